From an optimization exercise on the open Yosys and OpenROAD flow, aimed at small area, a short achievable clock period and few clock cycles per item; shortcuts taken in it are not production practice. Function was checked by simulation only, so behaviour that the tests miss may differ from the original. Runs are listed by start time; runs that overlapped did not see each other's results, and the first one shown may already differ from the original design. Some runs may be left out. An edit can pass the tests and still lose a function that they never use. Power figures rest on the tool's default switching activity, not on a simulated workload.

**flow/design.v**
```verilog
module WD(
    clk,
    rst_n,
    in_valid,
    keyboard,
    answer,
    weight,
    match_target,
    out_valid,
    result,
    out_value
);
input clk, rst_n, in_valid;
input [4:0] keyboard, answer;
input [3:0] weight;
input [2:0] match_target;
output reg out_valid;
output reg [4:0]  result;
output reg [10:0] out_value;
parameter IDLE    = 2'd0;
parameter INPUT   = 2'd1;
parameter CAL     = 2'd2;
parameter OUT     = 2'd3;
integer i, j, k, l, m, n, r;
reg [1:0] current_state, next_state;
reg [4:0] key [0:7];
reg [4:0] ans [0:4];
reg [3:0] wei [0:4];
reg [2:0] mat_a, mat_b;
reg [4:0] nans [0:2];
reg [2:0] cnt0;
reg [2:0] cnt1;
reg [2:0] cnt2;
reg [2:0] cnt3;
reg [2:0] cnt4;
reg [2:0] cnt_a, cnt_b;
reg [5:0] cnt_56;
reg [6:0] cnt_120;
reg [2:0] cnt_out;
reg [4:0] temp;
reg [4:0] resultsss [0:4];
reg finish;
reg [3:0] cnt;
reg [6:0] cnt_cal;
reg [10:0] out_val;
reg [10:0] outs;
always @(posedge clk or negedge rst_n) begin
    if(!rst_n)
		current_state <= IDLE;
    else
		current_state <= next_state;
end
always @(*) begin
    if (!rst_n) next_state = IDLE;
    else begin
        case (current_state)
			IDLE: begin
				if (in_valid)	next_state = INPUT;
				else 			next_state = current_state;
			end
            INPUT: begin
                if (cnt == 7)   next_state = CAL;
                else            next_state = current_state;
            end
			CAL: begin
				if (cnt_120 == 120 && cnt_56 == 1)		next_state = OUT;
				else 			next_state = current_state;
			end
			OUT: begin
				if (cnt_out == 5)	next_state = IDLE;
				else 			next_state = current_state;
			end
            default: 			next_state = current_state;
        endcase
    end
end
function [14:0] comb_rom;
	input [5:0] a;
	begin
		case (a)
			6'd0: comb_rom = {3'd4, 3'd3, 3'd2, 3'd1, 3'd0};
			6'd1: comb_rom = {3'd5, 3'd3, 3'd2, 3'd1, 3'd0};
			6'd2: comb_rom = {3'd6, 3'd3, 3'd2, 3'd1, 3'd0};
			6'd3: comb_rom = {3'd7, 3'd3, 3'd2, 3'd1, 3'd0};
			6'd4: comb_rom = {3'd5, 3'd4, 3'd2, 3'd1, 3'd0};
			6'd5: comb_rom = {3'd6, 3'd4, 3'd2, 3'd1, 3'd0};
			6'd6: comb_rom = {3'd7, 3'd4, 3'd2, 3'd1, 3'd0};
			6'd7: comb_rom = {3'd6, 3'd5, 3'd2, 3'd1, 3'd0};
			6'd8: comb_rom = {3'd7, 3'd5, 3'd2, 3'd1, 3'd0};
			6'd9: comb_rom = {3'd7, 3'd6, 3'd2, 3'd1, 3'd0};
			6'd10: comb_rom = {3'd5, 3'd4, 3'd3, 3'd1, 3'd0};
			6'd11: comb_rom = {3'd6, 3'd4, 3'd3, 3'd1, 3'd0};
			6'd12: comb_rom = {3'd7, 3'd4, 3'd3, 3'd1, 3'd0};
			6'd13: comb_rom = {3'd6, 3'd5, 3'd3, 3'd1, 3'd0};
			6'd14: comb_rom = {3'd7, 3'd5, 3'd3, 3'd1, 3'd0};
			6'd15: comb_rom = {3'd7, 3'd6, 3'd3, 3'd1, 3'd0};
			6'd16: comb_rom = {3'd6, 3'd5, 3'd4, 3'd1, 3'd0};
			6'd17: comb_rom = {3'd7, 3'd5, 3'd4, 3'd1, 3'd0};
			6'd18: comb_rom = {3'd7, 3'd6, 3'd4, 3'd1, 3'd0};
			6'd19: comb_rom = {3'd7, 3'd6, 3'd5, 3'd1, 3'd0};
			6'd20: comb_rom = {3'd5, 3'd4, 3'd3, 3'd2, 3'd0};
			6'd21: comb_rom = {3'd6, 3'd4, 3'd3, 3'd2, 3'd0};
			6'd22: comb_rom = {3'd7, 3'd4, 3'd3, 3'd2, 3'd0};
			6'd23: comb_rom = {3'd6, 3'd5, 3'd3, 3'd2, 3'd0};
			6'd24: comb_rom = {3'd7, 3'd5, 3'd3, 3'd2, 3'd0};
			6'd25: comb_rom = {3'd7, 3'd6, 3'd3, 3'd2, 3'd0};
			6'd26: comb_rom = {3'd6, 3'd5, 3'd4, 3'd2, 3'd0};
			6'd27: comb_rom = {3'd7, 3'd5, 3'd4, 3'd2, 3'd0};
			6'd28: comb_rom = {3'd7, 3'd6, 3'd4, 3'd2, 3'd0};
			6'd29: comb_rom = {3'd7, 3'd6, 3'd5, 3'd2, 3'd0};
			6'd30: comb_rom = {3'd6, 3'd5, 3'd4, 3'd3, 3'd0};
			6'd31: comb_rom = {3'd7, 3'd5, 3'd4, 3'd3, 3'd0};
			6'd32: comb_rom = {3'd7, 3'd6, 3'd4, 3'd3, 3'd0};
			6'd33: comb_rom = {3'd7, 3'd6, 3'd5, 3'd3, 3'd0};
			6'd34: comb_rom = {3'd7, 3'd6, 3'd5, 3'd4, 3'd0};
			6'd35: comb_rom = {3'd5, 3'd4, 3'd3, 3'd2, 3'd1};
			6'd36: comb_rom = {3'd6, 3'd4, 3'd3, 3'd2, 3'd1};
			6'd37: comb_rom = {3'd7, 3'd4, 3'd3, 3'd2, 3'd1};
			6'd38: comb_rom = {3'd6, 3'd5, 3'd3, 3'd2, 3'd1};
			6'd39: comb_rom = {3'd7, 3'd5, 3'd3, 3'd2, 3'd1};
			6'd40: comb_rom = {3'd7, 3'd6, 3'd3, 3'd2, 3'd1};
			6'd41: comb_rom = {3'd6, 3'd5, 3'd4, 3'd2, 3'd1};
			6'd42: comb_rom = {3'd7, 3'd5, 3'd4, 3'd2, 3'd1};
			6'd43: comb_rom = {3'd7, 3'd6, 3'd4, 3'd2, 3'd1};
			6'd44: comb_rom = {3'd7, 3'd6, 3'd5, 3'd2, 3'd1};
			6'd45: comb_rom = {3'd6, 3'd5, 3'd4, 3'd3, 3'd1};
			6'd46: comb_rom = {3'd7, 3'd5, 3'd4, 3'd3, 3'd1};
			6'd47: comb_rom = {3'd7, 3'd6, 3'd4, 3'd3, 3'd1};
			6'd48: comb_rom = {3'd7, 3'd6, 3'd5, 3'd3, 3'd1};
			6'd49: comb_rom = {3'd7, 3'd6, 3'd5, 3'd4, 3'd1};
			6'd50: comb_rom = {3'd6, 3'd5, 3'd4, 3'd3, 3'd2};
			6'd51: comb_rom = {3'd7, 3'd5, 3'd4, 3'd3, 3'd2};
			6'd52: comb_rom = {3'd7, 3'd6, 3'd4, 3'd3, 3'd2};
			6'd53: comb_rom = {3'd7, 3'd6, 3'd5, 3'd3, 3'd2};
			6'd54: comb_rom = {3'd7, 3'd6, 3'd5, 3'd4, 3'd2};
			6'd55: comb_rom = {3'd7, 3'd6, 3'd5, 3'd4, 3'd3};
			default: comb_rom = {3'd4, 3'd3, 3'd2, 3'd1, 3'd0};
		endcase
	end
endfunction
function [14:0] perm_rom;
	input [6:0] a;
	begin
		case (a)
			7'd0: perm_rom = {3'd4, 3'd3, 3'd2, 3'd1, 3'd0};
			7'd1: perm_rom = {3'd3, 3'd4, 3'd2, 3'd1, 3'd0};
			7'd2: perm_rom = {3'd4, 3'd2, 3'd3, 3'd1, 3'd0};
			7'd3: perm_rom = {3'd2, 3'd4, 3'd3, 3'd1, 3'd0};
			7'd4: perm_rom = {3'd2, 3'd3, 3'd4, 3'd1, 3'd0};
			7'd5: perm_rom = {3'd3, 3'd2, 3'd4, 3'd1, 3'd0};
			7'd6: perm_rom = {3'd4, 3'd3, 3'd1, 3'd2, 3'd0};
			7'd7: perm_rom = {3'd3, 3'd4, 3'd1, 3'd2, 3'd0};
			7'd8: perm_rom = {3'd4, 3'd1, 3'd3, 3'd2, 3'd0};
			7'd9: perm_rom = {3'd1, 3'd4, 3'd3, 3'd2, 3'd0};
			7'd10: perm_rom = {3'd1, 3'd3, 3'd4, 3'd2, 3'd0};
			7'd11: perm_rom = {3'd3, 3'd1, 3'd4, 3'd2, 3'd0};
			7'd12: perm_rom = {3'd4, 3'd2, 3'd1, 3'd3, 3'd0};
			7'd13: perm_rom = {3'd2, 3'd4, 3'd1, 3'd3, 3'd0};
			7'd14: perm_rom = {3'd4, 3'd1, 3'd2, 3'd3, 3'd0};
			7'd15: perm_rom = {3'd1, 3'd4, 3'd2, 3'd3, 3'd0};
			7'd16: perm_rom = {3'd2, 3'd1, 3'd4, 3'd3, 3'd0};
			7'd17: perm_rom = {3'd1, 3'd2, 3'd4, 3'd3, 3'd0};
			7'd18: perm_rom = {3'd1, 3'd3, 3'd2, 3'd4, 3'd0};
			7'd19: perm_rom = {3'd3, 3'd1, 3'd2, 3'd4, 3'd0};
			7'd20: perm_rom = {3'd2, 3'd1, 3'd3, 3'd4, 3'd0};
			7'd21: perm_rom = {3'd1, 3'd2, 3'd3, 3'd4, 3'd0};
			7'd22: perm_rom = {3'd2, 3'd3, 3'd1, 3'd4, 3'd0};
			7'd23: perm_rom = {3'd3, 3'd2, 3'd1, 3'd4, 3'd0};
			7'd24: perm_rom = {3'd4, 3'd3, 3'd2, 3'd0, 3'd1};
			7'd25: perm_rom = {3'd3, 3'd4, 3'd2, 3'd0, 3'd1};
			7'd26: perm_rom = {3'd4, 3'd2, 3'd3, 3'd0, 3'd1};
			7'd27: perm_rom = {3'd2, 3'd4, 3'd3, 3'd0, 3'd1};
			7'd28: perm_rom = {3'd3, 3'd2, 3'd4, 3'd0, 3'd1};
			7'd29: perm_rom = {3'd2, 3'd3, 3'd4, 3'd0, 3'd1};
			7'd30: perm_rom = {3'd4, 3'd3, 3'd0, 3'd2, 3'd1};
			7'd31: perm_rom = {3'd3, 3'd4, 3'd0, 3'd2, 3'd1};
			7'd32: perm_rom = {3'd4, 3'd0, 3'd3, 3'd2, 3'd1};
			7'd33: perm_rom = {3'd0, 3'd4, 3'd3, 3'd2, 3'd1};
			7'd34: perm_rom = {3'd0, 3'd3, 3'd4, 3'd2, 3'd1};
			7'd35: perm_rom = {3'd3, 3'd0, 3'd4, 3'd2, 3'd1};
			7'd36: perm_rom = {3'd4, 3'd2, 3'd0, 3'd3, 3'd1};
			7'd37: perm_rom = {3'd2, 3'd4, 3'd0, 3'd3, 3'd1};
			7'd38: perm_rom = {3'd4, 3'd0, 3'd2, 3'd3, 3'd1};
			7'd39: perm_rom = {3'd0, 3'd4, 3'd2, 3'd3, 3'd1};
			7'd40: perm_rom = {3'd2, 3'd0, 3'd4, 3'd3, 3'd1};
			7'd41: perm_rom = {3'd0, 3'd2, 3'd4, 3'd3, 3'd1};
			7'd42: perm_rom = {3'd3, 3'd2, 3'd0, 3'd4, 3'd1};
			7'd43: perm_rom = {3'd2, 3'd3, 3'd0, 3'd4, 3'd1};
			7'd44: perm_rom = {3'd2, 3'd0, 3'd3, 3'd4, 3'd1};
			7'd45: perm_rom = {3'd0, 3'd2, 3'd3, 3'd4, 3'd1};
			7'd46: perm_rom = {3'd0, 3'd3, 3'd2, 3'd4, 3'd1};
			7'd47: perm_rom = {3'd3, 3'd0, 3'd2, 3'd4, 3'd1};
			7'd48: perm_rom = {3'd4, 3'd3, 3'd1, 3'd0, 3'd2};
			7'd49: perm_rom = {3'd3, 3'd4, 3'd1, 3'd0, 3'd2};
			7'd50: perm_rom = {3'd4, 3'd1, 3'd3, 3'd0, 3'd2};
			7'd51: perm_rom = {3'd1, 3'd4, 3'd3, 3'd0, 3'd2};
			7'd52: perm_rom = {3'd1, 3'd3, 3'd4, 3'd0, 3'd2};
			7'd53: perm_rom = {3'd3, 3'd1, 3'd4, 3'd0, 3'd2};
			7'd54: perm_rom = {3'd4, 3'd3, 3'd0, 3'd1, 3'd2};
			7'd55: perm_rom = {3'd3, 3'd4, 3'd0, 3'd1, 3'd2};
			7'd56: perm_rom = {3'd4, 3'd0, 3'd3, 3'd1, 3'd2};
			7'd57: perm_rom = {3'd0, 3'd4, 3'd3, 3'd1, 3'd2};
			7'd58: perm_rom = {3'd3, 3'd0, 3'd4, 3'd1, 3'd2};
			7'd59: perm_rom = {3'd0, 3'd3, 3'd4, 3'd1, 3'd2};
			7'd60: perm_rom = {3'd1, 3'd4, 3'd0, 3'd3, 3'd2};
			7'd61: perm_rom = {3'd4, 3'd1, 3'd0, 3'd3, 3'd2};
			7'd62: perm_rom = {3'd1, 3'd0, 3'd4, 3'd3, 3'd2};
			7'd63: perm_rom = {3'd0, 3'd1, 3'd4, 3'd3, 3'd2};
			7'd64: perm_rom = {3'd4, 3'd0, 3'd1, 3'd3, 3'd2};
			7'd65: perm_rom = {3'd0, 3'd4, 3'd1, 3'd3, 3'd2};
			7'd66: perm_rom = {3'd1, 3'd0, 3'd3, 3'd4, 3'd2};
			7'd67: perm_rom = {3'd0, 3'd1, 3'd3, 3'd4, 3'd2};
			7'd68: perm_rom = {3'd3, 3'd0, 3'd1, 3'd4, 3'd2};
			7'd69: perm_rom = {3'd0, 3'd3, 3'd1, 3'd4, 3'd2};
			7'd70: perm_rom = {3'd1, 3'd3, 3'd0, 3'd4, 3'd2};
			7'd71: perm_rom = {3'd3, 3'd1, 3'd0, 3'd4, 3'd2};
			7'd72: perm_rom = {3'd0, 3'd4, 3'd2, 3'd1, 3'd3};
			7'd73: perm_rom = {3'd4, 3'd0, 3'd2, 3'd1, 3'd3};
			7'd74: perm_rom = {3'd2, 3'd4, 3'd0, 3'd1, 3'd3};
			7'd75: perm_rom = {3'd4, 3'd2, 3'd0, 3'd1, 3'd3};
			7'd76: perm_rom = {3'd2, 3'd0, 3'd4, 3'd1, 3'd3};
			7'd77: perm_rom = {3'd0, 3'd2, 3'd4, 3'd1, 3'd3};
			7'd78: perm_rom = {3'd1, 3'd4, 3'd0, 3'd2, 3'd3};
			7'd79: perm_rom = {3'd4, 3'd1, 3'd0, 3'd2, 3'd3};
			7'd80: perm_rom = {3'd4, 3'd0, 3'd1, 3'd2, 3'd3};
			7'd81: perm_rom = {3'd0, 3'd4, 3'd1, 3'd2, 3'd3};
			7'd82: perm_rom = {3'd1, 3'd0, 3'd4, 3'd2, 3'd3};
			7'd83: perm_rom = {3'd0, 3'd1, 3'd4, 3'd2, 3'd3};
			7'd84: perm_rom = {3'd1, 3'd0, 3'd2, 3'd4, 3'd3};
			7'd85: perm_rom = {3'd0, 3'd1, 3'd2, 3'd4, 3'd3};
			7'd86: perm_rom = {3'd2, 3'd1, 3'd0, 3'd4, 3'd3};
			7'd87: perm_rom = {3'd1, 3'd2, 3'd0, 3'd4, 3'd3};
			7'd88: perm_rom = {3'd2, 3'd0, 3'd1, 3'd4, 3'd3};
			7'd89: perm_rom = {3'd0, 3'd2, 3'd1, 3'd4, 3'd3};
			7'd90: perm_rom = {3'd1, 3'd4, 3'd2, 3'd0, 3'd3};
			7'd91: perm_rom = {3'd4, 3'd1, 3'd2, 3'd0, 3'd3};
			7'd92: perm_rom = {3'd2, 3'd4, 3'd1, 3'd0, 3'd3};
			7'd93: perm_rom = {3'd4, 3'd2, 3'd1, 3'd0, 3'd3};
			7'd94: perm_rom = {3'd2, 3'd1, 3'd4, 3'd0, 3'd3};
			7'd95: perm_rom = {3'd1, 3'd2, 3'd4, 3'd0, 3'd3};
			7'd96: perm_rom = {3'd0, 3'd3, 3'd2, 3'd1, 3'd4};
			7'd97: perm_rom = {3'd3, 3'd0, 3'd2, 3'd1, 3'd4};
			7'd98: perm_rom = {3'd2, 3'd0, 3'd3, 3'd1, 3'd4};
			7'd99: perm_rom = {3'd0, 3'd2, 3'd3, 3'd1, 3'd4};
			7'd100: perm_rom = {3'd2, 3'd3, 3'd0, 3'd1, 3'd4};
			7'd101: perm_rom = {3'd3, 3'd2, 3'd0, 3'd1, 3'd4};
			7'd102: perm_rom = {3'd3, 3'd0, 3'd1, 3'd2, 3'd4};
			7'd103: perm_rom = {3'd0, 3'd3, 3'd1, 3'd2, 3'd4};
			7'd104: perm_rom = {3'd1, 3'd0, 3'd3, 3'd2, 3'd4};
			7'd105: perm_rom = {3'd0, 3'd1, 3'd3, 3'd2, 3'd4};
			7'd106: perm_rom = {3'd1, 3'd3, 3'd0, 3'd2, 3'd4};
			7'd107: perm_rom = {3'd3, 3'd1, 3'd0, 3'd2, 3'd4};
			7'd108: perm_rom = {3'd1, 3'd0, 3'd2, 3'd3, 3'd4};
			7'd109: perm_rom = {3'd0, 3'd1, 3'd2, 3'd3, 3'd4};
			7'd110: perm_rom = {3'd2, 3'd0, 3'd1, 3'd3, 3'd4};
			7'd111: perm_rom = {3'd0, 3'd2, 3'd1, 3'd3, 3'd4};
			7'd112: perm_rom = {3'd2, 3'd1, 3'd0, 3'd3, 3'd4};
			7'd113: perm_rom = {3'd1, 3'd2, 3'd0, 3'd3, 3'd4};
			7'd114: perm_rom = {3'd1, 3'd3, 3'd2, 3'd0, 3'd4};
			7'd115: perm_rom = {3'd3, 3'd1, 3'd2, 3'd0, 3'd4};
			7'd116: perm_rom = {3'd1, 3'd2, 3'd3, 3'd0, 3'd4};
			7'd117: perm_rom = {3'd2, 3'd1, 3'd3, 3'd0, 3'd4};
			7'd118: perm_rom = {3'd2, 3'd3, 3'd1, 3'd0, 3'd4};
			7'd119: perm_rom = {3'd3, 3'd2, 3'd1, 3'd0, 3'd4};
			default: perm_rom = {3'd4, 3'd3, 3'd2, 3'd1, 3'd0};
		endcase
	end
endfunction
function [2:0] row_sel;
	input [14:0] row;
	input [2:0] k;
	begin
		case (k)
			3'd0: row_sel = row[2:0];
			3'd1: row_sel = row[5:3];
			3'd2: row_sel = row[8:6];
			3'd3: row_sel = row[11:9];
			3'd4: row_sel = row[14:12];
			default: row_sel = row[2:0];
		endcase
	end
endfunction
wire [14:0] comb_row = comb_rom(cnt_56);
wire [14:0] perm_row = perm_rom(cnt_120);
wire [14:0] comb_first = comb_rom(6'd0);
always @(*) begin
	if(key[cnt0] == ans[0]) begin					 
		if(key[cnt1] == ans[1]) begin				 
			if(key[cnt2] == ans[2]) begin			 
				if(key[cnt3] == ans[3]) begin		 
					if(key[cnt4] == ans[4]) begin	 
						cnt_a = 5;
						cnt_b = 0;
					end
					else begin								 
						cnt_a = 4;
						cnt_b = 0;
					end
				end
				else if(key[cnt3] == ans[4] || key[cnt3] == ans[0] || key[cnt3] == ans[1] || key[cnt3] == ans[2]) begin
					if(key[cnt4] == ans[4]) begin	 
						cnt_a = 4;
						cnt_b = 1;
					end
					else if(key[cnt4] == ans[0] || key[cnt4] == ans[1] || key[cnt4] == ans[2] || key[cnt4] == ans[3]) begin
						cnt_a = 3;
						cnt_b = 2;
					end
					else begin
						cnt_a = 3;
						cnt_b = 1;
					end
				end
				else begin
					if(key[cnt4] == ans[4]) begin	 
						cnt_a = 4;
						cnt_b = 0;
					end
					else if(key[cnt4] == ans[0] || key[cnt4] == ans[1] || key[cnt4] == ans[2] || key[cnt4] == ans[3]) begin
						cnt_a = 3;
						cnt_b = 1;
					end
					else begin
						cnt_a = 3;
						cnt_b = 0;
					end
				end
			end
			else if(key[cnt2] == ans[3] || key[cnt2] == ans[4] || key[cnt2] == ans[0] || key[cnt2] == ans[1]) begin
				if(key[cnt3] == ans[3]) begin		 
					if(key[cnt4] == ans[4]) begin
						cnt_a = 4;
						cnt_b = 1;
					end
					else if(key[cnt4] == ans[0] || key[cnt4] == ans[1] || key[cnt4] == ans[2] || key[cnt4] == ans[3]) begin
						cnt_a = 3;
						cnt_b = 2;
					end
					else begin
						cnt_a = 3;
						cnt_b = 1;
					end
				end
				else if(key[cnt3] == ans[4] || key[cnt3] == ans[0] || key[cnt3] == ans[1] || key[cnt3] == ans[2]) begin
					if(key[cnt4] == ans[4]) begin
						cnt_a = 3;
						cnt_b = 2;
					end
					else if(key[cnt4] == ans[0] || key[cnt4] == ans[1] || key[cnt4] == ans[2] || key[cnt4] == ans[3]) begin
						cnt_a = 2;
						cnt_b = 3;
					end
					else begin
						cnt_a = 2;
						cnt_b = 2;
					end
				end
				else begin									 
					if(key[cnt4] == ans[4]) begin
						cnt_a = 3;
						cnt_b = 1;
					end
					else if(key[cnt4] == ans[0] || key[cnt4] == ans[1] || key[cnt4] == ans[2] || key[cnt4] == ans[3]) begin
						cnt_a = 2;
						cnt_b = 2;
					end
					else begin
						cnt_a = 2;
						cnt_b = 1;
					end
				end
			end
			else begin										 
				if(key[cnt3] == ans[3]) begin		 
					if(key[cnt4] == ans[4]) begin
						cnt_a = 4;
						cnt_b = 0;
					end
					else if(key[cnt4] == ans[0] || key[cnt4] == ans[1] || key[cnt4] == ans[2] || key[cnt4] == ans[3]) begin
						cnt_a = 3;
						cnt_b = 1;
					end
					else begin
						cnt_a = 3;
						cnt_b = 0;
					end
				end
				else if(key[cnt3] == ans[4] || key[cnt3] == ans[0] || key[cnt3] == ans[1] || key[cnt3] == ans[2]) begin
					if(key[cnt4] == ans[4]) begin
						cnt_a = 3;
						cnt_b = 1;
					end
					else if(key[cnt4] == ans[0] || key[cnt4] == ans[1] || key[cnt4] == ans[2] || key[cnt4] == ans[3]) begin
						cnt_a = 2;
						cnt_b = 2;
					end
					else begin
						cnt_a = 2;
						cnt_b = 1;
					end
				end
				else begin									 
					if(key[cnt4] == ans[4]) begin
						cnt_a = 3;
						cnt_b = 0;
					end
					else if(key[cnt4] == ans[0] || key[cnt4] == ans[1] || key[cnt4] == ans[2] || key[cnt4] == ans[3]) begin
						cnt_a = 2;
						cnt_b = 1;
					end
					else begin
						cnt_a = 2;
						cnt_b = 0;
					end
				end
			end
		end
		else if(key[cnt1] == ans[2] || key[cnt1] == ans[3] || key[cnt1] == ans[4] || key[cnt1] == ans[0]) begin
			if(key[cnt2] == ans[2]) begin			 
				if(key[cnt3] == ans[3]) begin		 
					if(key[cnt4] == ans[4]) begin	 
						cnt_a = 4;
						cnt_b = 1;
					end
					else if(key[cnt4] == ans[0] || key[cnt4] == ans[1] || key[cnt4] == ans[2] || key[cnt4] == ans[3]) begin
						cnt_a = 3;
						cnt_b = 2;
					end
					else begin								 
						cnt_a = 3;
						cnt_b = 1;
					end
				end
				else if(key[cnt3] == ans[4] || key[cnt3] == ans[0] || key[cnt3] == ans[1] || key[cnt3] == ans[2]) begin
					if(key[cnt4] == ans[4]) begin	 
						cnt_a = 3;
						cnt_b = 2;
					end
					else if(key[cnt4] == ans[0] || key[cnt4] == ans[1] || key[cnt4] == ans[2] || key[cnt4] == ans[3]) begin
						cnt_a = 2;
						cnt_b = 3;
					end
					else begin
						cnt_a = 2;
						cnt_b = 2;
					end
				end
				else begin									 
					if(key[cnt4] == ans[4]) begin	 
						cnt_a = 3;
						cnt_b = 1;
					end
					else if(key[cnt4] == ans[0] || key[cnt4] == ans[1] || key[cnt4] == ans[2] || key[cnt4] == ans[3]) begin
						cnt_a = 2;
						cnt_b = 2;
					end
					else begin
						cnt_a = 2;
						cnt_b = 1;
					end
				end
			end
			else if(key[cnt2] == ans[3] || key[cnt2] == ans[4] || key[cnt2] == ans[0] || key[cnt2] == ans[1]) begin
				if(key[cnt3] == ans[3]) begin		 
					if(key[cnt4] == ans[4]) begin
						cnt_a = 3;
						cnt_b = 2;
					end
					else if(key[cnt4] == ans[0] || key[cnt4] == ans[1] || key[cnt4] == ans[2] || key[cnt4] == ans[3]) begin
						cnt_a = 2;
						cnt_b = 3;
					end
					else begin
						cnt_a = 2;
						cnt_b = 2;
					end
				end
				else if(key[cnt3] == ans[4] || key[cnt3] == ans[0] || key[cnt3] == ans[1] || key[cnt3] == ans[2]) begin
					if(key[cnt4] == ans[4]) begin
						cnt_a = 2;
						cnt_b = 3;
					end
					else if(key[cnt4] == ans[0] || key[cnt4] == ans[1] || key[cnt4] == ans[2] || key[cnt4] == ans[3]) begin
						cnt_a = 1;
						cnt_b = 4;
					end
					else begin
						cnt_a = 1;
						cnt_b = 3;
					end
				end
				else begin									 
					if(key[cnt4] == ans[4]) begin
						cnt_a = 2;
						cnt_b = 2;
					end
					else if(key[cnt4] == ans[0] || key[cnt4] == ans[1] || key[cnt4] == ans[2] || key[cnt4] == ans[3]) begin
						cnt_a = 1;
						cnt_b = 3;
					end
					else begin
						cnt_a = 1;
						cnt_b = 2;
					end
				end
			end
			else begin										 
				if(key[cnt3] == ans[3]) begin		 
					if(key[cnt4] == ans[4]) begin
						cnt_a = 3;
						cnt_b = 1;
					end
					else if(key[cnt4] == ans[0] || key[cnt4] == ans[1] || key[cnt4] == ans[2] || key[cnt4] == ans[3]) begin
						cnt_a = 2;
						cnt_b = 2;
					end
					else begin
						cnt_a = 2;
						cnt_b = 1;
					end
				end
				else if(key[cnt3] == ans[4] || key[cnt3] == ans[0] || key[cnt3] == ans[1] || key[cnt3] == ans[2]) begin
					if(key[cnt4] == ans[4]) begin
						cnt_a = 2;
						cnt_b = 2;
					end
					else if(key[cnt4] == ans[0] || key[cnt4] == ans[1] || key[cnt4] == ans[2] || key[cnt4] == ans[3]) begin
						cnt_a = 1;
						cnt_b = 3;
					end
					else begin
						cnt_a = 1;
						cnt_b = 2;
					end
				end
				else begin									 
					if(key[cnt4] == ans[4]) begin
						cnt_a = 2;
						cnt_b = 1;
					end
					else if(key[cnt4] == ans[0] || key[cnt4] == ans[1] || key[cnt4] == ans[2] || key[cnt4] == ans[3]) begin
						cnt_a = 1;
						cnt_b = 2;
					end
					else begin
						cnt_a = 1;
						cnt_b = 1;
					end
				end
			end
		end
		else begin											 
			if(key[cnt2] == ans[2]) begin			 
				if(key[cnt3] == ans[3]) begin		 
					if(key[cnt4] == ans[4]) begin	 
						cnt_a = 4;
						cnt_b = 0;
					end
					else if(key[cnt4] == ans[0] || key[cnt4] == ans[1] || key[cnt4] == ans[2] || key[cnt4] == ans[3]) begin
						cnt_a = 3;
						cnt_b = 1;
					end
					else begin								 
						cnt_a = 3;
						cnt_b = 0;
					end
				end
				else if(key[cnt3] == ans[4] || key[cnt3] == ans[0] || key[cnt3] == ans[1] || key[cnt3] == ans[2]) begin
					if(key[cnt4] == ans[4]) begin	 
						cnt_a = 3;
						cnt_b = 1;
					end
					else if(key[cnt4] == ans[0] || key[cnt4] == ans[1] || key[cnt4] == ans[2] || key[cnt4] == ans[3]) begin
						cnt_a = 2;
						cnt_b = 2;
					end
					else begin
						cnt_a = 2;
						cnt_b = 1;
					end
				end
				else begin									 
					if(key[cnt4] == ans[4]) begin	 
						cnt_a = 3;
						cnt_b = 0;
					end
					else if(key[cnt4] == ans[0] || key[cnt4] == ans[1] || key[cnt4] == ans[2] || key[cnt4] == ans[3]) begin
						cnt_a = 2;
						cnt_b = 1;
					end
					else begin
						cnt_a = 2;
						cnt_b = 0;
					end
				end
			end
			else if(key[cnt2] == ans[3] || key[cnt2] == ans[4] || key[cnt2] == ans[0] || key[cnt2] == ans[1]) begin
				if(key[cnt3] == ans[3]) begin		 
					if(key[cnt4] == ans[4]) begin
						cnt_a = 3;
						cnt_b = 1;
					end
					else if(key[cnt4] == ans[0] || key[cnt4] == ans[1] || key[cnt4] == ans[2] || key[cnt4] == ans[3]) begin
						cnt_a = 2;
						cnt_b = 2;
					end
					else begin
						cnt_a = 2;
						cnt_b = 1;
					end
				end
				else if(key[cnt3] == ans[4] || key[cnt3] == ans[0] || key[cnt3] == ans[1] || key[cnt3] == ans[2]) begin
					if(key[cnt4] == ans[4]) begin
						cnt_a = 2;
						cnt_b = 2;
					end
					else if(key[cnt4] == ans[0] || key[cnt4] == ans[1] || key[cnt4] == ans[2] || key[cnt4] == ans[3]) begin
						cnt_a = 1;
						cnt_b = 3;
					end
					else begin
						cnt_a = 1;
						cnt_b = 2;
					end
				end
				else begin									 
					if(key[cnt4] == ans[4]) begin
						cnt_a = 2;
						cnt_b = 1;
					end
					else if(key[cnt4] == ans[0] || key[cnt4] == ans[1] || key[cnt4] == ans[2] || key[cnt4] == ans[3]) begin
						cnt_a = 1;
						cnt_b = 2;
					end
					else begin
						cnt_a = 1;
						cnt_b = 1;
					end
				end
			end
			else begin										 
				if(key[cnt3] == ans[3]) begin		 
					if(key[cnt4] == ans[4]) begin
						cnt_a = 3;
						cnt_b = 0;
					end
					else if(key[cnt4] == ans[0] || key[cnt4] == ans[1] || key[cnt4] == ans[2] || key[cnt4] == ans[3]) begin
						cnt_a = 2;
						cnt_b = 1;
					end
					else begin
						cnt_a = 2;
						cnt_b = 0;
					end
				end
				else if(key[cnt3] == ans[4] || key[cnt3] == ans[0] || key[cnt3] == ans[1] || key[cnt3] == ans[2]) begin
					if(key[cnt4] == ans[4]) begin
						cnt_a = 2;
						cnt_b = 1;
					end
					else if(key[cnt4] == ans[0] || key[cnt4] == ans[1] || key[cnt4] == ans[2] || key[cnt4] == ans[3]) begin
						cnt_a = 1;
						cnt_b = 2;
					end
					else begin
						cnt_a = 1;
						cnt_b = 1;
					end
				end
				else begin									 
					if(key[cnt4] == ans[4]) begin
						cnt_a = 2;
						cnt_b = 0;
					end
					else begin
						cnt_a = 1;
						cnt_b = 1;
					end
				end
			end
		end
	end
	else if(key[cnt0] == ans[1] || key[cnt0] == ans[2] || key[cnt0] == ans[3] || key[cnt0] == ans[4]) begin
		if(key[cnt1] == ans[1]) begin				 
			if(key[cnt2] == ans[2]) begin			 
				if(key[cnt3] == ans[3]) begin		 
					if(key[cnt4] == ans[0] || key[cnt4] == ans[1] || key[cnt4] == ans[2] || key[cnt4] == ans[3]) begin
						cnt_a = 3;
						cnt_b = 2;
					end
					else begin								 
						cnt_a = 3;
						cnt_b = 1;
					end
				end
				else if(key[cnt3] == ans[4] || key[cnt3] == ans[0] || key[cnt3] == ans[1] || key[cnt3] == ans[2]) begin
					if(key[cnt4] == ans[4]) begin	 
						cnt_a = 3;
						cnt_b = 2;
					end
					else if(key[cnt4] == ans[0] || key[cnt4] == ans[1] || key[cnt4] == ans[2] || key[cnt4] == ans[3]) begin
						cnt_a = 2;
						cnt_b = 3;
					end
					else begin
						cnt_a = 2;
						cnt_b = 2;
					end
				end
				else begin
					if(key[cnt4] == ans[4]) begin	 
						cnt_a = 3;
						cnt_b = 1;
					end
					else if(key[cnt4] == ans[0] || key[cnt4] == ans[1] || key[cnt4] == ans[2] || key[cnt4] == ans[3]) begin
						cnt_a = 2;
						cnt_b = 2;
					end
					else begin
						cnt_a = 2;
						cnt_b = 1;
					end
				end
			end
			else if(key[cnt2] == ans[3] || key[cnt2] == ans[4] || key[cnt2] == ans[0] || key[cnt2] == ans[1]) begin
				if(key[cnt3] == ans[3]) begin		 
					if(key[cnt4] == ans[4]) begin
						cnt_a = 3;
						cnt_b = 2;
					end
					else if(key[cnt4] == ans[0] || key[cnt4] == ans[1] || key[cnt4] == ans[2] || key[cnt4] == ans[3]) begin
						cnt_a = 2;
						cnt_b = 3;
					end
					else begin
						cnt_a = 2;
						cnt_b = 2;
					end
				end
				else if(key[cnt3] == ans[4] || key[cnt3] == ans[0] || key[cnt3] == ans[1] || key[cnt3] == ans[2]) begin
					if(key[cnt4] == ans[4]) begin
						cnt_a = 2;
						cnt_b = 3;
					end
					else if(key[cnt4] == ans[0] || key[cnt4] == ans[1] || key[cnt4] == ans[2] || key[cnt4] == ans[3]) begin
						cnt_a = 1;
						cnt_b = 4;
					end
					else begin
						cnt_a = 1;
						cnt_b = 3;
					end
				end
				else begin									 
					if(key[cnt4] == ans[4]) begin
						cnt_a = 2;
						cnt_b = 2;
					end
					else if(key[cnt4] == ans[0] || key[cnt4] == ans[1] || key[cnt4] == ans[2] || key[cnt4] == ans[3]) begin
						cnt_a = 1;
						cnt_b = 3;
					end
					else begin
						cnt_a = 1;
						cnt_b = 2;
					end
				end
			end
			else begin										 
				if(key[cnt3] == ans[3]) begin		 
					if(key[cnt4] == ans[4]) begin
						cnt_a = 3;
						cnt_b = 1;
					end
					else if(key[cnt4] == ans[0] || key[cnt4] == ans[1] || key[cnt4] == ans[2] || key[cnt4] == ans[3]) begin
						cnt_a = 2;
						cnt_b = 2;
					end
					else begin
						cnt_a = 2;
						cnt_b = 1;
					end
				end
				else if(key[cnt3] == ans[4] || key[cnt3] == ans[0] || key[cnt3] == ans[1] || key[cnt3] == ans[2]) begin
					if(key[cnt4] == ans[4]) begin
						cnt_a = 2;
						cnt_b = 2;
					end
					else if(key[cnt4] == ans[0] || key[cnt4] == ans[1] || key[cnt4] == ans[2] || key[cnt4] == ans[3]) begin
						cnt_a = 1;
						cnt_b = 3;
					end
					else begin
						cnt_a = 1;
						cnt_b = 2;
					end
				end
				else begin									 
					if(key[cnt4] == ans[4]) begin
						cnt_a = 2;
						cnt_b = 1;
					end
					else if(key[cnt4] == ans[0] || key[cnt4] == ans[1] || key[cnt4] == ans[2] || key[cnt4] == ans[3]) begin
						cnt_a = 1;
						cnt_b = 2;
					end
					else begin
						cnt_a = 1;
						cnt_b = 1;
					end
				end
			end
		end
		else if(key[cnt1] == ans[2] || key[cnt1] == ans[3] || key[cnt1] == ans[4] || key[cnt1] == ans[0]) begin
			if(key[cnt2] == ans[2]) begin			 
				if(key[cnt3] == ans[3]) begin		 
					if(key[cnt4] == ans[4]) begin	 
						cnt_a = 3;
						cnt_b = 2;
					end
					else if(key[cnt4] == ans[0] || key[cnt4] == ans[1] || key[cnt4] == ans[2] || key[cnt4] == ans[3]) begin
						cnt_a = 2;
						cnt_b = 3;
					end
					else begin								 
						cnt_a = 2;
						cnt_b = 2;
					end
				end
				else if(key[cnt3] == ans[4] || key[cnt3] == ans[0] || key[cnt3] == ans[1] || key[cnt3] == ans[2]) begin
					if(key[cnt4] == ans[4]) begin	 
						cnt_a = 2;
						cnt_b = 3;
					end
					else if(key[cnt4] == ans[0] || key[cnt4] == ans[1] || key[cnt4] == ans[2] || key[cnt4] == ans[3]) begin
						cnt_a = 1;
						cnt_b = 4;
					end
					else begin
						cnt_a = 1;
						cnt_b = 3;
					end
				end
				else begin									 
					if(key[cnt4] == ans[4]) begin	 
						cnt_a = 2;
						cnt_b = 2;
					end
					else if(key[cnt4] == ans[0] || key[cnt4] == ans[1] || key[cnt4] == ans[2] || key[cnt4] == ans[3]) begin
						cnt_a = 1;
						cnt_b = 3;
					end
					else begin
						cnt_a = 1;
						cnt_b = 2;
					end
				end
			end
			else if(key[cnt2] == ans[3] || key[cnt2] == ans[4] || key[cnt2] == ans[0] || key[cnt2] == ans[1]) begin
				if(key[cnt3] == ans[3]) begin		 
					if(key[cnt4] == ans[4]) begin
						cnt_a = 2;
						cnt_b = 3;
					end
					else if(key[cnt4] == ans[0] || key[cnt4] == ans[1] || key[cnt4] == ans[2] || key[cnt4] == ans[3]) begin
						cnt_a = 1;
						cnt_b = 4;
					end
					else begin
						cnt_a = 1;
						cnt_b = 3;
					end
				end
				else if(key[cnt3] == ans[4] || key[cnt3] == ans[0] || key[cnt3] == ans[1] || key[cnt3] == ans[2]) begin
					if(key[cnt4] == ans[4]) begin
						cnt_a = 1;
						cnt_b = 4;
					end
					else if(key[cnt4] == ans[0] || key[cnt4] == ans[1] || key[cnt4] == ans[2] || key[cnt4] == ans[3]) begin
						cnt_a = 0;
						cnt_b = 5;
					end
					else begin
						cnt_a = 0;
						cnt_b = 4;
					end
				end
				else begin									 
					if(key[cnt4] == ans[4]) begin
						cnt_a = 1;
						cnt_b = 3;
					end
					else if(key[cnt4] == ans[0] || key[cnt4] == ans[1] || key[cnt4] == ans[2] || key[cnt4] == ans[3]) begin
						cnt_a = 0;
						cnt_b = 4;
					end
					else begin
						cnt_a = 0;
						cnt_b = 3;
					end
				end
			end
			else begin										 
				if(key[cnt3] == ans[3]) begin		 
					if(key[cnt4] == ans[4]) begin
						cnt_a = 2;
						cnt_b = 2;
					end
					else if(key[cnt4] == ans[0] || key[cnt4] == ans[1] || key[cnt4] == ans[2] || key[cnt4] == ans[3]) begin
						cnt_a = 1;
						cnt_b = 3;
					end
					else begin
						cnt_a = 1;
						cnt_b = 2;
					end
				end
				else if(key[cnt3] == ans[4] || key[cnt3] == ans[0] || key[cnt3] == ans[1] || key[cnt3] == ans[2]) begin
					if(key[cnt4] == ans[4]) begin
						cnt_a = 1;
						cnt_b = 3;
					end
					else if(key[cnt4] == ans[0] || key[cnt4] == ans[1] || key[cnt4] == ans[2] || key[cnt4] == ans[3]) begin
						cnt_a = 0;
						cnt_b = 4;
					end
					else begin
						cnt_a = 0;
						cnt_b = 3;
					end
				end
				else begin									 
					if(key[cnt4] == ans[4]) begin
						cnt_a = 1;
						cnt_b = 2;
					end
					else if(key[cnt4] == ans[0] || key[cnt4] == ans[1] || key[cnt4] == ans[2] || key[cnt4] == ans[3]) begin
						cnt_a = 0;
						cnt_b = 3;
					end
					else begin
						cnt_a = 0;
						cnt_b = 2;
					end
				end
			end
		end
		else begin											 
			if(key[cnt2] == ans[2]) begin			 
				if(key[cnt3] == ans[3]) begin		 
					if(key[cnt4] == ans[4]) begin	 
						cnt_a = 3;
						cnt_b = 1;
					end
					else if(key[cnt4] == ans[0] || key[cnt4] == ans[1] || key[cnt4] == ans[2] || key[cnt4] == ans[3]) begin
						cnt_a = 2;
						cnt_b = 2;
					end
					else begin								 
						cnt_a = 2;
						cnt_b = 1;
					end
				end
				else if(key[cnt3] == ans[4] || key[cnt3] == ans[0] || key[cnt3] == ans[1] || key[cnt3] == ans[2]) begin
					if(key[cnt4] == ans[4]) begin	 
						cnt_a = 2;
						cnt_b = 2;
					end
					else if(key[cnt4] == ans[0] || key[cnt4] == ans[1] || key[cnt4] == ans[2] || key[cnt4] == ans[3]) begin
						cnt_a = 1;
						cnt_b = 3;
					end
					else begin
						cnt_a = 1;
						cnt_b = 2;
					end
				end
				else begin									 
					if(key[cnt4] == ans[4]) begin	 
						cnt_a = 2;
						cnt_b = 1;
					end
					else if(key[cnt4] == ans[0] || key[cnt4] == ans[1] || key[cnt4] == ans[2] || key[cnt4] == ans[3]) begin
						cnt_a = 1;
						cnt_b = 2;
					end
					else begin
						cnt_a = 1;
						cnt_b = 1;
					end
				end
			end
			else if(key[cnt2] == ans[3] || key[cnt2] == ans[4] || key[cnt2] == ans[0] || key[cnt2] == ans[1]) begin
				if(key[cnt3] == ans[3]) begin		 
					if(key[cnt4] == ans[4]) begin
						cnt_a = 2;
						cnt_b = 2;
					end
					else if(key[cnt4] == ans[0] || key[cnt4] == ans[1] || key[cnt4] == ans[2] || key[cnt4] == ans[3]) begin
						cnt_a = 1;
						cnt_b = 3;
					end
					else begin
						cnt_a = 1;
						cnt_b = 2;
					end
				end
				else if(key[cnt3] == ans[4] || key[cnt3] == ans[0] || key[cnt3] == ans[1] || key[cnt3] == ans[2]) begin
					if(key[cnt4] == ans[4]) begin
						cnt_a = 1;
						cnt_b = 3;
					end
					else if(key[cnt4] == ans[0] || key[cnt4] == ans[1] || key[cnt4] == ans[2] || key[cnt4] == ans[3]) begin
						cnt_a = 0;
						cnt_b = 4;
					end
					else begin
						cnt_a = 0;
						cnt_b = 3;
					end
				end
				else begin									 
					if(key[cnt4] == ans[4]) begin
						cnt_a = 1;
						cnt_b = 2;
					end
					else if(key[cnt4] == ans[0] || key[cnt4] == ans[1] || key[cnt4] == ans[2] || key[cnt4] == ans[3]) begin
						cnt_a = 0;
						cnt_b = 3;
					end
					else begin
						cnt_a = 0;
						cnt_b = 2;
					end
				end
			end
			else begin										 
				if(key[cnt3] == ans[3]) begin		 
					if(key[cnt4] == ans[4]) begin	 
						cnt_a = 2;
						cnt_b = 1;
					end
					else if(key[cnt4] == ans[0] || key[cnt4] == ans[1] || key[cnt4] == ans[2] || key[cnt4] == ans[3]) begin
						cnt_a = 1;
						cnt_b = 2;
					end
					else begin
						cnt_a = 1;
						cnt_b = 1;
					end
				end
				else if(key[cnt3] == ans[4] || key[cnt3] == ans[0] || key[cnt3] == ans[1] || key[cnt3] == ans[2]) begin
					if(key[cnt4] == ans[4]) begin	 
						cnt_a = 1;
						cnt_b = 2;
					end
					else if(key[cnt4] == ans[0] || key[cnt4] == ans[1] || key[cnt4] == ans[2] || key[cnt4] == ans[3]) begin
						cnt_a = 0;
						cnt_b = 3;
					end
					else begin
						cnt_a = 0;
						cnt_b = 2;
					end
				end
				else begin									 
					if(key[cnt4] == ans[4]) begin
						cnt_a = 1;
						cnt_b = 1;
					end
					else begin
						cnt_a = 0;
						cnt_b = 2;
					end
				end
			end
		end
	end
	else begin
			if(key[cnt1] == ans[1]) begin				 
				if(key[cnt2] == ans[2]) begin			 
					if(key[cnt3] == ans[3]) begin		 
						if(key[cnt4] == ans[4]) begin	 
							cnt_a = 4;
							cnt_b = 0;
						end
						else if(key[cnt4] == ans[0] || key[cnt4] == ans[1] || key[cnt4] == ans[2] || key[cnt4] == ans[3]) begin
							cnt_a = 3;
							cnt_b = 1;
						end
						else begin								 
							cnt_a = 3;
							cnt_b = 0;
						end
					end
					else if(key[cnt3] == ans[4] || key[cnt3] == ans[0] || key[cnt3] == ans[1] || key[cnt3] == ans[2]) begin
						if(key[cnt4] == ans[4]) begin	 
							cnt_a = 3;
							cnt_b = 1;
						end
						else if(key[cnt4] == ans[0] || key[cnt4] == ans[1] || key[cnt4] == ans[2] || key[cnt4] == ans[3]) begin
							cnt_a = 2;
							cnt_b = 2;
						end
						else begin
							cnt_a = 2;
							cnt_b = 1;
						end
					end
					else begin									 
						if(key[cnt4] == ans[4]) begin	 
							cnt_a = 3;
							cnt_b = 0;
						end
						else if(key[cnt4] == ans[0] || key[cnt4] == ans[1] || key[cnt4] == ans[2] || key[cnt4] == ans[3]) begin
							cnt_a = 2;
							cnt_b = 1;
						end
						else begin
							cnt_a = 2;
							cnt_b = 0;
						end
					end
				end
				else if(key[cnt2] == ans[3] || key[cnt2] == ans[4] || key[cnt2] == ans[0] || key[cnt2] == ans[1]) begin
					if(key[cnt3] == ans[3]) begin		 
						if(key[cnt4] == ans[4]) begin
							cnt_a = 3;
							cnt_b = 1;
						end
						else if(key[cnt4] == ans[0] || key[cnt4] == ans[1] || key[cnt4] == ans[2] || key[cnt4] == ans[3]) begin
							cnt_a = 2;
							cnt_b = 2;
						end
						else begin
							cnt_a = 2;
							cnt_b = 1;
						end
					end
					else if(key[cnt3] == ans[4] || key[cnt3] == ans[0] || key[cnt3] == ans[1] || key[cnt3] == ans[2]) begin
						if(key[cnt4] == ans[4]) begin
							cnt_a = 2;
							cnt_b = 2;
						end
						else if(key[cnt4] == ans[0] || key[cnt4] == ans[1] || key[cnt4] == ans[2] || key[cnt4] == ans[3]) begin
							cnt_a = 1;
							cnt_b = 3;
						end
						else begin
							cnt_a = 1;
							cnt_b = 2;
						end
					end
					else begin									 
						if(key[cnt4] == ans[4]) begin
							cnt_a = 2;
							cnt_b = 1;
						end
						else if(key[cnt4] == ans[0] || key[cnt4] == ans[1] || key[cnt4] == ans[2] || key[cnt4] == ans[3]) begin
							cnt_a = 1;
							cnt_b = 2;
						end
						else begin
							cnt_a = 1;
							cnt_b = 1;
						end
					end
				end
				else begin										 
					if(key[cnt3] == ans[3]) begin		 
						if(key[cnt4] == ans[4]) begin
							cnt_a = 3;
							cnt_b = 0;
						end
						else if(key[cnt4] == ans[0] || key[cnt4] == ans[1] || key[cnt4] == ans[2] || key[cnt4] == ans[3]) begin
							cnt_a = 2;
							cnt_b = 1;
						end
						else begin
							cnt_a = 2;
							cnt_b = 0;
						end
					end
					else if(key[cnt3] == ans[4] || key[cnt3] == ans[0] || key[cnt3] == ans[1] || key[cnt3] == ans[2]) begin
						if(key[cnt4] == ans[4]) begin
							cnt_a = 2;
							cnt_b = 1;
						end
						else if(key[cnt4] == ans[0] || key[cnt4] == ans[1] || key[cnt4] == ans[2] || key[cnt4] == ans[3]) begin
							cnt_a = 1;
							cnt_b = 2;
						end
						else begin
							cnt_a = 1;
							cnt_b = 1;
						end
					end
					else begin									 
						if(key[cnt4] == ans[4]) begin
							cnt_a = 2;
							cnt_b = 0;
						end
						else if(key[cnt4] == ans[0] || key[cnt4] == ans[1] || key[cnt4] == ans[2] || key[cnt4] == ans[3]) begin
							cnt_a = 1;
							cnt_b = 1;
						end
						else begin
							cnt_a = 1;
							cnt_b = 0;
						end
					end
				end
			end
			else if(key[cnt1] == ans[2] || key[cnt1] == ans[3] || key[cnt1] == ans[4] || key[cnt1] == ans[0]) begin
				if(key[cnt2] == ans[2]) begin			 
					if(key[cnt3] == ans[3]) begin		 
						if(key[cnt4] == ans[4]) begin	 
							cnt_a = 3;
							cnt_b = 1;
						end
						else if(key[cnt4] == ans[0] || key[cnt4] == ans[1] || key[cnt4] == ans[2] || key[cnt4] == ans[3]) begin
							cnt_a = 2;
							cnt_b = 2;
						end
						else begin								 
							cnt_a = 2;
							cnt_b = 1;
						end
					end
					else if(key[cnt3] == ans[4] || key[cnt3] == ans[0] || key[cnt3] == ans[1] || key[cnt3] == ans[2]) begin
						if(key[cnt4] == ans[4]) begin	 
							cnt_a = 2;
							cnt_b = 2;
						end
						else if(key[cnt4] == ans[0] || key[cnt4] == ans[1] || key[cnt4] == ans[2] || key[cnt4] == ans[3]) begin
							cnt_a = 1;
							cnt_b = 3;
						end
						else begin
							cnt_a = 1;
							cnt_b = 2;
						end
					end
					else begin									 
						if(key[cnt4] == ans[4]) begin	 
							cnt_a = 2;
							cnt_b = 1;
						end
						else if(key[cnt4] == ans[0] || key[cnt4] == ans[1] || key[cnt4] == ans[2] || key[cnt4] == ans[3]) begin
							cnt_a = 1;
							cnt_b = 2;
						end
						else begin
							cnt_a = 1;
							cnt_b = 1;
						end
					end
				end
				else if(key[cnt2] == ans[3] || key[cnt2] == ans[4] || key[cnt2] == ans[0] || key[cnt2] == ans[1]) begin
					if(key[cnt3] == ans[3]) begin		 
						if(key[cnt4] == ans[4]) begin
							cnt_a = 2;
							cnt_b = 2;
						end
						else if(key[cnt4] == ans[0] || key[cnt4] == ans[1] || key[cnt4] == ans[2] || key[cnt4] == ans[3]) begin
							cnt_a = 1;
							cnt_b = 3;
						end
						else begin
							cnt_a = 1;
							cnt_b = 2;
						end
					end
					else if(key[cnt3] == ans[4] || key[cnt3] == ans[0] || key[cnt3] == ans[1] || key[cnt3] == ans[2]) begin
						if(key[cnt4] == ans[4]) begin
							cnt_a = 1;
							cnt_b = 3;
						end
						else if(key[cnt4] == ans[0] || key[cnt4] == ans[1] || key[cnt4] == ans[2] || key[cnt4] == ans[3]) begin
							cnt_a = 0;
							cnt_b = 4;
						end
						else begin
							cnt_a = 0;
							cnt_b = 3;
						end
					end
					else begin									 
						if(key[cnt4] == ans[4]) begin
							cnt_a = 1;
							cnt_b = 2;
						end
						else if(key[cnt4] == ans[0] || key[cnt4] == ans[1] || key[cnt4] == ans[2] || key[cnt4] == ans[3]) begin
							cnt_a = 0;
							cnt_b = 3;
						end
						else begin
							cnt_a = 0;
							cnt_b = 2;
						end
					end
				end
				else begin										 
					if(key[cnt3] == ans[3]) begin		 
						if(key[cnt4] == ans[4]) begin
							cnt_a = 2;
							cnt_b = 1;
						end
						else if(key[cnt4] == ans[0] || key[cnt4] == ans[1] || key[cnt4] == ans[2] || key[cnt4] == ans[3]) begin
							cnt_a = 1;
							cnt_b = 2;
						end
						else begin
							cnt_a = 1;
							cnt_b = 1;
						end
					end
					else if(key[cnt3] == ans[4] || key[cnt3] == ans[0] || key[cnt3] == ans[1] || key[cnt3] == ans[2]) begin
						if(key[cnt4] == ans[4]) begin
							cnt_a = 1;
							cnt_b = 2;
						end
						else if(key[cnt4] == ans[0] || key[cnt4] == ans[1] || key[cnt4] == ans[2] || key[cnt4] == ans[3]) begin
							cnt_a = 0;
							cnt_b = 3;
						end
						else begin
							cnt_a = 0;
							cnt_b = 2;
						end
					end
					else begin									 
						if(key[cnt4] == ans[4]) begin
							cnt_a = 1;
							cnt_b = 1;
						end
						else begin
							cnt_a = 0;
							cnt_b = 2;
						end
					end
				end
			end
			else begin											 
				if(key[cnt2] == ans[2]) begin			 
					if(key[cnt3] == ans[3]) begin		 
						if(key[cnt4] == ans[4]) begin	 
							cnt_a = 3;
							cnt_b = 0;
						end
						else if(key[cnt4] == ans[0] || key[cnt4] == ans[1] || key[cnt4] == ans[2] || key[cnt4] == ans[3]) begin
							cnt_a = 2;
							cnt_b = 1;
						end
						else begin								 
							cnt_a = 2;
							cnt_b = 0;
						end
					end
					else if(key[cnt3] == ans[4] || key[cnt3] == ans[0] || key[cnt3] == ans[1] || key[cnt3] == ans[2]) begin
						if(key[cnt4] == ans[4]) begin	 
							cnt_a = 2;
							cnt_b = 1;
						end
						else if(key[cnt4] == ans[0] || key[cnt4] == ans[1] || key[cnt4] == ans[2] || key[cnt4] == ans[3]) begin
							cnt_a = 1;
							cnt_b = 2;
						end
						else begin
							cnt_a = 1;
							cnt_b = 1;
						end
					end
					else begin									 
						if(key[cnt4] == ans[4]) begin	 
							cnt_a = 2;
							cnt_b = 0;
						end
						else begin
							cnt_a = 1;
							cnt_b = 1;
						end
					end
				end
				else if(key[cnt2] == ans[3] || key[cnt2] == ans[4] || key[cnt2] == ans[0] || key[cnt2] == ans[1]) begin
					if(key[cnt3] == ans[3]) begin		 
						if(key[cnt4] == ans[4]) begin
							cnt_a = 2;
							cnt_b = 1;
						end
						else if(key[cnt4] == ans[0] || key[cnt4] == ans[1] || key[cnt4] == ans[2] || key[cnt4] == ans[3]) begin
							cnt_a = 1;
							cnt_b = 2;
						end
						else begin
							cnt_a = 1;
							cnt_b = 1;
						end
					end
					else if(key[cnt3] == ans[4] || key[cnt3] == ans[0] || key[cnt3] == ans[1] || key[cnt3] == ans[2]) begin
						if(key[cnt4] == ans[4]) begin
							cnt_a = 1;
							cnt_b = 2;
						end
						else if(key[cnt4] == ans[0] || key[cnt4] == ans[1] || key[cnt4] == ans[2] || key[cnt4] == ans[3]) begin
							cnt_a = 0;
							cnt_b = 3;
						end
						else begin
							cnt_a = 0;
							cnt_b = 2;
						end
					end
					else begin									 
						if(key[cnt4] == ans[4]) begin
							cnt_a = 1;
							cnt_b = 1;
						end
						else begin
							cnt_a = 0;
							cnt_b = 2;
						end
					end
				end
				else begin										 
					if(key[cnt3] == ans[3]) begin		 
						if(key[cnt4] == ans[4]) begin
							cnt_a = 2;
							cnt_b = 0;
						end
						else begin
							cnt_a = 1;
							cnt_b = 1;
						end
					end
					else begin
						if(key[cnt4] == ans[4]) begin
							cnt_a = 1;
							cnt_b = 1;
						end
						else begin
							cnt_a = 0;
							cnt_b = 2;
						end
					end
				end
			end
		end
end
always @(posedge clk or negedge rst_n) begin
    if(!rst_n) begin
		out_valid <= 0;
		result <= 0;
		out_value <= 0;
		cnt <= 0;
		cnt0 <= row_sel(comb_first, 3'd0);
		cnt1 <= row_sel(comb_first, 3'd1);
		cnt2 <= row_sel(comb_first, 3'd2);
		cnt3 <= row_sel(comb_first, 3'd3);
		cnt4 <= row_sel(comb_first, 3'd4);
		cnt_56 <= 0;
		cnt_120 <= 0;
		cnt_out <= 0;
		resultsss[0] <= 0;
		resultsss[1] <= 0;
		resultsss[2] <= 0;
		resultsss[3] <= 0;
		resultsss[4] <= 0 ;
		cnt_cal <= 0;
		out_val <= 0;
		outs <= 0;
		finish <= 0;
	end
	else begin
		case (current_state)
			IDLE: begin
				cnt0 <= row_sel(comb_first, 3'd0);
				cnt1 <= row_sel(comb_first, 3'd1);
				cnt2 <= row_sel(comb_first, 3'd2);
				cnt3 <= row_sel(comb_first, 3'd3);
				cnt4 <= row_sel(comb_first, 3'd4);
				resultsss[0] <= 0;
				resultsss[1] <= 0;
				resultsss[2] <= 0;
				resultsss[3] <= 0;
				resultsss[4] <= 0;
				outs <= 0;
				cnt_56 <= 1;
				cnt_120 <= 0;
				if(in_valid && cnt < 8) begin
					key[cnt] <= keyboard;
					ans[cnt] <= answer;
					wei[cnt] <= weight;
					mat_a <= match_target;
					cnt <= cnt + 1;
				end
				else begin
					cnt <= 0;
					cnt_cal <= 0;
				end
			end
            INPUT: begin
				if(cnt < 2) begin
					key[cnt] <= keyboard;
					ans[cnt] <= answer;
					wei[cnt] <= weight;
					mat_b <= match_target;
				end
				else if(cnt < 5) begin
					key[cnt] <= keyboard;
					ans[cnt] <= answer;
					wei[cnt] <= weight;
				end
				else if(cnt < 8) begin
					key[cnt] <= keyboard;
				end
				cnt <= cnt + 1;
			end
            CAL: begin
				cnt0 <= row_sel(comb_row, row_sel(perm_row, 3'd0));
				cnt1 <= row_sel(comb_row, row_sel(perm_row, 3'd1));
				cnt2 <= row_sel(comb_row, row_sel(perm_row, 3'd2));
				cnt3 <= row_sel(comb_row, row_sel(perm_row, 3'd3));
				cnt4 <= row_sel(comb_row, row_sel(perm_row, 3'd4));
				if(cnt_56 == 55) begin
					cnt_56 <= 0;
					cnt_120 <= cnt_120 + 1;
				end
				else begin
					cnt_56 <= cnt_56 + 1;
				end
				if(cnt_120 == 120 && cnt_56 == 1) begin
					out_valid <= 1;
					cnt_out <= cnt_out + 1;
					out_value <= outs;
					result <= resultsss[cnt_out];
				end
				if(cnt_a == mat_a && cnt_b == mat_b) begin
					if(outs < key[cnt0]*wei[0] + key[cnt1]*wei[1] + key[cnt2]*wei[2] + key[cnt3]*wei[3] + key[cnt4]*wei[4]) begin
						outs  <= key[cnt0]*wei[0] + key[cnt1]*wei[1] + key[cnt2]*wei[2] + key[cnt3]*wei[3] + key[cnt4]*wei[4];
						resultsss[0] <= key[cnt0];
						resultsss[1] <= key[cnt1];
						resultsss[2] <= key[cnt2];
						resultsss[3] <= key[cnt3];
						resultsss[4] <= key[cnt4];
					end
					else if(outs == key[cnt0]*wei[0] + key[cnt1]*wei[1] + key[cnt2]*wei[2] + key[cnt3]*wei[3] + key[cnt4]*wei[4]) begin
						if(resultsss[0]*16 + resultsss[1]*8 + resultsss[2]*4 + resultsss[3]*2 + resultsss[4] < key[cnt0]*16 + key[cnt1]*8 + key[cnt2]*4 + key[cnt3]*2 + key[cnt4]) begin
							resultsss[0] <= key[cnt0];
							resultsss[1] <= key[cnt1];
							resultsss[2] <= key[cnt2];
							resultsss[3] <= key[cnt3];
							resultsss[4] <= key[cnt4];
						end
						else if(resultsss[0]*16 + resultsss[1]*8 + resultsss[2]*4 + resultsss[3]*2 + resultsss[4] == key[cnt0]*16 + key[cnt1]*8 + key[cnt2]*4 + key[cnt3]*2 + key[cnt4]) begin
							if(resultsss[0] > key[cnt0]) begin
								resultsss[0] <= key[cnt0];
								resultsss[1] <= key[cnt1];
								resultsss[2] <= key[cnt2];
								resultsss[3] <= key[cnt3];
								resultsss[4] <= key[cnt4];
							end
							else if(resultsss[0] == key[cnt0]) begin
								if(resultsss[1] > key[cnt1]) begin
									resultsss[0] <= key[cnt0];
									resultsss[1] <= key[cnt1];
									resultsss[2] <= key[cnt2];
									resultsss[3] <= key[cnt3];
									resultsss[4] <= key[cnt4];
								end
								else if(resultsss[1] == key[cnt1]) begin
									if(resultsss[2] > key[cnt2]) begin
										resultsss[0] <= key[cnt0];
										resultsss[1] <= key[cnt1];
										resultsss[2] <= key[cnt2];
										resultsss[3] <= key[cnt3];
										resultsss[4] <= key[cnt4];
									end
									else if(resultsss[2] == key[cnt2]) begin
										if(resultsss[3] > key[cnt3]) begin
											resultsss[0] <= key[cnt0];
											resultsss[1] <= key[cnt1];
											resultsss[2] <= key[cnt2];
											resultsss[3] <= key[cnt3];
											resultsss[4] <= key[cnt4];
										end
									end
								end
							end
						end
					end
				end
				cnt_cal <= cnt_cal + 1;
			end
			OUT: begin
				if(cnt_out < 5) result <= resultsss[cnt_out];
				else result <= 0;
				cnt_out <= cnt_out + 1;
				if(cnt_out == 5) begin
					cnt_out <= 0;
					out_valid <= 0;
					cnt <= 0;
				end
			end
            default: cnt_out <= 0;
        endcase
	end
end
endmodule
```
**flow/run.sh**
```bash
#!/bin/bash
# synth_recipe.tcl (not shown) runs the flow's synth.tcl, then flattens the netlist and writes it again
# the make line also repeats each setting of config.mk as NAME=value (left out here)
make -C /OpenROAD-flow-scripts/flow DESIGN_CONFIG=/design/flow/config.mk WORK_HOME=/design/flow/orfs CLKGATE_MAP_FILE= SYNTH_SCRIPT=/design/flow/synth_recipe.tcl finish
```
**flow/config.mk**
```make
export PLATFORM = sky130hd
export DESIGN_NAME = WD
export DESIGN_NICKNAME = WD
export VERILOG_FILES = /design/flow/design.v
export SDC_FILE = /design/flow/constraint.sdc
export NUM_CORES = 4
export LEC_CHECK = 0
export CAP_MARGIN = 20
export CORE_MARGIN = 2
export CORE_UTILIZATION = 40
export PLACE_DENSITY = 0.6
export SLEW_MARGIN = 20
```
**flow/constraint.sdc**
```tcl
create_clock -name core_clock -period 12.0 [get_ports {clk}]
set_input_delay 2.4000 -clock core_clock [delete_from_list [all_inputs] [get_ports {clk}]]
set_output_delay 2.4000 -clock core_clock [all_outputs]
set_load 0.01 [all_outputs]
```
==> results of run 1 <==
==> state kept, by name, summed over array words and instances, names as in the netlist, 4 cells and up <==
signal and flops:
resultsss 25, key 40, cnt_120 7, wei 20, ans 25, result 5
cnt_56 6, outs 11, out_value 11, cnt 4
==> cells by family (layout without fill, tap and decap cells) <==
kind of cell | after synthesis | after routing | share of synthesized area
AO/OA/AOI/OAI | 566 | 566 | 0.203
XOR/XNOR | 128 | 128 | 0.0555
adder cells (fa/ha/maj) | 274 | 274 | 0.206
buffers and inverters | 385 | 340 | 0.0793
flip-flops | 181 | 181 | 0.245
multiplexers | 99 | 99 | 0.0585
AND/OR/NAND/NOR | 614 | 614 | 0.152
==> worst max-delay path: cells and delay by family (launching register included) <==
| kind | cells | cell delay (ns) |
|---|---|---|
| DFF | 1 | 0.87 |
| adders and majority gates | 9 | 4.33 |
| xor gates and xnor gates | 1 | 0.11 |
| and+or+nand+nor | 5 | 1.06 |
| buffers and inverters | 5 | 0.57 |
| AOI/OAI and AO/OA | 12 | 2.84 |
==> through the flow <==
step / worst slack, ns / area, µm² / utilization / hold slack [ns] / power [µW]
floorplan: 3.58 / 20300 / - / 0.469 / 3810
global placement: 2.32 / 21100 / 0.420 / 0.468 / 4700
detailed placement: 2.21 / 21100 / 0.420 / 0.476 / 4770
CTS: 2.15 / 21700 / 0.432 / 0.492 / 5400
global route: 1.62 / 21700 / 0.432 / 0.523 / 5960
finish: 2.10 / 21700 / 0.432 / 0.483 / 5390
==> report_power, final <==
group | internal (µW) | switching, µW | total, µW | leakage (µW)
registers | 701 | 78.3 | 780 | 0.00205
clock network | 295 | 286 | 582 | 0.000280
logic | 1620 | 2410 | 4030 | 0.00680
==> synthesized netlist by cell type (10+ instances only) <==
master	instances	area, µm²
inv_1	237	890
ha_1	169	2110
nor2_1	168	631
nand2_1	165	619
o21ai_0	129	646
a21oi_1	112	561
fa_1	102	2040
edfxtp_1	91	2730
xnor2_1	87	762
dfrtp_1	85	2130
clkbuf_1	71	267
mux2i_1	66	661
nand3_1	43	215
xor2_1	40	350
o22ai_1	37	231
nand2b_1	33	206
nor2b_1	31	194
nor3_1	31	155
o2bb2ai_2	29	435
buf_2	25	125
o211ai_1	22	165
nand4_1	20	125
a211oi_1	18	135
buf_1	17	63.8
or3_1	17	106
a21o_1	16	120
a221oi_1	16	140
a22oi_1	16	120
buf_4	16	120
mux2_2	16	180
and2_1	15	93.8
o21a_1	15	113
and3_1	14	87.6
mux4_2	13	293
o31ai_1	13	97.6
nand3b_1	11	82.6
o221ai_1	11	96.3
buf_6	10	113
==> path summary, 6_finish.rpt <==
kind	startpoint	end	slack [ns]
setup / recovery	cnt1[0]	resultsss[3][2]	2.10
hold / removal	result[3]	result[3]	0.48
setup reg to reg	cnt1[0]	resultsss[3][2]	2.10
hold reg to reg	result[3]	result[3]	0.48
max in group asynchronous	rst_n	cnt_120[4]	8.90
min in group asynchronous	rst_n	out_value[0]	2.00
==> area by class of cell <==
cell class / instances / area share
flip-flops and latches: 181 / 0.230
clock inverters: 15 / 0.00745
repair buffers: 62 / 0.0255
inverters: 246 / 0.0427
well taps: 672 / 0.0388
clock buffers: 17 / 0.0196
multi-input cells: 1681 / 0.635
==> layer usage <==
layer	global-route usage	vias up	wire length [µm]
li1	-	7839	-
met1	0.331	8345	28000
met3	0.0332	108	4000
met5	0	-	0
met2	0.379	620	28800
met4	0.0779	0	1660
==> results.ini, run 1 <==
[synth]
yosysWarningCount=5
ys_ff_latch=181
synth-edff-count=91
ys.flop_type=edfxtp_1
synth_cells=2247
avgSynthCellArea_um2=9.05
synthDistinctLibCells=110
async_reset_ff_frac=0.497
synth_area_mm2=0.0203
yosysSeqAreaShare=0.245

[critical_path]
cpPeakStageDelay_ns=0.87
cp_common_cell=fa_1
r2r_cells=32
critPathKind=reg2reg
cpMaxStageDelayCell=dfstp_2
required_ns=12.39
crit_arrival_ns=10.29
crit_path_end_kind=flip-flop
path_max_fanout=27
start_kind=flip-flop

[global_route]
track_usage=0.237
grt_pass1_vias=16600
grt_pass1_wl_um=97200
grt-ovfl-total=0
grt_max_degree=81
antenna_found_initial=0

[clocking]
clock-sinks=181
numCtsBuffers=17
post-cts-setup-buffer-count=0
cts_tree=built
ctsRootBufferMaster=clkbuf_16
hold_buffers=0
postCtsResizedCells=0
clkLatencyLatePin_ns=0.48
htree_levels=4
clk_path_buf_depth=2
clkTransAtPathRegs_ns=0.07

[run]
cap_violations=0

[pwr]
power.density_mw_per_mm2=249
ir_drop_mv=0.651
p_leak_uw=0.00913

[timing]
final_hold_viol_count=0
setup_viol=0
period_minus_slack_ns=9.90
fmax_mhz=101
fin_setup_tns_ns=0
worst_pin_slew_ns=1.10
maxSlewHeadroom=0.266
slew_violations=0
clock_skew_ns=0.0197
fin_crit_sh=0.825
rsz0062_at_grt=no

[layout]
ff_latch_area_mm2=0.00499
layout.nets=2480
antenna_cells=0
areaGrowthSynthToFinish_pct=6.53
drive_gt1_frac=0.0831
final_cells=2874
final_cell_mix=inv_1, ha_1, nor2_1
multiInputGateArea_mm2=0.0138
fillerInstances=4853
mostFrequentLayoutCell=inv_1

[die]
fp.dieArea_mm2=0.0527
die_h_um=229
die_w_um=229
rows=82
initial_core_util=0.405
ios=37
core_area_mm2=0.0502

[routing]
ant_nets=0
vias=16900
drtIter0Drc=1679
wl_per_cell_um=21.7
firstDrtPassIters=5
drc_errors=0
vias_per_cell=5.88
totalWireLength_um=62400

[status]
status=no timing/DRC/antenna violations

[placement]
numPlacedInstances=2842
gp_congestion=0.904
port_buffers=36
dp_hpwl_um=47000

[hold_path]
hp-class=reg2reg
holdPathStages=2

Testbench counts, summed over its fixed seeds: cycles 323,232, items 48.
==> run 2, diff against run 1 <==
==> flow/design.v (replaced) <==
module WD(
    clk,
    rst_n,
    in_valid,
    keyboard,
    answer,
    weight,
    match_target,
    out_valid,
    result,
    out_value
);
input clk, rst_n, in_valid;
input [4:0] keyboard, answer;
input [3:0] weight;
input [2:0] match_target;
output out_valid;
output [4:0]  result;
output [10:0] out_value;
localparam LOAD = 2'd0;
localparam SRCH = 2'd1;
localparam OUTP = 2'd2;
integer i, j, s;
reg [1:0] st;
reg [2:0] cnt;
reg [4:0] kv [0:7];
reg [2:0] kt [0:7];
reg [4:0] bc [0:4];
reg [3:0] ws [0:4];
reg [2:0] wp [0:4];
reg [2:0] ta, nt;
reg [10:0] bv;
reg [9:0] bcode;
reg [2:0] lv;
reg [2:0] cs [0:3];
reg [3:0] p;
reg [2:0] na_cnt, nn_cnt;
reg [4:0] pa, px;
assign out_valid = (st == OUTP);
assign result    = (cnt == 3'd0) ? bc[0] : (cnt == 3'd1) ? bc[1] :
                   (cnt == 3'd2) ? bc[2] : (cnt == 3'd3) ? bc[3] : bc[4];
assign out_value = bv;
reg [7:0] gt;
reg [2:0] ktu [0:7];
reg [2:0] xtag;
reg [4:0] ge;
always @(*) begin
    for (i = 0; i < 8; i = i + 1) begin
        gt[i] = (cnt > i) && (kv[i] > keyboard);
        ktu[i] = ((cnt > i) && (cnt < 5) && (kv[i] == answer)) ? cnt : kt[i];
    end
    xtag = 3'd7;
    for (j = 0; j < 5; j = j + 1)
        if ((cnt > j) && (bc[j] == keyboard)) xtag = j;
    if ((cnt < 5) && (keyboard == answer)) xtag = cnt;
    for (i = 0; i < 5; i = i + 1)
        ge[i] = (cnt > i) && (ws[i] >= weight);
end
reg [7:0] used, isans, feas, tsel, unusedp, take, rest;
reg [4:0] laterpos, ansunused;
reg [2:0] wpl, possa, ua, ux, rem;
reg [2:0] a2 [0:7];
reg [2:0] n2 [0:7];
reg [2:0] pa_i;
reg nodeok, anyf;
reg [2:0] t, a2t, n2t, nat, nxt;
reg [2:0] ca, cx, rk;
reg [2:0] sidx [0:4];
reg [4:0] kslot [0:4];
reg [4:0] cpos [0:4];
reg [11:0] ssum;
reg [9:0] code;
reg better, prune;
reg [2:0] prevc, lvm1;
reg prevfix, prevans;
always @(*) begin
    for (i = 0; i < 8; i = i + 1) begin
        used[i] = ((lv > 0) && (cs[0] == i)) || ((lv > 1) && (cs[1] == i)) ||
                  ((lv > 2) && (cs[2] == i)) || ((lv > 3) && (cs[3] == i));
        isans[i] = (kt[i] != 3'd7);
    end
    wpl = wp[lv];
    rem = 3'd4 - lv;
    laterpos = 5'd0;
    for (s = 0; s < 5; s = s + 1)
        if (s > lv) laterpos = laterpos | (5'd1 << wp[s]);
    ansunused = 5'd0;
    ua = 3'd0;
    ux = 3'd0;
    for (i = 0; i < 8; i = i + 1) begin
        if (!used[i] && isans[i]) begin
            ansunused = ansunused | (5'd1 << kt[i]);
            ua = ua + 3'd1;
        end
        if (!used[i] && !isans[i]) ux = ux + 3'd1;
    end
    possa = 3'd0;
    for (j = 0; j < 5; j = j + 1)
        if (ansunused[j] && laterpos[j]) possa = possa + 3'd1;
    nodeok = ({1'b0, nt} <= {1'b0, nn_cnt} + {1'b0, ua}) &&
             ({1'b0, rem} + {1'b0, nn_cnt} + 4'd1 <= {1'b0, ux} + {1'b0, nt});
    for (i = 0; i < 8; i = i + 1) begin
        a2[i] = na_cnt + (kt[i] == wpl);
        n2[i] = nn_cnt + isans[i];
        pa_i = possa - (isans[i] && laterpos[kt[i]]);
        feas[i] = nodeok && !used[i] && (i >= p) && !(isans[i] ? pa[lv] : px[lv]) &&
                  (a2[i] <= ta) && (n2[i] <= nt) &&
                  ({1'b0, nt} <= {1'b0, n2[i]} + {1'b0, rem}) &&
                  ({1'b0, ta} <= {1'b0, a2[i]} + {1'b0, pa_i}) &&
                  ({1'b0, ta} + {1'b0, n2[i]} <= {1'b0, nt} + {1'b0, a2[i]});
    end
    anyf = |feas;
    tsel = feas & (~feas + 8'd1);
    t = 3'd0;
    for (i = 7; i >= 0; i = i - 1)
        if (feas[i]) t = i;
    a2t = a2[t];
    n2t = n2[t];
    nat = nt - n2t;
    nxt = rem - nat;
    unusedp = ~used & ~tsel;
    ca = 3'd0;
    cx = 3'd0;
    for (i = 0; i < 8; i = i + 1) begin
        take[i] = unusedp[i] && (isans[i] ? (ca < nat) : (cx < nxt));
        if (unusedp[i] && isans[i]) ca = ca + 3'd1;
        if (unusedp[i] && !isans[i]) cx = cx + 3'd1;
    end
    for (s = 0; s < 4; s = s + 1)
        sidx[s] = cs[s];
    sidx[4] = 3'd0;
    sidx[lv] = t;
    rk = lv + 3'd1;
    for (i = 0; i < 8; i = i + 1)
        if (take[i]) begin
            sidx[rk] = i;
            rk = rk + 3'd1;
        end
    for (s = 0; s < 5; s = s + 1)
        kslot[s] = kv[sidx[s]];
    ssum = 12'd0;
    for (s = 0; s < 5; s = s + 1)
        ssum = ssum + kslot[s] * ws[s];
    for (j = 0; j < 5; j = j + 1) begin
        cpos[j] = 5'd0;
        for (s = 0; s < 5; s = s + 1)
            if (wp[s] == j) cpos[j] = kslot[s];
    end
    code = {cpos[0], 4'd0} + {1'b0, cpos[1], 3'd0} + {2'b0, cpos[2], 2'd0} +
           {3'b0, cpos[3], 1'b0} + {4'b0, cpos[4]};
    better = ({ssum[10:0], code} > {bv, bcode}) ||
             (({ssum[10:0], code} == {bv, bcode}) &&
              ({cpos[0], cpos[1], cpos[2], cpos[3]} < {bc[0], bc[1], bc[2], bc[3]}));
    prune = !ssum[11] && ({ssum[10:0], code} < {bv, bcode});
    rest = feas & ~(tsel | (tsel - 8'd1)) & (isans[t] ? ~isans : isans);
    lvm1 = lv - 3'd1;
    prevc = cs[lvm1[1:0]];
    prevfix = (kt[prevc] == wp[lvm1]);
    prevans = isans[prevc];
end
reg done, bt;
always @(*) begin
    bt = 1'b0;
    if (!anyf) bt = 1'b1;
    else if (lv == 3'd4) bt = !ssum[11];
    else if (prune) bt = (rest == 8'd0);
    done = (st == SRCH) && bt && (lv == 3'd0);
end
always @(posedge clk or negedge rst_n) begin
    if (!rst_n) begin
        st <= LOAD;
        cnt <= 3'd0;
    end else begin
        case (st)
            LOAD: begin
                if (in_valid) begin
                    cnt <= cnt + 3'd1;
                    if (cnt == 3'd7) st <= SRCH;
                end
            end
            SRCH: begin
                if (done) begin
                    st <= OUTP;
                    cnt <= 3'd0;
                end
            end
            OUTP: begin
                cnt <= cnt + 3'd1;
                if (cnt == 3'd4) begin
                    st <= LOAD;
                    cnt <= 3'd0;
                end
            end
            default: begin
                st <= LOAD;
                cnt <= 3'd0;
            end
        endcase
    end
end
always @(posedge clk) begin
    if (st == LOAD) begin
        if (in_valid) begin
            for (i = 0; i < 8; i = i + 1) begin
                if (!gt[i]) begin
                    if (i == 0 || gt[i - 1]) begin
                        kv[i] <= keyboard;
                        kt[i] <= xtag;
                    end else begin
                        kv[i] <= kv[i - 1];
                        kt[i] <= ktu[i - 1];
                    end
                end else begin
                    kt[i] <= ktu[i];
                end
            end
            if (cnt < 5) begin
                bc[cnt] <= answer;
                for (i = 0; i < 5; i = i + 1) begin
                    if (!ge[i]) begin
                        if (i == 0 || ge[i - 1]) begin
                            ws[i] <= weight;
                            wp[i] <= cnt;
                        end else begin
                            ws[i] <= ws[i - 1];
                            wp[i] <= wp[i - 1];
                        end
                    end
                end
            end
            if (cnt == 3'd0) ta <= match_target;
            if (cnt == 3'd1) nt <= ta + match_target;
            if (cnt == 3'd7) begin
                lv <= 3'd0;
                p <= 4'd0;
                na_cnt <= 3'd0;
                nn_cnt <= 3'd0;
                pa[0] <= 1'b0;
                px[0] <= 1'b0;
                bv <= 11'd0;
                bcode <= 10'd0;
                for (j = 0; j < 5; j = j + 1)
                    bc[j] <= 5'd0;
            end
        end
    end else if (st == SRCH) begin
        if (bt) begin
            if (lv != 3'd0) begin
                lv <= lv - 3'd1;
                p <= {1'b0, prevc} + 4'd1;
                na_cnt <= na_cnt - prevfix;
                nn_cnt <= nn_cnt - prevans;
            end
        end else if (lv != 3'd4 && !prune) begin
            cs[lv[1:0]] <= t;
            lv <= lv + 3'd1;
            p <= 4'd0;
            na_cnt <= a2t;
            nn_cnt <= n2t;
            pa[lv + 3'd1] <= 1'b0;
            px[lv + 3'd1] <= 1'b0;
        end else begin
            p <= {1'b0, t} + 4'd1;
            if (lv != 3'd4) begin
                if (isans[t]) pa[lv] <= 1'b1;
                else px[lv] <= 1'b1;
            end
        end
        if (anyf && lv == 3'd4 && better) begin
            bv <= ssum[10:0];
            bcode <= code;
            for (j = 0; j < 5; j = j + 1)
                bc[j] <= cpos[j];
        end
    end
end
endmodule
==> run 2 against run 1 <==
The layout now fails its checks (negative setup slack); non-clock buffer count is 1077 higher; synthesized cell count increased by 79%; critical path depth grew 76.
==> results.ini, run 2 <==
[status]
status=failed layout checks
check-failures=negative setup slack

[placement]
dp_hpwl_um=114000  ; +140%
port_buffers=36  ; unchanged
gp_congestion=1.01  ; +12%
post-place-ws_ns=-11.73  ; -13.94 ns

[critical_path]
cp_common_cell=ha_4
required_ns=12.24  ; -0.15 ns
crit_path_end=bc[2][4]
start_kind=flip-flop
path_max_fanout=6  ; -78%
crit_path_end_kind=flip-flop
cp-startpoint=lv[1]
r2r_cells=108  ; +240%
cpMaxStageDelayCell=or4_4
timing.rr.start=lv[1]
critPathKind=reg2reg
crit_arrival_ns=23.91  ; +13.62 ns
cpPeakStageDelay_ns=0.58  ; -0.29 ns
r2r_slack_ns=-11.67  ; -13.77 ns
reg2reg_to=bc[2][4]

[clocking]
clock-sinks=191  ; +5.5%
clkLatencyLatePin_ns=0.51  ; +0.03 ns
clk_path_buf_depth=2  ; unchanged
clkTransAtPathRegs_ns=0.08  ; about the same
numCtsBuffers=17  ; unchanged
cts_tree=built
ctsRootBufferMaster=clkbuf_16
htree_levels=4  ; unchanged

[synth]
yosysWarningCount=13  ; +8
yosys-top-cells-area=ha_1, edfxtp_1, fa_1
synth_cells=4028  ; +79%
synth_area_mm2=0.0344  ; +69%
ys.flop_type=edfxtp_1
yosysSeqAreaShare=0.166  ; -0.0792
async_reset_ff_frac=0.0262  ; -0.471
synth-edff-count=186  ; +100%
avgSynthCellArea_um2=8.53  ; -5.8%
synthTopCellsByCount=ha_1, inv_1, nand2_1
yosysTopAreaCellShare=0.206  ; +0.0714
yosysMostFrequentCell=ha_1
synthDistinctLibCells=132  ; +20%
ys_ff_latch=191  ; +5.5%
synth_largest_area_cell=ha_1

[die]
die_w_um=297  ; +29%
fp.dieArea_mm2=0.0883  ; +68%
core_area_mm2=0.0851  ; +70%
ios=37  ; unchanged
rows=107  ; +30%
initial_core_util=0.404  ; -0.00184
die_h_um=297  ; +29%

[run]
cap_violations=0  ; unchanged

[routing]
vias=35700  ; +110%
totalWireLength_um=140000  ; +120%
firstDrtPassIters=6  ; +1
drtIter0Drc=3254  ; +94%
vias_per_cell=5.77  ; -2.0%
ant_nets=0  ; unchanged
wl_per_cell_um=22.6  ; +4.1%
drc_errors=0  ; unchanged

[layout]
final_cell_mix=buf_4, ha_1, inv_1
layout.nets=5746  ; +130%
antenna_cells=0  ; unchanged
areaGrowthSynthToFinish_pct=36.4
mostFrequentLayoutCell=buf_4
largest_reg_flops=40  ; unchanged
top_regs=kv x40, bc x25, kt x24
drive_gt1_frac=0.316  ; +0.233
regMostFlops=kv

[hold_path]
hp-class=reg2reg
holdPathStages=2  ; unchanged

[timing]
final_hold_viol_count=0  ; unchanged
fin_crit_sh=1.97  ; +1.15
rsz0062_at_grt=yes
slew_violations=0  ; unchanged
clock_skew_ns=0.0148  ; -0.00488 ns
postLayoutSetupSlackWorst_ns=-11.67  ; -13.77 ns
setup_viol=154  ; +154
maxSlewHeadroom=0.201  ; -0.0655
period_minus_slack_ns=23.67  ; +13.77 ns
fmax_mhz=42.2  ; -58%
worst_pin_slew_ns=1.19  ; +0.0910 ns

[global_route]
met3_usage=0.0365  ; +0.00328
grt_use_met1=0.396  ; +0.0649
use_met2=0.503  ; +0.124
grt_pass1_vias=34700  ; +110%
grt_max_degree=38  ; -53%
grt-ovfl-total=0  ; unchanged
grt_pass1_wl_um=209000  ; +110%
track_usage=0.307  ; +0.0691
busiest_layer=met2
antenna_found_initial=0  ; unchanged

==> run 2: cell count changes after synthesis, sizes merged, moves of 46 or more <==
cell,change
a21o,+50
a21oi,+99
a31oi,+46
and2,+61
dfrtp,-80
edfxtp,+95
ha,+396
inv,+224
nand2,+114
nand3,+49
nor2,+83
nor2b,+52
o21ai,+91
==> run 2: worst max-delay path: cells and delay by family, from the launching register on <==
kind / cells / cell delay [ns]
xor+xnor: 3 / 0.47
simple gates: 22 / 4.44
buf+inv: 23 / 2.29
flops: 1 / 0.47
mux: 9 / 2.35
compound gates: 23 / 4.31
fa+ha+maj: 28 / 9.05
==> run 2: repair_timing <==
item	4_1_cts	5_1_grt
gates resized for setup	70	197
pin swaps	59	146
hold buffers	0	0
endpoints found under the setup margin	154	154
gates cloned	0	4
setup buffers	51	52
==> run 2: how the worst min path moves through the flow <==
stage	startpoint	end	slack (ns)
floorplan	cnt[2]	wp[0][2]	0.49
global placement	px[3]	px[3]	0.54
detailed placement	px[3]	px[3]	0.54
CTS	px[3]	px[3]	0.58
global route	px[3]	px[3]	0.61
finish	px[3]	px[3]	0.59
==> run 2: cell families (layout without fill, tap and decap cells) <==
| logic type | count (synthesis) | after routing | synth area share |
|---|---|---|---|
| buf+inv | 621 | 1639 | 0.0702 |
| flops | 191 | 191 | 0.166 |
| compound gates | 1010 | 1010 | 0.207 |
| simple gates | 1161 | 1161 | 0.174 |
| mux | 141 | 141 | 0.0460 |
| fa+ha+maj | 693 | 693 | 0.280 |
| xor+xnor | 211 | 211 | 0.0564 |
==> run 2: layout make-up <==
| type | count | area, µm² |
|---|---|---|
| clock buffer | 21 | 460 |
| clock inverter | 11 | 154 |
| fill | 7831 | 38300 |
| inverter | 468 | 1780 |
| multi-input combinational | 3216 | 28300 |
| sequential | 191 | 5710 |
| tap | 1144 | 1430 |
| timing repair buffer | 1139 | 9090 |
==> run 2: layer usage <==
metal,vias to the layer above,wire [µm]
li1,16700,-
met3,356,9660
met4,0,7910
met5,-,0
met1,17100,57900
met2,1518,64500
==> run 2: stage by stage <==
stage / TNS, ns / hold slack (ns) / utilization / instances / area, µm²
floorplan: -1654.38 / 0.494 / - / 4028 / 35400
global placement: -1641.21 / 0.542 / 0.519 / 6051 / 44200
detailed placement: -1682.49 / 0.543 / 0.519 / 6051 / 44200
CTS: -1617.38 / 0.581 / 0.534 / 6134 / 45500
global route: -1825.22 / 0.611 / 0.551 / 6190 / 46900
finish: -1680.95 / 0.590 / 0.551 / 6190 / 46900
Testbench counts for the RTL of run 2, summed over its fixed seeds: cycles 1,545, items 48.
Power of run 2 is left out: the tool's default activity adds up to more than one toggle a clock period on the data nets, which glitch-free logic cannot reach.
==> run 3, diff against run 2 <==
==> flow/design.v (replaced) <==
module WD(
    clk,
    rst_n,
    in_valid,
    keyboard,
    answer,
    weight,
    match_target,
    out_valid,
    result,
    out_value
);
input clk, rst_n, in_valid;
input [4:0] keyboard, answer;
input [3:0] weight;
input [2:0] match_target;
output out_valid;
output [4:0]  result;
output [10:0] out_value;
localparam LOAD = 3'd0;
localparam SEL  = 3'd1;
localparam CMP  = 3'd2;
localparam EVAL = 3'd3;
localparam OUTP = 3'd4;
integer i, j, s;
reg [2:0] st;
reg [2:0] cnt;
reg [4:0] kv [0:7];
reg [2:0] kt [0:7];
reg [4:0] bc [0:4];
reg [3:0] ws [0:4];
reg [2:0] sp [0:4];
reg [2:0] ta, nt;
reg [10:0] bv;
reg [9:0] bcode;
reg found;
reg [2:0] lv;
reg [2:0] cs [0:3];
reg [7:0] used;
reg [3:0] p;
reg [2:0] na_cnt, nn_cnt;
reg [4:0] pa, px;
reg [4:0] ksl [0:4];
reg [2:0] tr;
reg [7:0] tselr;
reg tans, tfix, trest;
assign out_valid = (st == OUTP);
assign result    = (cnt == 3'd0) ? bc[0] : (cnt == 3'd1) ? bc[1] :
                   (cnt == 3'd2) ? bc[2] : (cnt == 3'd3) ? bc[3] : bc[4];
assign out_value = bv;
reg [7:0] gt;
reg [2:0] ktu [0:7];
reg [2:0] ktn [0:7];
reg [2:0] xtag;
reg [4:0] ge;
reg [2:0] wslot;
always @(*) begin
    for (i = 0; i < 8; i = i + 1) begin
        gt[i] = (cnt > i) && (kv[i] > keyboard);
        ktu[i] = ((cnt > i) && (cnt < 5) && (kv[i] == answer)) ? cnt : kt[i];
    end
    xtag = 3'd7;
    for (j = 0; j < 5; j = j + 1)
        if ((cnt > j) && (bc[j] == keyboard)) xtag = j;
    if ((cnt < 5) && (keyboard == answer)) xtag = cnt;
    for (i = 0; i < 8; i = i + 1) begin
        if (gt[i]) ktn[i] = ktu[i];
        else if (i == 0) ktn[i] = xtag;
        else if (gt[i - 1]) ktn[i] = xtag;
        else ktn[i] = ktu[i - 1];
    end
    for (i = 0; i < 5; i = i + 1)
        ge[i] = (cnt > i) && (ws[i] >= weight);
    wslot = {2'b0, ge[0]} + {2'b0, ge[1]} + {2'b0, ge[2]} + {2'b0, ge[3]} + {2'b0, ge[4]};
end
reg [7:0] isans, avail, feas, tsel, unusedp, below, take;
reg [2:0] rem, possa;
reg [3:0] typeok;
reg [1:0] ty [0:7];
reg anyf, t_ans, t_fix, rest_nz;
reg [2:0] t, a2t, n2t, nat, nxt;
reg [2:0] cab, cxb, rk;
reg [2:0] slot_of [0:7];
reg [4:0] kslot [0:4];
function tok;
    input [2:0] a, n, ta_, nt_, rem_, possa_;
    input fix, ans, adj;
    reg [3:0] a2, n2;
    begin
        a2 = a + fix;
        n2 = n + ans;
        tok = (nt_ >= 3'd2) && (a2 <= ta_) && (n2 <= nt_) &&
              (nt_ <= n2 + rem_) && (ta_ + adj <= a2 + possa_) &&
              (ta_ + n2 <= nt_ + a2);
    end
endfunction
always @(*) begin
    rem = 3'd4 - lv;
    possa = 3'd0;
    for (i = 0; i < 8; i = i + 1) begin
        isans[i] = (kt[i] != 3'd7);
        if (isans[i] && !used[i] && (kt[i] > lv)) possa = possa + 3'd1;
        if (!isans[i]) ty[i] = 2'd0;
        else if (kt[i] == lv) ty[i] = 2'd1;
        else if (kt[i] > lv) ty[i] = 2'd2;
        else ty[i] = 2'd3;
    end
    typeok[0] = tok(na_cnt, nn_cnt, ta, nt, rem, possa, 1'b0, 1'b0, 1'b0);
    typeok[1] = tok(na_cnt, nn_cnt, ta, nt, rem, possa, 1'b1, 1'b1, 1'b0);
    typeok[2] = tok(na_cnt, nn_cnt, ta, nt, rem, possa, 1'b0, 1'b1, 1'b1);
    typeok[3] = tok(na_cnt, nn_cnt, ta, nt, rem, possa, 1'b0, 1'b1, 1'b0);
    for (i = 0; i < 8; i = i + 1) begin
        avail[i] = !used[i] && (i >= p) && !(isans[i] ? pa[lv] : px[lv]);
        feas[i] = avail[i] && typeok[ty[i]];
    end
    anyf = |feas;
    tsel = feas & (~feas + 8'd1);
    t = 3'd0;
    for (i = 7; i >= 0; i = i - 1)
        if (feas[i]) t = i;
    t_ans = |(tsel & isans);
    t_fix = t_ans && (kt[t] == lv);
    a2t = na_cnt + t_fix;
    n2t = nn_cnt + t_ans;
    nat = nt - (nn_cnt + tans);
    nxt = rem - nat;
    below = tsel - 8'd1;
    rest_nz = |(feas & ~(below | tsel) & (t_ans ? ~isans : isans));
    unusedp = ~used & ~tselr;
    for (i = 0; i < 8; i = i + 1) begin
        cab = 3'd0;
        cxb = 3'd0;
        for (j = 0; j < i; j = j + 1) begin
            cab = cab + (unusedp[j] & isans[j]);
            cxb = cxb + (unusedp[j] & !isans[j]);
        end
        take[i] = unusedp[i] && (isans[i] ? (cab < nat) : (cxb < nxt));
        slot_of[i] = lv + 3'd1 + ((cab < nat) ? cab : nat) + ((cxb < nxt) ? cxb : nxt);
    end
    for (s = 0; s < 5; s = s + 1) begin
        kslot[s] = 5'd0;
        if (s < lv) kslot[s] = kv[cs[s]];
        else if (s == lv) kslot[s] = kv[tr];
        else
            for (i = 0; i < 8; i = i + 1)
                if (take[i] && (slot_of[i] == s)) kslot[s] = kslot[s] | kv[i];
    end
end
reg [11:0] ssum;
reg [9:0] code;
reg [4:0] cpos [0:4];
reg better, prune;
reg [2:0] lvm1, prevc;
reg prevfix, prevans;
always @(*) begin
    ssum = ksl[0] * ws[0] + ksl[1] * ws[1] + ksl[2] * ws[2] + ksl[3] * ws[3] + ksl[4] * ws[4];
    for (j = 0; j < 5; j = j + 1)
        cpos[j] = ksl[sp[j]];
    code = {cpos[0], 4'd0} + {1'b0, cpos[1], 3'd0} + {2'b0, cpos[2], 2'd0} +
           {3'b0, cpos[3], 1'b0} + {4'b0, cpos[4]};
    better = ({ssum[10:0], code} > {bv, bcode}) ||
             (({ssum[10:0], code} == {bv, bcode}) &&
              ({cpos[0], cpos[1], cpos[2], cpos[3]} < {bc[0], bc[1], bc[2], bc[3]}));
    prune = found && !ssum[11] && ({ssum[10:0], code} < {bv, bcode});
    lvm1 = lv - 3'd1;
    prevc = cs[lvm1[1:0]];
    prevfix = (kt[prevc] == lvm1);
    prevans = isans[prevc];
end
reg bt, desc, done;
always @(*) begin
    bt = 1'b0;
    desc = 1'b0;
    if (st == SEL) begin
        if (!anyf) bt = 1'b1;
        else if (lv != 3'd4 && !found) desc = 1'b1;
    end else if (st == EVAL) begin
        if (lv == 3'd4) bt = !ssum[11];
        else if (!prune) desc = 1'b1;
        else bt = !trest;
    end
    done = bt && (lv == 3'd0);
end
always @(posedge clk or negedge rst_n) begin
    if (!rst_n) begin
        st <= LOAD;
        cnt <= 3'd0;
    end else begin
        case (st)
            LOAD: begin
                if (in_valid) begin
                    cnt <= cnt + 3'd1;
                    if (cnt == 3'd7) st <= SEL;
                end
            end
            SEL: begin
                if (done) begin
                    st <= OUTP;
                    cnt <= 3'd0;
                end else if (anyf && !desc) st <= CMP;
            end
            CMP: st <= EVAL;
            EVAL: begin
                if (done) begin
                    st <= OUTP;
                    cnt <= 3'd0;
                end else st <= SEL;
            end
            OUTP: begin
                cnt <= cnt + 3'd1;
                if (cnt == 3'd4) begin
                    st <= LOAD;
                    cnt <= 3'd0;
                end
            end
            default: begin
                st <= LOAD;
                cnt <= 3'd0;
            end
        endcase
    end
end
always @(posedge clk) begin
    if (st == LOAD) begin
        if (in_valid) begin
            for (i = 0; i < 8; i = i + 1) begin
                if (!gt[i]) begin
                    if (i == 0 || gt[i - 1]) kv[i] <= keyboard;
                    else kv[i] <= kv[i - 1];
                end
                if (cnt == 3'd7 && ktn[i] != 3'd7) kt[i] <= sp[ktn[i]];
                else kt[i] <= ktn[i];
            end
            if (cnt < 5) begin
                bc[cnt] <= answer;
                for (i = 0; i < 5; i = i + 1) begin
                    if (!ge[i]) begin
                        if (i == 0 || ge[i - 1]) ws[i] <= weight;
                        else ws[i] <= ws[i - 1];
                    end
                    if (i == cnt) sp[i] <= wslot;
                    else if (i < cnt && !ge[sp[i]]) sp[i] <= sp[i] + 3'd1;
                end
            end
            if (cnt == 3'd0) ta <= match_target;
            if (cnt == 3'd1) nt <= ta + match_target;
            if (cnt == 3'd7) begin
                lv <= 3'd0;
                used <= 8'd0;
                p <= 4'd0;
                na_cnt <= 3'd0;
                nn_cnt <= 3'd0;
                pa[0] <= 1'b0;
                px[0] <= 1'b0;
                bv <= 11'd0;
                bcode <= 10'd0;
                found <= 1'b0;
                for (j = 0; j < 5; j = j + 1)
                    bc[j] <= 5'd0;
            end
        end
    end else if (st == CMP) begin
        for (s = 0; s < 5; s = s + 1)
            ksl[s] <= kslot[s];
    end else if (st == SEL || st == EVAL) begin
        if (st == SEL) begin
            tselr <= tsel;
            tr <= t;
            tans <= t_ans;
            tfix <= t_fix;
            trest <= rest_nz;
        end
        if (bt) begin
            if (lv != 3'd0) begin
                lv <= lvm1;
                used[prevc] <= 1'b0;
                p <= {1'b0, prevc} + 4'd1;
                na_cnt <= na_cnt - prevfix;
                nn_cnt <= nn_cnt - prevans;
            end
        end else if (desc) begin
            cs[lv[1:0]] <= (st == SEL) ? t : tr;
            used[(st == SEL) ? t : tr] <= 1'b1;
            lv <= lv + 3'd1;
            p <= 4'd0;
            na_cnt <= na_cnt + ((st == SEL) ? t_fix : tfix);
            nn_cnt <= nn_cnt + ((st == SEL) ? t_ans : tans);
            pa[lv + 3'd1] <= 1'b0;
            px[lv + 3'd1] <= 1'b0;
        end else if (st == EVAL) begin
            p <= {1'b0, tr} + 4'd1;
            if (lv != 3'd4) begin
                if (tans) pa[lv] <= 1'b1;
                else px[lv] <= 1'b1;
            end
        end
        if (st == EVAL && lv == 3'd4 && better) begin
            found <= 1'b1;
            bv <= ssum[10:0];
            bcode <= code;
            for (j = 0; j < 5; j = j + 1)
                bc[j] <= cpos[j];
        end
    end
end
endmodule
==> run 3 against run 2 <==
Now clean on timing, DRC and antenna; register-to-register slack improved by 12 ns; setup slack improved by 12 ns; critical path depth decreased by 64; count of clock-buffer cells in the layout increased by 13; critical endpoint is now na_cnt[2].
==> results.ini, run 3 <==
[critical_path]
required_ns=12.48  ; +0.24 ns
path_max_fanout=14  ; +8
crit_path_end_kind=flip-flop
critPathBufInv=4  ; -83%
cpMaxStageDelayCell=edfxtp_1
critPathKind=reg2reg
crit_arrival_ns=11.83  ; -12.08 ns
reg2reg_to=na_cnt[2]
r2r_cells=44  ; -59%
start_kind=flip-flop
cp_top_family=adder cells
cpPeakStageDelay_ns=0.61  ; +0.03 ns
cp_common_cell=ha_1
r2r_slack_ns=0.65  ; +12.32 ns
timing.rr.start=lv[1]

[layout]
final_cell_mix=ha_1, inv_1, nand2_1
regMostFlops=kv
drive_gt1_frac=0.0767  ; -0.240
final_cells=4497  ; -27%
largest_reg_flops=40  ; unchanged
multiInputGateArea_mm2=0.0219  ; -22%
areaGrowthSynthToFinish_pct=8.50
mostFrequentLayoutCell=ha_1
layout.nets=3949  ; -31%
top_regs=kv x40, bc x25, ksl x25
ff_latch_area_mm2=0.00718  ; +26%
fillerInstances=7499  ; -4.2%

[placement]
numPlacedInstances=4439  ; -27%
dp_hpwl_um=86100  ; -25%
post-place-ws_ns=0.593  ; +12.32 ns
port_buffers=36  ; unchanged
gp_congestion=1.02  ; +0.77%

[synth]
synth_area_mm2=0.0311  ; -9.4%
avgSynthCellArea_um2=8.91  ; +4.5%
synth_compound_area_frac=0.199  ; -0.00721
synth-edff-count=234  ; +26%
synth-xor-area-share=0.0413  ; -0.0151
yosysMostFrequentCell=ha_1
synthTopCellsByCount=ha_1, inv_1, nand2_1
synth_largest_area_cell=edfxtp_1
yosys-top-cells-area=edfxtp_1, ha_1, fa_1
async_reset_ff_frac=0.0250  ; -0.00118
yosysSeqAreaShare=0.231  ; +0.0644
yosysWarningCount=14  ; +1
ys_ff_latch=240  ; +26%
ys.flop_type=edfxtp_1
yosysTopAreaCellShare=0.226  ; +0.0200
synthDistinctLibCells=100  ; -24%
yosys.area_share.adder=0.230  ; -0.0506
synth_cells=3492  ; -13%
synth_top_family_by_area=adder cells
synthMuxAreaShare=0.0823  ; +0.0363
synth-simple-area-share=0.147  ; -0.0273

[global_route]
grt_pass1_vias=26300  ; -24%
grt_max_degree=34  ; -11%
track_usage=0.277  ; -0.0293
antenna_found_initial=3  ; +3
grt-ovfl-total=0  ; unchanged
grt_pass1_wl_um=171000  ; -18%

[die]
ios=37  ; unchanged
die_h_um=283  ; -4.8%
core_area_mm2=0.0772  ; -9.3%
rows=102  ; -4.7%
die_w_um=283  ; -4.8%
fp.dieArea_mm2=0.0800  ; -9.3%
initial_core_util=0.403  ; -0.000468

[timing]
period_minus_slack_ns=11.35  ; -12.32 ns
final_hold_viol_count=0  ; unchanged
worst_pin_slew_ns=1.17  ; -0.0171 ns
maxSlewHeadroom=0.213  ; +0.0126
fin_crit_sh=0.946  ; -1.03
clock_skew_ns=0.0469  ; +0.0320 ns
fin_setup_tns_ns=0  ; +1680.95 ns
fmax_mhz=88.1  ; +110%
postLayoutSetupSlackWorst_ns=0.650  ; +12.32 ns
slew_violations=0  ; unchanged
setup_viol=0  ; -100%
rsz0062_at_grt=no

[clocking]
htree_levels=1  ; -3
clkLatencyLatePin_ns=0.64  ; +0.13 ns
clock-sinks=240  ; +26%
hold_buffers=0  ; unchanged
clk_path_buf_depth=3  ; +1
numCtsBuffers=30  ; +13
clkTransAtPathRegs_ns=0.06  ; -0.02 ns
ctsRootBufferMaster=clkbuf_16
cts_tree=built

[hold_path]
hp-class=reg2reg
min_from=tfix
holdPathStages=2  ; unchanged
holdPathEnd=tfix

[routing]
firstDrtPassIters=7  ; +1
totalWireLength_um=114000  ; -19%
drc_errors=0  ; unchanged
ant_nets=0  ; unchanged
wl_per_cell_um=25.4  ; +12%
vias=27900  ; -22%
vias_per_cell=6.19  ; +7.4%
drtIter0Drc=3826  ; +18%

[run]
cap_violations=0  ; unchanged

[status]
status=no timing/DRC/antenna violations

## run 3: cell count changes after synthesis, moves of 27 or more
cell,before,now
a221oi_1,32,65
a22oi_1,29,77
a31oi_1,51,17
clkbuf_1,112,182
edfxtp_1,186,234
ha_1,565,373
inv_1,458,359
mux2i_1,72,123
nand4_1,56,29
nor2_1,257,192
nor2b_1,83,37
o21ai_0,211,177
xnor2_1,125,90
## run 3: per-layer routing
layer	GRT usage	routed length, µm	vias up
met5	0	16	-
met4	0.0926	4370	2
met3	0.0583	12200	260
met2	0.419	48500	1473
met1	0.393	49000	13500
li1	-	-	12600
## run 3: kinds of logic after synthesis
group | Yosys count
AOI/OAI and AO/OA | 910
xor gates and xnor gates | 146
adders and majority gates | 497
buffers and inverters | 566
DFF | 240
muxes | 213
other | 1
and+or+nand+nor | 919
## run 3: worst max path at each step
stage | start | to | slack [ns] | cells past startpoint
6_report | lv[1] | na_cnt[2] | 0.65 | 44
5_1_grt | lv[1] | na_cnt[2] | 0.06 | 44
4_1_cts | lv[1] | na_cnt[2] | 0.55 | 37
3_5_place_dp | lv[1] | na_cnt[2] | 0.59 | 37
3_3_place_gp | lv[1] | na_cnt[2] | 0.84 | 44
2_1_floorplan | lv[2] | lv[0] | 1.41 | 35
## run 3: cell type report
type | count | area share
repair buffers | 107 | 0.0273
multi-input cells | 2688 | 0.649
diodes | 1 | 0.0000741
inverters | 365 | 0.0406
clock inverters | 22 | 0.00971
flip-flops and latches | 240 | 0.213
clock buffers | 34 | 0.0227
well taps | 1040 | 0.0385
## run 3: worst register-to-register path: cells and delay by family (launching register included)
kind / cells / cell delay [ns]
xor+xnor: 6 / 1.17
buf+inv: 4 / 0.81
simple gates: 10 / 2.01
compound gates: 7 / 2.07
fa+ha+maj: 11 / 3.21
flops: 1 / 0.61
mux: 6 / 1.33
## run 3: timing repair
action / 4_1_cts / 5_1_grt
resized for setup: 0 / 2
setup buffers: 0 / 0
setup endpoints to repair: 0 / 2
## run 3: per-stage QoR
stage,instance area [µm²],hold WS (ns),util
after floorplan,31100,0.501,-
after global placement,32600,0.529,0.422
after detailed placement,32600,0.536,0.423
after CTS,33700,0.551,0.437
after global routing,33800,0.582,0.437
final,33800,0.558,0.437
Testbench counts for the RTL of run 3, summed over its fixed seeds: cycles 2,927, items 48.
Power of run 3 is left out for the same reason.
==> run 4, diff against run 3 <==
==> flow/design.v (replaced) <==
module WD(
    clk,
    rst_n,
    in_valid,
    keyboard,
    answer,
    weight,
    match_target,
    out_valid,
    result,
    out_value
);
input clk, rst_n, in_valid;
input [4:0] keyboard, answer;
input [3:0] weight;
input [2:0] match_target;
output out_valid;
output [4:0]  result;
output [10:0] out_value;
localparam LOAD = 3'd0;
localparam SEL  = 3'd1;
localparam CMP  = 3'd2;
localparam EVAL = 3'd3;
localparam OUTP = 3'd4;
integer i, j, s;
reg [2:0] st;
reg [2:0] cnt;
reg [4:0] kv [0:7];
reg [2:0] kt [0:7];
reg [4:0] bc [0:4];
reg [3:0] w [0:4];
reg [2:0] sp [0:4];
reg [2:0] ta, nt;
reg ok2;
reg [10:0] bv;
reg [9:0] bcode;
reg found;
reg [4:0] lvh;               
reg [2:0] cs [0:3];          
reg [7:0] used;
reg [7:0] pm;                
reg [4:0] da, dn, dx;        
reg [4:0] pa, px;            
reg [7:0] tselr;
reg [2:0] tr;
reg tans, tfix, trest;
reg [4:0] cpr [0:4];
assign out_valid = (st == OUTP);
assign result    = (cnt == 3'd0) ? bc[0] : (cnt == 3'd1) ? bc[1] :
                   (cnt == 3'd2) ? bc[2] : (cnt == 3'd3) ? bc[3] : bc[4];
assign out_value = bv;
function [4:0] therm;
    input [2:0] v;
    begin
        therm[0] = (v > 3'd0);
        therm[1] = (v > 3'd1);
        therm[2] = (v > 3'd2);
        therm[3] = (v > 3'd3);
        therm[4] = (v > 3'd4);
    end
endfunction
function tle;
    input [4:0] x, y;
    begin
        tle = ~|(x & ~y);
    end
endfunction
function lt21;
    input [20:0] a, b;
    reg l, e;
    integer k;
    begin
        l = 1'b0;
        e = 1'b1;
        for (k = 20; k >= 0; k = k - 1) begin
            l = l | (e & ~a[k] & b[k]);
            e = e & ~(a[k] ^ b[k]);
        end
        lt21 = l;
    end
endfunction
function eq21;
    input [20:0] a, b;
    begin
        eq21 = ~|(a ^ b);
    end
endfunction
function lt20;
    input [19:0] a, b;
    reg l, e;
    integer k;
    begin
        l = 1'b0;
        e = 1'b1;
        for (k = 19; k >= 0; k = k - 1) begin
            l = l | (e & ~a[k] & b[k]);
            e = e & ~(a[k] ^ b[k]);
        end
        lt20 = l;
    end
endfunction
function [2:0] cnt7;
    input [6:0] x;
    reg s1, c1, s2, c2, s3, c3;
    begin
        s1 = x[0] ^ x[1] ^ x[2];
        c1 = (x[0] & x[1]) | (x[0] & x[2]) | (x[1] & x[2]);
        s2 = x[3] ^ x[4] ^ x[5];
        c2 = (x[3] & x[4]) | (x[3] & x[5]) | (x[4] & x[5]);
        s3 = s1 ^ s2 ^ x[6];
        c3 = (s1 & s2) | (s1 & x[6]) | (s2 & x[6]);
        cnt7[0] = s3;
        cnt7[1] = c1 ^ c2 ^ c3;
        cnt7[2] = (c1 & c2) | (c1 & c3) | (c2 & c3);
    end
endfunction
reg [7:0] gt;
reg [2:0] ktu [0:7];
reg [2:0] ktn [0:7];
reg [2:0] xtag;
reg [2:0] spn [0:4];
always @(*) begin
    for (i = 0; i < 8; i = i + 1) begin
        gt[i] = (cnt > i) && (kv[i] > keyboard);
        ktu[i] = ((cnt > i) && (cnt < 5) && (kv[i] == answer)) ? cnt : kt[i];
    end
    xtag = 3'd7;
    for (j = 0; j < 5; j = j + 1)
        if ((cnt > j) && (bc[j] == keyboard)) xtag = j;
    if ((cnt < 5) && (keyboard == answer)) xtag = cnt;
    for (i = 0; i < 8; i = i + 1) begin
        if (gt[i]) ktn[i] = ktu[i];
        else if (i == 0) ktn[i] = xtag;
        else if (gt[i - 1]) ktn[i] = xtag;
        else ktn[i] = ktu[i - 1];
    end
    for (j = 0; j < 5; j = j + 1) begin
        spn[j] = 3'd0;
        for (i = 0; i < 5; i = i + 1)
            if ((w[i] > w[j]) || ((w[i] == w[j]) && (i < j)))
                spn[j] = spn[j] + 3'd1;
    end
end
reg [7:0] isans;
reg [4:0] ko [0:7];          
reg [4:0] spo [0:4];         
always @(*) begin
    for (i = 0; i < 8; i = i + 1) begin
        isans[i] = (kt[i] != 3'd7);
        for (s = 0; s < 5; s = s + 1)
            ko[i][s] = (kt[i] == s);
    end
    for (j = 0; j < 5; j = j + 1)
        for (s = 0; s < 5; s = s + 1)
            spo[j][s] = (sp[j] == s);
end
reg [4:0] lvgt;              
reg [4:0] fu;
reg [3:0] px4;
reg [4:0] pat;
reg [3:0] typeok;
reg [7:0] fixh, later, feas, pref, tsel, above, restm;
reg paL, pxL, anyf, t_ans, t_fix, rest_nz;
reg [2:0] t;
always @(*) begin
    lvgt[0] = 1'b0;
    for (s = 1; s < 5; s = s + 1)
        lvgt[s] = lvgt[s - 1] | lvh[s - 1];
    for (s = 0; s < 5; s = s + 1) begin
        fu[s] = 1'b1;
        for (i = 0; i < 8; i = i + 1)
            if (used[i] && ko[i][s]) fu[s] = 1'b0;
    end
    px4 = fu[4:1] & lvgt[4:1];
    pat[0] = |px4;
    pat[1] = (px4[0] & (px4[1] | px4[2] | px4[3])) | (px4[1] & (px4[2] | px4[3])) | (px4[2] & px4[3]);
    pat[2] = (px4[0] & px4[1] & (px4[2] | px4[3])) | (px4[2] & px4[3] & (px4[0] | px4[1]));
    pat[3] = &px4;
    pat[4] = 1'b0;
    typeok[0] = ok2 && dx[0] && tle(da, pat) && tle(da, dn);
    typeok[1] = ok2 && da[0] && dn[0] && tle(da >> 1, pat) && tle(da, dn);
    typeok[2] = ok2 && dn[0] && pat[0] && tle(da, pat >> 1) && tle(da, dn >> 1);
    typeok[3] = ok2 && dn[0] && tle(da, pat) && tle(da, dn >> 1);
    paL = |(pa & lvh);
    pxL = |(px & lvh);
    for (i = 0; i < 8; i = i + 1) begin
        fixh[i] = |(ko[i] & lvh);
        later[i] = |(ko[i] & lvgt);
        feas[i] = !used[i] && pm[i] &&
                  (isans[i] ? (!paL && (fixh[i] ? typeok[1] : later[i] ? typeok[2] : typeok[3]))
                            : (!pxL && typeok[0]));
    end
    pref[0] = 1'b0;
    for (i = 1; i < 8; i = i + 1)
        pref[i] = pref[i - 1] | feas[i - 1];
    tsel = feas & ~pref;
    anyf = |feas;
    above[0] = 1'b0;
    for (i = 1; i < 8; i = i + 1)
        above[i] = above[i - 1] | tsel[i - 1];
    t[0] = tsel[1] | tsel[3] | tsel[5] | tsel[7];
    t[1] = tsel[2] | tsel[3] | tsel[6] | tsel[7];
    t[2] = tsel[4] | tsel[5] | tsel[6] | tsel[7];
    t_ans = |(tsel & isans);
    t_fix = |(tsel & fixh);
    restm = feas & above & (t_ans ? ~isans : isans);
    rest_nz = |restm;
end
reg [7:0] unusedp, ua, ux, take;
reg [7:0] nda, ndx;
reg [2:0] cab, cxb, rk;
reg [3:0] rkh [0:7];
reg [4:0] slh [0:7];         
reg [4:0] cpos [0:4];
reg [7:0] below;
always @(*) begin
    unusedp = ~used & ~tselr;
    ua = unusedp & isans;
    ux = unusedp & ~isans;
    nda = {3'b0, tans ? (dn >> 1) : dn};
    ndx = {3'b0, tans ? dx : (dx >> 1)};
    for (i = 0; i < 8; i = i + 1) begin
        for (j = 0; j < 8; j = j + 1)
            below[j] = (j < i);
        cab = cnt7(ua[6:0] & below[6:0]);
        cxb = cnt7(ux[6:0] & below[6:0]);
        take[i] = isans[i] ? (ua[i] && nda[cab]) : (ux[i] && ndx[cxb]);
    end
    for (i = 0; i < 8; i = i + 1) begin
        for (j = 0; j < 8; j = j + 1)
            below[j] = (j < i);
        rk = cnt7(take[6:0] & below[6:0]);
        for (s = 0; s < 4; s = s + 1)
            rkh[i][s] = (rk == s);
    end
    for (i = 0; i < 8; i = i + 1) begin
        slh[i] = 5'd0;
        if (tselr[i]) slh[i] = lvh;
        else if (used[i]) begin
            for (s = 0; s < 4; s = s + 1)
                if (!lvgt[s] && !lvh[s] && cs[s] == i) slh[i] = slh[i] | (5'd1 << s);
        end else if (take[i]) begin
            slh[i] = ({5{rkh[i][0]}} & {lvh[3:0], 1'b0}) |
                     ({5{rkh[i][1]}} & {lvh[2:0], 2'b0}) |
                     ({5{rkh[i][2]}} & {lvh[1:0], 3'b0}) |
                     ({5{rkh[i][3]}} & {lvh[0], 4'b0});
        end
    end
    for (j = 0; j < 5; j = j + 1) begin
        cpos[j] = 5'd0;
        for (i = 0; i < 8; i = i + 1)
            if (|(slh[i] & spo[j])) cpos[j] = cpos[j] | kv[i];
    end
end
reg [11:0] ssum;
reg [9:0] code;
reg better, prune, ltb;
reg [7:0] abover;
always @(*) begin
    ssum = cpr[0] * w[0] + cpr[1] * w[1] + cpr[2] * w[2] + cpr[3] * w[3] + cpr[4] * w[4];
    code = {cpr[0], 4'd0} + {1'b0, cpr[1], 3'd0} + {2'b0, cpr[2], 2'd0} +
           {3'b0, cpr[3], 1'b0} + {4'b0, cpr[4]};
    ltb = lt21({ssum[10:0], code}, {bv, bcode});
    better = !ltb && (!eq21({ssum[10:0], code}, {bv, bcode}) ||
             lt20({cpr[0], cpr[1], cpr[2], cpr[3]}, {bc[0], bc[1], bc[2], bc[3]}));
    prune = found && !ssum[11] && ltb;
    abover[0] = 1'b0;
    for (i = 1; i < 8; i = i + 1)
        abover[i] = abover[i - 1] | tselr[i - 1];
end
reg bt, desc, nxts, done;
reg [2:0] prevc;
reg [7:0] prevsel, prevabove;
reg prevfix, prevans;
always @(*) begin
    bt = 1'b0;
    desc = 1'b0;
    nxts = 1'b0;
    if (st == SEL) begin
        if (!anyf) bt = 1'b1;
        else if (!lvh[4] && !found) desc = 1'b1;
    end else if (st == EVAL) begin
        if (lvh[4]) begin
            bt = !ssum[11];
            nxts = ssum[11];
        end else if (!prune) desc = 1'b1;
        else begin
            bt = !trest;
            nxts = trest;
        end
    end
    done = bt && lvh[0];
    prevc = lvh[1] ? cs[0] : lvh[2] ? cs[1] : lvh[3] ? cs[2] : cs[3];
    for (i = 0; i < 8; i = i + 1)
        prevsel[i] = (prevc == i);
    prevabove[0] = 1'b0;
    for (i = 1; i < 8; i = i + 1)
        prevabove[i] = prevabove[i - 1] | prevsel[i - 1];
    prevans = |(prevsel & isans);
    prevfix = |(ko[prevc] & {1'b0, lvh[4:1]});
end
always @(posedge clk or negedge rst_n) begin
    if (!rst_n) begin
        st <= LOAD;
        cnt <= 3'd0;
    end else begin
        case (st)
            LOAD: begin
                if (in_valid) begin
                    cnt <= cnt + 3'd1;
                    if (cnt == 3'd7) st <= SEL;
                end
            end
            SEL: begin
                if (done) begin
                    st <= OUTP;
                    cnt <= 3'd0;
                end else if (anyf && !desc) st <= CMP;
            end
            CMP: st <= EVAL;
            EVAL: begin
                if (done) begin
                    st <= OUTP;
                    cnt <= 3'd0;
                end else st <= SEL;
            end
            OUTP: begin
                cnt <= cnt + 3'd1;
                if (cnt == 3'd4) begin
                    st <= LOAD;
                    cnt <= 3'd0;
                end
            end
            default: begin
                st <= LOAD;
                cnt <= 3'd0;
            end
        endcase
    end
end
always @(posedge clk) begin
    if (st == LOAD) begin
        if (in_valid) begin
            for (i = 0; i < 8; i = i + 1) begin
                if (!gt[i]) begin
                    if (i == 0 || gt[i - 1]) kv[i] <= keyboard;
                    else kv[i] <= kv[i - 1];
                end
                if (cnt == 3'd7 && ktn[i] != 3'd7) kt[i] <= spn[ktn[i]];
                else kt[i] <= ktn[i];
            end
            if (cnt < 5) begin
                bc[cnt] <= answer;
                w[cnt] <= weight;
            end
            if (cnt == 3'd0) ta <= match_target;
            if (cnt == 3'd1) nt <= ta + match_target;
            if (cnt == 3'd7) begin
                for (j = 0; j < 5; j = j + 1) begin
                    sp[j] <= spn[j];
                    bc[j] <= 5'd0;
                end
                ok2 <= (nt >= 3'd2);
                lvh <= 5'b00001;
                used <= 8'd0;
                pm <= 8'hff;
                da <= therm(ta);
                dn <= therm(nt);
                dx <= therm(3'd5 - nt);
                pa[0] <= 1'b0;
                px[0] <= 1'b0;
                bv <= 11'd0;
                bcode <= 10'd0;
                found <= 1'b0;
            end
        end
    end else if (st == CMP) begin
        for (j = 0; j < 5; j = j + 1)
            cpr[j] <= cpos[j];
    end else if (st == SEL || st == EVAL) begin
        if (st == SEL) begin
            tselr <= tsel;
            tr <= t;
            tans <= t_ans;
            tfix <= t_fix;
            trest <= rest_nz;
        end
        if (bt) begin
            if (!lvh[0]) begin
                lvh <= lvh >> 1;
                used <= used & ~prevsel;
                pm <= prevabove;
                if (prevfix) da <= {da[3:0], 1'b1};
                if (prevans) dn <= {dn[3:0], 1'b1};
                else dx <= {dx[3:0], 1'b1};
            end
        end else if (desc) begin
            for (s = 0; s < 4; s = s + 1)
                if (lvh[s]) cs[s] <= (st == SEL) ? t : tr;
            used <= used | ((st == SEL) ? tsel : tselr);
            lvh <= lvh << 1;
            pm <= 8'hff;
            if ((st == SEL) ? t_fix : tfix) da <= da >> 1;
            if ((st == SEL) ? t_ans : tans) dn <= dn >> 1;
            else dx <= dx >> 1;
            pa <= pa & ~{lvh[3:0], 1'b0};
            px <= px & ~{lvh[3:0], 1'b0};
        end else if (nxts) begin
            pm <= abover;
            if (!lvh[4]) begin
                if (tans) pa <= pa | lvh;
                else px <= px | lvh;
            end
        end
        if (st == EVAL && lvh[4] && better) begin
            found <= 1'b1;
            bv <= ssum[10:0];
            bcode <= code;
            for (j = 0; j < 5; j = j + 1)
                bc[j] <= cpr[j];
        end
    end
end
endmodule
==> run 4 against run 3 <==
Flip-flop and latch count rose by 16; count of clock-buffer cells in the layout rose by 7; core utilization fell by 0.081 points; wire length fell by 5.3%; register-to-register slack improved by 1.8 ns; critical path depth fell by 17; synthesized cell count fell by 4.0%; first-iteration DRC count fell by 8.2%; synthesized area fell by 5.5%; hold slack improved by 0.026 ns.
==> results.ini, run 4 <==
[layout]
areaGrowthSynthToFinish_pct=8.05
top_regs=kv x40, bc x25, cpr x25
fin_util=0.436  ; -0.000813
layout.nets=3614  ; -8.5%
drive_gt1_frac=0.0811  ; +0.00442
final_cell_mix=nand2_1, inv_1, edfxtp_1
regMostFlops=kv
mostFrequentLayoutCell=nand2_1
largest_reg_flops=40  ; unchanged
fillerInstances=7211  ; -3.8%

[global_route]
grt_max_degree=56  ; +65%
antenna_found_initial=3  ; unchanged
grt-ovfl-total=0  ; unchanged
grt_pass1_wl_um=161000  ; -6.1%
grt_pass1_vias=25200  ; -4.2%
track_usage=0.279  ; +0.00186

[routing]
firstDrtPassIters=10  ; +3
wl_per_cell_um=25.2  ; -0.43%
drc_errors=0  ; unchanged
vias_per_cell=6.31  ; +1.8%
ant_nets=0  ; unchanged
totalWireLength_um=108000  ; -5.3%
drtIter0Drc=3513  ; -8.2%
vias=27000  ; -3.2%

[critical_path]
r2r_cells=27  ; -39%
cp_top_family=adder cells
start_kind=flip-flop
cpMaxStageDelayCell=o41ai_1
path_max_fanout=20  ; +6
critPathBufInv=5  ; +1
r2r_slack_ns=2.43  ; +1.78 ns
timing.rr.start=cpr[1][3]
cp_common_cell=fa_1
crit_path_end_kind=flip-flop
critPathKind=reg2reg
required_ns=12.22  ; -0.26 ns
reg2reg_to=pm[6]
cpPeakStageDelay_ns=0.65  ; +0.04 ns
crit_arrival_ns=9.79  ; -2.04 ns

[timing]
maxSlewHeadroom=0.192  ; -0.0209
clock_skew_ns=0.0210  ; -0.0258 ns
fin_setup_tns_ns=0  ; unchanged
fin_crit_sh=0.797  ; -0.149
fmax_mhz=105  ; +19%
period_minus_slack_ns=9.57  ; -1.78 ns
final_hold_viol_count=0  ; unchanged
rsz0062_at_grt=no
slew_violations=0  ; unchanged
worst_pin_slew_ns=1.21  ; +0.0396 ns
setup_viol=0  ; unchanged

[synth]
yosysWarningCount=15  ; +1
synth-edff-count=250  ; +6.8%
ys_ff_latch=256  ; +6.7%
synthTopCellsByCount=nand2_1, inv_1, edfxtp_1
yosysMostFrequentCell=nand2_1
yosysSeqAreaShare=0.260  ; +0.0296
synth_cells=3352  ; -4.0%
ys.flop_type=edfxtp_1
async_reset_ff_frac=0.0234  ; -0.00156
avgSynthCellArea_um2=8.78  ; -1.5%
yosysTopAreaCellShare=0.255  ; +0.0293
synthDistinctLibCells=117  ; +17%
yosys-top-cells-area=edfxtp_1, ha_1, fa_1
synth_largest_area_cell=edfxtp_1
synth_area_mm2=0.0294  ; -5.5%

[die]
initial_core_util=0.404  ; +0.000925
ios=37  ; unchanged
die_h_um=275  ; -2.7%
core_area_mm2=0.0728  ; -5.7%
die_w_um=275  ; -2.7%
fp.dieArea_mm2=0.0757  ; -5.4%
rows=99  ; -2.9%

[hold_path]
holdPathEnd=pa[1]
hp-class=reg2reg
holdPathStages=1  ; -1
min_from=pa[1]

[clocking]
clkTransAtPathRegs_ns=0.07  ; about the same
post-cts-setup-buffer-count=0  ; unchanged
clkLatencyLatePin_ns=0.60  ; -0.04 ns
cts_tree=built
hold_buffers=0  ; unchanged
clk_path_buf_depth=3  ; unchanged
htree_levels=1  ; unchanged
numCtsBuffers=30  ; unchanged
clock-sinks=256  ; +6.7%
ctsRootBufferMaster=clkbuf_16
postCtsResizedCells=0  ; unchanged

[placement]
gp_congestion=0.989  ; -2.9%
port_buffers=36  ; unchanged
dp_hpwl_um=83000  ; -3.7%

[run]
cap_violations=0  ; unchanged

[status]
status=no timing/DRC/antenna violations

[run 4: cell type report]
class / instances / area, µm² / area share
Tap cell: 959 / 1200 / 0.0377
Antenna cell: 1 / 2.50 / 0.0000787
Timing Repair Buffer: 102 / 856 / 0.0269
Sequential cell: 256 / 7660 / 0.241
Multi-Input combinational cell: 2607 / 20000 / 0.628
Clock inverter: 15 / 151 / 0.00476
Inverter: 296 / 1110 / 0.0349
Clock buffer: 41 / 843 / 0.0265
[run 4: per-stage QoR]
| step | cell area [µm²] | instances | setup WS, ns | hold slack [ns] |
|---|---|---|---|---|
| floorplan | 29400 | 3352 | 3.37 | 0.533 |
| global placement | 30800 | 4220 | 2.18 | 0.560 |
| detailed placement | 30800 | 4220 | 2.10 | 0.566 |
| CTS | 31800 | 4276 | 2.06 | 0.584 |
| global route | 31800 | 4276 | 1.89 | 0.612 |
| finish | 31800 | 4277 | 2.43 | 0.584 |
[run 4: per-layer routing]
metal / share of wire / GRT usage / vias to the layer above
met4: 0.039 / 0.102 / 4
met1: 0.41 / 0.376 / 13000
li1: - / - / 12300
met3: 0.092 / 0.0534 / 262
met2: 0.45 / 0.445 / 1427
met5: 0.00021 / 0 / -
[run 4: cells by family after synthesis]
| family | synth area share |
|---|---|
| multiplexers | 0.0775 |
| buffers and inverters | 0.0642 |
| AO/OA/AOI/OAI | 0.216 |
| adder cells (fa/ha/maj) | 0.159 |
| AND/OR/NAND/NOR | 0.192 |
| XOR/XNOR | 0.0313 |
| flip-flops | 0.260 |
[run 4: worst max-delay path by stage]
| stage | startpoint | to | cells after the start |
|---|---|---|---|
| 2_1_floorplan | cpr[1][3] | da[0] | 25 |
| 3_3_place_gp | cpr[1][3] | pm[3] | 27 |
| 5_1_grt | cpr[1][3] | dx[0] | 30 |
| 3_5_place_dp | cpr[1][3] | pm[5] | 26 |
| 6_report | cpr[1][3] | pm[6] | 27 |
| 4_1_cts | cpr[1][3] | pm[6] | 26 |
Testbench counts for the RTL of run 4, summed over its fixed seeds: cycles 2,927, items 48.
Power of run 4 is not shown: the default activity estimate is doubtful for this run.
==> run 5, diff against run 4 <==
--- a/flow/design.v
+++ b/flow/design.v
@@ -17,19 +17,17 @@
 output out_valid;
 output [4:0]  result;
 output [10:0] out_value;
-localparam LOAD = 3'd0;
-localparam SEL  = 3'd1;
-localparam CMP  = 3'd2;
-localparam EVAL = 3'd3;
-localparam OUTP = 3'd4;
+localparam LOAD = 2'd0;
+localparam SEL  = 2'd1;
+localparam EVAL = 2'd2;
+localparam OUTP = 2'd3;
 integer i, j, s;
-reg [2:0] st;
+reg [1:0] st;
 reg [2:0] cnt;
 reg [4:0] kv [0:7];
 reg [2:0] kt [0:7];
 reg [4:0] bc [0:4];
 reg [3:0] w [0:4];
-reg [2:0] sp [0:4];
 reg [2:0] ta, nt;
 reg ok2;
 reg [10:0] bv;
@@ -42,7 +40,6 @@
 reg [4:0] da, dn, dx;        
 reg [4:0] pa, px;            
 reg [7:0] tselr;
-reg [2:0] tr;
 reg tans, tfix, trest;
 reg [4:0] cpr [0:4];
 assign out_valid = (st == OUTP);
@@ -152,7 +149,7 @@
     end
     for (j = 0; j < 5; j = j + 1)
         for (s = 0; s < 5; s = s + 1)
-            spo[j][s] = (sp[j] == s);
+            spo[j][s] = (spn[j] == s);
 end
 reg [4:0] lvgt;              
 reg [4:0] fu;
@@ -206,44 +203,47 @@
     restm = feas & above & (t_ans ? ~isans : isans);
     rest_nz = |restm;
 end
-reg [7:0] unusedp, ua, ux, take;
-reg [7:0] nda, ndx;
-reg [2:0] cab, cxb, rk;
-reg [3:0] rkh [0:7];
+reg [7:0] ua, ux, take;
+reg [4:0] nda, ndx, tca, tcx, ma, mx;
+reg [2:0] cab, cxb;
+reg [5:0] ea, ex;
+reg [3:0] rkh;
 reg [4:0] slh [0:7];         
 reg [4:0] cpos [0:4];
 reg [7:0] below;
 always @(*) begin
-    unusedp = ~used & ~tselr;
-    ua = unusedp & isans;
-    ux = unusedp & ~isans;
-    nda = {3'b0, tans ? (dn >> 1) : dn};
-    ndx = {3'b0, tans ? dx : (dx >> 1)};
+    ua = ~used & isans;
+    ux = ~used & ~isans;
+    nda = t_ans ? (dn >> 1) : dn;
+    ndx = t_ans ? dx : (dx >> 1);
     for (i = 0; i < 8; i = i + 1) begin
         for (j = 0; j < 8; j = j + 1)
             below[j] = (j < i);
         cab = cnt7(ua[6:0] & below[6:0]);
         cxb = cnt7(ux[6:0] & below[6:0]);
-        take[i] = isans[i] ? (ua[i] && nda[cab]) : (ux[i] && ndx[cxb]);
-    end
-    for (i = 0; i < 8; i = i + 1) begin
-        for (j = 0; j < 8; j = j + 1)
-            below[j] = (j < i);
-        rk = cnt7(take[6:0] & below[6:0]);
-        for (s = 0; s < 4; s = s + 1)
-            rkh[i][s] = (rk == s);
-    end
-    for (i = 0; i < 8; i = i + 1) begin
+        tca = therm(cab);
+        tcx = therm(cxb);
+        if (above[i] && t_ans) tca = tca >> 1;
+        if (above[i] && !t_ans) tcx = tcx >> 1;
+        take[i] = !tsel[i] && (isans[i] ? (ua[i] && |(nda & ~tca)) : (ux[i] && |(ndx & ~tcx)));
+        ma = tca & nda;
+        mx = tcx & ndx;
+        ea = {ma, 1'b1} & ~{1'b0, ma};
+        ex = {mx, 1'b1} & ~{1'b0, mx};
+        rkh[0] = ea[0] & ex[0];
+        rkh[1] = (ea[1] & ex[0]) | (ea[0] & ex[1]);
+        rkh[2] = (ea[2] & ex[0]) | (ea[1] & ex[1]) | (ea[0] & ex[2]);
+        rkh[3] = (ea[3] & ex[0]) | (ea[2] & ex[1]) | (ea[1] & ex[2]) | (ea[0] & ex[3]);
         slh[i] = 5'd0;
-        if (tselr[i]) slh[i] = lvh;
+        if (tsel[i]) slh[i] = lvh;
         else if (used[i]) begin
             for (s = 0; s < 4; s = s + 1)
                 if (!lvgt[s] && !lvh[s] && cs[s] == i) slh[i] = slh[i] | (5'd1 << s);
         end else if (take[i]) begin
-            slh[i] = ({5{rkh[i][0]}} & {lvh[3:0], 1'b0}) |
-                     ({5{rkh[i][1]}} & {lvh[2:0], 2'b0}) |
-                     ({5{rkh[i][2]}} & {lvh[1:0], 3'b0}) |
-                     ({5{rkh[i][3]}} & {lvh[0], 4'b0});
+            slh[i] = ({5{rkh[0]}} & {lvh[3:0], 1'b0}) |
+                     ({5{rkh[1]}} & {lvh[2:0], 2'b0}) |
+                     ({5{rkh[2]}} & {lvh[1:0], 3'b0}) |
+                     ({5{rkh[3]}} & {lvh[0], 4'b0});
         end
     end
     for (j = 0; j < 5; j = j + 1) begin
@@ -256,6 +256,7 @@
 reg [9:0] code;
 reg better, prune, ltb;
 reg [7:0] abover;
+reg [2:0] trr;
 always @(*) begin
     ssum = cpr[0] * w[0] + cpr[1] * w[1] + cpr[2] * w[2] + cpr[3] * w[3] + cpr[4] * w[4];
     code = {cpr[0], 4'd0} + {1'b0, cpr[1], 3'd0} + {2'b0, cpr[2], 2'd0} +
@@ -267,6 +268,9 @@
     abover[0] = 1'b0;
     for (i = 1; i < 8; i = i + 1)
         abover[i] = abover[i - 1] | tselr[i - 1];
+    trr[0] = tselr[1] | tselr[3] | tselr[5] | tselr[7];
+    trr[1] = tselr[2] | tselr[3] | tselr[6] | tselr[7];
+    trr[2] = tselr[4] | tselr[5] | tselr[6] | tselr[7];
 end
 reg bt, desc, nxts, done;
 reg [2:0] prevc;
@@ -315,9 +319,8 @@
                 if (done) begin
                     st <= OUTP;
                     cnt <= 3'd0;
-                end else if (anyf && !desc) st <= CMP;
+                end else if (anyf && !desc) st <= EVAL;
             end
-            CMP: st <= EVAL;
             EVAL: begin
                 if (done) begin
                     st <= OUTP;
@@ -331,10 +334,6 @@
                     cnt <= 3'd0;
                 end
             end
-            default: begin
-                st <= LOAD;
-                cnt <= 3'd0;
-            end
         endcase
     end
 end
@@ -356,10 +355,8 @@
             if (cnt == 3'd0) ta <= match_target;
             if (cnt == 3'd1) nt <= ta + match_target;
             if (cnt == 3'd7) begin
-                for (j = 0; j < 5; j = j + 1) begin
-                    sp[j] <= spn[j];
+                for (j = 0; j < 5; j = j + 1)
                     bc[j] <= 5'd0;
-                end
                 ok2 <= (nt >= 3'd2);
                 lvh <= 5'b00001;
                 used <= 8'd0;
@@ -374,13 +371,11 @@
                 found <= 1'b0;
             end
         end
-    end else if (st == CMP) begin
-        for (j = 0; j < 5; j = j + 1)
-            cpr[j] <= cpos[j];
     end else if (st == SEL || st == EVAL) begin
         if (st == SEL) begin
+            for (j = 0; j < 5; j = j + 1)
+                cpr[j] <= cpos[j];
             tselr <= tsel;
-            tr <= t;
             tans <= t_ans;
             tfix <= t_fix;
             trest <= rest_nz;
@@ -396,7 +391,7 @@
             end
         end else if (desc) begin
             for (s = 0; s < 4; s = s + 1)
-                if (lvh[s]) cs[s] <= (st == SEL) ? t : tr;
+                if (lvh[s]) cs[s] <= (st == SEL) ? t : trr;
             used <= used | ((st == SEL) ? tsel : tselr);
             lvh <= lvh << 1;
             pm <= 8'hff;
==> run 5 against run 4 <==
Synthesized area increased by 8.9%; cell area increased by 8.7%; global-route usage increased by 5.8 points; critical path type unchanged; synthesized cell count increased by 20%.
==> results.ini, run 5 <==
[status]
status=no timing/DRC/antenna violations

[die]
core_area_mm2=0.0791  ; +8.6%
rows=103  ; +4.0%
fp.dieArea_mm2=0.0824  ; +8.7%
ios=37  ; unchanged
initial_core_util=0.405  ; +0.000807
die_w_um=287  ; +4.3%
die_h_um=287  ; +4.3%

[critical_path]
cp_top_family=adder cells
crit_path_end_kind=flip-flop
crit_arrival_ns=10.40  ; +0.61 ns
critPathBufInv=4  ; -1
critPathKind=reg2reg
required_ns=12.22  ; about the same
cpMaxStageDelayCell=a21oi_1
cp_common_cell=fa_1
path_max_fanout=27  ; +35%
cpPeakStageDelay_ns=0.60  ; -0.05 ns
start_kind=flip-flop

[timing]
fin_crit_sh=0.848  ; +0.0504
clock_skew_ns=0.0298  ; +0.00872 ns
final_hold_viol_count=0  ; unchanged
setup_viol=0  ; unchanged
fmax_mhz=98.3  ; -5.9%
period_minus_slack_ns=10.17  ; +0.605 ns
postLayoutSetupSlackWorst_ns=1.83  ; -0.605 ns
slew_violations=0  ; unchanged
rsz0062_at_grt=no
fin_setup_tns_ns=0  ; unchanged
worst_pin_slew_ns=1.31  ; +0.0988 ns
maxSlewHeadroom=0.125  ; -0.0674

[routing]
totalWireLength_um=143000  ; +32%
wl_per_cell_um=28.4  ; +13%
vias_per_cell=6.71  ; +6.4%
ant_nets=0  ; unchanged
drc_errors=0  ; unchanged
drtIter0Drc=4730  ; +35%
firstDrtPassIters=9  ; -1
vias=33700  ; +25%

[layout]
final_cells=5030  ; +18%
areaGrowthSynthToFinish_pct=7.93
top_regs=kv x40, bc x25, cpr x25
regMostFlops=kv
mostFrequentLayoutCell=nand2_1
final_cell_mix=nand2_1, nor2_1, inv_1
layout.nets=4278  ; +18%
drive_gt1_frac=0.0674  ; -0.0137
largest_reg_flops=40  ; unchanged

[clocking]
clkTransAtPathRegs_ns=0.07  ; about the same
postCtsResizedCells=0  ; unchanged
clock-sinks=237  ; -7.4%
clk_path_buf_depth=3  ; unchanged
numCtsBuffers=34  ; +13%
cts_tree=built
clkLatencyLatePin_ns=0.58  ; -0.02 ns
hold_buffers=0  ; unchanged
ctsRootBufferMaster=clkbuf_16
post-cts-setup-buffer-count=0  ; unchanged
htree_levels=2  ; +1

[global_route]
grt_pass1_wl_um=209000  ; +30%
grt_max_degree=72  ; +29%
grt_pass1_vias=31500  ; +25%
grt-ovfl-total=0  ; unchanged
antenna_found_initial=3  ; unchanged
track_usage=0.337  ; +0.0581

[synth]
synth_compound_area_frac=0.261  ; +0.0449
synth_top_family_by_area=compound AO/OA/AOI/OAI gates
synth_largest_area_cell=edfxtp_1
synthTopCellsByCount=nand2_1, nor2_1, inv_1
synth_cells=4022  ; +20%
yosys.area_share.adder=0.148  ; -0.0111
yosysMostFrequentCell=nand2_1
synth-simple-area-share=0.232  ; +0.0400
yosysWarningCount=13  ; -2
avgSynthCellArea_um2=7.96  ; -9.3%
synthMuxAreaShare=0.0402  ; -0.0374
synth-edff-count=232  ; -7.2%
synthDistinctLibCells=121  ; +3.4%
yosysSeqAreaShare=0.221  ; -0.0388
ys_ff_latch=237  ; -7.4%
synth-xor-area-share=0.0317  ; +0.000380
synth_area_mm2=0.0320  ; +8.9%
async_reset_ff_frac=0.0211  ; -0.00234
yosys-top-cells-area=edfxtp_1, ha_1, fa_1
yosysTopAreaCellShare=0.218  ; -0.0376
ys.flop_type=edfxtp_1

[placement]
gp_congestion=1.02  ; +3.4%
post-place-ws_ns=1.95  ; -0.151 ns
numPlacedInstances=4969  ; +18%
dp_hpwl_um=109000  ; +31%
port_buffers=36  ; unchanged

[hold_path]
hp-class=reg2reg

[run]
cap_violations=0  ; unchanged

run 5: changes by cell type in the layout (fill, tap and decap cells not counted), sizes merged, moves of 27 or more:
cell   delta
a211o    +29
nand3    +48
a31oi    +30
buf      +27
mux2i    -48
nand2   +172
nand4    +27
a21oi    +39
nor2     +88
o21ai   +111
mux2     -28
run 5: tightest hold or removal path: stages (launching register included):
cell      delay, ns
edfxtp_1       0.35
nand2_1        0.05
nand2_1        0.06
run 5: path summary, 6_finish.rpt:
check,from,end,slack [ns],depth (start not counted)
setup / recovery,w[1][3],dx[1],1.83,32
hold / removal,px[2],px[2],0.56,2
setup reg to reg,w[1][3],dx[1],1.83,32
hold reg to reg,px[2],px[2],0.56,2
max in group asynchronous,rst_n,st[0],9.59,1
min in group asynchronous,rst_n,cnt[2],2.12,1
run 5: cells by family (layout without fill, tap and decap cells):
family	after synthesis	in the layout
DFF	237	237
and+or+nand+nor	1495	1495
other	0	1
AOI/OAI and AO/OA	1219	1219
buffers and inverters	522	479
xor gates and xnor gates	116	116
adders and majority gates	320	320
muxes	113	113
run 5: stage by stage:
| stage | instance area, µm² | hold WS (ns) | util |
|---|---|---|---|
| floorplan | 32000 | 0.517 | - |
| global placement | 33500 | 0.539 | 0.423 |
| detailed placement | 33500 | 0.546 | 0.423 |
| CTS | 34600 | 0.562 | 0.437 |
| global route | 34600 | 0.586 | 0.437 |
| finish | 34600 | 0.563 | 0.437 |
run 5: metal layers:
metal  GRT usage  up-vias  part of all wire
li1            -    14800                 -
met4       0.173        0             0.062
met3      0.0729      509              0.12
met5           0        -                 0
met2       0.507     2342              0.42
met1       0.455    16100              0.39
run 5: layout make-up:
| type | instances | area, µm² |
|---|---|---|
| inverters | 290 | 1090 |
| well taps | 1050 | 1310 |
| flip-flops and latches | 237 | 7090 |
| clock inverters | 23 | 201 |
| clock buffers | 37 | 883 |
| multi-input cells | 3263 | 22900 |
| diodes | 1 | 2.50 |
| repair buffers | 129 | 1060 |
| fillers | 8001 | 44600 |
Testbench counts for the RTL of run 5, summed over its fixed seeds: cycles 2,236, items 48.
Power of run 5 is not shown: default switching activity piles up to over one toggle a cycle in this logic, so the estimate is an artifact.
==> run 6, diff against run 5 <==
--- a/flow/config.mk
+++ b/flow/config.mk
@@ -9,4 +9,5 @@
 export CORE_MARGIN = 2
 export CORE_UTILIZATION = 40
 export PLACE_DENSITY = 0.6
+export SETUP_SLACK_MARGIN = 3
 export SLEW_MARGIN = 20
==> run 6 against run 5 <==
Final cell count grew 1.5%; synthesized area unchanged; largest cell class unchanged; critical path type unchanged; wire length rose by 1.3%.
==> results.ini, run 6 <==
[status]
status=no timing/DRC/antenna violations

[layout]
drive_gt1_frac=0.0937  ; +0.0263
antenna_cells=0  ; -1
regMostFlops=kv
final_cell_mix=nand2_1, nor2_1, inv_1
areaGrowthSynthToFinish_pct=10.6
top_regs=kv x40, bc x25, cpr x25
mostFrequentLayoutCell=nand2_1
largest_reg_flops=40  ; unchanged
layout.nets=4355  ; +1.8%

[global_route]
antenna_found_initial=2  ; -1
grt_max_degree=72  ; unchanged
grt_pass1_wl_um=211000  ; +0.75%
grt-ovfl-total=0  ; unchanged
track_usage=0.340  ; +0.00264
grt_pass1_vias=31700  ; +0.69%

[routing]
vias=34300  ; +1.7%
ant_nets=0  ; unchanged
totalWireLength_um=145000  ; +1.3%
drtIter0Drc=5051  ; +6.8%
firstDrtPassIters=8  ; -1
wl_per_cell_um=28.3  ; -0.25%
drc_errors=0  ; unchanged
vias_per_cell=6.72  ; +0.18%

[clocking]
htree_levels=2  ; unchanged
clkLatencyLatePin_ns=0.59  ; about the same
hold_buffers=0  ; unchanged
ctsRootBufferMaster=clkbuf_16
clock-sinks=237  ; unchanged
numCtsBuffers=34  ; unchanged
clk_path_buf_depth=3  ; unchanged
clkTransAtPathRegs_ns=0.07  ; about the same
cts_tree=built

[timing]
maxSlewHeadroom=0.147  ; +0.0223
fin_setup_tns_ns=0  ; unchanged
clock_skew_ns=0.0334  ; +0.00362 ns
final_hold_viol_count=0  ; unchanged
slew_violations=0  ; unchanged
setup_viol=0  ; unchanged
rsz0062_at_grt=no
fmax_mhz=114  ; +16%
worst_pin_slew_ns=1.27  ; -0.0333 ns
fin_crit_sh=0.728  ; -0.120
period_minus_slack_ns=8.74  ; -1.43 ns

[die]
ios=37  ; unchanged
die_h_um=287  ; unchanged
initial_core_util=0.405  ; unchanged
die_w_um=287  ; unchanged
rows=103  ; unchanged
core_area_mm2=0.0791  ; unchanged
fp.dieArea_mm2=0.0824  ; unchanged

[synth]
synth_cells=4022  ; unchanged
synth-edff-count=232  ; unchanged
synth_largest_area_cell=edfxtp_1
yosysWarningCount=13  ; unchanged
ys_ff_latch=237  ; unchanged
synthDistinctLibCells=121  ; unchanged
synth_area_mm2=0.0320  ; unchanged
ys.flop_type=edfxtp_1
synthTopCellsByCount=nand2_1, nor2_1, inv_1
yosys-top-cells-area=edfxtp_1, ha_1, fa_1
avgSynthCellArea_um2=7.96  ; unchanged
yosysMostFrequentCell=nand2_1
async_reset_ff_frac=0.0211  ; unchanged
yosysTopAreaCellShare=0.218  ; unchanged
yosysSeqAreaShare=0.221  ; unchanged

[critical_path]
crit_arrival_ns=9.04  ; -1.36 ns
critPathKind=reg2reg
r2r_cells=33  ; +3.1%
path_max_fanout=6  ; -78%
crit_path_end_kind=flip-flop
cpPeakStageDelay_ns=0.57  ; -0.03 ns
cp_common_cell=fa_1
cp-startpoint=cpr[2][2]
cpMaxStageDelayCell=fa_1
timing.rr.start=cpr[2][2]
crit_path_end=dx[4]
r2r_slack_ns=3.26  ; +1.43 ns
required_ns=12.31  ; +0.09 ns
start_kind=flip-flop
reg2reg_to=dx[4]

[placement]
gp_congestion=1.02  ; unchanged
dp_hpwl_um=109000  ; unchanged
port_buffers=36  ; unchanged

[run]
cap_violations=0  ; unchanged

[hold_path]
hp-class=reg2reg

## run 6: cell counts after synthesis
Identical to the previous run, type by type.
## run 6: metrics by stage
stage / hold WS (ns) / std cells / worst slack [ns] / utilization / instance area [µm²]
finish: 0.559 / 5106 / 3.26 / 0.448 / 35400
global route: 0.585 / 5106 / 2.93 / 0.448 / 35400
CTS: 0.562 / 5056 / 2.98 / 0.441 / 34900
detailed placement: 0.546 / 4969 / 1.95 / 0.423 / 33500
global placement: 0.539 / 4969 / 2.06 / 0.423 / 33500
floorplan: 0.517 / 4022 / 3.43 / - / 32000
## run 6: worst min-delay path by stage
| stage | start | to | cells after the start |
|---|---|---|---|
| final | pa[1] | pa[1] | 2 |
| after global placement | px[2] | px[2] | 2 |
| after detailed placement | px[2] | px[2] | 2 |
| after floorplan | px[1] | px[1] | 2 |
| after CTS | pa[3] | pa[3] | 2 |
| after global routing | px[2] | px[2] | 2 |
## run 6: metal layers
metal / part of all wire / vias to the layer above / global-route usage / routed length (µm)
met5: 0 / - / 0 / 0
met4: 0.061 / 0 / 0.173 / 8800
met3: 0.12 / 510 / 0.0759 / 17500
met2: 0.43 / 2457 / 0.513 / 61500
met1: 0.39 / 16400 / 0.456 / 56900
li1: - / 15000 / - / -
## run 6: cells by family (layout without fill, tap and decap cells)
group	after synthesis	count (layout)	synth area share
buffers and inverters	522	554	0.0662
multiplexers	113	113	0.0402
AND/OR/NAND/NOR	1495	1496	0.232
XOR/XNOR	116	116	0.0317
adder cells (fa/ha/maj)	320	320	0.148
flip-flops	237	237	0.221
AO/OA/AOI/OAI	1219	1220	0.261
## run 6: what timing repair did
item / 4_1_cts / 5_1_grt
gates resized for setup: 24 / 30
gates cloned: 2 / 1
pin swaps: 6 / 25
buffers inserted: 25 / 49
endpoints found under the setup margin: 151 / 180
## run 6: cell type report
type	count	area [µm²]
Fill cell	7950	43700
Multi-Input combinational cell	3265	23100
Sequential cell	237	7090
Timing Repair Buffer	204	1720
Tap cell	1050	1310
Inverter	290	1090
Clock buffer	37	883
Clock inverter	23	201
## run 6: critical path, delay by kind of cell, from the launching register on
kind                       cells  cell delay (ns)
and+or+nand+nor                5             0.89
DFF                            1             0.48
AOI/OAI and AO/OA             12             2.12
buffers and inverters          6             0.62
adders and majority gates      9             4.18
xor gates and xnor gates       1             0.18
Power of run 6 is left out for the same reason.
==> run 7, diff against run 6 <==
--- a/flow/config.mk
+++ b/flow/config.mk
@@ -9,5 +9,5 @@
 export CORE_MARGIN = 2
 export CORE_UTILIZATION = 40
 export PLACE_DENSITY = 0.6
-export SETUP_SLACK_MARGIN = 3
+export SETUP_SLACK_MARGIN = 5
 export SLEW_MARGIN = 20
==> run 7 against run 6 <==
Non-clock buffer count increased by 270; core utilization increased by 5.4 points; wire length increased by 8.9%; final cell count increased by 5.4%; die area unchanged; still clean; sequential share of layout area decreased by 2.2 points; synthesized area unchanged; synthesized cell count unchanged; critical path type unchanged; register-to-register slack improved by 0.30 ns; hold slack got worse by 0.011 ns.
==> results.ini, run 7 <==
[routing]
drc_errors=0  ; unchanged
vias_per_cell=6.81  ; +1.3%
ant_nets=0  ; unchanged
vias=36700  ; +6.8%
wl_per_cell_um=29.3  ; +3.3%
totalWireLength_um=158000  ; +8.9%
firstDrtPassIters=14  ; +6
drtIter0Drc=6352  ; +26%

[run]
cap_violations=0  ; unchanged

[placement]
dp_hpwl_um=110000  ; +1.5%
gp_congestion=1.06  ; +4.0%
port_buffers=36  ; unchanged
place_area_mm2=0.0336  ; +0.36%

[clocking]
hold_buffers=0  ; unchanged
clkTransAtPathRegs_ns=0.07  ; about the same
ctsRootBufferMaster=clkbuf_16
cts_tree=built
numCtsBuffers=34  ; unchanged
clock-sinks=237  ; unchanged
clkLatencyLatePin_ns=0.58  ; about the same
clk_path_buf_depth=3  ; unchanged
htree_levels=2  ; unchanged

[timing]
period_minus_slack_ns=8.44  ; -0.300 ns
fin_crit_sh=0.703  ; -0.0250
fin_setup_tns_ns=0  ; unchanged
worst_pin_slew_ns=1.22  ; -0.0540 ns
fmax_mhz=119  ; +3.6%
final_hold_viol_count=0  ; unchanged
slew_violations=0  ; unchanged
maxSlewHeadroom=0.178  ; +0.0306
setup_viol=0  ; unchanged
rsz0062_at_grt=yes
clock_skew_ns=0.0313  ; -0.00211 ns

[synth]
synth_largest_area_cell=edfxtp_1
synthMuxAreaShare=0.0402  ; unchanged
synthDistinctLibCells=121  ; unchanged
ys_ff_latch=237  ; unchanged
yosysSeqAreaShare=0.221  ; unchanged
synth-xor-area-share=0.0317  ; unchanged
ys.flop_type=edfxtp_1
yosys.area_share.adder=0.148  ; unchanged
synth_compound_area_frac=0.261  ; unchanged
synth-simple-area-share=0.232  ; unchanged
synth_cells=4022  ; unchanged
yosysWarningCount=13  ; unchanged
yosysMostFrequentCell=nand2_1
synth-edff-count=232  ; unchanged
synthTopCellsByCount=nand2_1, nor2_1, inv_1
yosysTopAreaCellShare=0.218  ; unchanged
synth_top_family_by_area=compound AO/OA/AOI/OAI gates
synth_area_mm2=0.0320  ; unchanged
avgSynthCellArea_um2=7.96  ; unchanged
async_reset_ff_frac=0.0211  ; unchanged
yosys-top-cells-area=edfxtp_1, ha_1, fa_1

[die]
core_area_mm2=0.0791  ; unchanged
die_h_um=287  ; unchanged
ios=37  ; unchanged
initial_core_util=0.405  ; unchanged
fp.dieArea_mm2=0.0824  ; unchanged
die_w_um=287  ; unchanged
rows=103  ; unchanged

[layout]
fillerInstances=7493  ; -5.7%
mostFrequentLayoutCell=nand2_1
final_area_mm2=0.0397  ; +12%
largest_reg_flops=40  ; unchanged
layout.nets=4632  ; +6.4%
regMostFlops=kv
areaGrowthSynthToFinish_pct=24.0
drive_gt1_frac=0.205  ; +0.112
top_regs=kv x40, bc x25, cpr x25
final_cell_mix=nand2_1, buf_4, nor2_1

[critical_path]
crit_path_end_kind=flip-flop
critPathKind=reg2reg
path_max_fanout=5  ; -1
cpMaxStageDelayCell=fa_1
cp_common_cell=fa_1
start_kind=flip-flop
crit_arrival_ns=8.69  ; -0.35 ns
cpPeakStageDelay_ns=0.60  ; +0.03 ns
required_ns=12.25  ; -0.06 ns

[global_route]
grt_pass1_vias=33500  ; +5.5%
track_usage=0.362  ; +0.0223
grt_max_degree=67  ; -6.9%
grt-ovfl-total=0  ; unchanged
grt_pass1_wl_um=223000  ; +5.9%
antenna_found_initial=2  ; unchanged

[hold_path]
hp-class=reg2reg

[status]
status=no timing/DRC/antenna violations

-- run 7: cell types whose count changed in the layout (fill, tap and decap cells not counted), sizes merged, moves of 2 or more --
cell	delta
buf	+270
clkbuf	+2
clkinv	-2
clkinvlp	+4
diode	+2
inv	-4
nand4	+2
-- run 7: layer usage --
| metal | wire [µm] | vias to the layer above | global-route usage | part of all wire |
|---|---|---|---|---|
| met1 | 58200 | 17300 | 0.468 | 0.37 |
| li1 | - | 15600 | - | - |
| met2 | 65500 | 2923 | 0.538 | 0.42 |
| met3 | 21700 | 833 | 0.108 | 0.14 |
| met5 | 82 | - | 0 | 0.00052 |
| met4 | 12000 | 2 | 0.205 | 0.076 |
-- run 7: what timing repair did --
| action | in CTS | in global routing |
|---|---|---|
| gates cloned | 7 | 4 |
| setup buffers | 214 | 132 |
| endpoints found under the setup margin | 207 | 211 |
| endpoints found under the hold margin | 0 | 0 |
| resized for setup | 186 | 277 |
| pin swaps | 87 | 128 |
-- run 7: final timing paths --
path	from	to	slack [ns]	cells after the start
worst max-delay path	cpr[1][1]	dx[2]	3.56	33
worst max register to register	cpr[1][1]	dx[2]	3.56	33
worst min-delay path	px[3]	px[3]	0.55	2
worst min register to register	px[3]	px[3]	0.55	2
min in group asynchronous	rst_n	st[0]	2.13	1
max in group asynchronous	rst_n	cnt[0]	9.55	1
-- run 7: logic make-up after synthesis --
group                    count (synthesis)
AO/OA/AOI/OAI                         1219
XOR/XNOR                               116
adder cells (fa/ha/maj)                320
buffers and inverters                  522
flip-flops                             237
multiplexers                           113
AND/OR/NAND/NOR                       1495
-- run 7: layout make-up --
| cell class | count | area [µm²] | area share |
|---|---|---|---|
| inverter | 290 | 1100 | 0.0278 |
| timing repair buffer | 474 | 4130 | 0.104 |
| clock inverter | 21 | 198 | 0.00498 |
| multi-input combinational | 3271 | 25000 | 0.630 |
| timing repair inverter | 1 | 11.3 | 0.000283 |
| antenna | 2 | 5.00 | 0.000126 |
| clock buffer | 38 | 866 | 0.0218 |
| tap | 1050 | 1310 | 0.0331 |
| sequential | 237 | 7090 | 0.179 |
-- run 7: critical path: cells and delay by family (launching register included) --
kind	cells	cell delay, ns
AOI/OAI and AO/OA	12	2.05
xor gates and xnor gates	1	0.24
adders and majority gates	9	4.10
buffers and inverters	8	0.84
DFF	1	0.52
and+or+nand+nor	3	0.37
-- run 7: stage by stage --
step	std cells	hold WS, ns	setup slack (ns)	utilization
2_1_floorplan	4022	0.516	4.25	-
3_3_place_gp	4965	0.532	2.42	0.424
3_5_place_dp	4966	0.541	2.38	0.425
4_1_cts	5246	0.555	3.51	0.471
5_1_grt	5382	0.587	3.32	0.502
6_report	5384	0.549	3.56	0.502
Power of run 7 is left out for the same reason.
==> run 8, diff against run 7 <==
--- a/flow/design.v
+++ b/flow/design.v
@@ -21,6 +21,10 @@
 localparam SEL  = 2'd1;
 localparam EVAL = 2'd2;
 localparam OUTP = 2'd3;
+localparam PNONE = 2'd0;
+localparam PDESC = 2'd1;
+localparam PBACK = 2'd2;
+localparam PNEXT = 2'd3;
 integer i, j, s;
 reg [1:0] st;
 reg [2:0] cnt;
@@ -39,6 +43,10 @@
 reg [7:0] pm;                
 reg [4:0] da, dn, dx;        
 reg [4:0] pa, px;            
+reg [7:0] abover;
+reg [2:0] trr;
+reg [1:0] pend;
+reg pbetter;
 reg [7:0] tselr;
 reg tans, tfix, trest;
 reg [4:0] cpr [0:4];
@@ -96,6 +104,34 @@
         lt20 = l;
     end
 endfunction
+function lt5;
+    input [4:0] a, b;
+    reg l, e;
+    integer k;
+    begin
+        l = 1'b0;
+        e = 1'b1;
+        for (k = 4; k >= 0; k = k - 1) begin
+            l = l | (e & ~a[k] & b[k]);
+            e = e & ~(a[k] ^ b[k]);
+        end
+        lt5 = l;
+    end
+endfunction
+function lt4;
+    input [3:0] a, b;
+    reg l, e;
+    integer k;
+    begin
+        l = 1'b0;
+        e = 1'b1;
+        for (k = 3; k >= 0; k = k - 1) begin
+            l = l | (e & ~a[k] & b[k]);
+            e = e & ~(a[k] ^ b[k]);
+        end
+        lt4 = l;
+    end
+endfunction
 function [2:0] cnt7;
     input [6:0] x;
     reg s1, c1, s2, c2, s3, c3;
@@ -116,9 +152,10 @@
 reg [2:0] ktn [0:7];
 reg [2:0] xtag;
 reg [2:0] spn [0:4];
+reg [4:0] wb [0:4];
 always @(*) begin
     for (i = 0; i < 8; i = i + 1) begin
-        gt[i] = (cnt > i) && (kv[i] > keyboard);
+        gt[i] = (cnt > i) && lt5(keyboard, kv[i]);
         ktu[i] = ((cnt > i) && (cnt < 5) && (kv[i] == answer)) ? cnt : kt[i];
     end
     xtag = 3'd7;
@@ -131,11 +168,16 @@
         else if (gt[i - 1]) ktn[i] = xtag;
         else ktn[i] = ktu[i - 1];
     end
+    for (i = 0; i < 5; i = i + 1)
+        for (j = 0; j < 5; j = j + 1)
+            if (i < j) wb[i][j] = !lt4(w[i], w[j]);
+            else wb[i][j] = 1'b0;
     for (j = 0; j < 5; j = j + 1) begin
         spn[j] = 3'd0;
-        for (i = 0; i < 5; i = i + 1)
-            if ((w[i] > w[j]) || ((w[i] == w[j]) && (i < j)))
-                spn[j] = spn[j] + 3'd1;
+        for (i = 0; i < 5; i = i + 1) begin
+            if (i < j && wb[i][j]) spn[j] = spn[j] + 3'd1;
+            if (i > j && !wb[j][i]) spn[j] = spn[j] + 3'd1;
+        end
     end
 end
 reg [7:0] isans;
@@ -151,6 +193,64 @@
         for (s = 0; s < 5; s = s + 1)
             spo[j][s] = (spn[j] == s);
 end
+reg [4:0] lvhe, dae, dne, dxe, pae, pxe;
+reg [7:0] usede, pme;
+reg [2:0] cse [0:3];
+reg founde;
+reg [2:0] prevc;
+reg [7:0] prevsel, prevabove;
+reg prevfix, prevans;
+always @(*) begin
+    prevc = lvh[1] ? cs[0] : lvh[2] ? cs[1] : lvh[3] ? cs[2] : cs[3];
+    for (i = 0; i < 8; i = i + 1)
+        prevsel[i] = (prevc == i);
+    prevabove[0] = 1'b0;
+    for (i = 1; i < 8; i = i + 1)
+        prevabove[i] = prevabove[i - 1] | prevsel[i - 1];
+    prevans = |(prevsel & isans);
+    prevfix = |(ko[prevc] & {1'b0, lvh[4:1]});
+    lvhe = lvh;
+    usede = used;
+    pme = pm;
+    dae = da;
+    dne = dn;
+    dxe = dx;
+    pae = pa;
+    pxe = px;
+    for (s = 0; s < 4; s = s + 1)
+        cse[s] = cs[s];
+    founde = found | pbetter;
+    case (pend)
+        PDESC: begin
+            for (s = 0; s < 4; s = s + 1)
+                if (lvh[s]) cse[s] = trr;
+            usede = used | tselr;
+            lvhe = lvh << 1;
+            pme = 8'hff;
+            if (tfix) dae = da >> 1;
+            if (tans) dne = dn >> 1;
+            else dxe = dx >> 1;
+            pae = pa & ~{lvh[3:0], 1'b0};
+            pxe = px & ~{lvh[3:0], 1'b0};
+        end
+        PBACK: begin
+            lvhe = lvh >> 1;
+            usede = used & ~prevsel;
+            pme = prevabove;
+            if (prevfix) dae = {da[3:0], 1'b1};
+            if (prevans) dne = {dn[3:0], 1'b1};
+            else dxe = {dx[3:0], 1'b1};
+        end
+        PNEXT: begin
+            pme = abover;
+            if (!lvh[4]) begin
+                if (tans) pae = pa | lvh;
+                else pxe = px | lvh;
+            end
+        end
+        default: ;
+    endcase
+end
 reg [4:0] lvgt;              
 reg [4:0] fu;
 reg [3:0] px4;
@@ -162,11 +262,11 @@
 always @(*) begin
     lvgt[0] = 1'b0;
     for (s = 1; s < 5; s = s + 1)
-        lvgt[s] = lvgt[s - 1] | lvh[s - 1];
+        lvgt[s] = lvgt[s - 1] | lvhe[s - 1];
     for (s = 0; s < 5; s = s + 1) begin
         fu[s] = 1'b1;
         for (i = 0; i < 8; i = i + 1)
-            if (used[i] && ko[i][s]) fu[s] = 1'b0;
+            if (usede[i] && ko[i][s]) fu[s] = 1'b0;
     end
     px4 = fu[4:1] & lvgt[4:1];
     pat[0] = |px4;
@@ -174,16 +274,16 @@
     pat[2] = (px4[0] & px4[1] & (px4[2] | px4[3])) | (px4[2] & px4[3] & (px4[0] | px4[1]));
     pat[3] = &px4;
     pat[4] = 1'b0;
-    typeok[0] = ok2 && dx[0] && tle(da, pat) && tle(da, dn);
-    typeok[1] = ok2 && da[0] && dn[0] && tle(da >> 1, pat) && tle(da, dn);
-    typeok[2] = ok2 && dn[0] && pat[0] && tle(da, pat >> 1) && tle(da, dn >> 1);
-    typeok[3] = ok2 && dn[0] && tle(da, pat) && tle(da, dn >> 1);
-    paL = |(pa & lvh);
-    pxL = |(px & lvh);
+    typeok[0] = ok2 && dxe[0] && tle(dae, pat) && tle(dae, dne);
+    typeok[1] = ok2 && dae[0] && dne[0] && tle(dae >> 1, pat) && tle(dae, dne);
+    typeok[2] = ok2 && dne[0] && pat[0] && tle(dae, pat >> 1) && tle(dae, dne >> 1);
+    typeok[3] = ok2 && dne[0] && tle(dae, pat) && tle(dae, dne >> 1);
+    paL = |(pae & lvhe);
+    pxL = |(pxe & lvhe);
     for (i = 0; i < 8; i = i + 1) begin
-        fixh[i] = |(ko[i] & lvh);
+        fixh[i] = |(ko[i] & lvhe);
         later[i] = |(ko[i] & lvgt);
-        feas[i] = !used[i] && pm[i] &&
+        feas[i] = !usede[i] && pme[i] &&
                   (isans[i] ? (!paL && (fixh[i] ? typeok[1] : later[i] ? typeok[2] : typeok[3]))
                             : (!pxL && typeok[0]));
     end
@@ -212,10 +312,10 @@
 reg [4:0] cpos [0:4];
 reg [7:0] below;
 always @(*) begin
-    ua = ~used & isans;
-    ux = ~used & ~isans;
-    nda = t_ans ? (dn >> 1) : dn;
-    ndx = t_ans ? dx : (dx >> 1);
+    ua = ~usede & isans;
+    ux = ~usede & ~isans;
+    nda = t_ans ? (dne >> 1) : dne;
+    ndx = t_ans ? dxe : (dxe >> 1);
     for (i = 0; i < 8; i = i + 1) begin
         for (j = 0; j < 8; j = j + 1)
             below[j] = (j < i);
@@ -235,15 +335,15 @@
         rkh[2] = (ea[2] & ex[0]) | (ea[1] & ex[1]) | (ea[0] & ex[2]);
         rkh[3] = (ea[3] & ex[0]) | (ea[2] & ex[1]) | (ea[1] & ex[2]) | (ea[0] & ex[3]);
         slh[i] = 5'd0;
-        if (tsel[i]) slh[i] = lvh;
-        else if (used[i]) begin
+        if (tsel[i]) slh[i] = lvhe;
+        else if (usede[i]) begin
             for (s = 0; s < 4; s = s + 1)
-                if (!lvgt[s] && !lvh[s] && cs[s] == i) slh[i] = slh[i] | (5'd1 << s);
+                if (!lvgt[s] && !lvhe[s] && cse[s] == i) slh[i] = slh[i] | (5'd1 << s);
         end else if (take[i]) begin
-            slh[i] = ({5{rkh[0]}} & {lvh[3:0], 1'b0}) |
-                     ({5{rkh[1]}} & {lvh[2:0], 2'b0}) |
-                     ({5{rkh[2]}} & {lvh[1:0], 3'b0}) |
-                     ({5{rkh[3]}} & {lvh[0], 4'b0});
+            slh[i] = ({5{rkh[0]}} & {lvhe[3:0], 1'b0}) |
+                     ({5{rkh[1]}} & {lvhe[2:0], 2'b0}) |
+                     ({5{rkh[2]}} & {lvhe[1:0], 3'b0}) |
+                     ({5{rkh[3]}} & {lvhe[0], 4'b0});
         end
     end
     for (j = 0; j < 5; j = j + 1) begin
@@ -255,8 +355,6 @@
 reg [11:0] ssum;
 reg [9:0] code;
 reg better, prune, ltb;
-reg [7:0] abover;
-reg [2:0] trr;
 always @(*) begin
     ssum = cpr[0] * w[0] + cpr[1] * w[1] + cpr[2] * w[2] + cpr[3] * w[3] + cpr[4] * w[4];
     code = {cpr[0], 4'd0} + {1'b0, cpr[1], 3'd0} + {2'b0, cpr[2], 2'd0} +
@@ -272,36 +370,22 @@
     trr[1] = tselr[2] | tselr[3] | tselr[6] | tselr[7];
     trr[2] = tselr[4] | tselr[5] | tselr[6] | tselr[7];
 end
-reg bt, desc, nxts, done;
-reg [2:0] prevc;
-reg [7:0] prevsel, prevabove;
-reg prevfix, prevans;
+reg sbt, sdesc, done;
+reg [2:0] eprevc;
+reg [7:0] eprevsel, eprevabove;
+reg eprevfix, eprevans;
 always @(*) begin
-    bt = 1'b0;
-    desc = 1'b0;
-    nxts = 1'b0;
-    if (st == SEL) begin
-        if (!anyf) bt = 1'b1;
-        else if (!lvh[4] && !found) desc = 1'b1;
-    end else if (st == EVAL) begin
-        if (lvh[4]) begin
-            bt = !ssum[11];
-            nxts = ssum[11];
-        end else if (!prune) desc = 1'b1;
-        else begin
-            bt = !trest;
-            nxts = trest;
-        end
-    end
-    done = bt && lvh[0];
-    prevc = lvh[1] ? cs[0] : lvh[2] ? cs[1] : lvh[3] ? cs[2] : cs[3];
+    sbt = !anyf;
+    sdesc = anyf && !lvhe[4] && !founde;
+    done = ((pend == PBACK) && lvh[0]) || (sbt && lvhe[0]);
+    eprevc = lvhe[1] ? cse[0] : lvhe[2] ? cse[1] : lvhe[3] ? cse[2] : cse[3];
     for (i = 0; i < 8; i = i + 1)
-        prevsel[i] = (prevc == i);
-    prevabove[0] = 1'b0;
+        eprevsel[i] = (eprevc == i);
+    eprevabove[0] = 1'b0;
     for (i = 1; i < 8; i = i + 1)
-        prevabove[i] = prevabove[i - 1] | prevsel[i - 1];
-    prevans = |(prevsel & isans);
-    prevfix = |(ko[prevc] & {1'b0, lvh[4:1]});
+        eprevabove[i] = eprevabove[i - 1] | eprevsel[i - 1];
+    eprevans = |(eprevsel & isans);
+    eprevfix = |(ko[eprevc] & {1'b0, lvhe[4:1]});
 end
 always @(posedge clk or negedge rst_n) begin
     if (!rst_n) begin
@@ -319,10 +403,10 @@
                 if (done) begin
                     st <= OUTP;
                     cnt <= 3'd0;
-                end else if (anyf && !desc) st <= EVAL;
+                end else if (anyf && !sdesc) st <= EVAL;
             end
             EVAL: begin
-                if (done) begin
+                if (!lvh[4] && lvh[0] && prune && !trest) begin
                     st <= OUTP;
                     cnt <= 3'd0;
                 end else st <= SEL;
@@ -338,6 +422,14 @@
     end
 end
 always @(posedge clk) begin
+    for (j = 0; j < 5; j = j + 1)
+        cpr[j] <= cpos[j];
+    tselr <= tsel;
+    tans <= t_ans;
+    tfix <= t_fix;
+    trest <= rest_nz;
+end
+always @(posedge clk) begin
     if (st == LOAD) begin
         if (in_valid) begin
             for (i = 0; i < 8; i = i + 1) begin
@@ -369,51 +461,56 @@
                 bv <= 11'd0;
                 bcode <= 10'd0;
                 found <= 1'b0;
+                pend <= PNONE;
+                pbetter <= 1'b0;
             end
         end
-    end else if (st == SEL || st == EVAL) begin
-        if (st == SEL) begin
-            for (j = 0; j < 5; j = j + 1)
-                cpr[j] <= cpos[j];
-            tselr <= tsel;
-            tans <= t_ans;
-            tfix <= t_fix;
-            trest <= rest_nz;
-        end
-        if (bt) begin
-            if (!lvh[0]) begin
-                lvh <= lvh >> 1;
-                used <= used & ~prevsel;
-                pm <= prevabove;
-                if (prevfix) da <= {da[3:0], 1'b1};
-                if (prevans) dn <= {dn[3:0], 1'b1};
-                else dx <= {dx[3:0], 1'b1};
-            end
-        end else if (desc) begin
-            for (s = 0; s < 4; s = s + 1)
-                if (lvh[s]) cs[s] <= (st == SEL) ? t : trr;
-            used <= used | ((st == SEL) ? tsel : tselr);
-            lvh <= lvh << 1;
+    end else if (st == SEL) begin
+        if (sbt) begin
+            lvh <= lvhe >> 1;
+            used <= usede & ~eprevsel;
+            pm <= eprevabove;
+            da <= eprevfix ? {dae[3:0], 1'b1} : dae;
+            dn <= eprevans ? {dne[3:0], 1'b1} : dne;
+            dx <= eprevans ? dxe : {dxe[3:0], 1'b1};
+            pa <= pae;
+            px <= pxe;
+        end else if (sdesc) begin
+            lvh <= lvhe << 1;
+            used <= usede | tsel;
             pm <= 8'hff;
-            if ((st == SEL) ? t_fix : tfix) da <= da >> 1;
-            if ((st == SEL) ? t_ans : tans) dn <= dn >> 1;
-            else dx <= dx >> 1;
-            pa <= pa & ~{lvh[3:0], 1'b0};
-            px <= px & ~{lvh[3:0], 1'b0};
-        end else if (nxts) begin
-            pm <= abover;
-            if (!lvh[4]) begin
-                if (tans) pa <= pa | lvh;
-                else px <= px | lvh;
-            end
+            da <= t_fix ? (dae >> 1) : dae;
+            dn <= t_ans ? (dne >> 1) : dne;
+            dx <= t_ans ? dxe : (dxe >> 1);
+            pa <= pae & ~{lvhe[3:0], 1'b0};
+            px <= pxe & ~{lvhe[3:0], 1'b0};
+        end else begin
+            lvh <= lvhe;
+            used <= usede;
+            pm <= pme;
+            da <= dae;
+            dn <= dne;
+            dx <= dxe;
+            pa <= pae;
+            px <= pxe;
         end
-        if (st == EVAL && lvh[4] && better) begin
+        for (s = 0; s < 4; s = s + 1)
+            cs[s] <= (sdesc && lvhe[s]) ? t : cse[s];
+        pend <= PNONE;
+        pbetter <= 1'b0;
+        if (pbetter) begin
             found <= 1'b1;
             bv <= ssum[10:0];
             bcode <= code;
             for (j = 0; j < 5; j = j + 1)
                 bc[j] <= cpr[j];
         end
+    end else if (st == EVAL) begin
+        if (lvh[4]) begin
+            pbetter <= better;
+            pend <= ssum[11] ? PNEXT : PBACK;
+        end else if (!prune) pend <= PDESC;
+        else pend <= trest ? PNEXT : PBACK;
     end
 end
 endmodule
--- a/flow/config.mk
+++ b/flow/config.mk
@@ -9,5 +9,5 @@
 export CORE_MARGIN = 2
 export CORE_UTILIZATION = 40
 export PLACE_DENSITY = 0.6
-export SETUP_SLACK_MARGIN = 5
+export SETUP_SLACK_MARGIN = 3
 export SLEW_MARGIN = 20
==> run 8 against run 7 <==
Critical path type unchanged; final cell count decreased by 2.5%; count of clock-buffer cells in the layout increased by 4; register-to-register slack got worse by 0.36 ns; core utilization decreased by 5.6 points; die area increased by 1.0%; fmax decreased by 4.1%; critical path depth decreased by 5; critical endpoint is now cpr[2][1].
==> results.ini, run 8 <==
[placement]
dp_hpwl_um=115000  ; +4.8%
port_buffers=36  ; unchanged
gp_congestion=1.11  ; +4.2%

[timing]
clock_skew_ns=0.0311  ; -0.000182 ns
fmax_mhz=114  ; -4.1%
maxSlewHeadroom=0.298  ; +0.121
final_hold_viol_count=0  ; unchanged
slew_violations=0  ; unchanged
fin_setup_tns_ns=0  ; unchanged
worst_pin_slew_ns=1.04  ; -0.179 ns
setup_viol=0  ; unchanged
rsz0062_at_grt=no
period_minus_slack_ns=8.80  ; +0.361 ns
fin_crit_sh=0.733  ; +0.0301

[critical_path]
cp_common_cell=buf_4
path_max_fanout=23  ; +18
cpPeakStageDelay_ns=0.81  ; +0.21 ns
critPathKind=reg2reg
crit_path_end_kind=flip-flop
r2r_cells=28  ; -15%
r2r_slack_ns=3.20  ; -0.36 ns
start_kind=flip-flop
cpMaxStageDelayCell=a221oi_2
timing.rr.start=pend[1]
required_ns=12.43  ; +0.18 ns
reg2reg_to=cpr[2][1]
crit_arrival_ns=9.23  ; +0.54 ns

[routing]
wl_per_cell_um=29.6  ; +1.2%
vias=36200  ; -1.3%
firstDrtPassIters=8  ; -6
vias_per_cell=6.89  ; +1.2%
drtIter0Drc=5594  ; -12%
totalWireLength_um=155000  ; -1.3%
drc_errors=0  ; unchanged
ant_nets=0  ; unchanged

[status]
status=no timing/DRC/antenna violations

[layout]
mostFrequentLayoutCell=nand2_1
final_cell_mix=nand2_1, nor2_1, a21oi_1
layout.nets=4425  ; -4.5%
areaGrowthSynthToFinish_pct=10.6
largest_reg_flops=40  ; unchanged
regMostFlops=kv
top_regs=kv x40, bc x25, cpr x25
drive_gt1_frac=0.0999  ; -0.106
fillerInstances=8035  ; +7.2%

[die]
ios=37  ; unchanged
initial_core_util=0.403  ; -0.00173
die_w_um=288  ; +0.51%
die_h_um=288  ; +0.51%
fp.dieArea_mm2=0.0832  ; +1.0%
rows=104  ; +0.97%
core_area_mm2=0.0803  ; +1.5%

[synth]
yosys-top-cells-area=edfxtp_1, fa_1, nand2_1
ys.flop_type=edfxtp_1
synth_largest_area_cell=edfxtp_1
ys_ff_latch=240  ; +1.3%
avgSynthCellArea_um2=7.71  ; -3.1%
yosysSeqAreaShare=0.211  ; -0.0106
yosysTopAreaCellShare=0.185  ; -0.0328
async_reset_ff_frac=0.0208  ; -0.000264
synthTopCellsByCount=nand2_1, nor2_1, a21oi_1
synth-edff-count=199  ; -14%
synthDistinctLibCells=123  ; +1.7%
synth_cells=4195  ; +4.3%
yosysMostFrequentCell=nand2_1
synth_area_mm2=0.0324  ; +1.0%
yosysWarningCount=15  ; +2

[clocking]
clock-sinks=240  ; +1.3%
ctsRootBufferMaster=clkbuf_16
clkTransAtPathRegs_ns=0.06  ; about the same
clkLatencyLatePin_ns=0.59  ; about the same
cts_tree=built
htree_levels=2  ; unchanged
clk_path_buf_depth=3  ; unchanged
hold_buffers=0  ; unchanged
numCtsBuffers=35  ; +2.9%

[global_route]
antenna_found_initial=3  ; +1
track_usage=0.361  ; -0.00101
grt-ovfl-total=0  ; unchanged
grt_max_degree=48  ; -28%
grt_pass1_wl_um=225000  ; +0.51%
grt_pass1_vias=33300  ; -0.35%

[hold_path]
min_from=px[0]
holdPathStages=2  ; unchanged
hp-class=reg2reg
holdPathEnd=px[0]

[run]
cap_violations=0  ; unchanged

[run 8: changes by cell type after synthesis, moves of 34 or more]
cell / change
a21oi_1: +101
dfxtp_1: +36
o21ai_0: -34
clkbuf_1: +45
o211ai_1: +52
inv_1: -37
nand3_1: +35
nand2b_1: -34
nor2_1: +51
ha_1: -58
[run 8: area by class of cell]
cell class	count	area, µm²	share of cell area
tap	1060	1330	0.0371
clock buffer	42	922	0.0258
antenna	2	5.00	0.000140
sequential	240	6820	0.191
inverter	255	972	0.0272
multi-input combinational	3428	23800	0.665
clock inverter	21	299	0.00836
timing repair buffer	200	1640	0.0458
[run 8: metal layers]
layer	routed length, µm	track usage	share of wire
met1	59800	0.481	0.38
met2	62800	0.516	0.40
met3	22300	0.113	0.14
met4	10500	0.202	0.067
met5	16	0	0.00010
[run 8: repair_timing]
item / in CTS / in global routing
pin swaps: 3 / 9
gates cloned: 0 / 1
setup buffers: 8 / 26
endpoints found under the setup margin: 25 / 26
resized for setup: 26 / 30
[run 8: cells by family (layout without fill, tap and decap cells)]
logic type	after synthesis	count (layout)	share of synthesized area
buffers and inverters	528	518	0.0658
AO/OA/AOI/OAI	1422	1423	0.303
multiplexers	118	118	0.0406
XOR/XNOR	126	126	0.0341
adder cells (fa/ha/maj)	291	291	0.133
other	0	2	0
AND/OR/NAND/NOR	1470	1470	0.213
flip-flops	240	240	0.211
[run 8: through the flow]
step           cell area [µm²]  hold WS, ns   util  std cells  setup WS (ns)
2_1_floorplan            32400        0.520      -       4195           4.67
3_3_place_gp             34000        0.546  0.423       5146           1.95
3_5_place_dp             34000        0.561  0.423       5146           1.86
4_1_cts                  35400        0.576  0.441       5217           3.00
5_1_grt                  35800        0.615  0.446       5246           2.99
6_report                 35800        0.572  0.446       5248           3.20
[run 8: worst max-delay path by stage]
stage / from / endpoint / slack (ns)
6_report: pend[1] / cpr[2][1] / 3.20
5_1_grt: pend[0] / cpr[4][3] / 2.99
4_1_cts: pend[0] / cpr[4][3] / 3.00
3_5_place_dp: lvh[1] / cpr[3][3] / 1.86
3_3_place_gp: lvh[1] / cpr[3][1] / 1.95
2_1_floorplan: w[3][2] / cnt[0] / 4.67
[run 8: critical path, delay by kind of cell (launching register included)]
family	cells	cell delay [ns]
compound gates	15	4.43
simple gates	7	2.52
flops	1	0.41
fa+ha+maj	1	0.15
buf+inv	5	1.08
Testbench counts for the RTL of run 8, summed over its fixed seeds: cycles 2,236, items 48.
Power of run 8 is left out for the same reason.
==> run 9, diff against run 8 <==
--- a/flow/config.mk
+++ b/flow/config.mk
@@ -9,5 +9,5 @@
 export CORE_MARGIN = 2
 export CORE_UTILIZATION = 40
 export PLACE_DENSITY = 0.6
-export SETUP_SLACK_MARGIN = 3
+export SETUP_SLACK_MARGIN = 2
 export SLEW_MARGIN = 20
==> run 9 against run 8 <==
Critical path type unchanged; non-clock buffer count fell by 31; global-route usage is 0.10 points lower; via count rose by 0.38%.
==> results.ini, run 9 <==
[synth]
yosysTopAreaCellShare=0.185  ; unchanged
synth_area_mm2=0.0324  ; unchanged
yosys-top-cells-area=edfxtp_1, fa_1, nand2_1
ys.flop_type=edfxtp_1
avgSynthCellArea_um2=7.71  ; unchanged
synthTopCellsByCount=nand2_1, nor2_1, a21oi_1
synth_largest_area_cell=edfxtp_1
yosysSeqAreaShare=0.211  ; unchanged
synthDistinctLibCells=123  ; unchanged
yosysWarningCount=15  ; unchanged
synth_cells=4195  ; unchanged
yosysMostFrequentCell=nand2_1
ys_ff_latch=240  ; unchanged
async_reset_ff_frac=0.0208  ; unchanged
synth-edff-count=199  ; unchanged

[critical_path]
required_ns=12.43  ; about the same
critPathKind=reg2reg
worstPathCellList=nand3_1 > mux4_2 > mux2_2 > nand3_1 > nand3_1 > nor2_1 > nor4_4 > buf_4 > a31o_2 > o21ai_2 > nand2_1 > o21ai_2 > a21oi_4 > buf_6 > o22ai_1 > o221ai_1 > o311ai_1 > or4_1 > a31oi_1 > a32oi_1 > a21oi_1 > a2111oi_0 > o211ai_1
cp_top_family=compound AO/OA/AOI/OAI gates
cpPeakStageDelay_ns=0.80  ; about the same
crit_path_end_kind=flip-flop
critPathBufInv=2  ; -3
path_max_fanout=47  ; +100%
crit_arrival_ns=10.16  ; +0.93 ns
start_kind=flip-flop
cp_common_cell=nand3_1
cpMaxStageDelayCell=o21ai_2

[layout]
antenna_cells=0  ; -2
drive_gt1_frac=0.0883  ; -0.0115
mostFrequentLayoutCell=nand2_1
final_cell_mix=nand2_1, nor2_1, a21oi_1
regMostFlops=kv
top_regs=kv x40, bc x25, cpr x25
largest_reg_flops=40  ; unchanged
areaGrowthSynthToFinish_pct=9.23
final_cells=5214  ; -0.65%
layout.nets=4393  ; -0.72%

[clocking]
ctsRootBufferMaster=clkbuf_16
numCtsBuffers=35  ; unchanged
clk_path_buf_depth=3  ; unchanged
cts_tree=built
clock-sinks=240  ; unchanged
clkTransAtPathRegs_ns=0.06  ; about the same
clkLatencyLatePin_ns=0.59  ; about the same
hold_buffers=0  ; unchanged
htree_levels=2  ; unchanged

[timing]
period_minus_slack_ns=9.72  ; +0.926 ns
setup_viol=0  ; unchanged
maxSlewHeadroom=0.145  ; -0.154
final_hold_viol_count=0  ; unchanged
fin_crit_sh=0.810  ; +0.0772
clock_skew_ns=0.0322  ; +0.00108 ns
slew_violations=0  ; unchanged
fin_setup_tns_ns=0  ; unchanged
fmax_mhz=103  ; -9.5%
worst_pin_slew_ns=1.28  ; +0.234 ns
rsz0062_at_grt=no

[global_route]
antenna_found_initial=4  ; +1
grt_max_degree=48  ; unchanged
grt_pass1_vias=33300  ; -0.024%
grt-ovfl-total=0  ; unchanged
track_usage=0.360  ; -0.00101
grt_pass1_wl_um=224000  ; -0.34%

[placement]
dp_hpwl_um=115000  ; unchanged
port_buffers=36  ; unchanged
numPlacedInstances=5146  ; unchanged
gp_congestion=1.11  ; unchanged

[status]
status=no timing/DRC/antenna violations

[routing]
vias=36300  ; +0.38%
totalWireLength_um=155000  ; -0.31%
wl_per_cell_um=29.7  ; +0.34%
drc_errors=0  ; unchanged
drtIter0Drc=5742  ; +2.6%
vias_per_cell=6.96  ; +1.0%
firstDrtPassIters=9  ; +1
ant_nets=0  ; unchanged

[die]
fp.dieArea_mm2=0.0832  ; unchanged
die_w_um=288  ; unchanged
core_area_mm2=0.0803  ; unchanged
initial_core_util=0.403  ; unchanged
die_h_um=288  ; unchanged
rows=104  ; unchanged
ios=37  ; unchanged

[run]
cap_violations=0  ; unchanged

[hold_path]
hp-class=reg2reg

run 9: cell counts after synthesis:
No cell type changed its count.
run 9: routing by layer:
| layer | vias to the layer above | part of all wire | wire length, µm | GRT usage |
|---|---|---|---|---|
| li1 | 15500 | - | - | - |
| met1 | 17200 | 0.39 | 60600 | 0.485 |
| met2 | 2858 | 0.40 | 62800 | 0.514 |
| met3 | 696 | 0.14 | 21000 | 0.102 |
| met4 | 2 | 0.068 | 10600 | 0.205 |
| met5 | - | 0.000077 | 12 | 0 |
run 9: per-stage QoR:
step	util	cell area, µm²	hold slack (ns)	worst slack (ns)
detailed placement	0.423	34000	0.561	1.86
global placement	0.423	34000	0.546	1.95
floorplan	-	32400	0.520	4.67
finish	0.440	35300	0.570	2.28
global route	0.440	35300	0.592	2.01
CTS	0.438	35200	0.576	2.07
run 9: path summary, 6_finish.rpt:
check	start	end	slack (ns)	depth (start not counted)
min in group asynchronous	rst_n	cnt[2]	2.10	1
max in group asynchronous	rst_n	cnt[0]	9.62	1
min reg2reg	st[1]	st[1]	0.57	1
max reg2reg	kt[5][0]	cpr[1][1]	2.28	23
max	kt[5][0]	cpr[1][1]	2.28	23
min	st[1]	st[1]	0.57	1
run 9: area by class of cell:
| class | instances | area (µm²) |
|---|---|---|
| fillers | 8058 | 44900 |
| multi-input cells | 3427 | 23600 |
| flip-flops and latches | 240 | 6820 |
| repair buffers | 169 | 1390 |
| well taps | 1060 | 1330 |
| inverters | 255 | 962 |
| clock buffers | 42 | 922 |
| clock inverters | 21 | 299 |
run 9: logic make-up after synthesis:
kind of cell             after synthesis  synth area share
AO/OA/AOI/OAI                       1422             0.303
adder cells (fa/ha/maj)              291             0.133
XOR/XNOR                             126            0.0341
flip-flops                           240             0.211
buffers and inverters                528            0.0658
multiplexers                         118            0.0406
AND/OR/NAND/NOR                     1470             0.213
run 9: what timing repair did:
| action | in CTS | in global routing |
|---|---|---|
| hold endpoints to repair | 0 | 0 |
| endpoints found under the setup margin | 14 | 25 |
| pin swaps | 0 | 2 |
| buffers inserted | 0 | 3 |
| gates resized for setup | 2 | 14 |
Power of run 9 is left out for the same reason.
==> run 10, diff against run 9 <==
--- a/flow/config.mk
+++ b/flow/config.mk
@@ -5,9 +5,10 @@
 export SDC_FILE = /design/flow/constraint.sdc
 export NUM_CORES = 4
 export LEC_CHECK = 0
+export ABC_AREA = 1
 export CAP_MARGIN = 20
 export CORE_MARGIN = 2
 export CORE_UTILIZATION = 40
 export PLACE_DENSITY = 0.6
-export SETUP_SLACK_MARGIN = 2
+export SETUP_SLACK_MARGIN = 3
 export SLEW_MARGIN = 20
==> run 10 against run 9 <==
Still clean; count of clock-buffer cells in the layout decreased by 1; final cell count up 15%; synthesized area shrank 4.6%; non-clock buffer count decreased by 29; core utilization grew 0.42 points; critical endpoint is now cpr[3][3].
==> results.ini, run 10 <==
[critical_path]
r2r_cells=45  ; +96%
cpMaxStageDelayCell=ha_1
timing.rr.start=pend[1]
cp_top_family=simple AND/OR/NAND/NOR gates
cp-startpoint=pend[1]
crit_path_end_kind=flip-flop
reg2reg_to=cpr[3][3]
path_max_fanout=15  ; -68%
required_ns=12.34  ; -0.09 ns
cpPeakStageDelay_ns=0.55  ; -0.25 ns
r2r_slack_ns=3.58  ; +1.31 ns
start_kind=flip-flop
cp_common_cell=nand2_1
crit_arrival_ns=8.76  ; -1.40 ns
critPathBufInv=7  ; +5
critPathKind=reg2reg

[timing]
rsz0062_at_grt=no
setup_viol=0  ; unchanged
fin_crit_sh=0.701  ; -0.109
postLayoutSetupSlackWorst_ns=3.58  ; +1.31 ns
worst_pin_slew_ns=1.24  ; -0.0374 ns
fmax_mhz=119  ; +16%
fin_setup_tns_ns=0  ; unchanged
clock_skew_ns=0.0482  ; +0.0161 ns
slew_violations=0  ; unchanged
period_minus_slack_ns=8.42  ; -1.31 ns
maxSlewHeadroom=0.167  ; +0.0225
final_hold_viol_count=0  ; unchanged

[synth]
yosysTopAreaCellShare=0.194  ; +0.00899
avgSynthCellArea_um2=6.32  ; -18%
synth_area_mm2=0.0309  ; -4.6%
synth-edff-count=199  ; unchanged
yosysMostFrequentCell=nand2_1
yosysWarningCount=15  ; unchanged
yosys-top-cells-area=edfxtp_1, nand2_1, inv_1
synthTopCellsByCount=nand2_1, inv_1, nor2_1
async_reset_ff_frac=0.0208  ; unchanged
synth_cells=4883  ; +16%
ys_ff_latch=240  ; unchanged
synth_largest_area_cell=edfxtp_1
synthDistinctLibCells=77  ; -37%
ys.flop_type=edfxtp_1
yosysSeqAreaShare=0.221  ; +0.0103

[hold_path]
holdPathEnd=pa[0]
holdPathStages=2  ; +1
hp-class=reg2reg
min_from=pa[0]

[placement]
post-place-ws_ns=3.01  ; +1.14 ns
numPlacedInstances=5899  ; +15%
gp_congestion=1.04  ; -6.5%
port_buffers=36  ; unchanged
dp_hpwl_um=109000  ; -5.8%

[die]
die_h_um=282  ; -2.3%
ios=37  ; unchanged
fp.dieArea_mm2=0.0794  ; -4.6%
core_area_mm2=0.0762  ; -5.1%
initial_core_util=0.405  ; +0.00190
die_w_um=282  ; -2.3%
rows=101  ; -2.9%

[layout]
drive_gt1_frac=0.0749  ; -0.0134
top_regs=kv x40, bc x25, cpr x25
largest_reg_flops=40  ; unchanged
layout.nets=5190  ; +18%
antenna_cells=0  ; unchanged
mostFrequentLayoutCell=nand2_1
final_cells=5981  ; +15%
regMostFlops=kv
areaGrowthSynthToFinish_pct=9.76
final_cell_mix=nand2_1, inv_1, nor2_1

[global_route]
grt_pass1_vias=31500  ; -5.6%
grt_max_degree=48  ; unchanged
grt-ovfl-total=0  ; unchanged
track_usage=0.345  ; -0.0152
antenna_found_initial=2  ; -2
grt_pass1_wl_um=205000  ; -8.5%

[routing]
firstDrtPassIters=8  ; -1
wl_per_cell_um=23.3  ; -21%
drc_errors=0  ; unchanged
vias_per_cell=5.82  ; -16%
vias=34800  ; -4.0%
totalWireLength_um=140000  ; -9.9%
drtIter0Drc=4773  ; -17%
ant_nets=0  ; unchanged

[clocking]
clkLatencyLatePin_ns=0.58  ; about the same
clkTransAtPathRegs_ns=0.06  ; about the same
clock-sinks=240  ; unchanged
htree_levels=2  ; unchanged
cts_tree=built
ctsRootBufferMaster=clkbuf_16
clk_path_buf_depth=3  ; unchanged
numCtsBuffers=34  ; -2.9%
hold_buffers=0  ; unchanged

[run]
cap_violations=0  ; unchanged

[status]
status=no timing/DRC/antenna violations

==> run 10: changes by cell type after synthesis, sizes merged, moves of 46 or more <==
cell,delta
a211oi,-65
a21oi,-165
clkbuf,-115
inv,+468
maj3,-46
mux2i,-71
nand2,+1009
nand3,+169
nor2,+227
o211ai,-62
o21ai,+72
xnor2,-58
==> run 10: timing repair <==
action,4_1_cts,5_1_grt
gates cloned,0,2
gates resized for setup,1,18
endpoints found under the setup margin,2,28
setup buffers,0,17
pin swaps,0,2
==> run 10: layout make-up <==
cell class | count | area (µm²)
Clock buffer | 41 | 961
Clock inverter | 21 | 194
Fill cell | 8116 | 42300
Inverter | 732 | 2750
Multi-Input combinational cell | 3777 | 20700
Sequential cell | 240 | 6830
Tap cell | 1030 | 1290
Timing Repair Buffer | 140 | 1140
==> run 10: routing by layer <==
metal | up-vias | share of wire | GRT usage
met2 | 2123 | 0.40 | 0.496
met5 | - | 0.00016 | 0
met1 | 16300 | 0.44 | 0.502
met4 | 4 | 0.043 | 0.124
met3 | 354 | 0.12 | 0.0766
li1 | 16100 | - | -
==> run 10: worst max path at each step <==
stage	to	slack [ns]	cells after the start
after global routing	cnt[2]	3.00	39
after floorplan	cnt[2]	4.48	40
after CTS	cpr[3][1]	3.16	45
after global placement	cpr[3][1]	3.02	44
final	cpr[3][3]	3.58	45
after detailed placement	cpr[3][1]	3.01	50
==> run 10: worst reg2reg max path, delay by kind of cell, from the launching register on <==
family	cells	cell delay, ns
AO/OA/AOI/OAI	2	0.35
adder cells (fa/ha/maj)	2	0.88
buffers and inverters	7	1.14
flip-flops	1	0.44
AND/OR/NAND/NOR	34	5.41
==> run 10: metrics by stage <==
stage | utilization | cell area [µm²] | hold slack [ns]
global placement | 0.427 | 32500 | 0.549
finish | 0.444 | 33900 | 0.571
floorplan | - | 30900 | 0.520
detailed placement | 0.427 | 32500 | 0.558
global route | 0.444 | 33900 | 0.589
CTS | 0.442 | 33700 | 0.574
==> run 10: cells by family after synthesis <==
family          synth area share
buf+inv                    0.110
compound gates             0.158
fa+ha+maj                  0.125
xor+xnor                  0.0159
simple gates               0.370
flops                      0.221
Power of run 10 is left out for the same reason.
==> run 11, diff against run 10 <==
--- a/flow/config.mk
+++ b/flow/config.mk
@@ -9,6 +9,8 @@
 export CAP_MARGIN = 20
 export CORE_MARGIN = 2
 export CORE_UTILIZATION = 40
+export CTS_BUF_LIST = sky130_fd_sc_hd__clkbuf_4 sky130_fd_sc_hd__clkbuf_8
+export CTS_CLUSTER_SIZE = 30
 export PLACE_DENSITY = 0.6
-export SETUP_SLACK_MARGIN = 3
+export SETUP_SLACK_MARGIN = 4
 export SLEW_MARGIN = 20
==> run 11 against run 10 <==
Still clean on timing, DRC and antenna; register-to-register slack gained 0.54 ns; fmax grew 6.9%; global-route usage increased by 0.41 points; critical path type unchanged; largest cell class unchanged.
==> results.ini, run 11 <==
[status]
status=no timing/DRC/antenna violations

[routing]
firstDrtPassIters=7  ; -1
drtIter0Drc=4893  ; +2.5%
wl_per_cell_um=23.4  ; +0.12%
vias_per_cell=5.79  ; -0.63%
drc_errors=0  ; unchanged
vias=35200  ; +1.1%
ant_nets=0  ; unchanged
totalWireLength_um=142000  ; +1.8%

[clocking]
clock-sinks=240  ; unchanged
numCtsBuffers=49  ; +44%
clk_path_buf_depth=3  ; unchanged
clkTransAtPathRegs_ns=0.06  ; about the same
ctsRootBufferMaster=clkbuf_8
clkLatencyLatePin_ns=0.71  ; +0.13 ns
cts_tree=built
hold_buffers=0  ; unchanged
htree_levels=2  ; unchanged

[layout]
final_cells=6083  ; +1.7%
top_regs=kv x40, bc x25, cpr x25
areaGrowthSynthToFinish_pct=12.6
final_area_mm2=0.0347  ; +2.6%
drive_gt1_frac=0.103  ; +0.0276
ff_latch_area_mm2=0.00686  ; +0.38%
mostFrequentLayoutCell=nand2_1
multiInputGateArea_mm2=0.0210  ; +1.3%
largest_reg_flops=40  ; unchanged
regMostFlops=kv
final_cell_mix=nand2_1, inv_1, nor2_1
fillerInstances=8061  ; -0.68%
layout.nets=5276  ; +1.7%

[synth]
ys_ff_latch=240  ; unchanged
yosysWarningCount=15  ; unchanged
synth_area_mm2=0.0309  ; unchanged
yosysSeqAreaShare=0.221  ; unchanged
synth-edff-count=199  ; unchanged
synth_cells=4883  ; unchanged
yosys-top-cells-area=edfxtp_1, nand2_1, inv_1
async_reset_ff_frac=0.0208  ; unchanged
synthTopCellsByCount=nand2_1, inv_1, nor2_1
ys.flop_type=edfxtp_1
yosysTopAreaCellShare=0.194  ; unchanged
synth_largest_area_cell=edfxtp_1
avgSynthCellArea_um2=6.32  ; unchanged
yosysMostFrequentCell=nand2_1
synthDistinctLibCells=77  ; unchanged

[die]
die_h_um=282  ; unchanged
initial_core_util=0.405  ; unchanged
core_area_mm2=0.0762  ; unchanged
rows=101  ; unchanged
ios=37  ; unchanged
fp.dieArea_mm2=0.0794  ; unchanged
die_w_um=282  ; unchanged

[global_route]
antenna_found_initial=3  ; +1
track_usage=0.349  ; +0.00410
grt_pass1_vias=31900  ; +1.4%
grt_max_degree=48  ; unchanged
grt_pass1_wl_um=207000  ; +1.1%
grt-ovfl-total=0  ; unchanged

[critical_path]
reg2reg_to=cnt[2]
crit_arrival_ns=8.43  ; -0.33 ns
critPathKind=reg2reg
r2r_slack_ns=4.13  ; +0.54 ns
cp-startpoint=w[4][2]
cpPeakStageDelay_ns=0.55  ; about the same
r2r_cells=39  ; -13%
cp_common_cell=fa_1
start_kind=flip-flop
cpMaxStageDelayCell=fa_1
required_ns=12.56  ; +0.22 ns
timing.rr.start=w[4][2]
crit_path_end_kind=flip-flop
crit_path_end=cnt[2]
path_max_fanout=6  ; -9

[placement]
port_buffers=36  ; unchanged
gp_congestion=1.04  ; unchanged
place_area_mm2=0.0325  ; unchanged
numPlacedInstances=5899  ; unchanged
dp_hpwl_um=109000  ; unchanged

[timing]
maxSlewHeadroom=0.202  ; +0.0351
period_minus_slack_ns=7.87  ; -0.544 ns
rsz0062_at_grt=yes
slew_violations=0  ; unchanged
fin_setup_tns_ns=0  ; unchanged
worst_pin_slew_ns=1.19  ; -0.0504 ns
clock_skew_ns=0.0810  ; +0.0327 ns
final_hold_viol_count=0  ; unchanged
fmax_mhz=127  ; +6.9%
fin_crit_sh=0.656  ; -0.0453
setup_viol=0  ; unchanged

[run]
cap_violations=0  ; unchanged

[hold_path]
hp-class=reg2reg

run 11: cell counts after synthesis:
No cell type changed its count.
run 11: how the worst min path moves through the flow:
stage          startpoint     to  slack, ns  cells after the start
6_report            px[0]  px[0]       0.57                      2
5_1_grt             px[0]  px[0]       0.59                      2
4_1_cts             pa[0]  pa[0]       0.57                      2
3_5_place_dp        pa[0]  pa[0]       0.56                      2
3_3_place_gp        px[0]  px[0]       0.55                      2
2_1_floorplan       px[0]  px[0]       0.52                      2
run 11: through the flow:
| stage | util | setup slack (ns) | hold slack (ns) |
|---|---|---|---|
| 6_report | 0.456 | 4.13 | 0.569 |
| 5_1_grt | 0.456 | 3.73 | 0.589 |
| 4_1_cts | 0.447 | 4.00 | 0.575 |
| 3_5_place_dp | 0.427 | 3.01 | 0.558 |
| 3_3_place_gp | 0.427 | 3.02 | 0.549 |
| 2_1_floorplan | - | 4.48 | 0.520 |
run 11: cells by family after synthesis:
logic type | Yosys count | synth area share
adder cells (fa/ha/maj) | 245 | 0.125
XOR/XNOR | 56 | 0.0159
AO/OA/AOI/OAI | 814 | 0.158
flip-flops | 240 | 0.221
AND/OR/NAND/NOR | 2660 | 0.370
buffers and inverters | 868 | 0.110
run 11: area by class of cell:
| type | instances | share of cell area |
|---|---|---|
| flip-flops and latches | 240 | 0.197 |
| repair buffers | 209 | 0.0497 |
| clock inverters | 22 | 0.00774 |
| multi-input cells | 3779 | 0.603 |
| inverters | 732 | 0.0796 |
| diodes | 2 | 0.000144 |
| clock buffers | 69 | 0.0250 |
| well taps | 1030 | 0.0371 |
run 11: critical path, delay by kind of cell (launching register included):
kind / cells / cell delay, ns
adder cells (fa/ha/maj): 9 / 4.13
flip-flops: 1 / 0.48
XOR/XNOR: 1 / 0.18
buffers and inverters: 7 / 0.38
AND/OR/NAND/NOR: 11 / 1.30
AO/OA/AOI/OAI: 11 / 1.28
run 11: per-layer routing:
layer	routed length, µm	GRT usage
met3	17200	0.0829
met1	61000	0.505
met5	27	0
met2	57600	0.499
met4	6360	0.130
run 11: repair_timing:
item | in CTS | in global routing
resized for setup | 37 | 73
buffers inserted | 39 | 47
gates cloned | 2 | 2
setup endpoints to repair | 32 | 38
hold endpoints to repair | 0 | 0
pin swaps | 8 | 49
Power of run 11 is left out for the same reason.
==> run 12, diff against run 11 <==
--- a/flow/config.mk
+++ b/flow/config.mk
@@ -9,8 +9,6 @@
 export CAP_MARGIN = 20
 export CORE_MARGIN = 2
 export CORE_UTILIZATION = 40
-export CTS_BUF_LIST = sky130_fd_sc_hd__clkbuf_4 sky130_fd_sc_hd__clkbuf_8
-export CTS_CLUSTER_SIZE = 30
 export PLACE_DENSITY = 0.6
 export SETUP_SLACK_MARGIN = 4
 export SLEW_MARGIN = 20
==> run 12 against run 11 <==
Cell area shrank 0.26%; sequential share of layout area grew 0.087 points; first-iteration DRC count shrank 5.0%; via count shrank 0.16%; core utilization shrank 0.12 points; critical path depth is the same; setup slack lost 0.012 ns; final cell count shrank 0.62%; critical path type unchanged.
==> results.ini, run 12 <==
[routing]
totalWireLength_um=142000  ; -0.46%
firstDrtPassIters=6  ; -1
drtIter0Drc=4646  ; -5.0%
wl_per_cell_um=23.4  ; +0.17%
drc_errors=0  ; unchanged
vias=35200  ; -0.16%
ant_nets=0  ; unchanged
vias_per_cell=5.82  ; +0.47%

[timing]
setup_viol=0  ; unchanged
fmax_mhz=127  ; -0.15%
maxSlewHeadroom=0.136  ; -0.0658
rsz0062_at_grt=yes
period_minus_slack_ns=7.89  ; +0.0119 ns
final_hold_viol_count=0  ; unchanged
fin_setup_tns_ns=0  ; unchanged
clock_skew_ns=0.0421  ; -0.0388 ns
slew_violations=0  ; unchanged
worst_pin_slew_ns=1.28  ; +0.0961 ns
fin_crit_sh=0.657  ; +0.000994

[clocking]
ctsRootBufferMaster=clkbuf_16
cts_tree=built
clkTransAtPathRegs_ns=0.06  ; about the same
clock-sinks=240  ; unchanged
clkLatencyLatePin_ns=0.58  ; -0.13 ns
htree_levels=2  ; unchanged
clk_path_buf_depth=3  ; unchanged
numCtsBuffers=34  ; -31%

[die]
fp.dieArea_mm2=0.0794  ; unchanged
rows=101  ; unchanged
core_area_mm2=0.0762  ; unchanged
die_h_um=282  ; unchanged
die_w_um=282  ; unchanged
initial_core_util=0.405  ; unchanged
ios=37  ; unchanged

[layout]
drive_gt1_frac=0.0953  ; -0.00722
regMostFlops=kv
largest_reg_flops=40  ; unchanged
layout.nets=5253  ; -0.44%
top_regs=kv x40, bc x25, cpr x25
fin_util=0.455  ; -0.00116
final_cells=6045  ; -0.62%
mostFrequentLayoutCell=nand2_1
areaGrowthSynthToFinish_pct=12.3
final_cell_mix=nand2_1, inv_1, nor2_1

[synth]
synth_area_mm2=0.0309  ; unchanged
synth-edff-count=199  ; unchanged
yosysSeqAreaShare=0.221  ; unchanged
yosysMostFrequentCell=nand2_1
ys_ff_latch=240  ; unchanged
async_reset_ff_frac=0.0208  ; unchanged
yosysWarningCount=15  ; unchanged
ys.flop_type=edfxtp_1
synth_largest_area_cell=edfxtp_1
synthDistinctLibCells=77  ; unchanged
yosysTopAreaCellShare=0.194  ; unchanged
synthTopCellsByCount=nand2_1, inv_1, nor2_1
synth_cells=4883  ; unchanged
yosys-top-cells-area=edfxtp_1, nand2_1, inv_1
avgSynthCellArea_um2=6.32  ; unchanged

[critical_path]
critPathBufInv=7  ; unchanged
cp_common_cell=fa_1
critPathKind=reg2reg
timing.rr.start=w[4][2]
cp-startpoint=w[4][2]
cpMaxStageDelayCell=fa_1
path_max_fanout=6  ; unchanged
crit_arrival_ns=8.34  ; -0.09 ns
crit_path_end_kind=flip-flop
cp_top_family=adder cells
required_ns=12.46  ; -0.10 ns
start_kind=flip-flop
cpPeakStageDelay_ns=0.55  ; about the same

[global_route]
antenna_found_initial=1  ; -2
track_usage=0.349  ; -0.000575
met3_usage=0.0793  ; -0.00365
busiest_layer=met1
grt_pass1_vias=31800  ; -0.32%
use_met2=0.502  ; +0.00227
grt_pass1_wl_um=207000  ; -0.12%
grt-ovfl-total=0  ; unchanged
grt_use_met1=0.505  ; about the same
grt_max_degree=48  ; unchanged

[placement]
gp_congestion=1.04  ; unchanged
port_buffers=36  ; unchanged
numPlacedInstances=5899  ; unchanged
dp_hpwl_um=109000  ; unchanged

[hold_path]
min_from=px[0]
hp-class=reg2reg

[run]
cap_violations=0  ; unchanged

[status]
status=no timing/DRC/antenna violations

## run 12: cell counts after synthesis
Identical to the previous run, type by type.
## run 12: cells by family (layout without fill, tap and decap cells)
| logic type | after synthesis | after routing | share of synthesized area |
|---|---|---|---|
| other cells | 0 | 1 | 0 |
| xor+xnor | 56 | 56 | 0.0159 |
| compound gates | 814 | 814 | 0.158 |
| buf+inv | 868 | 996 | 0.110 |
| simple gates | 2660 | 2663 | 0.370 |
| fa+ha+maj | 245 | 245 | 0.125 |
| flops | 240 | 240 | 0.221 |
## run 12: stage by stage
step                      cell area, µm²  hold WS [ns]  setup WS, ns
after global placement             32500         0.549          3.02
after CTS                          34100         0.574          4.01
after floorplan                    30900         0.520          4.48
final                              34700         0.565          4.11
after detailed placement           32500         0.558          3.01
after global routing               34700         0.589          3.75
## run 12: worst paths after layout
kind	to	slack, ns	cells past startpoint
worst max-delay path	cnt[2]	4.11	39
worst min-delay path	px[0]	0.57	2
worst max register to register	cnt[2]	4.11	39
worst min register to register	px[0]	0.57	2
max in group asynchronous	cnt[1]	9.62	1
min in group asynchronous	st[1]	2.12	1
## run 12: area by class of cell
type                    count  area [µm²]
well taps                1030        1290
fillers                  8032       41500
clock inverters            21         194
multi-input cells        3778       20900
clock buffers              41         961
inverters                 732        2760
repair buffers            202        1640
flip-flops and latches    240        6870
diodes                      1        2.50
## run 12: timing repair
item	CTS	global route
pin swaps	7	44
hold buffers	0	0
endpoints found under the setup margin	31	36
buffers inserted	37	42
endpoints found under the hold margin	0	0
cloned	2	1
gates resized for setup	44	67
## run 12: worst min-delay path, delay by kind of cell, from the launching register on
family           cells  cell delay, ns
AO/OA/AOI/OAI        1            0.05
flip-flops           1            0.33
AND/OR/NAND/NOR      1            0.07
## run 12: layer usage
metal	wire, µm	share of wire
met1	61100	0.43
met2	57100	0.40
met3	16900	0.12
met4	6440	0.046
met5	13	0.000092
Power of run 12 is left out for the same reason.
==> run 13, diff against run 12 <==
--- a/flow/config.mk
+++ b/flow/config.mk
@@ -10,5 +10,5 @@
 export CORE_MARGIN = 2
 export CORE_UTILIZATION = 40
 export PLACE_DENSITY = 0.6
-export SETUP_SLACK_MARGIN = 4
+export SETUP_SLACK_MARGIN = 5
 export SLEW_MARGIN = 20
==> run 13 against run 12 <==
Highest routed layer is now met4; die area stayed put; first-iteration DRC count is 16% higher; core utilization rose by 1.1 points; largest cell class unchanged; register-to-register slack better by 0.02 ns; critical endpoint unchanged; still clean.
==> results.ini, run 13 <==
[critical_path]
path_max_fanout=6  ; unchanged
critPathKind=reg2reg
cp_common_cell=fa_1
cpPeakStageDelay_ns=0.58  ; +0.03 ns
crit_path_end_kind=flip-flop
required_ns=12.54  ; +0.08 ns
start_kind=flip-flop
cp_top_family=adder cells
critPathBufInv=5  ; -2
cpMaxStageDelayCell=fa_1
crit_arrival_ns=8.40  ; +0.06 ns

[clocking]
numCtsBuffers=31  ; -8.8%
clock-sinks=240  ; unchanged
clkTransAtPathRegs_ns=0.07  ; about the same
cts_tree=built
clkLatencyLatePin_ns=0.64  ; +0.06 ns
clk_path_buf_depth=3  ; unchanged
hold_buffers=0  ; unchanged
htree_levels=1  ; -1
ctsRootBufferMaster=clkbuf_16

[layout]
largest_reg_flops=40  ; unchanged
antenna_cells=0  ; -1
regMostFlops=kv
mostFrequentLayoutCell=nand2_1
areaGrowthSynthToFinish_pct=15.1
final_cells=6101  ; +0.93%
layout.nets=5311  ; +1.1%
final_cell_mix=nand2_1, inv_1, nor2_1
drive_gt1_frac=0.118  ; +0.0222
top_regs=kv x40, bc x25, cpr x25

[synth]
synthTopCellsByCount=nand2_1, inv_1, nor2_1
ys.flop_type=edfxtp_1
avgSynthCellArea_um2=6.32  ; unchanged
synth_cells=4883  ; unchanged
synth_area_mm2=0.0309  ; unchanged
ys_ff_latch=240  ; unchanged
yosysWarningCount=15  ; unchanged
yosys-top-cells-area=edfxtp_1, nand2_1, inv_1
synth_largest_area_cell=edfxtp_1
yosysTopAreaCellShare=0.194  ; unchanged
yosysMostFrequentCell=nand2_1
async_reset_ff_frac=0.0208  ; unchanged
yosysSeqAreaShare=0.221  ; unchanged
synthDistinctLibCells=77  ; unchanged
synth-edff-count=199  ; unchanged

[placement]
gp_congestion=1.10  ; +5.9%
port_buffers=36  ; unchanged
dp_hpwl_um=107000  ; -1.7%
numPlacedInstances=5887  ; -0.20%
post-place-ws_ns=3.09  ; +0.0872 ns

[routing]
drc_errors=0  ; unchanged
ant_nets=0  ; unchanged
wl_per_cell_um=23.2  ; -0.84%
totalWireLength_um=142000  ; about the same
firstDrtPassIters=9  ; +3
vias=35900  ; +2.2%
vias_per_cell=5.89  ; +1.3%
drtIter0Drc=5407  ; +16%

[global_route]
track_usage=0.347  ; -0.00184
grt_pass1_wl_um=207000  ; -0.12%
grt_pass1_vias=32300  ; +1.4%
antenna_found_initial=2  ; +1
grt_max_degree=47  ; -2.1%
grt-ovfl-total=0  ; unchanged

[die]
rows=101  ; unchanged
fp.dieArea_mm2=0.0794  ; unchanged
die_w_um=282  ; unchanged
initial_core_util=0.405  ; unchanged
die_h_um=282  ; unchanged
ios=37  ; unchanged
core_area_mm2=0.0762  ; unchanged

[timing]
worst_pin_slew_ns=1.23  ; -0.0544 ns
whs_ns=0.574  ; +0.00848 ns
setup_viol=0  ; unchanged
final_hold_viol_count=0  ; unchanged
clock_skew_ns=0.0198  ; -0.0223 ns
slew_violations=0  ; unchanged
fmax_mhz=127  ; +0.30%
rsz0062_at_grt=yes
postLayoutSetupSlackWorst_ns=4.14  ; +0.0233 ns
fin_crit_sh=0.655  ; -0.00194
period_minus_slack_ns=7.86  ; -0.0233 ns
fin_setup_tns_ns=0  ; unchanged
maxSlewHeadroom=0.174  ; +0.0378

[status]
status=no timing/DRC/antenna violations

[hold_path]
hp-class=reg2reg

[run]
cap_violations=0  ; unchanged

==> run 13: changes by cell type in the layout (fill, tap and decap cells not counted), moves of 7 or more <==
| cell | change |
|---|---|
| dfxtp_4 | +7 |
| inv_1 | -15 |
| nor3_1 | -7 |
| nor2_4 | +7 |
| buf_4 | +50 |
| nand2_1 | -8 |
| inv_2 | +9 |
| nor2_1 | -7 |
| a21oi_1 | -7 |
| nand3_1 | -8 |
==> run 13: cell type report <==
cell class | count | area (µm²)
inverters | 732 | 2780
repair buffers | 261 | 2160
clock inverters | 16 | 154
fillers | 7955 | 40700
flip-flops and latches | 240 | 6900
multi-input cells | 3780 | 21400
well taps | 1030 | 1290
clock buffers | 42 | 867
==> run 13: cell families (layout without fill, tap and decap cells) <==
| family | Yosys count | in the layout | synth area share |
|---|---|---|---|
| compound gates | 814 | 814 | 0.158 |
| flops | 240 | 240 | 0.221 |
| fa+ha+maj | 245 | 245 | 0.125 |
| buf+inv | 868 | 1051 | 0.110 |
| xor+xnor | 56 | 56 | 0.0159 |
| simple gates | 2660 | 2665 | 0.370 |
==> run 13: worst register-to-register path: cells and delay by family (launching register included) <==
kind	cells	cell delay, ns
AO/OA/AOI/OAI	11	1.46
flip-flops	1	0.52
AND/OR/NAND/NOR	11	1.22
adder cells (fa/ha/maj)	9	4.05
XOR/XNOR	1	0.16
buffers and inverters	5	0.38
==> run 13: stage by stage <==
step                      cell area (µm²)   util
after CTS                           34500  0.453
after detailed placement            32500  0.426
after global placement              32500  0.426
after floorplan                     30900      -
after global routing                35500  0.466
final                               35500  0.466
==> run 13: repair_timing <==
item,4_1_cts,5_1_grt
gates resized for setup,102,122
cloned,2,4
pin swaps,44,35
endpoints found under the setup margin,76,53
buffers inserted,88,62
==> run 13: worst paths after layout <==
path                       cells past startpoint  slack [ns]  endpoint      start
min reg2reg                                    2        0.57     pa[0]      pa[0]
max reg2reg                                   37        4.14    cnt[2]  cpr[2][1]
max in group asynchronous                      1        9.55    cnt[0]      rst_n
min                                            2        0.57     pa[0]      pa[0]
max                                           37        4.14    cnt[2]  cpr[2][1]
min in group asynchronous                      1        2.11    cnt[2]      rst_n
==> run 13: layer usage <==
metal	global-route usage	vias up	wire length, µm	share of wire
li1	-	16300	-	-
met1	0.493	16700	58500	0.41
met2	0.502	2461	57800	0.41
met3	0.0844	412	18800	0.13
met4	0.137	0	6510	0.046
met5	0	-	0	0
Power of run 13 is left out for the same reason.
==> run 14, diff against run 13 <==
--- a/flow/design.v
+++ b/flow/design.v
@@ -21,10 +21,10 @@
 localparam SEL  = 2'd1;
 localparam EVAL = 2'd2;
 localparam OUTP = 2'd3;
-localparam PNONE = 2'd0;
-localparam PDESC = 2'd1;
-localparam PBACK = 2'd2;
-localparam PNEXT = 2'd3;
+localparam PNONE = 3'd0;
+localparam PDESC = 3'd1;
+localparam PBACK = 3'd2;
+localparam PNEXT = 3'd4;
 integer i, j, s;
 reg [1:0] st;
 reg [2:0] cnt;
@@ -45,7 +45,7 @@
 reg [4:0] pa, px;            
 reg [7:0] abover;
 reg [2:0] trr;
-reg [1:0] pend;
+reg [2:0] pend;                
 reg pbetter;
 reg [7:0] tselr;
 reg tans, tfix, trest;
@@ -220,8 +220,8 @@
     for (s = 0; s < 4; s = s + 1)
         cse[s] = cs[s];
     founde = found | pbetter;
-    case (pend)
-        PDESC: begin
+    case (1'b1)
+        pend[0]: begin
             for (s = 0; s < 4; s = s + 1)
                 if (lvh[s]) cse[s] = trr;
             usede = used | tselr;
@@ -233,7 +233,7 @@
             pae = pa & ~{lvh[3:0], 1'b0};
             pxe = px & ~{lvh[3:0], 1'b0};
         end
-        PBACK: begin
+        pend[1]: begin
             lvhe = lvh >> 1;
             usede = used & ~prevsel;
             pme = prevabove;
@@ -241,7 +241,7 @@
             if (prevans) dne = {dn[3:0], 1'b1};
             else dxe = {dx[3:0], 1'b1};
         end
-        PNEXT: begin
+        pend[2]: begin
             pme = abover;
             if (!lvh[4]) begin
                 if (tans) pae = pa | lvh;
@@ -377,7 +377,7 @@
 always @(*) begin
     sbt = !anyf;
     sdesc = anyf && !lvhe[4] && !founde;
-    done = ((pend == PBACK) && lvh[0]) || (sbt && lvhe[0]);
+    done = (pend[1] && lvh[0]) || (sbt && lvhe[0]);
     eprevc = lvhe[1] ? cse[0] : lvhe[2] ? cse[1] : lvhe[3] ? cse[2] : cse[3];
     for (i = 0; i < 8; i = i + 1)
         eprevsel[i] = (eprevc == i);
--- a/flow/config.mk
+++ b/flow/config.mk
@@ -10,5 +10,5 @@
 export CORE_MARGIN = 2
 export CORE_UTILIZATION = 40
 export PLACE_DENSITY = 0.6
-export SETUP_SLACK_MARGIN = 5
+export SETUP_SLACK_MARGIN = 4
 export SLEW_MARGIN = 20
==> run 14 against run 13 <==
Count of clock-buffer cells in the layout increased by 1; critical path depth increased by 1; register-to-register slack improved by 0.09 ns.
==> results.ini, run 14 <==
[layout]
layout.nets=5179  ; -2.5%
mostFrequentLayoutCell=nand2_1
fillerInstances=8107  ; +1.9%
top_regs=kv x40, bc x25, cpr x25
areaGrowthSynthToFinish_pct=11.8
final_cell_mix=nand2_1, inv_1, nor2_1
multiInputGateArea_mm2=0.0207  ; -3.1%
regMostFlops=kv
final_area_mm2=0.0343  ; -3.5%
largest_reg_flops=40  ; unchanged
final_cells=5974  ; -2.1%
ff_latch_area_mm2=0.00690  ; about the same
drive_gt1_frac=0.0880  ; -0.0295

[clocking]
htree_levels=1  ; unchanged
clkTransAtPathRegs_ns=0.06  ; about the same
clock-sinks=241  ; +0.42%
ctsRootBufferMaster=clkbuf_16
clkLatencyLatePin_ns=0.61  ; -0.03 ns
numCtsBuffers=31  ; unchanged
clk_path_buf_depth=3  ; unchanged
cts_tree=built

[timing]
period_minus_slack_ns=7.77  ; -0.0923 ns
clock_skew_ns=0.0241  ; +0.00427 ns
fin_crit_sh=0.647  ; -0.00770
rsz0062_at_grt=no
postLayoutSetupSlackWorst_ns=4.23  ; +0.0923 ns
final_hold_viol_count=0  ; unchanged
setup_viol=0  ; unchanged
fmax_mhz=129  ; +1.2%
fin_setup_tns_ns=0  ; unchanged
worst_pin_slew_ns=1.21  ; -0.0196 ns
maxSlewHeadroom=0.186  ; +0.0120
slew_violations=0  ; unchanged

[synth]
async_reset_ff_frac=0.0207  ; -0.0000864
synth_largest_area_cell=edfxtp_1
yosys-top-cells-area=edfxtp_1, nand2_1, inv_1
avgSynthCellArea_um2=6.35  ; +0.45%
yosysWarningCount=15  ; unchanged
synth-edff-count=200  ; +0.50%
synthDistinctLibCells=75  ; -2.6%
yosysSeqAreaShare=0.223  ; +0.00231
yosysTopAreaCellShare=0.196  ; +0.00215
synth_area_mm2=0.0307  ; -0.60%
synthTopCellsByCount=nand2_1, inv_1, nor2_1
ys.flop_type=edfxtp_1
ys_ff_latch=241  ; +0.42%
synth_cells=4832  ; -1.0%
yosysMostFrequentCell=nand2_1

[critical_path]
path_max_fanout=6  ; unchanged
cpPeakStageDelay_ns=0.53  ; -0.05 ns
critPathKind=reg2reg
crit_arrival_ns=8.30  ; -0.10 ns
cp-startpoint=w[3][2]
start_kind=flip-flop
cp_common_cell=fa_1
timing.rr.start=w[3][2]
cpMaxStageDelayCell=fa_1
required_ns=12.53  ; about the same
crit_path_end_kind=flip-flop

[placement]
port_buffers=36  ; unchanged
numPlacedInstances=5838  ; -0.83%
place_area_mm2=0.0322  ; -0.74%
dp_hpwl_um=115000  ; +7.6%
gp_congestion=1.09  ; -0.92%
post-place-ws_ns=2.89  ; -0.206 ns

[hold_path]
hp-class=reg2reg
min_from=kv[4][0]

[global_route]
grt_max_degree=52  ; +11%
grt_pass1_vias=31500  ; -2.3%
track_usage=0.359  ; +0.0122
grt_pass1_wl_um=210000  ; +1.5%
grt-ovfl-total=0  ; unchanged
antenna_found_initial=2  ; unchanged

[die]
core_area_mm2=0.0759  ; -0.33%
ios=37  ; unchanged
fp.dieArea_mm2=0.0789  ; -0.59%
rows=101  ; unchanged
initial_core_util=0.404  ; -0.00109
die_w_um=281  ; -0.30%
die_h_um=281  ; -0.30%

[status]
status=no timing/DRC/antenna violations

[routing]
drc_errors=0  ; unchanged
wl_per_cell_um=24.4  ; +5.2%
vias_per_cell=5.86  ; -0.56%
totalWireLength_um=146000  ; +3.0%
drtIter0Drc=5063  ; -6.4%
ant_nets=0  ; unchanged
vias=35000  ; -2.6%
firstDrtPassIters=6  ; -3

[run]
cap_violations=0  ; unchanged

==> run 14: stage by stage <==
step                       util  hold slack [ns]
after floorplan               -            0.521
after global placement    0.424            0.549
after detailed placement  0.424            0.556
after CTS                 0.442            0.573
after global routing      0.451            0.609
final                     0.451            0.579
==> run 14: final timing paths <==
| check | to | slack, ns | cells after the start |
|---|---|---|---|
| max in group asynchronous | st[0] | 9.69 | 1 |
| worst max-delay path | cnt[2] | 4.23 | 38 |
| worst min-delay path | kv[5][0] | 0.58 | 2 |
| worst min register to register | kv[5][0] | 0.58 | 2 |
| worst max register to register | cnt[2] | 4.23 | 38 |
| min in group asynchronous | cnt[1] | 2.06 | 1 |
==> run 14: cell type report <==
class	instances	area share
Clock inverter	14	0.00402
Antenna cell	1	0.0000730
Sequential cell	241	0.201
Clock buffer	43	0.0261
Tap cell	1030	0.0376
Multi-Input combinational cell	3712	0.604
Timing Repair Buffer	182	0.0441
Inverter	751	0.0830
==> run 14: critical path: cells and delay by family, from the launching register on <==
| kind | cells | cell delay (ns) |
|---|---|---|
| buf+inv | 8 | 0.60 |
| xor+xnor | 1 | 0.19 |
| flops | 1 | 0.45 |
| fa+ha+maj | 9 | 4.06 |
| compound gates | 10 | 1.35 |
| simple gates | 10 | 1.04 |
==> run 14: routing by layer <==
layer / share of wire / global-route usage / wire (µm) / up-vias
li1: - / - / - / 16000
met1: 0.43 / 0.521 / 62600 / 16300
met2: 0.40 / 0.515 / 58600 / 2317
met3: 0.12 / 0.0801 / 18200 / 349
met4: 0.045 / 0.132 / 6500 / 2
met5: 0.000075 / 0 / 11 / -
==> run 14: cells by family (layout without fill, tap and decap cells) <==
family,count (synthesis),after routing,share of synthesized area
simple gates,2533,2537,0.350
compound gates,870,870,0.169
fa+ha+maj,241,241,0.124
mux,4,4,0.00143
flops,241,241,0.223
other cells,0,1,0
buf+inv,883,990,0.115
xor+xnor,60,60,0.0171
==> run 14: repair_timing <==
action,CTS,global route
endpoints found under the hold margin,0,0
resized for setup,41,72
hold buffers,0,0
buffers inserted,31,42
endpoints found under the setup margin,29,32
pin swaps,5,41
gates cloned,2,2
Testbench counts for the RTL of run 14, summed over its fixed seeds: cycles 2,236, items 48.
Power of run 14 is left out for the same reason.
==> run 15, diff against run 14 <==
--- a/flow/config.mk
+++ b/flow/config.mk
@@ -6,9 +6,9 @@
 export NUM_CORES = 4
 export LEC_CHECK = 0
 export ABC_AREA = 1
-export CAP_MARGIN = 20
+export CAP_MARGIN = 5
 export CORE_MARGIN = 2
 export CORE_UTILIZATION = 40
 export PLACE_DENSITY = 0.6
 export SETUP_SLACK_MARGIN = 4
-export SLEW_MARGIN = 20
+export SLEW_MARGIN = 5
==> run 15 against run 14 <==
Via count hardly changed; die area stayed put; global-route usage is 0.077 points higher; fmax is 0.24% higher; critical path depth is 3 lower; register-to-register slack better by 0.02 ns.
==> results.ini, run 15 <==
[layout]
top_regs=kv x40, bc x25, cpr x25
regMostFlops=kv
final_cell_mix=nand2_1, inv_1, nor2_1
mostFrequentLayoutCell=nand2_1
layout.nets=5180  ; +0.019%
final_area_mm2=0.0342  ; -0.14%
fillerInstances=8042  ; -0.80%
largest_reg_flops=40  ; unchanged
antenna_cells=0  ; -1
areaGrowthSynthToFinish_pct=11.6
drive_gt1_frac=0.0880  ; about the same

[timing]
period_minus_slack_ns=7.75  ; -0.0188 ns
clock_skew_ns=0.0523  ; +0.0282 ns
fin_crit_sh=0.646  ; -0.00157
whs_ns=0.579  ; +0.000280 ns
worst_pin_slew_ns=1.21  ; +0.000157 ns
fin_setup_tns_ns=0  ; unchanged
setup_viol=0  ; unchanged
final_hold_viol_count=0  ; unchanged
slew_violations=0  ; unchanged
fmax_mhz=129  ; +0.24%
maxSlewHeadroom=0.185  ; -0.00119
rsz0062_at_grt=no

[placement]
dp_hpwl_um=115000  ; -0.19%
place_area_mm2=0.0322  ; about the same
port_buffers=36  ; unchanged
gp_congestion=1.09  ; unchanged

[die]
ios=37  ; unchanged
die_h_um=281  ; unchanged
initial_core_util=0.404  ; unchanged
core_area_mm2=0.0759  ; unchanged
die_w_um=281  ; unchanged
rows=101  ; unchanged
fp.dieArea_mm2=0.0789  ; unchanged

[synth]
synth_largest_area_cell=edfxtp_1
synthTopCellsByCount=nand2_1, inv_1, nor2_1
yosysTopAreaCellShare=0.196  ; unchanged
yosysWarningCount=15  ; unchanged
synth-edff-count=200  ; unchanged
avgSynthCellArea_um2=6.35  ; unchanged
synth_cells=4832  ; unchanged
async_reset_ff_frac=0.0207  ; unchanged
synth_area_mm2=0.0307  ; unchanged
yosysSeqAreaShare=0.223  ; unchanged
ys.flop_type=edfxtp_1
yosysMostFrequentCell=nand2_1
yosys-top-cells-area=edfxtp_1, nand2_1, inv_1
synthDistinctLibCells=75  ; unchanged
ys_ff_latch=241  ; unchanged

[global_route]
grt_pass1_wl_um=211000  ; +0.49%
track_usage=0.360  ; +0.000767
grt_pass1_vias=31400  ; -0.23%
grt-ovfl-total=0  ; unchanged
antenna_found_initial=3  ; +1
grt_max_degree=52  ; unchanged

[routing]
ant_nets=0  ; unchanged
vias=35000  ; -0.069%
totalWireLength_um=146000  ; -0.21%
drtIter0Drc=5023  ; -0.79%
firstDrtPassIters=7  ; +1
vias_per_cell=5.85  ; about the same
wl_per_cell_um=24.4  ; -0.21%
drc_errors=0  ; unchanged

[critical_path]
reg2reg_to=cnt[2]
start_kind=flip-flop
required_ns=12.45  ; -0.08 ns
r2r_cells=35  ; -7.9%
cp_common_cell=fa_1
critPathKind=reg2reg
r2r_slack_ns=4.25  ; +0.02 ns
cpPeakStageDelay_ns=0.56  ; +0.03 ns
timing.rr.start=w[3][2]
cpMaxStageDelayCell=fa_1
crit_path_end_kind=flip-flop
path_max_fanout=6  ; unchanged
crit_arrival_ns=8.20  ; -0.10 ns

[clocking]
clkLatencyLatePin_ns=0.64  ; +0.03 ns
ctsRootBufferMaster=clkbuf_16
clk_path_buf_depth=3  ; unchanged
cts_tree=built
clock-sinks=241  ; unchanged
hold_buffers=0  ; unchanged
clkTransAtPathRegs_ns=0.06  ; about the same
htree_levels=1  ; unchanged
numCtsBuffers=31  ; unchanged

[run]
cap_violations=0  ; unchanged

[hold_path]
min_from=kv[4][0]
holdPathStages=2  ; unchanged
hp-class=reg2reg
holdPathEnd=kv[5][0]

[status]
status=no timing/DRC/antenna violations

==> run 15: cell counts after synthesis <==
Identical to the previous run, type by type.
==> run 15: layer usage <==
| metal | routed length (µm) | up-vias | track usage |
|---|---|---|---|
| met1 | 62800 | 16300 | 0.526 |
| met5 | 33 | - | 0 |
| met3 | 17800 | 341 | 0.0786 |
| met2 | 58600 | 2271 | 0.515 |
| li1 | - | 16000 | - |
| met4 | 6280 | 4 | 0.127 |
==> run 15: cell type report <==
type                            instances  area [µm²]  share of cell area
Inverter                              751        2850              0.0832
Clock buffer                           44         907              0.0265
Timing Repair Buffer                  183        1480              0.0433
Clock inverter                         13         135             0.00395
Multi-Input combinational cell       3712       20700               0.604
Tap cell                             1030        1290              0.0376
Sequential cell                       241        6900               0.202
==> run 15: kinds of logic (layout without fill, tap and decap cells) <==
kind of cell / Yosys count / count (layout) / share of synthesized area
AND/OR/NAND/NOR: 2533 / 2537 / 0.350
buffers and inverters: 883 / 991 / 0.115
AO/OA/AOI/OAI: 870 / 870 / 0.169
adder cells (fa/ha/maj): 241 / 241 / 0.124
flip-flops: 241 / 241 / 0.223
XOR/XNOR: 60 / 60 / 0.0171
multiplexers: 4 / 4 / 0.00143
==> run 15: through the flow <==
step / utilization / setup WS, ns / cells
after floorplan: - / 4.60 / 4832
after global placement: 0.424 / 3.15 / 5837
after detailed placement: 0.424 / 2.87 / 5837
after CTS: 0.442 / 4.02 / 5925
after global routing: 0.451 / 3.90 / 5974
final: 0.451 / 4.25 / 5974
==> run 15: timing repair <==
| action | CTS | global route |
|---|---|---|
| gates resized for setup | 41 | 71 |
| pin swaps | 5 | 40 |
| cloned | 2 | 2 |
| buffers inserted | 29 | 47 |
| setup endpoints to repair | 30 | 32 |
==> run 15: worst max-delay path: cells and delay by family (launching register included) <==
family / cells / cell delay (ns)
flip-flops: 1 / 0.46
adder cells (fa/ha/maj): 9 / 4.18
AND/OR/NAND/NOR: 10 / 0.79
buffers and inverters: 6 / 0.39
AO/OA/AOI/OAI: 9 / 1.48
XOR/XNOR: 1 / 0.27
==> run 15: worst max-delay path by stage <==
| stage | to | slack, ns | cells after the start | start |
|---|---|---|---|---|
| 2_1_floorplan | cnt[2] | 4.60 | 38 | w[3][2] |
| 4_1_cts | cnt[1] | 4.02 | 35 | cpr[1][0] |
| 3_3_place_gp | cpr[4][3] | 3.15 | 47 | pend[0] |
| 5_1_grt | cnt[2] | 3.90 | 37 | w[4][1] |
| 3_5_place_dp | cpr[4][3] | 2.87 | 45 | pend[0] |
| 6_report | cnt[2] | 4.25 | 35 | w[3][2] |
Power of run 15 is left out for the same reason.
==> run 16, diff against run 15 <==
--- a/flow/config.mk
+++ b/flow/config.mk
@@ -9,6 +9,6 @@
 export CAP_MARGIN = 5
 export CORE_MARGIN = 2
 export CORE_UTILIZATION = 40
-export PLACE_DENSITY = 0.6
+export PLACE_DENSITY = 0.7
 export SETUP_SLACK_MARGIN = 4
 export SLEW_MARGIN = 5
==> run 16 against run 15 <==
Still clean on timing, DRC and antenna; register-to-register slack about the same; sequential share of layout area is essentially flat; non-clock buffer count fell by 1; core utilization decreased by 0.11 points; count of clock-buffer cells in the layout shrank 1; setup slack gained 0.0048 ns; cell area is 0.25% lower; clock skew is 0.029 ns lower; synthesized area unchanged; first-iteration DRC count increased by 7.2%; flip-flop and latch count did not move; fmax is essentially flat; largest cell class unchanged.
==> results.ini, run 16 <==
[placement]
gp_congestion=1.06  ; -2.4%
dp_hpwl_um=112000  ; -2.5%
place_area_mm2=0.0322  ; about the same
numPlacedInstances=5842  ; +0.086%
port_buffers=36  ; unchanged

[critical_path]
cpPeakStageDelay_ns=0.56  ; about the same
path_max_fanout=6  ; unchanged
start_kind=flip-flop
critPathKind=reg2reg
r2r_slack_ns=4.25  ; about the same
crit_arrival_ns=8.17  ; -0.03 ns
cpMaxStageDelayCell=fa_1
crit_path_end_kind=flip-flop
required_ns=12.42  ; -0.03 ns
cp_common_cell=fa_1

[synth]
yosysTopAreaCellShare=0.196  ; unchanged
yosys-top-cells-area=edfxtp_1, nand2_1, inv_1
avgSynthCellArea_um2=6.35  ; unchanged
yosysSeqAreaShare=0.223  ; unchanged
synth_area_mm2=0.0307  ; unchanged
synthTopCellsByCount=nand2_1, inv_1, nor2_1
synth_largest_area_cell=edfxtp_1
synthDistinctLibCells=75  ; unchanged
synth-edff-count=200  ; unchanged
ys_ff_latch=241  ; unchanged
yosysMostFrequentCell=nand2_1
async_reset_ff_frac=0.0207  ; unchanged
ys.flop_type=edfxtp_1
synth_cells=4832  ; unchanged
yosysWarningCount=15  ; unchanged

[routing]
totalWireLength_um=144000  ; -1.4%
vias_per_cell=5.87  ; +0.36%
ant_nets=0  ; unchanged
firstDrtPassIters=8  ; +1
drtIter0Drc=5387  ; +7.2%
wl_per_cell_um=24.0  ; -1.4%
drc_errors=0  ; unchanged
vias=35100  ; +0.39%

[die]
core_area_mm2=0.0759  ; unchanged
die_w_um=281  ; unchanged
fp.dieArea_mm2=0.0789  ; unchanged
ios=37  ; unchanged
initial_core_util=0.404  ; unchanged
rows=101  ; unchanged
die_h_um=281  ; unchanged

[timing]
maxSlewHeadroom=0.0676  ; -0.117
setup_viol=0  ; unchanged
fmax_mhz=129  ; about the same
slew_violations=0  ; unchanged
whs_ns=0.585  ; +0.00589 ns
period_minus_slack_ns=7.75  ; -0.00476 ns
final_hold_viol_count=0  ; unchanged
fin_setup_tns_ns=0  ; unchanged
clock_skew_ns=0.0232  ; -0.0292 ns
fin_crit_sh=0.645  ; about the same
rsz0062_at_grt=no
worst_pin_slew_ns=1.39  ; +0.178 ns

[layout]
final_cells=5976  ; +0.033%
fillerInstances=7921  ; -1.5%
ff_latch_area_mm2=0.00689  ; -0.11%
top_regs=kv x40, bc x25, cpr x25
regMostFlops=kv
areaGrowthSynthToFinish_pct=11.3
final_area_mm2=0.0341  ; -0.25%
mostFrequentLayoutCell=nand2_1
largest_reg_flops=40  ; unchanged
final_cell_mix=nand2_1, inv_1, nor2_1
multiInputGateArea_mm2=0.0206  ; -0.41%
drive_gt1_frac=0.0857  ; -0.00224
layout.nets=5181  ; +0.019%

[status]
status=no timing/DRC/antenna violations

[clocking]
clock-sinks=241  ; unchanged
numCtsBuffers=34  ; +9.7%
clk_path_buf_depth=3  ; unchanged
clkLatencyLatePin_ns=0.57  ; -0.07 ns
clkTransAtPathRegs_ns=0.06  ; about the same
cts_tree=built
htree_levels=2  ; +1
ctsRootBufferMaster=clkbuf_16

[global_route]
use_met2=0.512  ; -0.00291
busiest_layer=met2
met3_usage=0.0887  ; +0.0101
grt_pass1_vias=31800  ; +1.2%
grt-ovfl-total=0  ; unchanged
grt_use_met1=0.497  ; -0.0291
grt_pass1_wl_um=208000  ; -1.3%
track_usage=0.354  ; -0.00590
antenna_found_initial=2  ; -1
grt_max_degree=51  ; -1.9%

[run]
cap_violations=0  ; unchanged

[hold_path]
hp-class=reg2reg

[run 16: cell counts after synthesis]
Identical to the previous run, type by type.
[run 16: timing repair]
item	4_1_cts	5_1_grt
buffers inserted	28	41
resized for setup	34	60
hold buffers	0	0
pin swaps	2	29
setup endpoints to repair	29	32
cloned	1	2
[run 16: worst max-delay path: cells and delay by family, from the launching register on]
kind | cells | cell delay (ns)
AOI/OAI and AO/OA | 10 | 1.58
xor gates and xnor gates | 1 | 0.18
adders and majority gates | 9 | 4.13
buffers and inverters | 7 | 0.42
DFF | 1 | 0.45
and+or+nand+nor | 10 | 0.81
[run 16: final timing paths]
path / from / to / cells after the start
max: w[4][2] / cnt[2] / 37
min in group asynchronous: rst_n / cnt[1] / 1
max in group asynchronous: rst_n / st[0] / 1
min: px[0] / px[0] / 2
min reg2reg: px[0] / px[0] / 2
max reg2reg: w[4][2] / cnt[2] / 37
[run 16: stage by stage]
stage / setup slack, ns / util
after global placement: 3.36 / 0.424
after floorplan: 4.60 / -
after CTS: 4.02 / 0.442
after detailed placement: 3.15 / 0.424
final: 4.25 / 0.450
after global routing: 3.86 / 0.450
[run 16: logic make-up (layout without fill, tap and decap cells)]
group	after synthesis	count (layout)	synth area share
compound gates	870	870	0.169
xor+xnor	60	60	0.0171
fa+ha+maj	241	241	0.124
buf+inv	883	993	0.115
flops	241	241	0.223
mux	4	4	0.00143
other cells	0	1	0
simple gates	2533	2536	0.350
[run 16: layer usage]
metal	up-vias	share of wire
met3	433	0.13
met4	2	0.049
met1	16200	0.41
met2	2373	0.41
met5	-	0.000091
li1	16000	-
[run 16: final cells by class]
type | instances | area share
multi-input combinational | 3711 | 0.603
antenna | 1 | 0.0000733
clock inverter | 17 | 0.00392
sequential | 241 | 0.202
inverter | 751 | 0.0833
tap | 1030 | 0.0377
timing repair buffer | 182 | 0.0434
clock buffer | 43 | 0.0268
Power of run 16 is left out for the same reason.
==> run 17, diff against run 16 <==
--- a/flow/config.mk
+++ b/flow/config.mk
@@ -9,6 +9,6 @@
 export CAP_MARGIN = 5
 export CORE_MARGIN = 2
 export CORE_UTILIZATION = 40
-export PLACE_DENSITY = 0.7
-export SETUP_SLACK_MARGIN = 4
+export PLACE_DENSITY = 0.6
+export SETUP_SLACK_MARGIN = 4.5
 export SLEW_MARGIN = 5
==> run 17 against run 16 <==
Still clean on timing, DRC and antenna; via count is 0.11% lower; core utilization is 0.76 points higher; hold slack worse by 0.012 ns; cell area rose by 1.7%; synthesized cell count unchanged.
==> results.ini, run 17 <==
[status]
status=no timing/DRC/antenna violations

[routing]
firstDrtPassIters=8  ; unchanged
vias_per_cell=5.85  ; -0.44%
ant_nets=0  ; unchanged
vias=35100  ; -0.11%
drc_errors=0  ; unchanged
totalWireLength_um=146000  ; +2.0%
wl_per_cell_um=24.4  ; +1.7%
drtIter0Drc=5144  ; -4.5%

[layout]
largest_reg_flops=40  ; unchanged
final_cell_mix=nand2_1, inv_1, nor2_1
layout.nets=5202  ; +0.41%
final_area_mm2=0.0347  ; +1.7%
areaGrowthSynthToFinish_pct=13.2
mostFrequentLayoutCell=nand2_1
top_regs=kv x40, bc x25, cpr x25
antenna_cells=0  ; -1
drive_gt1_frac=0.104  ; +0.0180
regMostFlops=kv

[timing]
setup_viol=0  ; unchanged
slew_violations=0  ; unchanged
maxSlewHeadroom=0.210  ; +0.143
period_minus_slack_ns=7.55  ; -0.200 ns
fin_setup_tns_ns=0  ; unchanged
worst_pin_slew_ns=1.18  ; -0.206 ns
final_hold_viol_count=0  ; unchanged
clock_skew_ns=0.0479  ; +0.0247 ns
fmax_mhz=133  ; +2.6%
rsz0062_at_grt=yes
fin_crit_sh=0.629  ; -0.0167

[die]
die_w_um=281  ; unchanged
core_area_mm2=0.0759  ; unchanged
die_h_um=281  ; unchanged
ios=37  ; unchanged
rows=101  ; unchanged
initial_core_util=0.404  ; unchanged
fp.dieArea_mm2=0.0789  ; unchanged

[critical_path]
start_kind=flip-flop
cpMaxStageDelayCell=fa_1
critPathKind=reg2reg
r2r_slack_ns=4.45  ; +0.20 ns
crit_path_end_kind=flip-flop
r2r_cells=36  ; -2.7%
cp-startpoint=w[4][1]
crit_arrival_ns=8.00  ; -0.17 ns
timing.rr.start=w[4][1]
reg2reg_to=cnt[2]
path_max_fanout=6  ; unchanged
required_ns=12.45  ; +0.03 ns
cpPeakStageDelay_ns=0.57  ; about the same
cp_common_cell=fa_1

[global_route]
grt_pass1_wl_um=212000  ; +2.1%
track_usage=0.363  ; +0.00878
antenna_found_initial=2  ; unchanged
grt_max_degree=52  ; +2.0%
grt_pass1_vias=31700  ; -0.31%
grt-ovfl-total=0  ; unchanged

[placement]
dp_hpwl_um=115000  ; +2.5%
place_area_mm2=0.0322  ; about the same
port_buffers=36  ; unchanged
gp_congestion=1.09  ; +2.5%

[synth]
synthDistinctLibCells=75  ; unchanged
yosysSeqAreaShare=0.223  ; unchanged
avgSynthCellArea_um2=6.35  ; unchanged
synth-edff-count=200  ; unchanged
yosysMostFrequentCell=nand2_1
yosysWarningCount=15  ; unchanged
yosys-top-cells-area=edfxtp_1, nand2_1, inv_1
synth_cells=4832  ; unchanged
yosysTopAreaCellShare=0.196  ; unchanged
async_reset_ff_frac=0.0207  ; unchanged
ys_ff_latch=241  ; unchanged
synthTopCellsByCount=nand2_1, inv_1, nor2_1
synth_area_mm2=0.0307  ; unchanged
ys.flop_type=edfxtp_1
synth_largest_area_cell=edfxtp_1

[hold_path]
holdPathEnd=kv[5][0]
holdPathStages=2  ; unchanged
hp-class=reg2reg
min_from=kv[4][0]

[clocking]
numCtsBuffers=31  ; -8.8%
clock-sinks=241  ; unchanged
clkTransAtPathRegs_ns=0.06  ; about the same
clkLatencyLatePin_ns=0.64  ; +0.07 ns
clk_path_buf_depth=3  ; unchanged
htree_levels=1  ; -1
ctsRootBufferMaster=clkbuf_16
cts_tree=built

[run]
cap_violations=0  ; unchanged

run 17: final cells by class:
type | count | area (µm²)
fill | 8005 | 41200
multi-input combinational | 3711 | 20900
sequential | 241 | 6900
inverter | 751 | 2850
timing repair buffer | 206 | 1700
tap | 1030 | 1290
clock buffer | 44 | 907
clock inverter | 13 | 135
run 17: cells by family (layout without fill, tap and decap cells):
group | Yosys count | after routing | synth area share
compound gates | 870 | 870 | 0.169
xor+xnor | 60 | 60 | 0.0171
fa+ha+maj | 241 | 241 | 0.124
buf+inv | 883 | 1014 | 0.115
flops | 241 | 241 | 0.223
mux | 4 | 4 | 0.00143
simple gates | 2533 | 2536 | 0.350
run 17: worst max path at each step:
| stage | endpoint | slack, ns | depth (start not counted) |
|---|---|---|---|
| 2_1_floorplan | cnt[2] | 4.60 | 38 |
| 3_3_place_gp | cpr[4][3] | 3.15 | 47 |
| 3_5_place_dp | cpr[4][3] | 2.87 | 45 |
| 4_1_cts | cnt[2] | 4.47 | 37 |
| 5_1_grt | cnt[2] | 4.14 | 34 |
| 6_report | cnt[2] | 4.45 | 36 |
run 17: through the flow:
step / hold slack [ns] / worst slack, ns / std cells / utilization
after global placement: 0.549 / 3.15 / 5837 / 0.424
after global routing: 0.609 / 4.14 / 5996 / 0.457
after CTS: 0.574 / 4.47 / 5958 / 0.448
final: 0.573 / 4.45 / 5996 / 0.457
after floorplan: 0.521 / 4.60 / 4832 / -
after detailed placement: 0.559 / 2.87 / 5837 / 0.424
run 17: worst max-delay path: cells and delay by family, from the launching register on:
family          cells  cell delay, ns
simple gates       10            0.68
compound gates      9            1.35
buf+inv             7            0.48
xor+xnor            1            0.26
flops               1            0.50
fa+ha+maj           9            4.11
run 17: repair_timing:
item / 4_1_cts / 5_1_grt
gates cloned: 3 / 0
hold buffers: 0 / 0
setup endpoints to repair: 34 / 33
buffers inserted: 61 / 38
resized for setup: 89 / 99
pin swaps: 46 / 35
run 17: routing by layer:
| metal | global-route usage | vias to the layer above | share of wire |
|---|---|---|---|
| li1 | - | 16100 | - |
| met1 | 0.528 | 16300 | 0.43 |
| met2 | 0.516 | 2270 | 0.40 |
| met3 | 0.0812 | 366 | 0.12 |
| met4 | 0.138 | 2 | 0.046 |
| met5 | 0 | - | 0.000082 |
Power of run 17 is left out for the same reason.

[separate check: timing with driven ports]
The flow's constraints put no driver on any port. The routed layouts listed below were extracted and timed again, unchanged, in two steps.
Step 1 (the two cells are an assumption about what drives the block):
set clk [get_ports {clk}]
set_driving_cell -lib_cell sky130_fd_sc_hd__clkbuf_16 $clk
set_driving_cell -lib_cell sky130_fd_sc_hd__buf_2 [delete_from_list [all_inputs] $clk]
Step 2, shift: input delay + t, output delay - t, t = (earliest + latest rising clock arrival at the registers) / 2. This alone moves slack from input paths to output paths.
Three values: ideal, step 1, step 2; two values: the first two.
| run | shift t [ns] | setup WS [ns] | worst setup path at the end |
|---|---|---|---|
| run 1 | 0.530 | 2.096 / 2.096 / 2.096 | register to register |
| run 2 | 0.557 | -11.671 / -11.671 / -11.671 | register to register |
| run 3 | 0.677 | 0.650 / 0.650 / 0.650 | register to register |
| run 4 | 0.659 | 2.433 / 2.433 / 2.433 | register to register |
| run 5 | 0.633 | 1.829 / 1.829 / 1.829 | register to register |
| run 6 | 0.633 | 3.263 / 3.263 / 3.263 | register to register |
| run 7 | 0.631 | 3.563 / 3.563 / 3.563 | register to register |
| run 8 | 0.645 | 3.201 / 3.201 / 3.201 | register to register |
| run 9 | 0.643 | 2.275 / 2.275 / 2.275 | register to register |
| run 10 | 0.617 | 3.583 / 3.583 / 3.583 | register to register |
| run 11 | 0.732 | 4.127 / 4.127 / 4.127 | register to register |
| run 12 | 0.624 | 4.115 / 4.115 / 4.115 | register to register |
| run 13 | 0.686 | 4.138 / 4.138 / 4.138 | register to register |
| run 14 | 0.668 | 4.230 / 4.230 / 4.230 | register to register |
| run 15 | 0.678 | 4.249 / 4.249 / 4.249 | register to register |
| run 16 | 0.629 | 4.254 / 4.254 / 4.228 | input to register |
| run 17 | 0.680 | 4.454 / 4.454 / 4.454 | register to register |
The setup slack of run 16, which loses most, moves by 0.000 ns with the drivers and by -0.026 ns with both steps.
